What follows belongs to an exercise in optimizing a design on an open flow for small area; a production flow would make more cautious choices. RTL that was checked went through simulation tests only; none was proved equivalent to the original. The runs stand in the order in which they began. Some may have run side by side, so a run need not build on the results above it, and the first need not be the original design. Some runs may be left out. An edit can pass the tests and still lose a function that they never use. For runs 5, 6 and 8, only the layout was checked, not whether the RTL still works. Power figures rest on the tool's default switching activity, not on a simulated workload.

`flow/design.v`:
```
module synchronizer #(parameter WIDTH = 1) (
    input  wire clk,
    input  wire [WIDTH-1:0] async_in,
    output wire [WIDTH-1:0] sync_out
);
    genvar i;
    generate
        for (i = 0; i < WIDTH; i = i + 1) begin : GEN_SYNC
            reg d1, d2;
            always @(posedge clk) begin
                d1 <= async_in[i];
                d2 <= d1;
            end
            assign sync_out[i] = d2;
        end
    endgenerate
endmodule
module debounce_button_shift #(parameter SAMPLES = 8) (
    input  wire clk,
    input  wire rst,       
    input  wire btn_raw,   
    output reg  btn_pulse  
);
    reg d1, d2;
    always @(posedge clk) begin
        d1 <= btn_raw;
        d2 <= d1;
    end
    reg [SAMPLES-1:0] shift;
    reg stable;
    reg prev_stable;
    integer i;
    always @(posedge clk) begin
        if (rst) begin
            shift <= {SAMPLES{1'b0}};
            stable <= 1'b0;
            prev_stable <= 1'b0;
            btn_pulse <= 1'b0;
        end else begin
            shift <= {shift[SAMPLES-2:0], d2};
            prev_stable <= stable;
            if (&shift) stable <= 1'b1;
            else if (~|shift) stable <= 1'b0;
            btn_pulse <= (prev_stable == 1'b0) && (stable == 1'b1);
        end
    end
endmodule
module alu_add_sub (
    input  wire signed [7:0] a,
    input  wire signed [7:0] b,
    input  wire op_add,               
    output wire signed [7:0] result,
    output wire ovf                   
);
    wire signed [8:0] b_used_ext;
    wire signed [8:0] sum_ext;
    wire signed [7:0] b_used;
    assign b_used = op_add ? b : -b;
    assign sum_ext = $signed(a) + $signed(b_used);
    assign result = sum_ext[7:0];
    assign ovf = (~a[7] & ~b_used[7] & result[7]) |
                 ( a[7] &  b_used[7] & ~result[7]);
endmodule
module alu_shift_mul2_div2 (
    input  wire signed [7:0] a,       
    input  wire op_mul2,              
    output reg  signed [7:0] result,  
    output reg  err                   
);
    wire signed [8:0] a_ext    = {a[7], a};    
    wire signed [8:0] mul_tmp  = a_ext <<< 1;  
    integer abs_val;
    always @(*) begin
        err = 1'b0;
        result = 8'sd0;
        if (a == -8'sd128)
            abs_val = 128;
        else
            abs_val = a[7] ? -a : a;
        if (op_mul2) begin
            if (abs_val > 63) begin
                err = 1'b1;
                result = a;  
            end else begin
                result = (mul_tmp >>> 0);  
                result = result;           
                err = 1'b0;
            end
        end else begin
            if (a >= 0)
                result = a >>> 1;
            else if (a == -8'sd128)
                result = -8'sd64;
            else
                result = -((-a) >>> 1);
            err = 1'b0;
        end
    end
endmodule
module fraction_manager (
    input  wire        clk,
    input  wire        rst,
    input  wire        calc_pulse,      
    input  wire [1:0]  op_sel,          
    input  wire signed [7:0] acc_int,   
    input  wire signed [7:0] data_in,   
    output reg  [6:0]  frac_q,          
    output reg         frac_err         
);
    reg signed [31:0] combined;
    reg signed [31:0] combined2;
    reg signed [31:0] data_scaled;
    integer mag;
    integer tmp_frac;
    integer tmp_int;
    always @(posedge clk) begin
        if (rst) begin
            frac_q <= 7'd0;
            frac_err <= 1'b0;
        end else begin
            frac_err <= 1'b0;  
            if (calc_pulse) begin
                combined = acc_int * 100;
                if (acc_int < 0)
                    combined = combined - $signed(frac_q);
                else
                    combined = combined + $signed(frac_q);
                data_scaled = data_in * 100;
                case (op_sel)
                    2'b00: combined2 = combined + data_scaled;  
                    2'b01: combined2 = combined - data_scaled;  
                    2'b10: combined2 = combined <<< 1;          
                    2'b11: begin                               
                                combined2 = combined >>> 1;
                            end
                    default: combined2 = combined;
                endcase
                tmp_int = combined2 / 100;  
                if ((tmp_int > 127) || (tmp_int < -128)) begin
                    frac_err <= 1'b1;
                end else begin
                    mag = combined2;
                    if (mag < 0) mag = -mag;
                    tmp_frac = mag % 100;  
                    frac_q <= tmp_frac[6:0];
                end
            end
        end
    end
endmodule
module result_mux (
input wire [1:0] op_sel,
input wire signed [7:0] addsub_res,
input wire addsub_ovf,
input wire signed [7:0] muldiv_res,
input wire muldiv_err,
output reg signed [7:0] sel_res,
output reg ovf_flag,
output reg muldiv_err_flag
);
always @(*) begin
sel_res = 8'sd0;
ovf_flag = 1'b0;
muldiv_err_flag = 1'b0;
case (op_sel)
2'b00: begin sel_res = addsub_res; ovf_flag = addsub_ovf; end
2'b01: begin sel_res = addsub_res; ovf_flag = addsub_ovf; end
2'b10: begin sel_res = muldiv_res; muldiv_err_flag = muldiv_err; end
2'b11: begin sel_res = muldiv_res; muldiv_err_flag = muldiv_err; end
endcase
end
endmodule
module overflow_controller (
    input  wire clk,
    input  wire rst,
    input  wire calc_pulse,
    input  wire ovf_in,
    input  wire muldiv_err_in,
    output reg  accept_write,
    output reg  error_flag
);
    always @(posedge clk) begin
        if (rst) begin
            accept_write <= 1'b0;
            error_flag <= 1'b0;
        end else begin
            accept_write <= 1'b0;
            if (calc_pulse) begin
					 if (ovf_in || muldiv_err_in) begin
						  error_flag <= 1'b1;
						  accept_write <= 1'b0;  
								 end else begin
									  error_flag <= 1'b0;
									  accept_write <= 1'b1;  
								 end
							end
						else begin
                error_flag <= error_flag;
            end
        end
    end
endmodule
module accumulator (
    input  wire clk,
    input  wire rst,
    input  wire load_en,
    input  wire signed [7:0] d_in,
    output reg  signed [7:0] acc_out
);
    always @(posedge clk) begin
        if (rst) acc_out <= 8'sd0;
        else if (load_en) acc_out <= d_in;
        else acc_out <= acc_out;
    end
endmodule
module bin2decimal_fixed_combined (
    input  wire signed [7:0] acc_int,  
    input  wire [6:0]        frac,     
    output reg  [3:0] d4,  
    output reg  [3:0] d3,  
    output reg  [3:0] d2,  
    output reg  [3:0] d1,  
    output reg  [3:0] d0,  
    output reg         sign
);
    integer combined;
    integer mag;
    integer int_part;
    integer dec_part;
    always @(*) begin
        sign = acc_int[7];
        combined = acc_int * 100;
        if (acc_int < 0) combined = combined - frac;
        else combined = combined + frac;
        if (combined < 0) mag = -combined;
        else mag = combined;
        int_part = mag / 100;   
        dec_part = mag % 100;   
        d0 = dec_part % 10;            
        d1 = (dec_part / 10) % 10;     
        d2 = int_part % 10;            
        d3 = (int_part / 10) % 10;     
        d4 = (int_part / 100) % 10;    
    end
endmodule
module seven_seg_decoder #(parameter ACTIVE_LOW = 1) (
    input  wire [3:0] digit,  
    output reg  [6:0] seg_out  
);
    reg [6:0] seg_high;  
    always @(*) begin
        case (digit)
            4'd0: seg_high = 7'b1111110;
            4'd1: seg_high = 7'b0110000;
            4'd2: seg_high = 7'b1101101;
            4'd3: seg_high = 7'b1111001;
            4'd4: seg_high = 7'b0110011;
            4'd5: seg_high = 7'b1011011;
            4'd6: seg_high = 7'b1011111;
            4'd7: seg_high = 7'b1110000;
            4'd8: seg_high = 7'b1111111;
            4'd9: seg_high = 7'b1111011;
            4'd10: seg_high = 7'b0000001;  
            default: seg_high = 7'b0000000;  
        endcase
    end
    always @(*) begin
        if (ACTIVE_LOW)
            seg_out = ~seg_high;  
        else
            seg_out = seg_high;
    end
endmodule
module display_driver_top (
    input  wire [3:0] d4,
    input  wire [3:0] d3,
    input  wire [3:0] d2,
    input  wire [3:0] d1,
    input  wire [3:0] d0,
    output wire [6:0] disp4,
    output wire [6:0] disp3,
    output wire [6:0] disp2,
    output wire [6:0] disp1,
    output wire [6:0] disp0
);
    seven_seg_decoder #(.ACTIVE_LOW(1)) dec4(.digit(d4), .seg_out(disp4));
    seven_seg_decoder #(.ACTIVE_LOW(1)) dec3(.digit(d3), .seg_out(disp3));
    seven_seg_decoder #(.ACTIVE_LOW(1)) dec2(.digit(d2), .seg_out(disp2));
    seven_seg_decoder #(.ACTIVE_LOW(1)) dec1(.digit(d1), .seg_out(disp1));
    seven_seg_decoder #(.ACTIVE_LOW(1)) dec0(.digit(d0), .seg_out(disp0));
endmodule
module top_calc_accum_final (
    input  wire clk,
    input  wire reset,
    input  wire [1:0] op_sel_raw,
    input  wire [7:0] data_in_raw,
    input  wire calc_btn_raw,
    output wire [6:0] disp0,  
    output wire [6:0] disp1,  
    output wire [6:0] disp2,  
    output wire [6:0] disp3,  
    output wire [6:0] disp4,  
    output wire neg_flag,
    output wire error_flag,
    output wire [7:0] acc_out
);
    wire [1:0] op_sel;
    wire [7:0] data_in;
    wire calc_pulse;
	 wire [6:0] frac_q;
    wire frac_err;
    wire op_add, op_sub, op_mul2, op_div2;
    wire signed [7:0] addsub_res;
    wire addsub_ovf;
    wire signed [7:0] muldiv_res;
    wire muldiv_err;
    wire signed [7:0] sel_res;
    wire ovf_from_mux, muldiv_err_from_mux;
    wire acc_write_en;
    wire signed [7:0] acc_q;
    wire [3:0] D4, D3, D2, D1, D0;
    synchronizer #(.WIDTH(2)) sync_op(.clk(clk), .async_in(op_sel_raw), .sync_out(op_sel));
    synchronizer #(.WIDTH(8)) sync_data(.clk(clk), .async_in(data_in_raw), .sync_out(data_in));
    debounce_button_shift #(.SAMPLES(8)) db(
        .clk(clk),
        .rst(reset),
        .btn_raw(calc_btn_raw),
        .btn_pulse(calc_pulse)
    );
    wire op_add_local  = (op_sel == 2'b00);
    wire op_sub_local  = (op_sel == 2'b01);
    wire op_mul2_local = (op_sel == 2'b10);
    wire op_div2_local = (op_sel == 2'b11);
    alu_add_sub u_addsub(
        .a(acc_q),
        .b(data_in),
        .op_add(op_add_local),
        .result(addsub_res),
        .ovf(addsub_ovf)
    );
    alu_shift_mul2_div2 u_muldiv(
        .a(acc_q),
        .op_mul2(op_mul2_local),
        .result(muldiv_res),
        .err(muldiv_err)
    );
    fraction_manager u_frac (
        .clk(clk),
        .rst(reset),
        .calc_pulse(calc_pulse),
        .op_sel(op_sel),
        .acc_int(acc_q),
        .data_in(data_in),
        .frac_q(frac_q),
        .frac_err(frac_err)
    );
    result_mux u_mux(
        .op_sel(op_sel),
        .addsub_res(addsub_res),
        .addsub_ovf(addsub_ovf),
        .muldiv_res(muldiv_res),
        .muldiv_err(muldiv_err),
        .sel_res(sel_res),
        .ovf_flag(ovf_from_mux),
        .muldiv_err_flag(muldiv_err_from_mux)
    );
    wire muldiv_err_combined = muldiv_err_from_mux | frac_err;
    overflow_controller u_ovf(
        .clk(clk),
        .rst(reset),
        .calc_pulse(calc_pulse),
        .ovf_in(ovf_from_mux),
        .muldiv_err_in(muldiv_err_combined),
        .accept_write(acc_write_en),
        .error_flag(error_flag)
    );
    accumulator u_acc(
        .clk(clk),
        .rst(reset),
        .load_en(acc_write_en),
        .d_in(sel_res),
        .acc_out(acc_q)
    );
    assign acc_out = acc_q;
    assign neg_flag = ~acc_q[7];
    bin2decimal_fixed_combined u_b2d(
        .acc_int(acc_q),
        .frac(frac_q),
        .d4(D4), .d3(D3), .d2(D2), .d1(D1), .d0(D0),
        .sign()
    );
    display_driver_top u_displays(
        .d4(D4),
        .d3(D3),
        .d2(D2),
        .d1(D1),
        .d0(D0),
        .disp4(disp4),
        .disp3(disp3),
        .disp2(disp2),
        .disp1(disp1),
        .disp0(disp0)
    );
endmodule
```
`flow/run.sh`:
```
#!/bin/bash
# synth_recipe.tcl (not shown) runs the flow's synth.tcl, then flattens the netlist and writes it again
# the make line also repeats each setting of config.mk as NAME=value (left out here)
make -C /OpenROAD-flow-scripts/flow DESIGN_CONFIG=/design/flow/config.mk WORK_HOME=/design/flow/orfs CLKGATE_MAP_FILE= SYNTH_SCRIPT=/design/flow/synth_recipe.tcl finish
```
`flow/config.mk`:
```
export PLATFORM = sky130hd
export DESIGN_NAME = top_calc_accum_final
export DESIGN_NICKNAME = top_calc_accum_final
export VERILOG_FILES = /design/flow/design.v
export SDC_FILE = /design/flow/constraint.sdc
export NUM_CORES = 4
export LEC_CHECK = 0
export CAP_MARGIN = 20
export CORE_MARGIN = 2
export CORE_UTILIZATION = 40
export SLEW_MARGIN = 20
```
`flow/constraint.sdc`:
```
create_clock -name core_clock -period 40.0 [get_ports {clk}]
set_input_delay 8.0000 -clock core_clock [delete_from_list [all_inputs] [get_ports {clk}]]
set_output_delay 8.0000 -clock core_clock [all_outputs]
set_load 0.01 [all_outputs]
```
==> results of run 1 <==
## state kept, by name, summed over array words and instances (netlist names), 2 cells and up
signal,cells
u_frac.frac_q,7
sync_data.GEN_SYNC.d1,8
sync_data.GEN_SYNC.d2,8
sync_op.GEN_SYNC.d2,2
u_acc.acc_out,8
sync_op.GEN_SYNC.d1,2
db.shift,8
## path summary, 6_finish.rpt
| check | to | slack (ps) |
|---|---|---|
| worst max-delay path | disp3[1] | 2970 |
| worst max register to register | u_frac.frac_q[4] | 7210 |
| worst min-delay path | sync_data.GEN_SYNC[1].d2 | 320 |
| worst min register to register | sync_data.GEN_SYNC[1].d2 | 320 |
## cell type report
cell class	count	share of cell area
multi-input cells	3418	0.861
clock buffers	5	0.00466
clock inverters	3	0.000885
repair buffers	91	0.0308
well taps	846	0.0394
flip-flops and latches	51	0.0381
inverters	177	0.0247
## kinds of logic after synthesis
logic type | after synthesis | share of synthesized area
AND/OR/NAND/NOR | 1466 | 0.285
multiplexers | 86 | 0.0350
XOR/XNOR | 258 | 0.0905
adder cells (fa/ha/maj) | 226 | 0.113
buffers and inverters | 342 | 0.0545
flip-flops | 51 | 0.0400
AO/OA/AOI/OAI | 1382 | 0.382
## cell usage in the layout, fill, tap and decap left out, types with 62 or more instances in the layout
| cell | count |
|---|---|
| nand2_1 | 356 |
| xnor2_1 | 190 |
| a21o_1 | 70 |
| nor2_1 | 382 |
| nand3_1 | 126 |
| a21oi_1 | 296 |
| xor2_1 | 62 |
| a31oi_1 | 65 |
| inv_1 | 172 |
| o21ai_0 | 206 |
| mux2i_1 | 63 |
| nor3_1 | 130 |
| ha_1 | 191 |
| a211oi_1 | 63 |
## routing by layer
| layer | GRT usage | wire [um] | vias to the layer above |
|---|---|---|---|
| li1 | - | - | 14290 |
| met1 | 0.340 | 39400 | 13503 |
| met2 | 0.395 | 37100 | 1107 |
| met3 | 0.0182 | 5150 | 132 |
| met4 | 0.0662 | 2320 | 0 |
| met5 | 0 | 0 | - |
## per-stage QoR
step | setup slack [ps] | utilization | area (sq um) | hold WS [ps]
2_1_floorplan | 7650 | - | 25500 | 310
3_3_place_gp | 4460 | 0.423 | 26700 | 311
3_5_place_dp | 3690 | 0.423 | 26700 | 314
4_1_cts | 3240 | 0.425 | 26800 | 331
5_1_grt | 307 | 0.426 | 26800 | 334
6_report | 2970 | 0.426 | 26800 | 321
## worst register-to-register path: cells and delay by family, from the launching register on
family	cells	cell delay [ps]
AOI/OAI and AO/OA	53	15720
and+or+nand+nor	26	9890
adders and majority gates	9	3250
xor gates and xnor gates	5	1530
buffers and inverters	5	950
muxes	2	830
DFF	1	570
==> results by group, run 1 <==
Timing
  • TNS Setup: 0 ps
  • Final worst-path cycle share: 0.926
  • Worst-Margin Slew: 1040 ps
  • Final setup viols: 0
  • Hold Vio Cnt, Final: 0
  • Fmax: 0.0270 GHz
  • Final min period: 37030 ps
  • Final max-slew violation count: 0
  • Clk_skew: 12.0 ps
  • Rel. slew slack: 0.305
  • RSZ-0062 raised after global routing: false

Floorplan
  • Die X: 257 um
  • Number of top-level pins: 58
  • Core box area: 63100 sq um
  • Die Y: 257 um
  • Total Die Area: 65800 sq um
  • Initial Util: 0.405
  • FP Rows: 92

Logic synthesis
  • Count of state elements after synthesis: 51
  • Synth Area per Inst: 6.70 sq um
  • Cell Area, Synth: 25500 sq um
  • Ys flop type: dfxtp_1
  • Post-synth top area share: 0.0937
  • Post-synth EDFFs: 0
  • Post-synthesis sequential area ratio: 0.0400
  • Post-synthesis async set-or-reset flop share: 0
  • Most frequent cell after synthesis: nor2_1
  • Synth top area cells: ha_1, xnor2_1, a21oi_1
  • Most instantiated cells after synthesis: nor2_1, nand2_1, a21oi_1
  • Yosys top cell by area: ha_1
  • Post-synthesis instance total: 3811
  • Synth Warn #: 10
  • Netlist cell types: 141

Routing
  • Routed vias/inst: 6.32
  • Post-Route WL: 83900 um
  • DRC: 0
  • Vias: 29032
  • Initial DRT Pass Iterations: 6
  • Antenna viol nets, final: 0
  • Post-DR wirelength/cell: 18.3 um
  • Initial DRC count: 2672

Worst hold path
  • Hold Path Class: flip-flop to flip-flop
  • Hold Path Stages: 0
  • Worst Min Path Start: sync_data.GEN_SYNC[1].d1

CTS
  • Post-CTS setup buffers: 0
  • Worst-Skew Late Latency: 320 ps
  • Clock Sinks: 51
  • Clock H-tree levels: 2
  • TritonCTS clock tree: built
  • Num CTS Buffers: 5
  • Post-cts sizing count: 0
  • Worst-path clk slew: 80 ps
  • Clk root buf: clkbuf_16
  • CTS Hold Bufs: 0
  • CTS Buffer Depth: 2

Global route
  • Gr ovfl total: 0
  • First-pass GRT wire length: 137000 um
  • Pin count of the biggest net entering global routing: 66
  • All-Layer GR Usage: 0.242
  • Vias in the first global route: 26177
  • Initial antenna violation count: 0

Cells and area
  • Final std cells w/o fill: 4591
  • # diodes: 0
  • Share of layout cells above drive strength 1: 0.0577
  • Multi-input logic area: 23100 sq um
  • Storage element area: 1020 sq um
  • P&R area growth vs syn: 5.22%
  • Net count, final: 3963
  • FILL cells: 6807

Outcome
  • Status: no timing/DRC/antenna violations

Setup path
  • Launch point of the worst reg-to-reg path: u_acc.acc_out[1]
  • CP Data Arrival Time: 29030 ps
  • Worst Path Class, Setup: flip-flop to output port
  • CP Buf/Inv Count: 6
  • Worst setup SP type: flip-flop
  • Cell family with most CP delay: compound AO/OA/AOI/OAI gates
  • Crit. path cell count: 103
  • Worst-path fanout max: 19
  • Worst r2r path cells: 100
  • Data required, critical path: 32000 ps
  • Slowest stage delay, CP: 860 ps
  • Critical Path Start: u_acc.acc_out[1]
  • Crit end category: output port
  • Slowest CP cell: o21ai_1

Placement
  • # port buffers: 57
  • Dpl cells: 4582
  • Final Wtd Congestion: 0.980
  • Post-DP HPWL: 66100 um

Job
  • Max-cap violations: 0
Power of run 1 is left out: the tool's default activity adds up to more than one toggle a clock period on the data nets, which glitch-free logic cannot reach.
==> run 2: changes to the inputs <==
==> flow/design.v (replaced) <==
module top_calc_accum_final (
    input  wire clk,
    input  wire reset,
    input  wire [1:0] op_sel_raw,
    input  wire [7:0] data_in_raw,
    input  wire calc_btn_raw,
    output wire [6:0] disp0,  
    output wire [6:0] disp1,  
    output wire [6:0] disp2,  
    output wire [6:0] disp3,  
    output wire [6:0] disp4,  
    output wire neg_flag,
    output wire error_flag,
    output wire [7:0] acc_out
);
    reg [1:0] op_s1, op;
    reg [7:0] d_s1, d;
    always @(posedge clk) begin
        op_s1 <= op_sel_raw;
        op    <= op_s1;
        d_s1  <= data_in_raw;
        d     <= d_s1;
    end
    reg       bv;         
    reg [2:0] brun;       
    reg [2:0] st;         
    localparam LOW = 3'd0, R0 = 3'd1, R1 = 3'd2, R2 = 3'd3,
               PULSE = 3'd4, ACC = 3'd5, HIGH = 3'd6;
    wire same = (calc_btn_raw == bv);
    wire full = (brun == 3'd7);
    always @(posedge clk) begin
        bv <= calc_btn_raw;
        if (reset)
            brun <= same ? (calc_btn_raw ? 3'd1 : 3'd7) : 3'd0;
        else
            brun <= same ? (full ? 3'd7 : brun + 3'd1) : 3'd0;
    end
    always @(posedge clk) begin
        if (reset) st <= LOW;
        else case (st)
            LOW:     st <= (full & bv) ? R0 : LOW;
            R0:      st <= R1;
            R1:      st <= R2;
            R2:      st <= PULSE;
            PULSE:   st <= ACC;
            ACC:     st <= HIGH;
            HIGH:    st <= (full & ~bv) ? LOW : HIGH;
            default: st <= LOW;
        endcase
    end
    wire calc_pulse = (st == PULSE);
    reg  signed [7:0] acc;
    reg         [6:0] frac;
    reg               err_q;
    wire sub = op[0];
    wire signed [8:0] a9 = {acc[7], acc};
    wire signed [8:0] d9 = {d[7], d};
    wire signed [8:0] n_as = sub ? (a9 - d9) : (a9 + d9);
    wire bu7 = sub ? (d[7] ^ (|d[6:0])) : d[7];
    wire ovf = (acc[7] == bu7) & (n_as[7] != acc[7]);
    wire merr = (acc[7] ^ acc[6]) | (acc[7] & ~|acc[5:0]);
    wire [7:0] mres = merr ? acc : {acc[6:0], 1'b0};
    wire [7:0] dsum = acc + {7'd0, acc[7]};
    wire [7:0] dres = {dsum[7], dsum[7:1]};
    wire [7:0] sel_res = op[1] ? (op[0] ? dres : mres) : n_as[7:0];
    wire       refuse  = op[1] ? (~op[0] & merr) : ovf;
    wire signed [7:0] F  = {frac[6], frac};
    wire signed [7:0] g  = acc[7] ? -F : F;            
    wire signed [9:0] g10 = {{2{g[7]}}, g};
    wire signed [9:0] n =
        op[1] ? (op[0] ? {{3{acc[7]}}, acc[7:1]} : {acc[7], acc, 1'b0})
              : {n_as[8], n_as};
    wire signed [9:0] h =
        op[1] ? (op[0] ? ((g10 >>> 1) + (acc[0] ? 10'sd50 : 10'sd0)) : (g10 <<< 1))
              : g10;
    reg signed [9:0] k;
    reg signed [9:0] r;
    always @(*) begin
        if (h < -10'sd100)      begin k = -10'sd2; r = h + 10'sd200; end
        else if (h < 10'sd0)    begin k = -10'sd1; r = h + 10'sd100; end
        else if (h < 10'sd100)  begin k =  10'sd0; r = h;            end
        else                    begin k =  10'sd1; r = h - 10'sd100; end
    end
    wire signed [9:0] q = n + k;
    wire neg = q[9] & (r != 10'sd0);
    wire [9:0] fnew = neg ? (10'sd100 - r) : r;
    wire signed [9:0] t = q + {9'd0, neg};
    wire ferr = (t > 10'sd127) | (t < -10'sd128);
    always @(posedge clk) begin
        if (reset) begin
            acc   <= 8'd0;
            frac  <= 7'd0;
            err_q <= 1'b0;
        end else begin
            if (calc_pulse) begin
                err_q <= refuse;
                if (!ferr) frac <= fnew[6:0];
            end
            if ((st == ACC) & ~err_q) acc <= sel_res;
        end
    end
    assign acc_out    = acc;
    assign neg_flag   = ~acc[7];
    assign error_flag = err_q;
    wire [7:0] mag = acc[7] ? -acc : acc;              
    wire [3:0] u2 = mag % 10;
    wire [3:0] u3 = (mag / 10) % 10;
    wire       u4 = (mag >= 8'd100);
    wire [3:0] u0 = frac % 10;
    wire [3:0] u1 = frac / 10;
    function [6:0] seg;     
        input [3:0] v;
        case (v)
            4'd0: seg = ~7'b1111110;
            4'd1: seg = ~7'b0110000;
            4'd2: seg = ~7'b1101101;
            4'd3: seg = ~7'b1111001;
            4'd4: seg = ~7'b0110011;
            4'd5: seg = ~7'b1011011;
            4'd6: seg = ~7'b1011111;
            4'd7: seg = ~7'b1110000;
            4'd8: seg = ~7'b1111111;
            4'd9: seg = ~7'b1111011;
            default: seg = 7'b1111111;
        endcase
    endfunction
    assign disp0 = seg(u0);
    assign disp1 = seg(u1);
    assign disp2 = seg(u2);
    assign disp3 = seg(u3);
    assign disp4 = {u4, 2'b00, u4, u4, u4, 1'b1};
endmodule
--- a/flow/config.mk
+++ b/flow/config.mk
@@ -5,6 +5,7 @@
 export SDC_FILE = /design/flow/constraint.sdc
 export NUM_CORES = 4
 export LEC_CHECK = 0
+export ABC_AREA = 1
 export CAP_MARGIN = 20
 export CORE_MARGIN = 2
 export CORE_UTILIZATION = 40
==> run 2 against run 1 <==
- sequential share of layout area rose by 9.0 points
- still clean
- first-iteration DRC count fell by 88%
- highest routed layer unchanged
- clock skew fell by 6.7 ps
- area after synthesis fell by 77%
- cell count fell by 75%
- routed wire length fell by 85%
- largest cell class unchanged
- via count fell by 81%
- die area fell by 76%
- maximum frequency rose to 2.6 times the previous value
==> results by group, run 2 <==
Logic synthesis
  • Cell Area, Synth: 5870 sq um (-77%)
  • Ys flop type: dfxtp_1
  • Most frequent cell after synthesis: nand2_1
  • Post-synthesis async set-or-reset flop share: 0 (unchanged)
  • Compound-Gate Fraction of Synth Area: 0.181 (-0.201)
  • Post-synth top area share: 0.151 (+0.0578)
  • Yosys top cell by area: ha_1
  • Most instantiated cells after synthesis: nand2_1, inv_1, ha_1
  • Post-synthesis instance total: 901 (-76%)
  • Count of state elements after synthesis: 43 (-16%)
  • Synth top area cells: ha_1, dfxtp_1, nand2_1
  • Synth Warn #: 1 (-9)
  • Post-synth EDFFs: 0 (unchanged)
  • Post-synthesis sequential area ratio: 0.147 (+0.107)
  • Synth Area in Simple Gates: 0.330 (+0.0448)
  • Post-Synth Adder-Cell Area: 0.158 (+0.0449)
  • Post-synthesis mux area share: 0 (-0.0350)
  • Combinational family with the most area after synthesis: simple AND/OR/NAND/NOR gates
  • Synth Area per Inst: 6.51 sq um (-2.7%)
  • Xor and xnor area share after synthesis: 0.0621 (-0.0284)
  • Netlist cell types: 55 (-61%)

Floorplan
  • Total Die Area: 15700 sq um (-76%)
  • Number of top-level pins: 58 (unchanged)
  • Die Y: 125 um (-51%)
  • Initial Util: 0.407 (+0.00223)
  • FP Rows: 44 (-52%)
  • Die X: 125 um (-51%)
  • Core box area: 14400 sq um (-77%)

CTS
  • Worst-Skew Late Latency: 290 ps (-30 ps)
  • Clock H-tree levels: 2 (unchanged)
  • Post-CTS setup buffers: 0 (unchanged)
  • Post-cts sizing count: 0 (unchanged)
  • Clk root buf: clkbuf_16
  • Num CTS Buffers: 5 (unchanged)
  • TritonCTS clock tree: built
  • Clock Sinks: 43 (-16%)
  • Worst-path clk slew: 60 ps (-20 ps)
  • CTS Buffer Depth: 2 (unchanged)
  • CTS Hold Bufs: 0 (unchanged)

Routing
  • Vias: 5575 (-81%)
  • Post-Route WL: 13000 um (-85%)
  • Routed vias/inst: 4.93 (-22%)
  • Initial DRT Pass Iterations: 5 (-1)
  • DRC: 0 (unchanged)
  • Post-DR wirelength/cell: 11.5 um (-37%)
  • Initial DRC count: 329 (-88%)
  • Antenna viol nets, final: 0 (unchanged)

Setup path
  • Data required, critical path: 32000 ps (about the same)
  • Slowest stage delay, CP: 530 ps (-330 ps)
  • Worst setup SP type: flip-flop
  • Crit end category: output port
  • Cell family with most CP delay: simple AND/OR/NAND/NOR gates
  • CP Buf/Inv Count: 5 (-1)
  • Worst-path fanout max: 12 (-7)
  • CP Data Arrival Time: 6430 ps (-22600 ps)
  • Slowest CP cell: clkdlybuf4s50_1
  • Worst Path Class, Setup: flip-flop to output port
  • Top cell by count, worst path: nand2_1

Cells and area
  • Most frequent cells in the layout: nand2_1, inv_1, ha_1, nor2_1, o21ai_0
  • Fin area: 6710 sq um (-75%)
  • # diodes: 0 (unchanged)
  • Most common cell after layout, fill and taps aside: nand2_1
  • Multi-input logic area: 4300 sq um (-81%)
  • Share of layout cells above drive strength 1: 0.115 (+0.0574)
  • Final std cells w/o fill: 1131 (-75%)
  • Net count, final: 1033 (-74%)
  • Storage element area: 861 sq um (-16%)
  • Final core utilization: 0.465 (+0.0392)
  • FILL cells: 1503 (-78%)
  • P&R area growth vs syn: 14.3%
  • Top Registers: acc: 8 flops, d: 8 flops, d_s1: 8 flops

Placement
  • # port buffers: 54 (-5.3%)
  • Dpl cell area: 6540 sq um (-75%)
  • Post-DP HPWL: 10500 um (-84%)
  • Dpl cells: 1124 (-75%)
  • Final Wtd Congestion: 0.865 (-12%)
  • DP Worst Slack: 25830 ps (+22140 ps)

Timing
  • Fmax: 0.0693 GHz (+160%)
  • Worst Slack Setup Final: 25570 ps (+22600 ps)
  • TNS Setup: 0 ps (unchanged)
  • Final min period: 14430 ps (-22600 ps)
  • Clk_skew: 5.38 ps (-6.67 ps)
  • Worst hold slack: 326 ps (+4.50 ps)
  • Final worst-path cycle share: 0.361 (-0.565)
  • Rel. slew slack: 0.533 (+0.229)
  • Hold Vio Cnt, Final: 0 (unchanged)
  • Final setup viols: 0 (unchanged)
  • Worst-Margin Slew: 695 ps (-341 ps)
  • Final max-slew violation count: 0 (unchanged)
  • RSZ-0062 raised after global routing: false

Global route
  • All-Layer GR Usage: 0.170 (-0.0720)
  • Vias in the first global route: 5159 (-80%)
  • Initial antenna violation count: 0 (unchanged)
  • Pin count of the biggest net entering global routing: 29 (-56%)
  • First-pass GRT wire length: 22900 um (-83%)
  • Gr ovfl total: 0 (unchanged)

Outcome
  • Status: no timing/DRC/antenna violations

Pwr
  • Pwr dens: 22.7 nW/um^2
  • Total power draw: 0.152 mW
  • VDD IR-drop max: 0.0222 mV
  • Leakage power: 3.40 nW

Worst hold path
  • Hold Path Class: flip-flop to flip-flop

Job
  • Max-cap violations: 0 (unchanged)
-- run 2: cell count changes in the layout (fill, tap and decap cells not counted), moves of 59 or more --
cell / previous run / this run
a211oi_1: 63 / 4
a21o_1: 70 / 1
a21oi_1: 296 / 39
ha_1: 191 / 71
mux2i_1: 63 / 0
nand2_1: 356 / 186
nand3_1: 126 / 53
nor2_1: 382 / 63
nor3_1: 130 / 6
o21ai_0: 206 / 57
xnor2_1: 190 / 7
-- run 2: path summary, 6_finish.rpt --
check	slack, ps	depth (start not counted)	endpoint	from
hold reg to reg	330	0	d[4]	d_s1[4]
setup / recovery	25570	38	disp2[3]	acc[0]
setup reg to reg	32360	39	frac[6]	acc[7]
hold / removal	330	0	d[4]	d_s1[4]
-- run 2: cell families after synthesis --
kind of cell	count (synthesis)
flip-flops	43
buffers and inverters	176
adder cells (fa/ha/maj)	73
AO/OA/AOI/OAI	176
AND/OR/NAND/NOR	392
XOR/XNOR	39
other	2
-- run 2: layout make-up --
| cell class | count | share of cell area |
|---|---|---|
| Tap cell | 184 | 0.0343 |
| Inverter | 157 | 0.0879 |
| Timing Repair Buffer | 57 | 0.0840 |
| Clock inverter | 2 | 0.00560 |
| Clock buffer | 5 | 0.0187 |
| Multi-Input combinational cell | 683 | 0.641 |
| Sequential cell | 43 | 0.128 |
-- run 2: power breakdown --
| group | switching, mW | total [mW] | leakage [nW] | internal (mW) |
|---|---|---|---|---|
| combinational | 0.0345 | 0.0588 | 2.97 | 0.0243 |
| sequential | 0.00184 | 0.0474 | 0.356 | 0.0456 |
| clock | 0.0171 | 0.0462 | 0.0759 | 0.0291 |
-- run 2: layer usage --
metal / track usage / share of wire
met1: 0.231 / 0.50
met2: 0.284 / 0.45
met3: 0.0214 / 0.037
met4: 0.0451 / 0.015
met5: 0 / 0
==> run 3: changes to the inputs <==
==> flow/design.v (replaced) <==
module top_calc_accum_final (
    input  wire clk,
    input  wire reset,
    input  wire [1:0] op_sel_raw,
    input  wire [7:0] data_in_raw,
    input  wire calc_btn_raw,
    output wire [6:0] disp0,
    output wire [6:0] disp1,
    output wire [6:0] disp2,
    output wire [6:0] disp3,
    output wire [6:0] disp4,
    output wire neg_flag,
    output wire error_flag,
    output wire [7:0] acc_out
);
    reg [1:0] op_s1, op;
    reg [7:0] d_s1, d;
    reg [7:0] acc;
    reg [6:0] frac;
    reg       err_q;
    reg [2:0] mode, cnt;
    wire [7:0] acc_n;
    wire [6:0] frac_n;
    wire       err_n;
    wire [2:0] mode_n, cnt_n;
    wire       hund;
    calc_core u_core (
        .reset(reset), .btn(calc_btn_raw), .op(op), .d(d),
        .acc(acc), .frac(frac), .err_q(err_q), .mode(mode), .cnt(cnt),
        .acc_n(acc_n), .frac_n(frac_n), .err_n(err_n), .mode_n(mode_n), .cnt_n(cnt_n),
        .disp0(disp0), .disp1(disp1), .disp2(disp2), .disp3(disp3), .hund(hund)
    );
    always @(posedge clk) begin
        op_s1 <= op_sel_raw;
        op    <= op_s1;
        d_s1  <= data_in_raw;
        d     <= d_s1;
        acc   <= acc_n;
        frac  <= frac_n;
        err_q <= err_n;
        mode  <= mode_n;
        cnt   <= cnt_n;
    end
    assign disp4      = {hund, 2'b00, hund, hund, hund, 1'b1};
    assign acc_out    = acc;
    assign neg_flag   = ~acc[7];
    assign error_flag = err_q;
endmodule
module calc_core (
    input  wire       reset,
    input  wire       btn,
    input  wire [1:0] op,
    input  wire [7:0] d,
    input  wire [7:0] acc,
    input  wire [6:0] frac,
    input  wire       err_q,
    input  wire [2:0] mode,
    input  wire [2:0] cnt,
    output wire [7:0] acc_n,
    output wire [6:0] frac_n,
    output wire       err_n,
    output reg  [2:0] mode_n,
    output reg  [2:0] cnt_n,
    output wire [6:0] disp0, disp1, disp2, disp3,
    output wire       hund
);
    localparam LOW = 3'd0, RM1 = 3'd1, R0 = 3'd2, R1 = 3'd3, R2 = 3'd4,
               PULSE = 3'd5, ACC = 3'd6, HIGH = 3'd7;
    wire is_low = (mode == LOW);
    wire v = is_low ? (cnt != 3'd0) : (cnt == 3'd0);
    wire tgt = is_low ? btn : ~btn;
    wire cfull = (cnt == 3'd7);
    always @(*) begin
        cnt_n = tgt ? cnt + 3'd1 : 3'd0;
        case (mode)
            LOW:  mode_n = (tgt & cfull) ? RM1 : LOW;
            HIGH: mode_n = (tgt & cfull) ? LOW : HIGH;
            default: mode_n = mode + 3'd1;
        endcase
        if ((mode == LOW || mode == HIGH) && tgt && cfull) cnt_n = 3'd0;
        if (reset) begin
            mode_n = LOW;
            cnt_n = btn ? (v ? 3'd2 : 3'd1) : 3'd0;
        end
    end
    wire pulse = (mode == PULSE);
    wire acc_en = (mode == ACC) & ~err_q;
    wire [7:0] sel;
    wire refuse, rho, ferr;
    wire [6:0] fnew;
    alu2 u_alu (.op(op), .d(d), .acc(acc), .frac(frac), .sel(sel), .refuse(refuse), .rho(rho), .ferr(ferr));
    fr2  u_fr  (.op(op), .a7(acc[7]), .a0(acc[0]), .rho(rho), .frac(frac), .fnew(fnew));
    dispM u_dm (.acc(acc), .disp2(disp2), .disp3(disp3), .u4(hund));
    dispF u_df (.frac(frac), .disp0(disp0), .disp1(disp1));
    assign acc_n  = reset ? 8'd0 : (acc_en ? sel : acc);
    assign frac_n = reset ? 7'd0 : ((pulse & ~ferr) ? fnew : frac);
    assign err_n  = reset ? 1'b0 : (pulse ? refuse : err_q);
endmodule
module alu2 (
  input wire [1:0] op,
  input wire [7:0] d,
  input wire [7:0] acc,
  input wire [6:0] frac,
  output wire [7:0] sel,
  output wire refuse,
  output wire rho,
  output wire ferr
);
  wire new_n37, new_n38, new_n39, new_n40, new_n41, new_n42, new_n43, new_n44, new_n45, new_n46, new_n47, new_n48, new_n49, new_n50, new_n51, new_n52, new_n53, new_n54, new_n55, new_n56, new_n57, new_n58, new_n59, new_n60, new_n61, new_n62, new_n63, new_n64, new_n65, new_n66, new_n67, new_n69, new_n70, new_n71, new_n72, new_n73, new_n74, new_n75, new_n77, new_n78, new_n79, new_n80, new_n81, new_n82, new_n83, new_n84, new_n85, new_n86, new_n87, new_n88, new_n89, new_n90, new_n91, new_n92, new_n93, new_n94, new_n95, new_n96, new_n98, new_n99, new_n100, new_n101, new_n102, new_n103, new_n104, new_n105, new_n106, new_n107, new_n108, new_n109, new_n110, new_n112, new_n113, new_n114, new_n115, new_n116, new_n117, new_n118, new_n119, new_n120, new_n121, new_n122, new_n123, new_n124, new_n126, new_n127, new_n128, new_n129, new_n130, new_n131, new_n132, new_n133, new_n134, new_n135, new_n136, new_n137, new_n138, new_n139, new_n140, new_n141, new_n142, new_n143, new_n144, new_n145, new_n146, new_n148, new_n149, new_n150, new_n151, new_n152, new_n153, new_n154, new_n155, new_n156, new_n157, new_n158, new_n159, new_n160, new_n161, new_n163, new_n165, new_n166, new_n167, new_n168, new_n169, new_n170, new_n171, new_n172, new_n173, new_n174, new_n175, new_n176, new_n177, new_n178, new_n180, new_n181, new_n182, new_n183, new_n184, new_n185, new_n186, new_n187, new_n188, new_n189, new_n190, new_n191, new_n192, new_n193, new_n194, new_n195, new_n196, new_n197, new_n198, new_n199, new_n200, new_n202, new_n203, new_n204, new_n205, new_n206, new_n207, new_n208, new_n209, new_n210, new_n211, new_n212, new_n213, new_n214, new_n215, new_n216, new_n217, new_n218, new_n219, new_n220, new_n221, new_n222, new_n223;
  assign new_n37 = op[0] & op[1] ;
  assign new_n38 = ~op[1] & d[0] ;
  assign new_n39 = acc[0] & ~new_n38;
  assign new_n40 = ~acc[0] & new_n38;
  assign new_n41 = ~new_n39 & ~new_n40;
  assign new_n42 = ~new_n37 & new_n41;
  assign new_n43 = ~op[0] & op[1] ;
  assign new_n44 = ~acc[6] & ~acc[7] ;
  assign new_n45 = acc[6] & acc[7] ;
  assign new_n46 = ~new_n44 & ~new_n45;
  assign new_n47 = new_n43 & ~new_n46;
  assign new_n48 = ~new_n42 & ~new_n47;
  assign new_n49 = ~op[1] & ~d[0] ;
  assign new_n50 = acc[0] & acc[7] ;
  assign new_n51 = ~new_n49 & ~new_n50;
  assign new_n52 = op[0] & ~new_n51;
  assign new_n53 = acc[0] & ~new_n48;
  assign new_n54 = ~new_n52 & ~new_n53;
  assign new_n55 = op[0] & ~op[1] ;
  assign new_n56 = ~d[1] & ~new_n55;
  assign new_n57 = ~op[0] & ~op[1] ;
  assign new_n58 = d[1] & ~new_n57;
  assign new_n59 = ~new_n56 & ~new_n58;
  assign new_n60 = ~acc[1] & ~new_n59;
  assign new_n61 = ~new_n47 & ~new_n59;
  assign new_n62 = acc[1] & ~new_n61;
  assign new_n63 = ~new_n60 & ~new_n62;
  assign new_n64 = new_n54 & new_n63;
  assign new_n65 = ~new_n54 & ~new_n63;
  assign new_n66 = ~new_n64 & ~new_n65;
  assign new_n67 = new_n37 & new_n66;
  assign sel[0] = new_n48 & ~new_n67;
  assign new_n69 = ~new_n60 & ~new_n64;
  assign new_n70 = acc[2] & ~new_n47;
  assign new_n71 = ~new_n69 & new_n70;
  assign new_n72 = new_n69 & ~new_n70;
  assign new_n73 = ~new_n71 & ~new_n72;
  assign new_n74 = new_n37 & ~new_n73;
  assign new_n75 = ~new_n37 & ~new_n66;
  assign sel[1] = new_n74 | new_n75;
  assign new_n77 = ~d[2] & ~new_n55;
  assign new_n78 = d[2] & ~new_n57;
  assign new_n79 = ~new_n77 & ~new_n78;
  assign new_n80 = ~new_n73 & new_n79;
  assign new_n81 = acc[2] & ~new_n71;
  assign new_n82 = ~new_n80 & ~new_n81;
  assign new_n83 = ~d[3] & ~new_n55;
  assign new_n84 = d[3] & ~new_n57;
  assign new_n85 = ~new_n83 & ~new_n84;
  assign new_n86 = ~new_n47 & ~new_n85;
  assign new_n87 = acc[3] & ~new_n86;
  assign new_n88 = ~acc[3] & ~new_n85;
  assign new_n89 = ~new_n87 & ~new_n88;
  assign new_n90 = ~new_n82 & new_n89;
  assign new_n91 = new_n82 & ~new_n89;
  assign new_n92 = ~new_n90 & ~new_n91;
  assign new_n93 = new_n37 & ~new_n92;
  assign new_n94 = new_n73 & ~new_n79;
  assign new_n95 = ~new_n80 & ~new_n94;
  assign new_n96 = ~new_n37 & ~new_n95;
  assign sel[2] = ~new_n93 & ~new_n96;
  assign new_n98 = ~new_n87 & ~new_n90;
  assign new_n99 = ~d[4] & ~new_n55;
  assign new_n100 = d[4] & ~new_n57;
  assign new_n101 = ~new_n99 & ~new_n100;
  assign new_n102 = ~acc[4] & ~new_n101;
  assign new_n103 = ~new_n47 & ~new_n101;
  assign new_n104 = acc[4] & ~new_n103;
  assign new_n105 = ~new_n102 & ~new_n104;
  assign new_n106 = new_n98 & new_n105;
  assign new_n107 = ~new_n98 & ~new_n105;
  assign new_n108 = ~new_n106 & ~new_n107;
  assign new_n109 = new_n37 & ~new_n108;
  assign new_n110 = ~new_n37 & new_n92;
  assign sel[3] = new_n109 | new_n110;
  assign new_n112 = ~new_n102 & ~new_n106;
  assign new_n113 = ~d[5] & ~new_n55;
  assign new_n114 = d[5] & ~new_n57;
  assign new_n115 = ~new_n113 & ~new_n114;
  assign new_n116 = ~new_n47 & ~new_n115;
  assign new_n117 = acc[5] & ~new_n116;
  assign new_n118 = ~acc[5] & ~new_n115;
  assign new_n119 = ~new_n117 & ~new_n118;
  assign new_n120 = ~new_n112 & new_n119;
  assign new_n121 = new_n112 & ~new_n119;
  assign new_n122 = ~new_n120 & ~new_n121;
  assign new_n123 = new_n37 & ~new_n122;
  assign new_n124 = ~new_n37 & ~new_n108;
  assign sel[4] = new_n123 | new_n124;
  assign new_n126 = new_n112 & ~new_n118;
  assign new_n127 = ~new_n117 & ~new_n126;
  assign new_n128 = ~acc[4] & ~acc[5] ;
  assign new_n129 = acc[6] & new_n128;
  assign new_n130 = ~acc[0] & ~acc[1] ;
  assign new_n131 = ~acc[2] & ~acc[3] ;
  assign new_n132 = new_n130 & new_n131;
  assign new_n133 = new_n129 & new_n132;
  assign new_n134 = new_n47 & ~new_n133;
  assign new_n135 = ~d[6] & ~new_n55;
  assign new_n136 = d[6] & ~new_n57;
  assign new_n137 = ~new_n135 & ~new_n136;
  assign new_n138 = ~acc[6] & ~new_n137;
  assign new_n139 = acc[6] & new_n137;
  assign new_n140 = ~new_n138 & ~new_n139;
  assign new_n141 = ~new_n134 & new_n140;
  assign new_n142 = new_n127 & ~new_n141;
  assign new_n143 = ~new_n127 & new_n141;
  assign new_n144 = ~new_n142 & ~new_n143;
  assign new_n145 = new_n37 & ~new_n144;
  assign new_n146 = ~new_n37 & new_n122;
  assign sel[5] = ~new_n145 & ~new_n146;
  assign new_n148 = ~new_n37 & new_n144;
  assign new_n149 = ~op[0] & ~d[7] ;
  assign new_n150 = op[0] & d[7] ;
  assign new_n151 = ~new_n149 & ~new_n150;
  assign new_n152 = ~op[1] & new_n151;
  assign new_n153 = new_n127 & ~new_n139;
  assign new_n154 = ~new_n138 & ~new_n153;
  assign new_n155 = new_n152 & ~new_n154;
  assign new_n156 = ~new_n152 & new_n154;
  assign new_n157 = ~acc[7] & ~new_n156;
  assign new_n158 = ~new_n155 & new_n157;
  assign new_n159 = ~new_n43 & new_n156;
  assign new_n160 = ~new_n155 & ~new_n159;
  assign new_n161 = acc[7] & ~new_n160;
  assign sel[7] = ~new_n158 & ~new_n161;
  assign new_n163 = new_n37 & sel[7] ;
  assign sel[6] = new_n148 | new_n163;
  assign new_n165 = ~new_n151 & new_n154;
  assign new_n166 = ~d[3] & ~d[4] ;
  assign new_n167 = ~d[5] & ~d[6] ;
  assign new_n168 = new_n166 & new_n167;
  assign new_n169 = ~d[1] & ~d[2] ;
  assign new_n170 = new_n49 & new_n169;
  assign new_n171 = new_n168 & new_n170;
  assign new_n172 = acc[7] & ~new_n171;
  assign new_n173 = ~acc[7] & new_n171;
  assign new_n174 = ~new_n172 & ~new_n173;
  assign new_n175 = new_n165 & new_n174;
  assign new_n176 = acc[7] & new_n155;
  assign new_n177 = new_n43 & ~new_n134;
  assign new_n178 = ~new_n176 & ~new_n177;
  assign refuse = new_n175 | ~new_n178;
  assign new_n180 = ~frac[1] & ~frac[2] ;
  assign new_n181 = ~frac[3] & new_n180;
  assign new_n182 = ~frac[4] & ~frac[5] ;
  assign new_n183 = ~frac[0] & new_n182;
  assign new_n184 = new_n181 & new_n183;
  assign new_n185 = ~frac[6] & ~new_n184;
  assign new_n186 = acc[7] & ~new_n185;
  assign new_n187 = ~acc[7] & ~frac[6] ;
  assign new_n188 = new_n41 & ~new_n187;
  assign new_n189 = ~new_n186 & new_n188;
  assign new_n190 = new_n66 & new_n189;
  assign new_n191 = ~new_n95 & new_n190;
  assign new_n192 = ~new_n92 & new_n191;
  assign new_n193 = new_n108 & new_n192;
  assign new_n194 = new_n122 & new_n193;
  assign new_n195 = ~new_n144 & new_n194;
  assign new_n196 = ~new_n155 & ~new_n195;
  assign new_n197 = new_n157 & ~new_n196;
  assign new_n198 = new_n165 & ~new_n195;
  assign new_n199 = ~op[1] & acc[7] ;
  assign new_n200 = new_n198 & new_n199;
  assign rho = new_n197 | new_n200;
  assign new_n202 = frac[6] & ~new_n41;
  assign new_n203 = ~new_n66 & new_n202;
  assign new_n204 = new_n95 & new_n203;
  assign new_n205 = new_n92 & new_n204;
  assign new_n206 = ~new_n108 & new_n205;
  assign new_n207 = ~new_n122 & new_n206;
  assign new_n208 = new_n144 & new_n207;
  assign new_n209 = new_n176 & ~new_n208;
  assign new_n210 = frac[1] & frac[2] ;
  assign new_n211 = frac[3] & new_n210;
  assign new_n212 = acc[7] & new_n182;
  assign new_n213 = ~new_n211 & new_n212;
  assign new_n214 = new_n207 & new_n213;
  assign new_n215 = frac[4] & frac[5] ;
  assign new_n216 = ~new_n181 & new_n215;
  assign new_n217 = acc[7] & ~new_n216;
  assign new_n218 = ~frac[6] & ~new_n217;
  assign new_n219 = new_n133 & ~new_n218;
  assign new_n220 = new_n177 & ~new_n219;
  assign new_n221 = ~new_n214 & new_n220;
  assign new_n222 = ~acc[7] & new_n198;
  assign new_n223 = ~new_n221 & ~new_n222;
  assign ferr = new_n209 | ~new_n223;
endmodule
module fr2 (
  input wire [1:0] op,
  input wire a7,
  input wire a0,
  input wire rho,
  input wire [6:0] frac,
  output wire [6:0] fnew
);
  wire new_n20, new_n21, new_n22, new_n23, new_n24, new_n25, new_n26, new_n27, new_n28, new_n30, new_n31, new_n32, new_n33, new_n34, new_n35, new_n36, new_n37, new_n38, new_n39, new_n40, new_n41, new_n42, new_n43, new_n44, new_n45, new_n46, new_n47, new_n49, new_n50, new_n51, new_n52, new_n53, new_n54, new_n55, new_n56, new_n57, new_n58, new_n59, new_n60, new_n61, new_n62, new_n63, new_n64, new_n65, new_n66, new_n67, new_n68, new_n69, new_n70, new_n71, new_n72, new_n73, new_n74, new_n75, new_n76, new_n77, new_n78, new_n79, new_n80, new_n81, new_n82, new_n83, new_n84, new_n85, new_n86, new_n87, new_n88, new_n89, new_n90, new_n91, new_n92, new_n93, new_n94, new_n95, new_n96, new_n97, new_n98, new_n99, new_n100, new_n101, new_n102, new_n103, new_n104, new_n105, new_n106, new_n107, new_n108, new_n109, new_n110, new_n111, new_n112, new_n113, new_n114, new_n115, new_n116, new_n117, new_n118, new_n119, new_n120, new_n121, new_n122, new_n123, new_n124, new_n125, new_n126, new_n127, new_n128, new_n129, new_n130, new_n131, new_n132, new_n133, new_n134, new_n135, new_n136, new_n137, new_n138, new_n140, new_n141, new_n142, new_n143, new_n144, new_n145, new_n146, new_n148, new_n149, new_n150, new_n151, new_n152, new_n154, new_n155, new_n156, new_n157, new_n158, new_n159, new_n160, new_n162, new_n163, new_n164;
  assign new_n20 = a7 & ~rho;
  assign new_n21 = op[0] & ~frac[1] ;
  assign new_n22 = new_n20 & new_n21;
  assign new_n23 = op[1] & ~new_n22;
  assign new_n24 = frac[0] & ~new_n23;
  assign new_n25 = frac[0] & new_n20;
  assign new_n26 = op[0] & op[1] ;
  assign new_n27 = frac[1] & new_n26;
  assign new_n28 = ~new_n25 & new_n27;
  assign fnew[0] = new_n24 | new_n28;
  assign new_n30 = ~rho & ~new_n25;
  assign new_n31 = frac[1] & ~new_n30;
  assign new_n32 = frac[2] & ~new_n31;
  assign new_n33 = ~frac[2] & new_n31;
  assign new_n34 = ~new_n32 & ~new_n33;
  assign new_n35 = a0 & new_n26;
  assign new_n36 = ~new_n34 & new_n35;
  assign new_n37 = ~a0 & new_n26;
  assign new_n38 = new_n34 & new_n37;
  assign new_n39 = rho & frac[0] ;
  assign new_n40 = frac[1] & ~new_n39;
  assign new_n41 = ~frac[1] & new_n39;
  assign new_n42 = ~new_n40 & ~new_n41;
  assign new_n43 = ~op[1] & new_n42;
  assign new_n44 = ~op[0] & op[1] ;
  assign new_n45 = ~frac[0] & new_n44;
  assign new_n46 = ~new_n43 & ~new_n45;
  assign new_n47 = ~new_n38 & new_n46;
  assign fnew[1] = ~new_n36 & new_n47;
  assign new_n49 = ~frac[0] & ~frac[1] ;
  assign new_n50 = ~frac[2] & new_n49;
  assign new_n51 = rho & ~new_n50;
  assign new_n52 = frac[3] & new_n51;
  assign new_n53 = ~frac[3] & ~new_n51;
  assign new_n54 = ~new_n52 & ~new_n53;
  assign new_n55 = new_n26 & new_n54;
  assign new_n56 = rho & ~new_n49;
  assign new_n57 = frac[2] & ~new_n56;
  assign new_n58 = ~frac[2] & new_n56;
  assign new_n59 = ~new_n57 & ~new_n58;
  assign new_n60 = new_n34 & ~new_n59;
  assign new_n61 = ~new_n42 & new_n44;
  assign new_n62 = ~op[1] & ~new_n59;
  assign new_n63 = ~new_n61 & ~new_n62;
  assign new_n64 = ~new_n36 & new_n63;
  assign new_n65 = ~new_n60 & new_n64;
  assign new_n66 = new_n55 & ~new_n65;
  assign new_n67 = ~new_n55 & new_n65;
  assign new_n68 = ~new_n66 & ~new_n67;
  assign new_n69 = rho & ~new_n53;
  assign new_n70 = ~frac[4] & ~new_n69;
  assign new_n71 = rho & ~new_n70;
  assign new_n72 = frac[5] & ~new_n71;
  assign new_n73 = ~frac[5] & new_n71;
  assign new_n74 = ~new_n72 & ~new_n73;
  assign new_n75 = new_n44 & new_n74;
  assign new_n76 = frac[4] & new_n69;
  assign new_n77 = ~new_n70 & ~new_n76;
  assign new_n78 = new_n54 & new_n77;
  assign new_n79 = new_n60 & new_n78;
  assign new_n80 = new_n74 & new_n79;
  assign new_n81 = ~new_n74 & ~new_n79;
  assign new_n82 = ~new_n80 & ~new_n81;
  assign new_n83 = new_n35 & new_n82;
  assign new_n84 = ~new_n34 & new_n78;
  assign new_n85 = new_n83 & ~new_n84;
  assign new_n86 = ~rho & ~frac[6] ;
  assign new_n87 = rho & frac[6] ;
  assign new_n88 = ~new_n86 & ~new_n87;
  assign new_n89 = ~new_n82 & new_n88;
  assign new_n90 = ~frac[5] & ~frac[6] ;
  assign new_n91 = frac[5] & frac[6] ;
  assign new_n92 = ~new_n90 & ~new_n91;
  assign new_n93 = new_n82 & new_n92;
  assign new_n94 = ~new_n89 & ~new_n93;
  assign new_n95 = new_n26 & new_n94;
  assign new_n96 = ~new_n85 & new_n95;
  assign new_n97 = new_n85 & ~new_n94;
  assign new_n98 = ~op[1] & new_n74;
  assign new_n99 = new_n44 & ~new_n77;
  assign new_n100 = ~new_n98 & ~new_n99;
  assign new_n101 = ~new_n97 & new_n100;
  assign new_n102 = ~new_n96 & new_n101;
  assign new_n103 = new_n37 & ~new_n82;
  assign new_n104 = ~op[1] & new_n77;
  assign new_n105 = new_n44 & new_n54;
  assign new_n106 = ~new_n104 & ~new_n105;
  assign new_n107 = ~new_n83 & new_n106;
  assign new_n108 = ~new_n103 & new_n107;
  assign new_n109 = new_n26 & new_n77;
  assign new_n110 = ~new_n79 & new_n109;
  assign new_n111 = new_n44 & ~new_n59;
  assign new_n112 = new_n60 & ~new_n77;
  assign new_n113 = op[1] & ~new_n112;
  assign new_n114 = new_n54 & ~new_n113;
  assign new_n115 = ~new_n111 & ~new_n114;
  assign new_n116 = ~new_n110 & new_n115;
  assign new_n117 = ~new_n68 & new_n116;
  assign new_n118 = new_n108 & new_n117;
  assign new_n119 = new_n102 & ~new_n118;
  assign new_n120 = ~new_n75 & ~new_n119;
  assign new_n121 = ~new_n108 & ~new_n116;
  assign new_n122 = new_n68 & new_n121;
  assign new_n123 = ~new_n102 & ~new_n122;
  assign new_n124 = new_n88 & new_n123;
  assign new_n125 = ~new_n35 & new_n88;
  assign new_n126 = ~new_n44 & ~new_n125;
  assign new_n127 = ~new_n123 & new_n126;
  assign new_n128 = ~new_n26 & ~new_n74;
  assign new_n129 = ~new_n35 & ~new_n128;
  assign new_n130 = new_n94 & new_n129;
  assign new_n131 = ~new_n127 & ~new_n130;
  assign new_n132 = ~new_n124 & new_n131;
  assign new_n133 = ~new_n120 & new_n132;
  assign new_n134 = new_n125 & ~new_n130;
  assign new_n135 = new_n120 & new_n134;
  assign new_n136 = ~new_n133 & ~new_n135;
  assign new_n137 = ~new_n68 & ~new_n136;
  assign new_n138 = new_n68 & new_n136;
  assign fnew[2] = new_n137 | new_n138;
  assign new_n140 = new_n36 & new_n54;
  assign new_n141 = ~new_n134 & ~new_n140;
  assign new_n142 = new_n116 & new_n141;
  assign new_n143 = ~new_n116 & ~new_n141;
  assign new_n144 = ~new_n142 & ~new_n143;
  assign new_n145 = ~new_n137 & new_n144;
  assign new_n146 = new_n137 & ~new_n144;
  assign fnew[3] = new_n145 | new_n146;
  assign new_n148 = new_n137 & ~new_n142;
  assign new_n149 = ~new_n137 & ~new_n143;
  assign new_n150 = ~new_n148 & ~new_n149;
  assign new_n151 = new_n108 & ~new_n150;
  assign new_n152 = ~new_n108 & new_n150;
  assign fnew[4] = ~new_n151 & ~new_n152;
  assign new_n154 = ~new_n122 & new_n134;
  assign new_n155 = ~new_n120 & ~new_n134;
  assign new_n156 = ~new_n154 & ~new_n155;
  assign new_n157 = new_n132 & ~new_n156;
  assign new_n158 = ~new_n120 & ~new_n121;
  assign new_n159 = new_n154 & ~new_n158;
  assign new_n160 = ~new_n102 & ~new_n159;
  assign fnew[5] = ~new_n157 & ~new_n160;
  assign new_n162 = ~new_n75 & ~new_n132;
  assign new_n163 = new_n75 & new_n132;
  assign new_n164 = ~new_n155 & ~new_n163;
  assign fnew[6] = ~new_n162 & new_n164;
endmodule
module dispM (
  input wire [7:0] acc,
  output wire [6:0] disp2,
  output wire [6:0] disp3,
  output wire u4
);
  wire new_n24, new_n25, new_n26, new_n27, new_n28, new_n29, new_n30, new_n31, new_n32, new_n33, new_n34, new_n35, new_n36, new_n37, new_n38, new_n39, new_n40, new_n41, new_n42, new_n43, new_n44, new_n45, new_n46, new_n47, new_n48, new_n49, new_n50, new_n51, new_n52, new_n53, new_n54, new_n55, new_n56, new_n57, new_n58, new_n59, new_n60, new_n61, new_n62, new_n63, new_n64, new_n65, new_n66, new_n67, new_n68, new_n69, new_n70, new_n71, new_n72, new_n73, new_n74, new_n75, new_n77, new_n78, new_n79, new_n82, new_n85, new_n86, new_n87, new_n89, new_n91, new_n92, new_n93, new_n94, new_n95, new_n96, new_n97, new_n98, new_n99, new_n100, new_n101, new_n102, new_n103, new_n104, new_n105, new_n106, new_n107, new_n109, new_n110, new_n111, new_n113, new_n114, new_n115, new_n116, new_n117, new_n118, new_n122, new_n123, new_n124, new_n126, new_n128, new_n129;
  assign new_n24 = acc[4] & ~acc[6] ;
  assign new_n25 = ~acc[2] & new_n24;
  assign new_n26 = ~acc[4] & acc[6] ;
  assign new_n27 = acc[2] & new_n26;
  assign new_n28 = ~new_n25 & ~new_n27;
  assign new_n29 = acc[3] & ~acc[5] ;
  assign new_n30 = ~acc[3] & acc[5] ;
  assign new_n31 = ~new_n29 & ~new_n30;
  assign new_n32 = acc[3] & ~acc[4] ;
  assign new_n33 = ~acc[3] & acc[4] ;
  assign new_n34 = ~new_n32 & ~new_n33;
  assign new_n35 = ~new_n31 & new_n34;
  assign new_n36 = ~new_n28 & new_n35;
  assign new_n37 = new_n28 & new_n31;
  assign new_n38 = ~new_n36 & ~new_n37;
  assign new_n39 = acc[1] & new_n38;
  assign new_n40 = new_n28 & new_n30;
  assign new_n41 = ~acc[2] & ~new_n26;
  assign new_n42 = ~new_n24 & ~new_n41;
  assign new_n43 = new_n29 & new_n42;
  assign new_n44 = new_n25 & new_n31;
  assign new_n45 = ~acc[1] & ~new_n44;
  assign new_n46 = ~new_n43 & new_n45;
  assign new_n47 = ~new_n40 & new_n46;
  assign new_n48 = ~new_n39 & ~new_n47;
  assign new_n49 = ~new_n36 & ~new_n40;
  assign new_n50 = ~new_n27 & new_n42;
  assign new_n51 = new_n49 & ~new_n50;
  assign new_n52 = new_n42 & ~new_n49;
  assign new_n53 = ~new_n51 & ~new_n52;
  assign new_n54 = ~new_n48 & new_n53;
  assign new_n55 = acc[7] & ~new_n54;
  assign new_n56 = ~new_n48 & ~new_n55;
  assign new_n57 = ~acc[0] & ~new_n56;
  assign new_n58 = new_n28 & new_n29;
  assign new_n59 = ~acc[1] & new_n31;
  assign new_n60 = acc[1] & new_n29;
  assign new_n61 = ~new_n59 & ~new_n60;
  assign new_n62 = acc[1] & new_n30;
  assign new_n63 = new_n42 & ~new_n62;
  assign new_n64 = new_n61 & new_n63;
  assign new_n65 = ~new_n58 & new_n64;
  assign new_n66 = ~new_n42 & ~new_n61;
  assign new_n67 = new_n25 & new_n62;
  assign new_n68 = ~new_n66 & ~new_n67;
  assign new_n69 = ~new_n65 & new_n68;
  assign new_n70 = ~new_n57 & ~new_n69;
  assign new_n71 = new_n55 & new_n69;
  assign new_n72 = ~new_n55 & ~new_n69;
  assign new_n73 = new_n48 & ~new_n72;
  assign new_n74 = ~acc[0] & ~new_n73;
  assign new_n75 = new_n71 & new_n74;
  assign disp2[0] = new_n70 | new_n75;
  assign new_n77 = ~new_n71 & ~new_n74;
  assign new_n78 = ~acc[7] & ~new_n48;
  assign new_n79 = new_n69 & new_n78;
  assign disp2[1] = new_n77 & ~new_n79;
  assign disp2[2] = acc[0] | new_n54;
  assign new_n82 = acc[0] & new_n69;
  assign disp2[3] = disp2[2] & ~new_n82;
  assign disp2[4] = ~acc[0] & disp2[1] ;
  assign new_n85 = new_n48 & ~new_n77;
  assign new_n86 = acc[0] & ~acc[7] ;
  assign new_n87 = new_n54 & new_n86;
  assign disp2[5] = new_n85 | new_n87;
  assign new_n89 = ~new_n56 & ~new_n73;
  assign disp2[6] = disp2[3] & ~new_n89;
  assign new_n91 = new_n55 & new_n82;
  assign new_n92 = new_n47 & ~new_n91;
  assign new_n93 = new_n38 & ~new_n91;
  assign new_n94 = acc[1] & ~new_n93;
  assign new_n95 = ~new_n92 & ~new_n94;
  assign new_n96 = ~acc[5] & ~acc[6] ;
  assign new_n97 = acc[5] & acc[6] ;
  assign new_n98 = ~new_n96 & ~new_n97;
  assign new_n99 = ~new_n95 & new_n98;
  assign new_n100 = acc[4] & ~acc[7] ;
  assign new_n101 = ~acc[4] & acc[7] ;
  assign new_n102 = ~new_n100 & ~new_n101;
  assign new_n103 = ~new_n95 & ~new_n102;
  assign new_n104 = new_n98 & ~new_n102;
  assign new_n105 = ~new_n35 & ~new_n104;
  assign new_n106 = new_n95 & ~new_n105;
  assign new_n107 = ~new_n103 & ~new_n106;
  assign disp3[0] = ~new_n99 & new_n107;
  assign new_n109 = new_n34 & ~new_n98;
  assign new_n110 = new_n95 & ~new_n109;
  assign new_n111 = new_n102 & ~new_n110;
  assign disp3[1] = ~new_n104 & ~new_n111;
  assign new_n113 = new_n31 & new_n34;
  assign new_n114 = acc[6] & ~acc[7] ;
  assign new_n115 = ~acc[6] & acc[7] ;
  assign new_n116 = ~new_n114 & ~new_n115;
  assign new_n117 = new_n98 & new_n116;
  assign new_n118 = ~new_n113 & new_n117;
  assign disp3[2] = new_n95 | new_n118;
  assign disp3[3] = ~new_n106 & disp3[2] ;
  assign disp3[4] = ~new_n98 & new_n103;
  assign new_n122 = ~new_n95 & ~new_n113;
  assign new_n123 = new_n104 & new_n116;
  assign new_n124 = ~new_n99 & ~new_n123;
  assign disp3[5] = ~new_n122 & ~new_n124;
  assign new_n126 = new_n98 & ~new_n116;
  assign disp3[6] = disp3[3] & ~new_n126;
  assign new_n128 = new_n34 & new_n95;
  assign new_n129 = ~new_n98 & ~new_n116;
  assign u4 = ~new_n128 & new_n129;
endmodule
module dispF (
  input wire [6:0] frac,
  output wire [6:0] disp0,
  output wire [6:0] disp1
);
  wire new_n22, new_n23, new_n24, new_n25, new_n26, new_n27, new_n28, new_n29, new_n30, new_n31, new_n32, new_n33, new_n34, new_n35, new_n36, new_n37, new_n38, new_n39, new_n40, new_n41, new_n42, new_n43, new_n44, new_n45, new_n46, new_n47, new_n48, new_n49, new_n50, new_n51, new_n52, new_n53, new_n54, new_n55, new_n56, new_n57, new_n58, new_n59, new_n60, new_n62, new_n63, new_n64, new_n65, new_n66, new_n67, new_n68, new_n70, new_n71, new_n72, new_n73, new_n74, new_n76, new_n80, new_n82, new_n83, new_n84, new_n85, new_n86, new_n87, new_n88, new_n89, new_n91, new_n92, new_n93, new_n94, new_n96, new_n98, new_n99, new_n100, new_n102, new_n103, new_n104, new_n105, new_n108;
  assign new_n22 = ~frac[2] & ~frac[3] ;
  assign new_n23 = ~frac[4] & new_n22;
  assign new_n24 = frac[6] & ~new_n23;
  assign new_n25 = frac[5] & ~new_n24;
  assign new_n26 = frac[2] & ~frac[4] ;
  assign new_n27 = frac[1] & ~frac[3] ;
  assign new_n28 = ~new_n26 & ~new_n27;
  assign new_n29 = ~frac[1] & frac[3] ;
  assign new_n30 = ~frac[2] & frac[4] ;
  assign new_n31 = ~new_n29 & ~new_n30;
  assign new_n32 = new_n28 & new_n31;
  assign new_n33 = frac[6] & new_n32;
  assign new_n34 = ~new_n26 & ~new_n30;
  assign new_n35 = ~new_n29 & ~new_n34;
  assign new_n36 = ~new_n28 & ~new_n35;
  assign new_n37 = ~frac[6] & ~new_n36;
  assign new_n38 = frac[2] & new_n27;
  assign new_n39 = ~frac[2] & ~new_n27;
  assign new_n40 = ~new_n38 & ~new_n39;
  assign new_n41 = new_n35 & ~new_n40;
  assign new_n42 = ~new_n27 & ~new_n34;
  assign new_n43 = ~new_n41 & new_n42;
  assign new_n44 = new_n37 & new_n43;
  assign new_n45 = ~new_n33 & ~new_n44;
  assign new_n46 = new_n25 & ~new_n45;
  assign new_n47 = frac[6] & ~new_n36;
  assign new_n48 = ~frac[6] & ~new_n41;
  assign new_n49 = ~frac[5] & ~new_n48;
  assign new_n50 = ~new_n47 & new_n49;
  assign new_n51 = ~new_n46 & ~new_n50;
  assign new_n52 = frac[0] & ~new_n51;
  assign new_n53 = ~frac[6] & ~new_n32;
  assign new_n54 = ~frac[5] & ~new_n53;
  assign new_n55 = frac[6] & ~new_n41;
  assign new_n56 = new_n54 & ~new_n55;
  assign new_n57 = ~new_n31 & ~new_n42;
  assign new_n58 = frac[5] & ~frac[6] ;
  assign new_n59 = new_n57 & new_n58;
  assign new_n60 = ~new_n56 & ~new_n59;
  assign disp0[0] = new_n52 | ~new_n60;
  assign new_n62 = frac[0] & ~new_n60;
  assign new_n63 = new_n32 & new_n58;
  assign new_n64 = frac[6] & ~new_n57;
  assign new_n65 = ~frac[5] & ~new_n37;
  assign new_n66 = ~new_n64 & new_n65;
  assign new_n67 = ~new_n63 & ~new_n66;
  assign new_n68 = ~new_n62 & new_n67;
  assign disp0[1] = new_n52 | ~new_n68;
  assign new_n70 = new_n36 & new_n58;
  assign new_n71 = ~frac[5] & ~new_n45;
  assign new_n72 = ~new_n70 & ~new_n71;
  assign new_n73 = frac[5] & new_n24;
  assign new_n74 = frac[0] & ~new_n73;
  assign disp0[2] = ~new_n72 | new_n74;
  assign new_n76 = ~frac[0] & ~new_n72;
  assign disp0[6] = new_n62 | new_n76;
  assign disp0[3] = new_n52 | disp0[6] ;
  assign disp0[4] = ~frac[0] & ~new_n67;
  assign new_n80 = new_n51 & new_n72;
  assign disp0[5] = ~disp0[3] & ~new_n80;
  assign new_n82 = ~frac[4] & ~frac[6] ;
  assign new_n83 = ~frac[1] & ~frac[2] ;
  assign new_n84 = frac[3] & ~new_n83;
  assign new_n85 = ~new_n59 & ~new_n84;
  assign new_n86 = new_n82 & ~new_n85;
  assign new_n87 = frac[4] & ~frac[6] ;
  assign new_n88 = new_n22 & new_n87;
  assign new_n89 = ~new_n59 & new_n88;
  assign disp1[6] = new_n86 | new_n89;
  assign new_n91 = ~frac[3] & ~new_n38;
  assign new_n92 = ~frac[4] & ~frac[5] ;
  assign new_n93 = frac[6] & new_n92;
  assign new_n94 = ~new_n91 & new_n93;
  assign disp1[3] = disp1[6] | new_n94;
  assign new_n96 = ~new_n82 & ~disp1[3] ;
  assign disp1[0] = ~frac[5] & ~new_n96;
  assign new_n98 = ~new_n87 & ~disp1[3] ;
  assign new_n99 = new_n58 & ~new_n98;
  assign new_n100 = ~new_n58 & new_n98;
  assign disp1[1] = ~new_n99 & ~new_n100;
  assign new_n102 = frac[2] & frac[3] ;
  assign new_n103 = new_n25 & ~new_n102;
  assign new_n104 = new_n54 & new_n84;
  assign new_n105 = ~new_n103 & ~new_n104;
  assign disp1[2] = disp1[3] | ~new_n105;
  assign disp1[4] = disp1[1] & ~disp1[2] ;
  assign new_n108 = ~new_n58 & ~new_n92;
  assign disp1[5] = new_n96 & ~new_n108;
endmodule
==> run 3 against run 2 <==
- total power decreased by 43%
- area after synthesis decreased by 34%
- cell count decreased by 32%
- largest power group is now sequential cells
==> results by group, run 3 <==
Outcome
  • Status: no timing/DRC/antenna violations

Logic synthesis
  • Synth Area per Inst: 6.55 sq um (+0.63%)
  • Cell Area, Synth: 3900 sq um (-34%)
  • Count of state elements after synthesis: 42 (-2.3%)
  • Synth Warn #: 2 (+1)
  • Yosys top cell by area: dfxtp_1
  • Post-synth top area share: 0.216 (+0.0642)
  • Most frequent cell after synthesis: nand2_1
  • Post-synthesis sequential area ratio: 0.216 (+0.0689)
  • Synth top area cells: dfxtp_1, nand2_1, inv_1
  • Most instantiated cells after synthesis: nand2_1, inv_1, nor2_1
  • Ys flop type: dfxtp_1
  • Post-synthesis async set-or-reset flop share: 0 (unchanged)
  • Post-synth EDFFs: 0 (unchanged)
  • Post-synthesis instance total: 595 (-34%)
  • Netlist cell types: 56 (+1.8%)

Timing
  • Rel. slew slack: 0.501 (-0.0322)
  • TNS Setup: 0 ps (unchanged)
  • RSZ-0062 raised after global routing: false
  • Worst-Margin Slew: 746 ps (+50.6 ps)
  • Final setup viols: 0 (unchanged)
  • Final worst-path cycle share: 0.289 (-0.0720)
  • Final max-slew violation count: 0 (unchanged)
  • Final min period: 11550 ps (-2880 ps)
  • Fmax: 0.0866 GHz (+25%)
  • Clk_skew: 11.8 ps (+6.41 ps)
  • Hold Vio Cnt, Final: 0 (unchanged)
  • Worst Slack Setup Final: 28460 ps (+2880 ps)

Global route
  • Pin count of the biggest net entering global routing: 18 (-38%)
  • Gr ovfl total: 0 (unchanged)
  • Initial antenna violation count: 0 (unchanged)
  • All-Layer GR Usage: 0.190 (+0.0198)
  • First-pass GRT wire length: 16400 um (-28%)
  • Vias in the first global route: 3643 (-29%)

Placement
  • Post-DP HPWL: 7920 um (-24%)
  • DP Worst Slack: 28830 ps (+3000 ps)
  • Dpl cells: 762 (-32%)
  • Final Wtd Congestion: 0.855 (-1.1%)
  • # port buffers: 54 (unchanged)

Cells and area
  • Net count, final: 675 (-35%)
  • P&R area growth vs syn: 17.0%
  • Most frequent cells in the layout: nand2_1, inv_1, clkdlybuf4s50_1, nor2_1, dfxtp_1
  • Final std cells w/o fill: 770 (-32%)
  • Share of layout cells above drive strength 1: 0.111 (-0.00364)
  • # diodes: 0 (unchanged)
  • Storage element area: 841 sq um (-2.3%)
  • FILL cells: 1027 (-32%)
  • Multi-input logic area: 2530 sq um (-41%)
  • Top Registers: acc: 8 flops, d: 8 flops, d_s1: 8 flops
  • Most common cell after layout, fill and taps aside: nand2_1

Routing
  • Post-Route WL: 9870 um (-24%)
  • Routed vias/inst: 5.15 (+4.5%)
  • Initial DRT Pass Iterations: 6 (+1)
  • Antenna viol nets, final: 0 (unchanged)
  • Initial DRC count: 281 (-15%)
  • Vias: 3965 (-29%)
  • DRC: 0 (unchanged)
  • Post-DR wirelength/cell: 12.8 um (+12%)

Pwr
  • Pwr dens: 19.1 nW/um^2 (-16%)
  • Total power draw: 0.0870 mW (-43%)
  • Leakage power: 2.15 nW (-37%)
  • VDD IR-drop max: 0.0141 mV (-37%)

Setup path
  • Data required, critical path: 32000 ps (about the same)
  • Crit end category: output port
  • Worst Path Class, Setup: flip-flop to output port
  • Worst-path fanout max: 7 (-5)
  • CP Data Arrival Time: 3550 ps (-2880 ps)
  • Worst setup SP type: flip-flop

Floorplan
  • Die X: 103 um (-18%)
  • Total Die Area: 10600 sq um (-33%)
  • Die Y: 103 um (-18%)
  • Core box area: 9590 sq um (-33%)
  • Number of top-level pins: 58 (unchanged)
  • FP Rows: 36 (-18%)
  • Initial Util: 0.406 (about the same)

CTS
  • TritonCTS clock tree: built
  • CTS Hold Bufs: 0 (unchanged)
  • Post-cts sizing count: 0 (unchanged)
  • Clk root buf: clkbuf_8
  • Post-CTS setup buffers: 0 (unchanged)
  • Clock H-tree levels: 2 (unchanged)
  • Worst-Skew Late Latency: 310 ps (+20 ps)
  • Clock Sinks: 42 (-2.3%)
  • Worst-path clk slew: 100 ps (+40 ps)
  • CTS Buffer Depth: 2 (unchanged)
  • Num CTS Buffers: 5 (unchanged)

Worst hold path
  • Hold Path Class: flip-flop to flip-flop

Job
  • Max-cap violations: 0 (unchanged)
[run 3: final timing paths]
path                start       end  slack, ps  depth (start not counted)
setup / recovery   acc[4]  disp3[6]      28460                         23
setup reg to reg    op[1]   frac[4]      32730                         42
hold reg to reg   d_s1[4]      d[4]        320                          0
hold / removal    d_s1[4]      d[4]        320                          0
[run 3: critical path, cell delays in order (launching register included)]
cell and delay (ps):
dfxtp_1 490, inv_1 130, nor2_1 110, inv_1 60, nor2_1 80, inv_1 70
nand2_1 110, inv_1 60, nand2_1 70, o211ai_1 80, nor2_1 130, inv_1 50
nand2_1 130, nand2_1 110, nand2_1 100, nor2_1 50, inv_1 100, o21ai_0 80
nand2_1 60, nand2_1 130, inv_1 150, o211ai_1 140, a22oi_1 170, clkdlybuf4s50_1 560
[run 3: layout make-up]
type / instances / share of cell area
multi-input combinational: 431 / 0.555
clock buffer: 5 / 0.0151
tap: 133 / 0.0365
inverter: 102 / 0.0845
sequential: 42 / 0.184
clock inverter: 3 / 0.00603
timing repair buffer: 54 / 0.118
[run 3: kinds of logic (layout without fill, tap and decap cells)]
group / after synthesis / in the layout / synth area share
adder cells (fa/ha/maj): 26 / 26 / 0.0834
multiplexers: 1 / 1 / 0.00257
AO/OA/AOI/OAI: 114 / 114 / 0.175
buffers and inverters: 123 / 164 / 0.135
flip-flops: 42 / 42 / 0.216
other: 2 / 3 / 0.00193
XOR/XNOR: 11 / 11 / 0.0247
AND/OR/NAND/NOR: 276 / 276 / 0.361
[run 3: where the power goes]
part           switching [mW]  internal (mW)
clock network          0.0171         0.0130
logic                 0.00802        0.00478
registers            0.000999         0.0432
[run 3: per-layer routing]
layer / share of wire / track usage / vias to the layer above / routed length, um
met3: 0.047 / 0.0210 / 14 / 461
met2: 0.46 / 0.331 / 114 / 4580
met1: 0.48 / 0.256 / 1822 / 4710
li1: - / - / 2015 / -
met5: 0 / 0 / - / 0
met4: 0.011 / 0.0318 / 0 / 112
[run 3: metrics by stage]
step | util | cell area (sq um) | hold WS (ps)
after floorplan | - | 3900 | 310
after global placement | 0.466 | 4470 | 310
after detailed placement | 0.466 | 4470 | 312
after CTS | 0.476 | 4560 | 333
after global routing | 0.476 | 4560 | 342
final | 0.476 | 4560 | 322
==> run 4: changes to the inputs <==
==> flow/flow/run.sh (new file) <==
#!/bin/bash
# Own layout flow: the standard synthesis, then an area-oriented re-mapping of the
# combinational logic (registers untouched), then the standard layout steps with
# minimum-size port buffers.  Each tool's output goes to a log of its own here.
set -euo pipefail
W=$PWD
R=$W/orfs/results/$FLOW_PLATFORM/top_calc_accum_final/base
LIB=$FLOW_HOME/platforms/$FLOW_PLATFORM/lib/sky130_fd_sc_hd__tt_025C_1v80.lib

bash standard.sh synth > $W/log_1_synth.txt 2>&1
cp $R/1_2_yosys.v $W/std_1_2_yosys.v

DONT=""
for c in $(grep -oE 'cell *\( *"?sky130_fd_sc_hd__(lpflow_[a-z0-9_]+|probe[a-z0-9_]*)' $LIB | sed -E 's/.*(sky130_fd_sc_hd__[a-z0-9_]+)/\1/' | sort -u); do
  DONT="$DONT -dont_use $c"
done
LIB=$LIB IN=$W/std_1_2_yosys.v OUT=$W/remap_1_2_yosys.v ABCSCR=$W/flow/remap.abc DONT="$DONT" \
  yosys -c $W/flow/remap.tcl > $W/log_2_remap.txt 2>&1
# refuse to go on if the re-mapping lost logic
python3 - "$W/std_1_2_yosys.v" "$W/remap_1_2_yosys.v" <<'PY'
import re, sys
a, b = (open(f).read() for f in sys.argv[1:3])
ff = lambda s: sorted(re.findall(r'sky130_fd_sc_hd__(dfxtp_\d|edfxtp_\d|dfrtp_\d)\s+(\S+)', s))
assert ff(a) == ff(b), "registers differ"
assert len(re.findall(r'sky130_fd_sc_hd__', b)) > len(ff(b)) + 20, "logic missing"
PY
cp $W/remap_1_2_yosys.v $R/1_2_yosys.v
rm -f $R/1_synth.odb $R/1_synth.sdc
bash standard.sh "BUFFER_PORTS_ARGS=-buffer_cell sky130_fd_sc_hd__buf_1" finish > $W/log_3_layout.txt 2>&1
==> flow/flow/remap.abc (new file) <==
strash
&get -n
&dch -f
&nf -R 2000 -F 10 -A 10
&put
topo
==> flow/flow/remap.tcl (new file) <==
# Re-map the combinational cells of the standard synthesis for area.
# Registers (and their instance names) are kept as they are.
yosys read_liberty -ignore_miss_func $::env(LIB)
yosys read_verilog $::env(IN)
yosys hierarchy -top top_calc_accum_final
foreach m {sky130_fd_sc_hd__dfxtp_1 sky130_fd_sc_hd__dfxtp_2 sky130_fd_sc_hd__dfxtp_4 sky130_fd_sc_hd__edfxtp_1 sky130_fd_sc_hd__dfrtp_1} {
  if {[llength [yosys tee -q -s result.string select -list $m]]} { }
  catch { yosys setattr -mod -set keep_hierarchy 1 $m }
}
yosys flatten
yosys opt -purge
yosys tee -o remap_stat_before.txt stat
yosys abc -liberty $::env(LIB) {*}$::env(DONT) -script $::env(ABCSCR)
yosys opt_clean -purge
yosys hilomap -singleton -hicell sky130_fd_sc_hd__conb_1 HI -locell sky130_fd_sc_hd__conb_1 LO
yosys cd top_calc_accum_final
yosys select w:* i:* o:* %u %d
yosys rename -hide
yosys select -clear
yosys cd
yosys opt_clean -purge
yosys rename -enumerate -pattern n%_ w:*
yosys tee -o remap_stat.txt stat -liberty $::env(LIB)
yosys select top_calc_accum_final
yosys write_verilog -noattr -noexpr -selected $::env(OUT)
==> flow/standard.sh (new file) <==
#!/bin/bash
# synth_recipe.tcl (not shown) runs the flow's synth.tcl, then flattens the netlist and writes it again
# the make line also repeats each setting of config.mk as NAME=value (left out here)
make -C /OpenROAD-flow-scripts/flow DESIGN_CONFIG=/design/flow/config.mk WORK_HOME=/design/flow/orfs CLKGATE_MAP_FILE= SYNTH_SCRIPT=/design/flow/synth_recipe.tcl "${@:-finish}"
--- a/flow/config.mk
+++ b/flow/config.mk
@@ -9,4 +9,5 @@
 export CAP_MARGIN = 20
 export CORE_MARGIN = 2
 export CORE_UTILIZATION = 40
+export CTS_BUF_LIST = sky130_fd_sc_hd__clkbuf_8
 export SLEW_MARGIN = 20
removed: flow/run.sh
==> run 4 against run 3 <==
- still clean
- maximum frequency shrank 1.7%
- clock power hardly changed
- first-iteration DRC count grew 0.36%
- routed wire length down 21%
- die area fell by 23%
- via count down 20%
- global-route usage is 0.43 points higher
- combinational power up 16%
- clock skew is 4.0 ps higher
- critical endpoint unchanged
- largest cell class unchanged
- highest routed layer unchanged
==> results by group, run 4 <==
CTS
  • Num CTS Buffers: 5 (unchanged)
  • TritonCTS clock tree: built
  • Clk root buf: clkbuf_8
  • Post-cts sizing count: 0 (unchanged)
  • Clock H-tree levels: 2 (unchanged)
  • Worst-Skew Late Latency: 300 ps (about the same)
  • CTS Buffer Depth: 2 (unchanged)
  • Worst-path clk slew: 100 ps (about the same)
  • Post-CTS setup buffers: 0 (unchanged)
  • Clock Sinks: 42 (unchanged)
  • CTS Hold Bufs: 0 (unchanged)

Timing
  • Final setup viols: 0 (unchanged)
  • Clk_skew: 15.8 ps (+4.00 ps)
  • Final worst-path cycle share: 0.294 (+0.00500)
  • Rel. slew slack: 0.472 (-0.0291)
  • Worst hold slack: 329 ps (+7.50 ps)
  • TNS Setup: 0 ps (unchanged)
  • RSZ-0062 raised after global routing: false
  • Worst Slack Setup Final: 28260 ps (-200 ps)
  • Final max-slew violation count: 0 (unchanged)
  • Final min period: 11740 ps (+200 ps)
  • Worst-Margin Slew: 772 ps (+26.0 ps)
  • Hold Vio Cnt, Final: 0 (unchanged)
  • Fmax: 0.0851 GHz (-1.7%)

Global route
  • Gr ovfl total: 0 (unchanged)
  • Initial antenna violation count: 0 (unchanged)
  • All-Layer GR Usage: 0.194 (+0.00434)
  • Vias in the first global route: 2809 (-23%)
  • First-pass GRT wire length: 13300 um (-19%)
  • Pin count of the biggest net entering global routing: 25 (+7)

Routing
  • Vias: 3161 (-20%)
  • Initial DRT Pass Iterations: 4 (-2)
  • Max Used Layer: met4
  • Routed vias/inst: 5.39 (+4.6%)
  • Met1 WL: 3820 um (-19%)
  • Antenna viol nets, final: 0 (unchanged)
  • Post-DR wirelength/cell: 13.2 um (+3.2%)
  • Metal2 WL: 3370 um (-26%)
  • Post-Route WL: 7760 um (-21%)
  • DRC: 0 (unchanged)
  • Initial DRC count: 282 (+0.36%)
  • Met3 WL: 489 um (+6.1%)

Pwr
  • Leakage power: 1.23 nW (-43%)
  • VDD IR-drop max: 0.0200 mV (+42%)
  • Pwr dens: 27.1 nW/um^2 (+42%)
  • Total power draw: 0.0925 mW (+6.3%)

Setup path
  • Cell family with most CP delay: compound AO/OA/AOI/OAI gates
  • Worst setup SP type: flip-flop
  • Slowest CP cell: o21ai_0
  • CP Data Arrival Time: 3740 ps (+190 ps)
  • Slowest stage delay, CP: 560 ps (about the same)
  • Data required, critical path: 32000 ps (about the same)
  • CP cell instances: nand2b_1, nor2_1, a21o_1, nor3b_1, a211oi_1, o21ai_0, o21a_1, o21ai_0, nor2b_1, and2_0, o21ai_0, and2_0, nand2_1, a22oi_1, buf_1
  • CP Buf/Inv Count: 1 (-7)
  • Worst Path Class, Setup: flip-flop to output port
  • Crit end category: output port
  • Worst-path fanout max: 10 (+3)
  • Top cell by count, worst path: o21ai_0

Floorplan
  • Die X: 90.3 um (-12%)
  • Core box area: 7250 sq um (-24%)
  • Die Y: 90.3 um (-12%)
  • Initial Util: 0.411 (+0.00471)
  • Total Die Area: 8160 sq um (-23%)
  • Number of top-level pins: 58 (unchanged)
  • FP Rows: 31 (-14%)

Logic synthesis
  • Cell Area, Synth: 2980 sq um (-24%)
  • Post-synthesis instance total: 424 (-29%)
  • Synth Area per Inst: 7.03 sq um (+7.3%)
  • Synth Warn #: 2 (unchanged)

Cells and area
  • P&R area growth vs syn: 14.6%
  • Storage element area: 841 sq um (unchanged)
  • Share of layout cells above drive strength 1: 0.0205 (-0.0910)
  • Multi-input logic area: 2100 sq um (-17%)
  • Net count, final: 500 (-26%)
  • Most common cell after layout, fill and taps aside: nor2_1
  • # diodes: 0 (unchanged)
  • FILL cells: 782 (-24%)
  • Most frequent cells in the layout: nor2_1, buf_1, nand2_1, dfxtp_1, a21oi_1
  • Top Registers: acc: 8 flops, d: 8 flops, d_s1: 8 flops

Outcome
  • Status: no timing/DRC/antenna violations

Placement
  • DP Worst Slack: 28540 ps (-287 ps)
  • # port buffers: 54 (unchanged)
  • Final Wtd Congestion: 0.916 (+7.1%)
  • Post-DP HPWL: 5760 um (-27%)

Worst hold path
  • Hold Path Class: flip-flop to flip-flop

Job
  • Max-cap violations: 0 (unchanged)
run 4: path summary, 6_finish.rpt:
path / start / endpoint / slack (ps) / cells past startpoint
setup / recovery: acc[4] / disp3[6] / 28260 / 15
hold / removal: d_s1[1] / d[1] / 330 / 0
setup reg to reg: op[1] / frac[4] / 32020 / 32
hold reg to reg: d_s1[1] / d[1] / 330 / 0
run 4: metal layers:
metal / track usage / vias up
met5: 0 / -
li1: - / 1643
met4: 0.0577 / 0
met1: 0.274 / 1398
met2: 0.304 / 112
met3: 0.0317 / 8
run 4: power by group:
group	leakage, nW	switching, mW	internal (mW)
clock	0.0495	0.0171	0.0130
sequential	0.347	0.00319	0.0445
combinational	0.833	0.00862	0.00617
total	1.23	0.0289	0.0637
run 4: per-stage QoR:
stage | utilization | std cells | cell area (sq um)
detailed placement | 0.458 | 579 | 3320
finish | 0.471 | 587 | 3420
global route | 0.471 | 587 | 3420
global placement | 0.458 | 579 | 3320
CTS | 0.471 | 587 | 3410
floorplan | - | 425 | 2990
run 4: cell type report:
| type | instances | share of cell area |
|---|---|---|
| Sequential cell | 42 | 0.246 |
| Tap cell | 99 | 0.0363 |
| Clock inverter | 3 | 0.00769 |
| Inverter | 12 | 0.0132 |
| Multi-Input combinational cell | 371 | 0.615 |
| Clock buffer | 5 | 0.0201 |
| Timing Repair Buffer | 55 | 0.0619 |
run 4: worst reg2reg max path, delay by kind of cell, from the launching register on:
| kind | cells | cell delay (ps) |
|---|---|---|
| flops | 1 | 750 |
| xor+xnor | 5 | 1160 |
| mux | 1 | 250 |
| simple gates | 9 | 2080 |
| compound gates | 17 | 3670 |
==> run 5: changes to the inputs <==
==> flow/design.v (replaced) <==
module top_calc_accum_final (
    input  wire clk,
    input  wire reset,
    input  wire [1:0] op_sel_raw,
    input  wire [7:0] data_in_raw,
    input  wire calc_btn_raw,
    output wire [6:0] disp0,
    output wire [6:0] disp1,
    output wire [6:0] disp2,
    output wire [6:0] disp3,
    output wire [6:0] disp4,
    output wire neg_flag,
    output wire error_flag,
    output wire [7:0] acc_out
);
    reg [1:0] op_s1, op;
    reg [7:0] d_s1, d;
    reg [7:0] acc;
    reg [6:0] frac;
    reg       err_q;
    reg [2:0] mode, cnt;
    wire [7:0] acc_n;
    wire [6:0] frac_n;
    wire       err_n;
    wire [2:0] mode_n, cnt_n;
    wire       hund;
    calc_core u_core (
        .reset(reset), .btn(calc_btn_raw), .op(op), .d(d),
        .acc(acc), .frac(frac), .err_q(err_q), .mode(mode), .cnt(cnt),
        .acc_n(acc_n), .frac_n(frac_n), .err_n(err_n), .mode_n(mode_n), .cnt_n(cnt_n),
        .disp0(disp0), .disp1(disp1), .disp2(disp2), .disp3(disp3), .hund(hund)
    );
    always @(posedge clk) begin
        op_s1 <= op_sel_raw;
        op    <= op_s1;
        d_s1  <= data_in_raw;
        d     <= d_s1;
        acc   <= acc_n;
        frac  <= frac_n;
        err_q <= err_n;
        mode  <= mode_n;
        cnt   <= cnt_n;
    end
    assign disp4      = {hund, 2'b00, hund, hund, hund, 1'b1};
    assign acc_out    = acc;
    assign neg_flag   = ~acc[7];
    assign error_flag = err_q;
endmodule
module calc_core (
    input  wire       reset,
    input  wire       btn,
    input  wire [1:0] op,
    input  wire [7:0] d,
    input  wire [7:0] acc,
    input  wire [6:0] frac,
    input  wire       err_q,
    input  wire [2:0] mode,
    input  wire [2:0] cnt,
    output wire [7:0] acc_n,
    output wire [6:0] frac_n,
    output wire       err_n,
    output reg  [2:0] mode_n,
    output reg  [2:0] cnt_n,
    output wire [6:0] disp0, disp1, disp2, disp3,
    output wire       hund
);
    localparam LOW = 3'd0, RM1 = 3'd1, R0 = 3'd2, R1 = 3'd3, R2 = 3'd4,
               PULSE = 3'd5, ACC = 3'd6, HIGH = 3'd7;
    wire is_low = (mode == LOW);
    wire v = is_low ? (cnt != 3'd0) : (cnt == 3'd0);
    wire tgt = is_low ? btn : ~btn;
    wire cfull = (cnt == 3'd7);
    always @(*) begin
        cnt_n = tgt ? cnt + 3'd1 : 3'd0;
        case (mode)
            LOW:  mode_n = (tgt & cfull) ? RM1 : LOW;
            HIGH: mode_n = (tgt & cfull) ? LOW : HIGH;
            default: mode_n = mode + 3'd1;
        endcase
        if ((mode == LOW || mode == HIGH) && tgt && cfull) cnt_n = 3'd0;
        if (reset) begin
            mode_n = LOW;
            cnt_n = btn ? (v ? 3'd2 : 3'd1) : 3'd0;
        end
    end
    wire pulse = (mode == PULSE);
    wire acc_en = (mode == ACC) & ~err_q;
    wire [7:0] sel;
    wire refuse, ferr;
    wire [6:0] fnew;
    dp2 u_dp (.op(op), .d(d), .acc(acc), .frac(frac), .sel(sel), .refuse(refuse), .fnew(fnew), .ferr(ferr));
    dispM u_dm (.acc(acc), .disp2(disp2), .disp3(disp3), .u4(hund));
    dispF u_df (.frac(frac), .disp0(disp0), .disp1(disp1));
    assign acc_n  = reset ? 8'd0 : (acc_en ? sel : acc);
    assign frac_n = reset ? 7'd0 : ((pulse & ~ferr) ? fnew : frac);
    assign err_n  = reset ? 1'b0 : (pulse ? refuse : err_q);
endmodule
module dp2 (
  input wire [1:0] op,
  input wire [7:0] d,
  input wire [7:0] acc,
  input wire [6:0] frac,
  output wire [7:0] sel,
  output wire refuse,
  output wire [6:0] fnew,
  output wire ferr
);
  wire new_n43, new_n44, new_n45, new_n46, new_n47, new_n48, new_n49, new_n50, new_n51, new_n52, new_n53, new_n54, new_n55, new_n56, new_n57, new_n58, new_n59, new_n60, new_n61, new_n62, new_n63, new_n64, new_n65, new_n66, new_n67, new_n68, new_n69, new_n70, new_n71, new_n72, new_n73, new_n75, new_n76, new_n77, new_n78, new_n79, new_n80, new_n81, new_n83, new_n84, new_n85, new_n86, new_n87, new_n88, new_n89, new_n90, new_n91, new_n92, new_n93, new_n94, new_n95, new_n96, new_n97, new_n98, new_n99, new_n100, new_n101, new_n102, new_n104, new_n105, new_n106, new_n107, new_n108, new_n109, new_n110, new_n111, new_n112, new_n113, new_n114, new_n115, new_n116, new_n118, new_n119, new_n120, new_n121, new_n122, new_n123, new_n124, new_n125, new_n126, new_n127, new_n128, new_n129, new_n130, new_n132, new_n133, new_n134, new_n135, new_n136, new_n137, new_n138, new_n139, new_n140, new_n141, new_n142, new_n143, new_n144, new_n145, new_n146, new_n147, new_n148, new_n149, new_n150, new_n151, new_n152, new_n154, new_n155, new_n156, new_n157, new_n158, new_n159, new_n160, new_n161, new_n162, new_n163, new_n164, new_n165, new_n166, new_n168, new_n170, new_n171, new_n172, new_n173, new_n174, new_n175, new_n176, new_n177, new_n178, new_n179, new_n180, new_n181, new_n182, new_n183, new_n185, new_n186, new_n187, new_n188, new_n189, new_n190, new_n192, new_n193, new_n194, new_n195, new_n196, new_n197, new_n198, new_n199, new_n200, new_n201, new_n202, new_n203, new_n204, new_n205, new_n206, new_n207, new_n208, new_n209, new_n210, new_n211, new_n212, new_n213, new_n214, new_n215, new_n216, new_n217, new_n218, new_n219, new_n220, new_n221, new_n222, new_n223, new_n224, new_n225, new_n226, new_n227, new_n228, new_n229, new_n230, new_n231, new_n232, new_n234, new_n235, new_n236, new_n237, new_n238, new_n239, new_n240, new_n241, new_n242, new_n243, new_n244, new_n245, new_n246, new_n247, new_n248, new_n249, new_n250, new_n251, new_n252, new_n253, new_n254, new_n255, new_n256, new_n257, new_n258, new_n259, new_n260, new_n261, new_n262, new_n263, new_n264, new_n265, new_n266, new_n267, new_n268, new_n269, new_n270, new_n271, new_n272, new_n273, new_n274, new_n275, new_n276, new_n277, new_n278, new_n279, new_n280, new_n281, new_n282, new_n283, new_n284, new_n285, new_n286, new_n287, new_n288, new_n289, new_n290, new_n291, new_n292, new_n293, new_n294, new_n295, new_n296, new_n297, new_n298, new_n299, new_n300, new_n301, new_n302, new_n303, new_n304, new_n305, new_n306, new_n307, new_n308, new_n309, new_n310, new_n311, new_n312, new_n313, new_n314, new_n315, new_n316, new_n317, new_n318, new_n319, new_n320, new_n321, new_n323, new_n324, new_n325, new_n326, new_n327, new_n328, new_n329, new_n331, new_n332, new_n333, new_n334, new_n335, new_n337, new_n338, new_n339, new_n340, new_n341, new_n342, new_n343, new_n345, new_n346, new_n347, new_n349, new_n350, new_n351, new_n352, new_n353, new_n354, new_n355, new_n356, new_n357, new_n358, new_n359, new_n360, new_n361, new_n362, new_n363, new_n364, new_n365, new_n366, new_n367, new_n368, new_n369, new_n370;
  assign new_n43 = ~op[1] & d[0] ;
  assign new_n44 = acc[0] & ~new_n43;
  assign new_n45 = ~acc[0] & new_n43;
  assign new_n46 = ~new_n44 & ~new_n45;
  assign new_n47 = op[0] & op[1] ;
  assign new_n48 = new_n46 & ~new_n47;
  assign new_n49 = ~op[0] & op[1] ;
  assign new_n50 = ~acc[6] & ~acc[7] ;
  assign new_n51 = acc[6] & acc[7] ;
  assign new_n52 = ~new_n50 & ~new_n51;
  assign new_n53 = new_n49 & ~new_n52;
  assign new_n54 = ~new_n48 & ~new_n53;
  assign new_n55 = acc[0] & ~new_n54;
  assign new_n56 = ~op[1] & ~d[0] ;
  assign new_n57 = acc[0] & acc[7] ;
  assign new_n58 = ~new_n56 & ~new_n57;
  assign new_n59 = op[0] & ~new_n58;
  assign new_n60 = ~new_n55 & ~new_n59;
  assign new_n61 = op[0] & ~op[1] ;
  assign new_n62 = ~d[1] & ~new_n61;
  assign new_n63 = ~op[0] & ~op[1] ;
  assign new_n64 = d[1] & ~new_n63;
  assign new_n65 = ~new_n62 & ~new_n64;
  assign new_n66 = ~acc[1] & ~new_n65;
  assign new_n67 = ~new_n53 & ~new_n65;
  assign new_n68 = acc[1] & ~new_n67;
  assign new_n69 = ~new_n66 & ~new_n68;
  assign new_n70 = new_n60 & new_n69;
  assign new_n71 = ~new_n60 & ~new_n69;
  assign new_n72 = ~new_n70 & ~new_n71;
  assign new_n73 = new_n47 & new_n72;
  assign sel[0] = new_n54 & ~new_n73;
  assign new_n75 = ~new_n66 & ~new_n70;
  assign new_n76 = acc[2] & ~new_n53;
  assign new_n77 = ~new_n75 & new_n76;
  assign new_n78 = new_n75 & ~new_n76;
  assign new_n79 = ~new_n77 & ~new_n78;
  assign new_n80 = new_n47 & ~new_n79;
  assign new_n81 = ~new_n47 & ~new_n72;
  assign sel[1] = new_n80 | new_n81;
  assign new_n83 = ~d[2] & ~new_n61;
  assign new_n84 = d[2] & ~new_n63;
  assign new_n85 = ~new_n83 & ~new_n84;
  assign new_n86 = ~new_n79 & new_n85;
  assign new_n87 = acc[2] & ~new_n77;
  assign new_n88 = ~new_n86 & ~new_n87;
  assign new_n89 = ~d[3] & ~new_n61;
  assign new_n90 = d[3] & ~new_n63;
  assign new_n91 = ~new_n89 & ~new_n90;
  assign new_n92 = ~new_n53 & ~new_n91;
  assign new_n93 = acc[3] & ~new_n92;
  assign new_n94 = ~acc[3] & ~new_n91;
  assign new_n95 = ~new_n93 & ~new_n94;
  assign new_n96 = ~new_n88 & new_n95;
  assign new_n97 = new_n88 & ~new_n95;
  assign new_n98 = ~new_n96 & ~new_n97;
  assign new_n99 = new_n47 & ~new_n98;
  assign new_n100 = new_n79 & ~new_n85;
  assign new_n101 = ~new_n86 & ~new_n100;
  assign new_n102 = ~new_n47 & ~new_n101;
  assign sel[2] = ~new_n99 & ~new_n102;
  assign new_n104 = ~new_n93 & ~new_n96;
  assign new_n105 = ~d[4] & ~new_n61;
  assign new_n106 = d[4] & ~new_n63;
  assign new_n107 = ~new_n105 & ~new_n106;
  assign new_n108 = ~acc[4] & ~new_n107;
  assign new_n109 = ~new_n53 & ~new_n107;
  assign new_n110 = acc[4] & ~new_n109;
  assign new_n111 = ~new_n108 & ~new_n110;
  assign new_n112 = new_n104 & new_n111;
  assign new_n113 = ~new_n104 & ~new_n111;
  assign new_n114 = ~new_n112 & ~new_n113;
  assign new_n115 = new_n47 & ~new_n114;
  assign new_n116 = ~new_n47 & new_n98;
  assign sel[3] = new_n115 | new_n116;
  assign new_n118 = ~new_n108 & ~new_n112;
  assign new_n119 = ~d[5] & ~new_n61;
  assign new_n120 = d[5] & ~new_n63;
  assign new_n121 = ~new_n119 & ~new_n120;
  assign new_n122 = ~new_n53 & ~new_n121;
  assign new_n123 = acc[5] & ~new_n122;
  assign new_n124 = ~acc[5] & ~new_n121;
  assign new_n125 = ~new_n123 & ~new_n124;
  assign new_n126 = new_n118 & ~new_n125;
  assign new_n127 = ~new_n118 & new_n125;
  assign new_n128 = ~new_n126 & ~new_n127;
  assign new_n129 = new_n47 & ~new_n128;
  assign new_n130 = ~new_n47 & ~new_n114;
  assign sel[4] = new_n129 | new_n130;
  assign new_n132 = new_n118 & ~new_n124;
  assign new_n133 = ~new_n123 & ~new_n132;
  assign new_n134 = ~d[6] & ~new_n61;
  assign new_n135 = d[6] & ~new_n63;
  assign new_n136 = ~new_n134 & ~new_n135;
  assign new_n137 = acc[6] & new_n136;
  assign new_n138 = ~acc[4] & ~acc[5] ;
  assign new_n139 = acc[6] & new_n138;
  assign new_n140 = ~acc[0] & ~acc[1] ;
  assign new_n141 = ~acc[2] & ~acc[3] ;
  assign new_n142 = new_n140 & new_n141;
  assign new_n143 = new_n139 & new_n142;
  assign new_n144 = new_n53 & ~new_n143;
  assign new_n145 = ~acc[6] & ~new_n136;
  assign new_n146 = ~new_n144 & ~new_n145;
  assign new_n147 = ~new_n137 & new_n146;
  assign new_n148 = new_n133 & ~new_n147;
  assign new_n149 = ~new_n133 & new_n147;
  assign new_n150 = ~new_n148 & ~new_n149;
  assign new_n151 = new_n47 & ~new_n150;
  assign new_n152 = ~new_n47 & new_n128;
  assign sel[5] = ~new_n151 & ~new_n152;
  assign new_n154 = ~new_n47 & new_n150;
  assign new_n155 = ~op[0] & ~d[7] ;
  assign new_n156 = op[0] & d[7] ;
  assign new_n157 = ~new_n155 & ~new_n156;
  assign new_n158 = ~op[1] & new_n157;
  assign new_n159 = new_n133 & ~new_n137;
  assign new_n160 = ~new_n145 & ~new_n159;
  assign new_n161 = new_n158 & ~new_n160;
  assign new_n162 = ~new_n158 & new_n160;
  assign new_n163 = ~new_n49 & new_n162;
  assign new_n164 = ~new_n161 & ~new_n163;
  assign new_n165 = acc[7] & ~new_n164;
  assign new_n166 = ~acc[7] & new_n164;
  assign sel[7] = ~new_n165 & ~new_n166;
  assign new_n168 = new_n47 & sel[7] ;
  assign sel[6] = new_n154 | new_n168;
  assign new_n170 = acc[7] & new_n161;
  assign new_n171 = ~new_n157 & new_n160;
  assign new_n172 = ~d[3] & ~d[4] ;
  assign new_n173 = ~d[5] & ~d[6] ;
  assign new_n174 = new_n172 & new_n173;
  assign new_n175 = ~d[1] & ~d[2] ;
  assign new_n176 = new_n56 & new_n175;
  assign new_n177 = new_n174 & new_n176;
  assign new_n178 = acc[7] & ~new_n177;
  assign new_n179 = ~acc[7] & new_n177;
  assign new_n180 = ~new_n178 & ~new_n179;
  assign new_n181 = new_n171 & new_n180;
  assign new_n182 = new_n49 & ~new_n144;
  assign new_n183 = ~new_n181 & ~new_n182;
  assign refuse = new_n170 | ~new_n183;
  assign new_n185 = ~op[1] & frac[0] ;
  assign new_n186 = acc[7] & frac[0] ;
  assign new_n187 = frac[1] & new_n186;
  assign new_n188 = ~frac[1] & ~new_n186;
  assign new_n189 = new_n47 & ~new_n188;
  assign new_n190 = ~new_n187 & new_n189;
  assign fnew[0] = new_n185 | new_n190;
  assign new_n192 = acc[7] & ~frac[4] ;
  assign new_n193 = ~frac[5] & new_n192;
  assign new_n194 = ~frac[1] & ~frac[2] ;
  assign new_n195 = ~frac[0] & new_n194;
  assign new_n196 = ~frac[3] & new_n195;
  assign new_n197 = new_n193 & new_n196;
  assign new_n198 = acc[7] & ~frac[6] ;
  assign new_n199 = ~acc[7] & frac[6] ;
  assign new_n200 = ~new_n198 & ~new_n199;
  assign new_n201 = new_n46 & ~new_n200;
  assign new_n202 = ~new_n197 & new_n201;
  assign new_n203 = new_n72 & new_n202;
  assign new_n204 = ~new_n101 & new_n203;
  assign new_n205 = ~new_n98 & new_n204;
  assign new_n206 = new_n114 & new_n205;
  assign new_n207 = new_n128 & new_n206;
  assign new_n208 = ~new_n150 & new_n207;
  assign new_n209 = new_n171 & ~new_n208;
  assign new_n210 = ~op[1] & acc[7] ;
  assign new_n211 = new_n209 & new_n210;
  assign new_n212 = ~new_n161 & ~new_n208;
  assign new_n213 = ~acc[7] & ~new_n162;
  assign new_n214 = ~new_n212 & new_n213;
  assign new_n215 = ~new_n211 & ~new_n214;
  assign new_n216 = frac[1] & ~new_n215;
  assign new_n217 = ~new_n187 & ~new_n216;
  assign new_n218 = frac[2] & ~new_n217;
  assign new_n219 = ~frac[2] & new_n217;
  assign new_n220 = ~new_n218 & ~new_n219;
  assign new_n221 = acc[0] & new_n47;
  assign new_n222 = new_n220 & new_n221;
  assign new_n223 = ~acc[0] & new_n47;
  assign new_n224 = ~new_n220 & new_n223;
  assign new_n225 = frac[0] & ~new_n215;
  assign new_n226 = ~frac[1] & ~new_n225;
  assign new_n227 = frac[0] & new_n216;
  assign new_n228 = ~new_n226 & ~new_n227;
  assign new_n229 = ~op[1] & ~new_n228;
  assign new_n230 = ~frac[0] & new_n49;
  assign new_n231 = ~new_n229 & ~new_n230;
  assign new_n232 = ~new_n224 & new_n231;
  assign fnew[1] = ~new_n222 & new_n232;
  assign new_n234 = ~new_n195 & ~new_n215;
  assign new_n235 = frac[3] & new_n234;
  assign new_n236 = ~frac[3] & ~new_n234;
  assign new_n237 = ~new_n235 & ~new_n236;
  assign new_n238 = new_n47 & new_n237;
  assign new_n239 = ~new_n216 & ~new_n225;
  assign new_n240 = frac[2] & ~new_n239;
  assign new_n241 = ~frac[2] & new_n239;
  assign new_n242 = ~new_n240 & ~new_n241;
  assign new_n243 = op[1] & new_n220;
  assign new_n244 = new_n242 & ~new_n243;
  assign new_n245 = new_n49 & new_n228;
  assign new_n246 = ~new_n222 & ~new_n245;
  assign new_n247 = ~new_n244 & new_n246;
  assign new_n248 = new_n238 & ~new_n247;
  assign new_n249 = ~new_n238 & new_n247;
  assign new_n250 = ~new_n248 & ~new_n249;
  assign new_n251 = ~new_n196 & ~new_n215;
  assign new_n252 = ~frac[4] & ~new_n251;
  assign new_n253 = ~new_n215 & ~new_n252;
  assign new_n254 = frac[5] & ~new_n253;
  assign new_n255 = ~frac[5] & new_n253;
  assign new_n256 = ~new_n254 & ~new_n255;
  assign new_n257 = new_n49 & new_n256;
  assign new_n258 = ~new_n220 & new_n242;
  assign new_n259 = frac[4] & new_n251;
  assign new_n260 = ~new_n252 & ~new_n259;
  assign new_n261 = new_n237 & new_n260;
  assign new_n262 = new_n258 & new_n261;
  assign new_n263 = new_n256 & new_n262;
  assign new_n264 = ~new_n256 & ~new_n262;
  assign new_n265 = ~new_n263 & ~new_n264;
  assign new_n266 = new_n221 & new_n265;
  assign new_n267 = new_n220 & new_n261;
  assign new_n268 = new_n266 & ~new_n267;
  assign new_n269 = ~frac[6] & ~new_n215;
  assign new_n270 = frac[6] & new_n215;
  assign new_n271 = ~new_n269 & ~new_n270;
  assign new_n272 = ~new_n265 & new_n271;
  assign new_n273 = frac[5] & ~frac[6] ;
  assign new_n274 = ~frac[5] & frac[6] ;
  assign new_n275 = ~new_n273 & ~new_n274;
  assign new_n276 = new_n265 & new_n275;
  assign new_n277 = ~new_n272 & ~new_n276;
  assign new_n278 = new_n47 & ~new_n277;
  assign new_n279 = ~new_n268 & new_n278;
  assign new_n280 = new_n268 & new_n277;
  assign new_n281 = new_n49 & ~new_n260;
  assign new_n282 = ~op[1] & new_n256;
  assign new_n283 = ~new_n281 & ~new_n282;
  assign new_n284 = ~new_n280 & new_n283;
  assign new_n285 = ~new_n279 & new_n284;
  assign new_n286 = new_n223 & ~new_n265;
  assign new_n287 = ~op[1] & new_n260;
  assign new_n288 = new_n49 & new_n237;
  assign new_n289 = ~new_n287 & ~new_n288;
  assign new_n290 = ~new_n266 & new_n289;
  assign new_n291 = ~new_n286 & new_n290;
  assign new_n292 = new_n258 & ~new_n260;
  assign new_n293 = op[1] & ~new_n292;
  assign new_n294 = new_n237 & ~new_n293;
  assign new_n295 = new_n49 & new_n242;
  assign new_n296 = new_n47 & new_n260;
  assign new_n297 = ~new_n262 & new_n296;
  assign new_n298 = ~new_n295 & ~new_n297;
  assign new_n299 = ~new_n294 & new_n298;
  assign new_n300 = ~new_n250 & new_n299;
  assign new_n301 = new_n291 & new_n300;
  assign new_n302 = new_n285 & ~new_n301;
  assign new_n303 = ~new_n257 & ~new_n302;
  assign new_n304 = ~new_n291 & ~new_n299;
  assign new_n305 = new_n250 & new_n304;
  assign new_n306 = ~new_n285 & ~new_n305;
  assign new_n307 = ~new_n47 & ~new_n256;
  assign new_n308 = ~new_n277 & ~new_n307;
  assign new_n309 = ~new_n221 & ~new_n271;
  assign new_n310 = ~new_n308 & new_n309;
  assign new_n311 = ~new_n49 & ~new_n310;
  assign new_n312 = ~new_n306 & new_n311;
  assign new_n313 = ~new_n221 & new_n308;
  assign new_n314 = ~new_n271 & new_n306;
  assign new_n315 = ~new_n313 & ~new_n314;
  assign new_n316 = ~new_n312 & new_n315;
  assign new_n317 = ~new_n303 & ~new_n316;
  assign new_n318 = new_n303 & ~new_n310;
  assign new_n319 = ~new_n317 & ~new_n318;
  assign new_n320 = ~new_n250 & new_n319;
  assign new_n321 = new_n250 & ~new_n319;
  assign fnew[2] = new_n320 | new_n321;
  assign new_n323 = new_n222 & new_n237;
  assign new_n324 = ~new_n310 & ~new_n323;
  assign new_n325 = new_n299 & new_n324;
  assign new_n326 = ~new_n299 & ~new_n324;
  assign new_n327 = ~new_n325 & ~new_n326;
  assign new_n328 = ~new_n320 & new_n327;
  assign new_n329 = new_n320 & ~new_n327;
  assign fnew[3] = new_n328 | new_n329;
  assign new_n331 = new_n320 & ~new_n325;
  assign new_n332 = ~new_n320 & ~new_n326;
  assign new_n333 = ~new_n331 & ~new_n332;
  assign new_n334 = new_n291 & ~new_n333;
  assign new_n335 = ~new_n291 & new_n333;
  assign fnew[4] = ~new_n334 & ~new_n335;
  assign new_n337 = ~new_n303 & ~new_n310;
  assign new_n338 = ~new_n305 & new_n310;
  assign new_n339 = ~new_n337 & ~new_n338;
  assign new_n340 = new_n316 & ~new_n339;
  assign new_n341 = ~new_n303 & ~new_n304;
  assign new_n342 = new_n338 & ~new_n341;
  assign new_n343 = ~new_n285 & ~new_n342;
  assign fnew[5] = ~new_n340 & ~new_n343;
  assign new_n345 = ~new_n257 & ~new_n316;
  assign new_n346 = new_n257 & new_n316;
  assign new_n347 = ~new_n337 & ~new_n346;
  assign fnew[6] = ~new_n345 & new_n347;
  assign new_n349 = frac[6] & ~new_n46;
  assign new_n350 = ~new_n72 & new_n349;
  assign new_n351 = new_n101 & new_n350;
  assign new_n352 = new_n98 & new_n351;
  assign new_n353 = ~new_n114 & new_n352;
  assign new_n354 = ~new_n128 & new_n353;
  assign new_n355 = new_n150 & new_n354;
  assign new_n356 = new_n170 & ~new_n355;
  assign new_n357 = ~acc[7] & new_n209;
  assign new_n358 = frac[1] & frac[2] ;
  assign new_n359 = frac[3] & new_n358;
  assign new_n360 = new_n193 & ~new_n359;
  assign new_n361 = new_n354 & new_n360;
  assign new_n362 = ~frac[3] & new_n194;
  assign new_n363 = frac[4] & frac[5] ;
  assign new_n364 = ~new_n362 & new_n363;
  assign new_n365 = acc[7] & ~new_n364;
  assign new_n366 = ~frac[6] & ~new_n365;
  assign new_n367 = new_n143 & ~new_n366;
  assign new_n368 = new_n182 & ~new_n367;
  assign new_n369 = ~new_n361 & new_n368;
  assign new_n370 = ~new_n357 & ~new_n369;
  assign ferr = new_n356 | ~new_n370;
endmodule
module dispM (
  input wire [7:0] acc,
  output wire [6:0] disp2,
  output wire [6:0] disp3,
  output wire u4
);
  wire new_n24, new_n25, new_n26, new_n27, new_n28, new_n29, new_n30, new_n31, new_n32, new_n33, new_n34, new_n35, new_n36, new_n37, new_n38, new_n39, new_n40, new_n41, new_n42, new_n43, new_n44, new_n45, new_n46, new_n47, new_n48, new_n49, new_n50, new_n51, new_n52, new_n53, new_n54, new_n55, new_n56, new_n57, new_n58, new_n59, new_n60, new_n61, new_n63, new_n64, new_n65, new_n66, new_n67, new_n68, new_n69, new_n71, new_n73, new_n76, new_n77, new_n78, new_n81, new_n82, new_n83, new_n84, new_n85, new_n86, new_n87, new_n88, new_n89, new_n90, new_n91, new_n92, new_n93, new_n94, new_n95, new_n96, new_n97, new_n99, new_n100, new_n101, new_n102, new_n104, new_n105, new_n106, new_n107, new_n108, new_n109, new_n110, new_n112, new_n116, new_n118;
  assign new_n24 = ~acc[4] & acc[6] ;
  assign new_n25 = acc[2] & new_n24;
  assign new_n26 = acc[4] & ~acc[6] ;
  assign new_n27 = ~acc[2] & new_n26;
  assign new_n28 = ~new_n25 & ~new_n27;
  assign new_n29 = ~acc[3] & acc[5] ;
  assign new_n30 = acc[3] & ~acc[5] ;
  assign new_n31 = ~new_n29 & ~new_n30;
  assign new_n32 = new_n28 & new_n31;
  assign new_n33 = acc[4] & ~new_n30;
  assign new_n34 = ~acc[4] & ~new_n29;
  assign new_n35 = ~new_n33 & ~new_n34;
  assign new_n36 = ~new_n28 & new_n35;
  assign new_n37 = ~new_n32 & ~new_n36;
  assign new_n38 = ~acc[1] & new_n37;
  assign new_n39 = acc[1] & ~new_n37;
  assign new_n40 = ~new_n38 & ~new_n39;
  assign new_n41 = ~acc[0] & ~new_n40;
  assign new_n42 = ~acc[0] & acc[7] ;
  assign new_n43 = acc[2] & ~new_n26;
  assign new_n44 = ~new_n24 & ~new_n43;
  assign new_n45 = acc[1] & ~new_n44;
  assign new_n46 = ~acc[1] & new_n44;
  assign new_n47 = ~new_n45 & ~new_n46;
  assign new_n48 = new_n31 & new_n47;
  assign new_n49 = ~new_n29 & new_n44;
  assign new_n50 = ~new_n30 & ~new_n44;
  assign new_n51 = new_n28 & ~new_n50;
  assign new_n52 = ~new_n49 & new_n51;
  assign new_n53 = new_n47 & ~new_n52;
  assign new_n54 = ~new_n31 & ~new_n53;
  assign new_n55 = ~new_n48 & ~new_n54;
  assign new_n56 = ~new_n42 & new_n55;
  assign new_n57 = ~new_n41 & new_n56;
  assign new_n58 = ~new_n37 & ~new_n55;
  assign new_n59 = ~new_n52 & ~new_n58;
  assign new_n60 = ~new_n55 & new_n59;
  assign new_n61 = new_n42 & new_n60;
  assign disp2[0] = new_n57 | new_n61;
  assign new_n63 = acc[7] & ~new_n40;
  assign new_n64 = ~acc[0] & ~new_n63;
  assign new_n65 = new_n55 & ~new_n64;
  assign new_n66 = ~acc[7] & new_n40;
  assign new_n67 = ~new_n42 & ~new_n63;
  assign new_n68 = ~new_n66 & new_n67;
  assign new_n69 = ~new_n59 & new_n68;
  assign disp2[1] = new_n65 | new_n69;
  assign new_n71 = new_n40 & ~new_n59;
  assign disp2[2] = acc[0] | new_n71;
  assign new_n73 = acc[0] & ~new_n55;
  assign disp2[3] = disp2[2] & ~new_n73;
  assign disp2[4] = ~acc[0] & disp2[1] ;
  assign new_n76 = new_n41 & new_n56;
  assign new_n77 = ~new_n64 & ~new_n68;
  assign new_n78 = ~new_n59 & new_n77;
  assign disp2[5] = new_n76 | new_n78;
  assign disp2[6] = ~new_n68 & disp2[3] ;
  assign new_n81 = ~new_n41 & ~new_n68;
  assign new_n82 = new_n60 & ~new_n81;
  assign new_n83 = new_n37 & ~new_n82;
  assign new_n84 = acc[5] & ~acc[6] ;
  assign new_n85 = ~acc[5] & acc[6] ;
  assign new_n86 = ~new_n84 & ~new_n85;
  assign new_n87 = ~acc[5] & ~acc[7] ;
  assign new_n88 = acc[5] & acc[7] ;
  assign new_n89 = ~new_n87 & ~new_n88;
  assign new_n90 = ~new_n86 & new_n89;
  assign new_n91 = ~new_n35 & ~new_n90;
  assign new_n92 = new_n83 & ~new_n91;
  assign new_n93 = ~acc[4] & ~acc[7] ;
  assign new_n94 = acc[4] & acc[7] ;
  assign new_n95 = ~new_n93 & ~new_n94;
  assign new_n96 = new_n86 & ~new_n95;
  assign new_n97 = ~new_n83 & ~new_n96;
  assign disp3[0] = ~new_n92 & ~new_n97;
  assign new_n99 = new_n86 & new_n95;
  assign new_n100 = new_n35 & new_n86;
  assign new_n101 = ~new_n95 & ~new_n100;
  assign new_n102 = new_n83 & new_n101;
  assign disp3[1] = new_n99 | new_n102;
  assign new_n104 = acc[3] & ~new_n83;
  assign new_n105 = ~acc[7] & new_n83;
  assign new_n106 = ~new_n104 & ~new_n105;
  assign new_n107 = acc[4] & new_n84;
  assign new_n108 = ~new_n106 & new_n107;
  assign new_n109 = ~acc[5] & new_n24;
  assign new_n110 = new_n106 & new_n109;
  assign disp3[5] = new_n108 | new_n110;
  assign new_n112 = new_n90 & ~disp3[5] ;
  assign disp3[2] = new_n83 | new_n112;
  assign disp3[3] = ~new_n92 & disp3[2] ;
  assign disp3[4] = disp3[1] & ~disp3[2] ;
  assign new_n116 = new_n83 & ~new_n86;
  assign disp3[6] = disp3[3] & ~new_n116;
  assign new_n118 = new_n86 & new_n89;
  assign u4 = ~new_n92 & new_n118;
endmodule
module dispF (
  input wire [6:0] frac,
  output wire [6:0] disp0,
  output wire [6:0] disp1
);
  wire new_n22, new_n23, new_n24, new_n25, new_n26, new_n27, new_n28, new_n29, new_n30, new_n31, new_n32, new_n33, new_n34, new_n35, new_n36, new_n37, new_n38, new_n39, new_n40, new_n41, new_n42, new_n43, new_n44, new_n45, new_n46, new_n47, new_n48, new_n49, new_n50, new_n51, new_n52, new_n54, new_n55, new_n56, new_n57, new_n59, new_n60, new_n61, new_n63, new_n66, new_n67, new_n68, new_n71, new_n72, new_n73, new_n74, new_n75, new_n76, new_n77, new_n78, new_n79, new_n80, new_n81, new_n82, new_n83, new_n86, new_n87, new_n88, new_n89, new_n91;
  assign new_n22 = ~frac[3] & frac[5] ;
  assign new_n23 = frac[4] & ~frac[6] ;
  assign new_n24 = ~frac[2] & new_n23;
  assign new_n25 = ~new_n22 & ~new_n24;
  assign new_n26 = ~frac[4] & frac[6] ;
  assign new_n27 = ~new_n23 & ~new_n26;
  assign new_n28 = frac[2] & ~frac[6] ;
  assign new_n29 = new_n22 & ~new_n28;
  assign new_n30 = ~new_n27 & new_n29;
  assign new_n31 = ~new_n25 & ~new_n30;
  assign new_n32 = ~frac[2] & new_n26;
  assign new_n33 = frac[2] & new_n27;
  assign new_n34 = ~new_n32 & ~new_n33;
  assign new_n35 = frac[3] & ~frac[5] ;
  assign new_n36 = new_n26 & new_n35;
  assign new_n37 = new_n34 & ~new_n36;
  assign new_n38 = ~new_n31 & new_n37;
  assign new_n39 = ~frac[0] & ~new_n38;
  assign new_n40 = ~new_n26 & ~new_n33;
  assign new_n41 = ~new_n30 & ~new_n35;
  assign new_n42 = new_n40 & ~new_n41;
  assign new_n43 = ~new_n22 & ~new_n35;
  assign new_n44 = ~new_n40 & new_n43;
  assign new_n45 = ~new_n42 & ~new_n44;
  assign new_n46 = ~frac[1] & ~new_n45;
  assign new_n47 = ~new_n22 & new_n34;
  assign new_n48 = new_n22 & ~new_n40;
  assign new_n49 = ~new_n47 & ~new_n48;
  assign new_n50 = ~frac[1] & ~new_n49;
  assign new_n51 = new_n45 & ~new_n50;
  assign new_n52 = ~new_n46 & ~new_n51;
  assign disp0[0] = ~new_n39 & new_n52;
  assign new_n54 = ~new_n38 & new_n45;
  assign new_n55 = frac[1] & new_n54;
  assign new_n56 = frac[0] & ~new_n46;
  assign new_n57 = ~new_n51 & ~new_n56;
  assign disp0[1] = ~new_n55 & ~new_n57;
  assign new_n59 = new_n49 & new_n55;
  assign new_n60 = ~new_n46 & ~new_n59;
  assign new_n61 = ~new_n38 & ~new_n60;
  assign disp0[2] = frac[0] | new_n61;
  assign new_n63 = frac[0] & ~new_n52;
  assign disp0[3] = disp0[2] & ~new_n63;
  assign disp0[4] = disp0[1] & ~disp0[2] ;
  assign new_n66 = new_n39 & new_n52;
  assign new_n67 = frac[0] & ~new_n38;
  assign new_n68 = ~new_n60 & new_n67;
  assign disp0[5] = new_n66 | new_n68;
  assign disp0[6] = disp0[3] & ~new_n67;
  assign new_n71 = frac[5] & ~frac[6] ;
  assign new_n72 = new_n38 & ~new_n45;
  assign new_n73 = ~new_n54 & ~new_n72;
  assign new_n74 = ~new_n46 & ~new_n73;
  assign new_n75 = new_n71 & new_n74;
  assign new_n76 = ~frac[3] & ~new_n28;
  assign new_n77 = frac[4] & ~new_n76;
  assign new_n78 = ~frac[3] & new_n32;
  assign new_n79 = ~new_n77 & ~new_n78;
  assign new_n80 = ~new_n75 & new_n79;
  assign new_n81 = ~frac[5] & frac[6] ;
  assign new_n82 = ~new_n71 & ~new_n81;
  assign new_n83 = ~new_n71 & ~new_n74;
  assign disp1[3] = new_n80 & ~new_n83;
  assign disp1[6] = ~new_n81 & disp1[3] ;
  assign new_n86 = ~frac[4] & ~disp1[6] ;
  assign new_n87 = ~new_n27 & ~disp1[3] ;
  assign new_n88 = new_n86 & ~new_n87;
  assign new_n89 = ~new_n82 & ~new_n88;
  assign disp1[0] = new_n80 & ~new_n89;
  assign new_n91 = new_n82 & new_n86;
  assign disp1[1] = ~new_n89 & ~new_n91;
  assign disp1[2] = new_n74 | disp1[6] ;
  assign disp1[4] = disp1[1] & ~disp1[2] ;
  assign disp1[5] = ~new_n82 & new_n87;
endmodule
--- a/flow/flow/run.sh
+++ b/flow/flow/run.sh
@@ -26,4 +26,4 @@
 PY
 cp $W/remap_1_2_yosys.v $R/1_2_yosys.v
 rm -f $R/1_synth.odb $R/1_synth.sdc
-bash standard.sh "BUFFER_PORTS_ARGS=-buffer_cell sky130_fd_sc_hd__buf_1" finish > $W/log_3_layout.txt 2>&1
+bash standard.sh "BUFFER_PORTS_ARGS=-buffer_cell sky130_fd_sc_hd__buf_1" "CTS_ARGS=-sink_clustering_enable -sink_clustering_size 50 -sink_clustering_max_diameter 500 -repair_clock_nets -buf_list sky130_fd_sc_hd__clkbuf_16 -dont_use_dummy_load" finish > $W/log_3_layout.txt 2>&1
==> run 5 against run 4 <==
- maximum frequency fell by 2.4%
- still clean on timing, DRC and antenna
- non-clock buffer count rose by 1
- highest routed layer unchanged
- final area fell by 0.81%
- worst setup slack got worse by 290 ps
- synthesized cell count fell by 2.1%
- hold slack got worse by 2.6 ps
- cell count fell by 1.9%
==> results by group, run 5 <==
Outcome
  • Status: no timing/DRC/antenna violations

Floorplan
  • Core box area: 7140 sq um (-1.6%)
  • Die Y: 89.4 um (-1.1%)
  • FP Rows: 31 (unchanged)
  • Number of top-level pins: 58 (unchanged)
  • Total Die Area: 7980 sq um (-2.2%)
  • Initial Util: 0.408 (-0.00276)
  • Die X: 89.4 um (-1.1%)

Cells and area
  • Most common cell after layout, fill and taps aside: nor2_1
  • Net count, final: 492 (-1.6%)
  • Share of layout cells above drive strength 1: 0.0147 (-0.00582)
  • P&R area growth vs syn: 16.3%
  • FILL cells: 756 (-3.3%)
  • Top Registers: acc: 8 flops, d: 8 flops, d_s1: 8 flops
  • # diodes: 0 (unchanged)
  • Most frequent cells in the layout: nor2_1, buf_1, dfxtp_1, nand2_1, a21oi_1
  • Fin area: 3390 sq um (-0.81%)

Routing
  • Antenna viol nets, final: 0 (unchanged)
  • Initial DRT Pass Iterations: 6 (+2)
  • Routed vias/inst: 5.40 (+0.23%)
  • Vias: 3109 (-1.6%)
  • Post-Route WL: 7460 um (-3.9%)
  • Initial DRC count: 210 (-26%)
  • DRC: 0 (unchanged)
  • Post-DR wirelength/cell: 12.9 um (-2.1%)

CTS
  • Worst-path clk slew: 60 ps (-40 ps)
  • Num CTS Buffers: 5 (unchanged)
  • Clock H-tree levels: 2 (unchanged)
  • CTS Buffer Depth: 2 (unchanged)
  • Post-CTS setup buffers: 0 (unchanged)
  • Post-cts sizing count: 0 (unchanged)
  • Clock Sinks: 42 (unchanged)
  • Worst-Skew Late Latency: 280 ps (-20 ps)
  • Clk root buf: clkbuf_16
  • CTS Hold Bufs: 0 (unchanged)
  • TritonCTS clock tree: built

Logic synthesis
  • Cell Area, Synth: 2910 sq um (-2.3%)
  • Post-synthesis instance total: 415 (-2.1%)
  • Synth Warn #: 2 (unchanged)
  • Synth Area per Inst: 7.02 sq um (-0.15%)

Timing
  • Hold Vio Cnt, Final: 0 (unchanged)
  • Final max-slew violation count: 0 (unchanged)
  • Worst-Margin Slew: 992 ps (+220 ps)
  • Rel. slew slack: 0.339 (-0.133)
  • TNS Setup: 0 ps (unchanged)
  • Worst Slack Setup Final: 27960 ps (-294 ps)
  • RSZ-0062 raised after global routing: false
  • Final setup viols: 0 (unchanged)
  • Final worst-path cycle share: 0.301 (+0.00736)
  • Final min period: 12040 ps (+294 ps)
  • Worst hold slack: 327 ps (-2.57 ps)
  • Clk_skew: 18.3 ps (+2.48 ps)
  • Fmax: 0.0831 GHz (-2.4%)

Setup path
  • Top cell by count, worst path: o21ai_0
  • Worst r2r path cells: 32 (unchanged)
  • Data required, critical path: 32000 ps (about the same)
  • Worst-path fanout max: 10 (unchanged)
  • Cell family with most CP delay: compound AO/OA/AOI/OAI gates
  • CP Buf/Inv Count: 1 (unchanged)
  • Slowest CP cell: o21ai_0
  • Slowest stage delay, CP: 530 ps (-30 ps)
  • Launch point of the worst reg-to-reg path: op[1]
  • Worst reg-to-reg setup slack: 31550 ps (-470 ps)
  • Crit end category: output port
  • Worst setup SP type: flip-flop
  • CP cell instances: nor2b_1, nor2b_1, o21ai_0, xor2_1, a21oi_1, a21oi_1, nor2_1, o21ai_0, o21ai_0, nand3_1, o21ai_0, o21ai_0, nor2b_1, a21boi_0, buf_1
  • Worst R2R End: frac[4]
  • CP Data Arrival Time: 4040 ps (+300 ps)
  • Worst Path Class, Setup: flip-flop to output port

Worst hold path
  • Hold Path End: d[3]
  • Hold Path Stages: 0 (unchanged)
  • Worst Min Path Start: d_s1[3]
  • Hold Path Class: flip-flop to flip-flop

Global route
  • Initial antenna violation count: 0 (unchanged)
  • Vias in the first global route: 2644 (-5.9%)
  • First-pass GRT wire length: 12000 um (-10%)
  • Gr ovfl total: 0 (unchanged)
  • Pin count of the biggest net entering global routing: 23 (-8.0%)
  • All-Layer GR Usage: 0.187 (-0.00732)

Placement
  • # port buffers: 54 (unchanged)
  • Final Wtd Congestion: 0.817 (-11%)
  • DP Worst Slack: 28330 ps (-212 ps)
  • Dpl cell area: 3250 sq um (-2.0%)
  • Post-DP HPWL: 5550 um (-3.7%)

Pwr
  • VDD IR-drop max: 0.0197 mV (-1.5%)
  • Leakage power: 1.16 nW (-6.0%)
  • Pwr dens: 28.4 nW/um^2 (+4.9%)

Job
  • Max-cap violations: 0 (unchanged)
[run 5: worst max path at each step]
stage | start | to | slack, ps | cells past startpoint
6_report | acc[5] | disp3[6] | 27960 | 15
5_1_grt | acc[5] | disp3[6] | 27670 | 15
4_1_cts | acc[5] | disp3[6] | 28020 | 15
3_5_place_dp | acc[5] | disp3[6] | 28330 | 15
3_3_place_gp | acc[5] | disp3[6] | 28530 | 15
2_1_floorplan | acc[4] | disp3[6] | 28390 | 16
[run 5: routing by layer]
layer,GRT usage,part of all wire,vias to the layer above
met4,0.0583,0.0055,0
met1,0.244,0.48,1374
met3,0.0342,0.063,2
met5,0,0,-
li1,-,-,1619
met2,0.311,0.45,114
[run 5: report_power, final]
part	internal (mW)	switching, mW	total (mW)	leakage, nW
logic	0.00516	0.00754	0.0127	0.747
registers	0.0443	0.00268	0.0470	0.347
clock network	0.0220	0.0146	0.0367	0.0616
total	0.0715	0.0249	0.0963	1.16
[run 5: per-stage QoR]
stage | utilization | cells | total power [mW]
after floorplan | - | 416 | 0.0570
after global placement | 0.456 | 570 | 0.0601
after detailed placement | 0.456 | 570 | 0.0603
after CTS | 0.473 | 575 | 0.0972
after global routing | 0.475 | 576 | 0.102
final | 0.475 | 576 | 0.0963
[run 5: worst register-to-register path, delay by kind of cell (launching register included)]
kind	cells	cell delay, ps
xor gates and xnor gates	5	1040
and+or+nand+nor	12	2810
DFF	1	680
AOI/OAI and AO/OA	14	3460
muxes	1	380
[run 5: layout make-up]
| class | count | area (sq um) | share of cell area |
|---|---|---|---|
| clock buffer | 5 | 125 | 0.0369 |
| multi-input combinational | 355 | 2010 | 0.592 |
| tap | 99 | 124 | 0.0366 |
| timing repair buffer | 56 | 221 | 0.0654 |
| sequential | 42 | 841 | 0.248 |
| inverter | 19 | 71.3 | 0.0210 |
==> run 6: changes to the inputs <==
--- a/flow/flow/run.sh
+++ b/flow/flow/run.sh
@@ -26,4 +26,4 @@
 PY
 cp $W/remap_1_2_yosys.v $R/1_2_yosys.v
 rm -f $R/1_synth.odb $R/1_synth.sdc
-bash standard.sh "BUFFER_PORTS_ARGS=-buffer_cell sky130_fd_sc_hd__buf_1" "CTS_ARGS=-sink_clustering_enable -sink_clustering_size 50 -sink_clustering_max_diameter 500 -repair_clock_nets -buf_list sky130_fd_sc_hd__clkbuf_16 -dont_use_dummy_load" finish > $W/log_3_layout.txt 2>&1
+bash standard.sh "BUFFER_PORTS_ARGS=-buffer_cell sky130_fd_sc_hd__buf_1" "CTS_ARGS=-sink_clustering_enable -repair_clock_nets -buf_list sky130_fd_sc_hd__clkbuf_8 -dont_use_dummy_load" finish > $W/log_3_layout.txt 2>&1
==> run 6 against run 5 <==
- critical path type unchanged
- largest cell class unchanged
- combinational power barely moved
- hold slack improved by 5.7 ps
- highest routed layer unchanged
- flip-flop and latch count did not move
==> results by group, run 6 <==
Floorplan
  • Initial Util: 0.408 (unchanged)
  • FP Rows: 31 (unchanged)
  • Total Die Area: 7980 sq um (unchanged)
  • Die Y: 89.4 um (unchanged)
  • Core box area: 7140 sq um (unchanged)
  • Number of top-level pins: 58 (unchanged)
  • Die X: 89.4 um (unchanged)

Worst hold path
  • Hold Path Stages: 0 (unchanged)
  • Hold Path Class: flip-flop to flip-flop
  • Worst Min Path Start: d_s1[3]
  • Hold Path End: d[3]

Global route
  • Gr ovfl total: 0 (unchanged)
  • Pin count of the biggest net entering global routing: 23 (unchanged)
  • First-pass GRT wire length: 11900 um (-0.40%)
  • All-Layer GR Usage: 0.186 (-0.000571)
  • Initial antenna violation count: 0 (unchanged)
  • Vias in the first global route: 2652 (+0.30%)

Routing
  • Post-DR wirelength/cell: 12.9 um (unchanged)
  • Met1 WL: 3630 um (+1.7%)
  • Metal2 WL: 3320 um (-1.7%)
  • Antenna viol nets, final: 0 (unchanged)
  • Vias: 3112 (+0.096%)
  • Initial DRT Pass Iterations: 7 (+1)
  • Met3 WL: 450 um (-4.7%)
  • Post-Route WL: 7460 um (unchanged)
  • Initial DRC count: 223 (+6.2%)
  • DRC: 0 (unchanged)
  • Max Used Layer: met4
  • Routed vias/inst: 5.40 (about the same)

Timing
  • Final min period: 12050 ps (+6.30 ps)
  • Final max-slew violation count: 0 (unchanged)
  • Fmax: 0.0830 GHz (about the same)
  • Hold Vio Cnt, Final: 0 (unchanged)
  • Final setup viols: 0 (unchanged)
  • Worst-Margin Slew: 987 ps (-4.95 ps)
  • Clk_skew: 23.6 ps (+5.31 ps)
  • Final worst-path cycle share: 0.301 (about the same)
  • RSZ-0062 raised after global routing: false
  • TNS Setup: 0 ps (unchanged)
  • Rel. slew slack: 0.342 (+0.00330)

Setup path
  • Data required, critical path: 32000 ps (about the same)
  • CP Data Arrival Time: 4050 ps (about the same)
  • Worst r2r path cells: 32 (unchanged)
  • Worst reg-to-reg setup slack: 31560 ps (about the same)
  • Critical Path Start: acc[5]
  • Launch point of the worst reg-to-reg path: op[1]
  • Worst setup SP type: flip-flop
  • Crit end category: output port
  • Worst-path fanout max: 10 (unchanged)
  • Worst R2R End: frac[4]
  • Worst Path Class, Setup: flip-flop to output port

Pwr
  • Leakage power: 1.13 nW (-2.2%)
  • Internal power: 0.0606 mW (-15%)
  • Switching power: 0.0233 mW (-6.2%)
  • VDD IR-drop max: 0.0185 mV (-6.1%)
  • Flop pwr share: 0.559 (+0.071)
  • Clock power share: 0.290 (-0.091)
  • Total power draw: 0.0840 mW (-13%)
  • Switching part of the total: 0.278 (+0.0197)
  • Pwr dens: 25.2 nW/um^2 (-11%)
  • Comb power frac: 0.151 (+0.019)

Cells and area
  • Fin area: 3330 sq um (-1.7%)
  • # diodes: 0 (unchanged)
  • P&R area growth vs syn: 14.3%
  • Most frequent cells in the layout: nor2_1, buf_1, dfxtp_1, nand2_1, a21oi_1
  • Share of layout cells above drive strength 1: 0.0147 (unchanged)
  • Top Registers: acc: 8 flops, d: 8 flops, d_s1: 8 flops
  • Net count, final: 492 (unchanged)
  • Most common cell after layout, fill and taps aside: nor2_1

Job
  • Max-cap violations: 0 (unchanged)

Placement
  • Final Wtd Congestion: 0.817 (unchanged)
  • Post-DP HPWL: 5550 um (unchanged)
  • # port buffers: 54 (unchanged)
  • Dpl cell area: 3250 sq um (unchanged)

Logic synthesis
  • Cell Area, Synth: 2910 sq um (unchanged)
  • Synth Area per Inst: 7.02 sq um (unchanged)
  • Synth Warn #: 2 (unchanged)
  • Post-synthesis instance total: 415 (unchanged)

CTS
  • Clock H-tree levels: 2 (unchanged)
  • TritonCTS clock tree: built
  • Post-CTS setup buffers: 0 (unchanged)
  • Worst-Skew Late Latency: 290 ps (about the same)
  • Num CTS Buffers: 5 (unchanged)
  • Worst-path clk slew: 90 ps (+30 ps)
  • Clk root buf: clkbuf_8
  • CTS Hold Bufs: 0 (unchanged)
  • Clock Sinks: 42 (unchanged)
  • Post-cts sizing count: 0 (unchanged)
  • CTS Buffer Depth: 2 (unchanged)

Outcome
  • Status: no timing/DRC/antenna violations
run 6: critical path, cell delays in order, from the launching register on:
cell      delay (ps)
dfxtp_1          520
nor2b_1          270
nor2b_1          100
o21ai_0          390
xor2_1           340
a21oi_1           70
a21oi_1          250
nor2_1            60
o21ai_0          530
o21ai_0          200
nand3_1          110
o21ai_0          120
o21ai_0          230
nor2b_1          190
a21boi_0         200
buf_1            170
run 6: final cells by class:
cell class	instances	area, sq um
Fill cell	761	3800
Sequential cell	42	841
Tap cell	99	124
Timing Repair Buffer	56	221
Clock buffer	5	68.8
Multi-Input combinational cell	355	2010
Inverter	19	71.3
run 6: worst max-delay path by stage:
stage,endpoint,cells past startpoint
2_1_floorplan,disp3[6],16
3_3_place_gp,disp3[6],15
3_5_place_dp,disp3[6],15
4_1_cts,disp3[6],15
5_1_grt,disp3[6],15
6_report,disp3[6],15
run 6: through the flow:
step	std cells	utilization	worst slack, ps	hold WS, ps
6_report	576	0.467	27950	333
5_1_grt	576	0.467	27650	343
4_1_cts	575	0.465	28000	334
3_5_place_dp	570	0.456	28330	312
3_3_place_gp	570	0.456	28530	312
2_1_floorplan	416	-	28390	310
run 6: power by group through the flow:
stage	registers, mW	logic (mW)	clock network [mW]
after CTS	0.0469	0.0125	0.0255
after floorplan	0.0473	0.00975	0
final	0.0469	0.0127	0.0244
after global routing	0.0473	0.0147	0.0271
after global placement	0.0479	0.0123	0
after detailed placement	0.0479	0.0125	0
run 6: layer usage:
metal / track usage / vias to the layer above
li1: - / 1619
met1: 0.244 / 1375
met2: 0.310 / 113
met3: 0.0332 / 5
met4: 0.0570 / 0
met5: 0 / -
==> run 7: changes to the inputs <==
--- a/flow/design.v
+++ b/flow/design.v
@@ -64,8 +64,8 @@
     output wire [6:0] disp0, disp1, disp2, disp3,
     output wire       hund
 );
-    localparam LOW = 3'd0, RM1 = 3'd1, R0 = 3'd2, R1 = 3'd3, R2 = 3'd4,
-               PULSE = 3'd5, ACC = 3'd6, HIGH = 3'd7;
+    localparam LOW = 3'd0, RM1 = 3'd1, R0 = 3'd3, R1 = 3'd4, R2 = 3'd5,
+               PULSE = 3'd7, ACC = 3'd6, HIGH = 3'd2;
     wire is_low = (mode == LOW);
     wire v = is_low ? (cnt != 3'd0) : (cnt == 3'd0);
     wire tgt = is_low ? btn : ~btn;
@@ -75,7 +75,12 @@
         case (mode)
             LOW:  mode_n = (tgt & cfull) ? RM1 : LOW;
             HIGH: mode_n = (tgt & cfull) ? LOW : HIGH;
-            default: mode_n = mode + 3'd1;
+            RM1: mode_n = R0;
+            R0: mode_n = R1;
+            R1: mode_n = R2;
+            R2: mode_n = PULSE;
+            PULSE: mode_n = ACC;
+            default: mode_n = HIGH;    
         endcase
         if ((mode == LOW || mode == HIGH) && tgt && cfull) cnt_n = 3'd0;
         if (reset) begin
==> flow/flow/remap.abc (replaced) <==
strash
&get -n
&dc2
&dch -f
&nf -R 5000 -F 50 -A 50 -E 3000 -C 32
&put
topo
==> run 7 against run 6 <==
- still clean
- global-route usage grew 0.89 points
- critical endpoint is now disp1[4]
- first-iteration DRC count fell by 5.4%
- area after synthesis down 2.6%
- die area down 2.5%
- synthesized cell count is 3.9% lower
- clock skew is 3.2 ps lower
- critical path type unchanged
==> results by group, run 7 <==
Logic synthesis
  • Synth Area per Inst: 7.11 sq um (+1.3%)
  • Cell Area, Synth: 2840 sq um (-2.6%)
  • Post-synthesis instance total: 399 (-3.9%)
  • Synth Warn #: 2 (unchanged)

CTS
  • Worst-Skew Late Latency: 290 ps (about the same)
  • Num CTS Buffers: 5 (unchanged)
  • Post-CTS setup buffers: 0 (unchanged)
  • Worst-path clk slew: 70 ps (-20 ps)
  • CTS Buffer Depth: 2 (unchanged)
  • Clock Sinks: 42 (unchanged)
  • CTS Hold Bufs: 0 (unchanged)
  • Post-cts sizing count: 0 (unchanged)
  • TritonCTS clock tree: built
  • Clk root buf: clkbuf_8
  • Clock H-tree levels: 2 (unchanged)

Setup path
  • Crit end category: output port
  • Worst r2r path cells: 35 (+9.4%)
  • Data required, critical path: 32000 ps (about the same)
  • Worst reg-to-reg setup slack: 31240 ps (-320 ps)
  • Worst-path fanout max: 12 (+2)
  • Worst setup SP type: flip-flop
  • Launch point of the worst reg-to-reg path: op[1]
  • Worst R2R End: frac[4]
  • Worst Path Class, Setup: flip-flop to output port
  • CP cell instances: clkinv_1, a21oi_1, clkinv_1, or3_1, a211oi_1, and3_1, nor2_1, o21ai_0, a21oi_1, a21boi_0, or2_0, a21oi_1, o21a_1, nor2b_1, buf_1
  • Slowest CP cell: dfxtp_1
  • Slowest stage delay, CP: 650 ps (+120 ps)
  • CP Data Arrival Time: 3970 ps (-80 ps)
  • Top cell by count, worst path: a21oi_1

Global route
  • Gr ovfl total: 0 (unchanged)
  • First-pass GRT wire length: 12100 um (+1.6%)
  • Initial antenna violation count: 0 (unchanged)
  • All-Layer GR Usage: 0.195 (+0.00893)
  • Pin count of the biggest net entering global routing: 23 (unchanged)
  • Vias in the first global route: 2626 (-0.98%)

Timing
  • Clk_skew: 20.4 ps (-3.19 ps)
  • RSZ-0062 raised after global routing: false
  • Final min period: 11970 ps (-73.4 ps)
  • Worst hold slack: 330 ps (-2.83 ps)
  • Final max-slew violation count: 0 (unchanged)
  • Final worst-path cycle share: 0.299 (-0.00184)
  • Worst Slack Setup Final: 28030 ps (+73.4 ps)
  • TNS Setup: 0 ps (unchanged)
  • Fmax: 0.0835 GHz (+0.61%)
  • Final setup viols: 0 (unchanged)
  • Rel. slew slack: 0.399 (+0.0568)
  • Worst-Margin Slew: 894 ps (-92.8 ps)
  • Hold Vio Cnt, Final: 0 (unchanged)

Job
  • Max-cap violations: 0 (unchanged)

Cells and area
  • Most frequent cells in the layout: nor2_1, buf_1, nand2_1, dfxtp_1, a21oi_1
  • Most common cell after layout, fill and taps aside: nor2_1
  • Multi-input logic area: 1930 sq um (-3.9%)
  • P&R area growth vs syn: 14.3% (about the same)
  • Final std cells w/o fill: 556 (-3.5%)
  • Top Registers: acc: 8 flops, d: 8 flops, d_s1: 8 flops
  • # diodes: 0 (unchanged)
  • Net count, final: 475 (-3.5%)
  • Fin area: 3240 sq um (-2.7%)
  • Storage element area: 841 sq um (unchanged)
  • Final core utilization: 0.475 (+0.00786)
  • FILL cells: 729 (-4.2%)
  • Share of layout cells above drive strength 1: 0.0152 (+0.000542)

Worst hold path
  • Worst Min Path Start: op_s1[1]
  • Hold Path End: op[1]
  • Hold Path Class: flip-flop to flip-flop
  • Hold Path Stages: 0 (unchanged)

Placement
  • DP Worst Slack: 28390 ps (+61.8 ps)
  • Post-DP HPWL: 5610 um (+1.0%)
  • # port buffers: 54 (unchanged)
  • Final Wtd Congestion: 0.925 (+13%)
  • Dpl cell area: 3170 sq um (-2.4%)
  • Dpl cells: 551 (-3.3%)

Floorplan
  • Initial Util: 0.415 (+0.00707)
  • Total Die Area: 7780 sq um (-2.5%)
  • Core box area: 6830 sq um (-4.3%)
  • Die X: 88.2 um (-1.3%)
  • Die Y: 88.2 um (-1.3%)
  • FP Rows: 30 (-3.2%)
  • Number of top-level pins: 58 (unchanged)

Routing
  • DRC: 0 (unchanged)
  • Antenna viol nets, final: 0 (unchanged)
  • Vias: 3033 (-2.5%)
  • Initial DRT Pass Iterations: 4 (-3)
  • Post-DR wirelength/cell: 13.3 um (+2.6%)
  • Routed vias/inst: 5.46 (+0.97%)
  • Initial DRC count: 211 (-5.4%)
  • Post-Route WL: 7390 um (-0.98%)

Pwr
  • VDD IR-drop max: 0.0235 mV (+27%)
  • Pwr dens: 25.6 nW/um^2 (+1.5%)
  • Total power draw: 0.0830 mW (-1.2%)
  • Leakage power: 1.11 nW (-1.6%)

Outcome
  • Status: no timing/DRC/antenna violations
run 7: worst max path at each step:
stage | from | end | slack (ps) | cells past startpoint
6_report | frac[6] | disp1[4] | 28030 | 15
5_1_grt | frac[6] | disp1[4] | 27620 | 15
4_1_cts | frac[6] | disp1[4] | 28060 | 15
3_5_place_dp | frac[6] | disp1[4] | 28390 | 15
3_3_place_gp | acc[3] | disp3[6] | 28520 | 17
2_1_floorplan | acc[6] | disp3[6] | 28610 | 16
run 7: layer usage:
metal | vias up | track usage | share of wire
met2 | 89 | 0.323 | 0.45
li1 | 1563 | - | -
met1 | 1375 | 0.267 | 0.47
met5 | - | 0 | 0
met3 | 6 | 0.0243 | 0.062
met4 | 0 | 0.0565 | 0.0097
run 7: final cells by class:
cell class	instances	area share
clock buffer	5	0.0212
inverter	20	0.0231
sequential	42	0.259
multi-input combinational	338	0.594
timing repair buffer	55	0.0652
tap	96	0.0370
run 7: worst max-delay path, delay by kind of cell, from the launching register on:
family / cells / cell delay (ps)
simple gates: 5 / 1040
buf+inv: 3 / 430
flops: 1 / 650
compound gates: 7 / 1580
run 7: power breakdown:
group	internal [mW]	leakage (nW)	switching (mW)
Sequential	0.0443	0.347	0.00241
Combinational	0.00451	0.729	0.00749
Clock	0.0113	0.0359	0.0130
Total	0.0600	1.11	0.0229
==> run 8: changes to the inputs <==
--- a/flow/design.v
+++ b/flow/design.v
@@ -59,46 +59,20 @@
     output wire [7:0] acc_n,
     output wire [6:0] frac_n,
     output wire       err_n,
-    output reg  [2:0] mode_n,
-    output reg  [2:0] cnt_n,
+    output wire [2:0] mode_n,
+    output wire [2:0] cnt_n,
     output wire [6:0] disp0, disp1, disp2, disp3,
     output wire       hund
 );
-    localparam LOW = 3'd0, RM1 = 3'd1, R0 = 3'd3, R1 = 3'd4, R2 = 3'd5,
-               PULSE = 3'd7, ACC = 3'd6, HIGH = 3'd2;
-    wire is_low = (mode == LOW);
-    wire v = is_low ? (cnt != 3'd0) : (cnt == 3'd0);
-    wire tgt = is_low ? btn : ~btn;
-    wire cfull = (cnt == 3'd7);
-    always @(*) begin
-        cnt_n = tgt ? cnt + 3'd1 : 3'd0;
-        case (mode)
-            LOW:  mode_n = (tgt & cfull) ? RM1 : LOW;
-            HIGH: mode_n = (tgt & cfull) ? LOW : HIGH;
-            RM1: mode_n = R0;
-            R0: mode_n = R1;
-            R1: mode_n = R2;
-            R2: mode_n = PULSE;
-            PULSE: mode_n = ACC;
-            default: mode_n = HIGH;    
-        endcase
-        if ((mode == LOW || mode == HIGH) && tgt && cfull) cnt_n = 3'd0;
-        if (reset) begin
-            mode_n = LOW;
-            cnt_n = btn ? (v ? 3'd2 : 3'd1) : 3'd0;
-        end
-    end
-    wire pulse = (mode == PULSE);
-    wire acc_en = (mode == ACC) & ~err_q;
     wire [7:0] sel;
     wire refuse, ferr;
     wire [6:0] fnew;
     dp2 u_dp (.op(op), .d(d), .acc(acc), .frac(frac), .sel(sel), .refuse(refuse), .fnew(fnew), .ferr(ferr));
+    ctl5 u_ctl (.sel(sel), .refuse(refuse), .ferr(ferr), .fnew(fnew), .reset(reset), .btn(btn), .op(op), .d(d), .dummy(),
+                .acc(acc), .frac(frac), .err_q(err_q), .mode(mode), .cnt(cnt),
+                .acc_n(acc_n), .frac_n(frac_n), .err_n(err_n), .mode_n(mode_n), .cnt_n(cnt_n));
     dispM u_dm (.acc(acc), .disp2(disp2), .disp3(disp3), .u4(hund));
     dispF u_df (.frac(frac), .disp0(disp0), .disp1(disp1));
-    assign acc_n  = reset ? 8'd0 : (acc_en ? sel : acc);
-    assign frac_n = reset ? 7'd0 : ((pulse & ~ferr) ? fnew : frac);
-    assign err_n  = reset ? 1'b0 : (pulse ? refuse : err_q);
 endmodule
 module dp2 (
   input wire [1:0] op,
@@ -441,6 +415,125 @@
   assign new_n370 = ~new_n357 & ~new_n369;
   assign ferr = new_n356 | ~new_n370;
 endmodule
+module ctl5 (
+  input wire [7:0] sel,
+  input wire refuse,
+  input wire ferr,
+  input wire [6:0] fnew,
+  input wire reset,
+  input wire btn,
+  input wire [1:0] op,
+  input wire [7:0] d,
+  input wire [7:0] acc,
+  input wire [6:0] frac,
+  input wire err_q,
+  input wire [2:0] mode,
+  input wire [2:0] cnt,
+  output wire [7:0] acc_n,
+  output wire [6:0] frac_n,
+  output wire err_n,
+  output wire [2:0] mode_n,
+  output wire [2:0] cnt_n,
+  output wire dummy
+);
+  wire new_n76, new_n77, new_n78, new_n79, new_n80, new_n81, new_n82, new_n84, new_n85, new_n87, new_n88, new_n90, new_n91, new_n93, new_n94, new_n96, new_n97, new_n99, new_n100, new_n102, new_n103, new_n105, new_n106, new_n107, new_n108, new_n109, new_n110, new_n112, new_n113, new_n115, new_n116, new_n118, new_n119, new_n121, new_n122, new_n124, new_n125, new_n127, new_n128, new_n130, new_n131, new_n132, new_n134, new_n135, new_n136, new_n137, new_n138, new_n139, new_n140, new_n141, new_n142, new_n143, new_n144, new_n145, new_n147, new_n148, new_n149, new_n151, new_n152, new_n154, new_n155, new_n156, new_n157, new_n158, new_n159, new_n160, new_n161, new_n162, new_n164, new_n165, new_n166, new_n168, new_n169;
+  assign new_n76 = mode[1] & mode[2] ;
+  assign new_n77 = ~err_q & ~mode[0] ;
+  assign new_n78 = new_n76 & new_n77;
+  assign new_n79 = ~reset & ~new_n78;
+  assign new_n80 = acc[0] & new_n79;
+  assign new_n81 = ~reset & new_n78;
+  assign new_n82 = sel[0] & new_n81;
+  assign acc_n[0] = new_n80 | new_n82;
+  assign new_n84 = acc[1] & new_n79;
+  assign new_n85 = sel[1] & new_n81;
+  assign acc_n[1] = new_n84 | new_n85;
+  assign new_n87 = acc[2] & new_n79;
+  assign new_n88 = sel[2] & new_n81;
+  assign acc_n[2] = new_n87 | new_n88;
+  assign new_n90 = acc[3] & new_n79;
+  assign new_n91 = sel[3] & new_n81;
+  assign acc_n[3] = new_n90 | new_n91;
+  assign new_n93 = acc[4] & new_n79;
+  assign new_n94 = sel[4] & new_n81;
+  assign acc_n[4] = new_n93 | new_n94;
+  assign new_n96 = acc[5] & new_n79;
+  assign new_n97 = sel[5] & new_n81;
+  assign acc_n[5] = new_n96 | new_n97;
+  assign new_n99 = acc[6] & new_n79;
+  assign new_n100 = sel[6] & new_n81;
+  assign acc_n[6] = new_n99 | new_n100;
+  assign new_n102 = acc[7] & new_n79;
+  assign new_n103 = sel[7] & new_n81;
+  assign acc_n[7] = new_n102 | new_n103;
+  assign new_n105 = mode[0] & new_n76;
+  assign new_n106 = ~ferr & new_n105;
+  assign new_n107 = ~reset & ~new_n106;
+  assign new_n108 = frac[0] & new_n107;
+  assign new_n109 = ~reset & new_n106;
+  assign new_n110 = fnew[0] & new_n109;
+  assign frac_n[0] = new_n108 | new_n110;
+  assign new_n112 = frac[1] & new_n107;
+  assign new_n113 = fnew[1] & new_n109;
+  assign frac_n[1] = new_n112 | new_n113;
+  assign new_n115 = frac[2] & new_n107;
+  assign new_n116 = fnew[2] & new_n109;
+  assign frac_n[2] = new_n115 | new_n116;
+  assign new_n118 = frac[3] & new_n107;
+  assign new_n119 = fnew[3] & new_n109;
+  assign frac_n[3] = new_n118 | new_n119;
+  assign new_n121 = frac[4] & new_n107;
+  assign new_n122 = fnew[4] & new_n109;
+  assign frac_n[4] = new_n121 | new_n122;
+  assign new_n124 = frac[5] & new_n107;
+  assign new_n125 = fnew[5] & new_n109;
+  assign frac_n[5] = new_n124 | new_n125;
+  assign new_n127 = frac[6] & new_n107;
+  assign new_n128 = fnew[6] & new_n109;
+  assign frac_n[6] = new_n127 | new_n128;
+  assign new_n130 = ~refuse & new_n105;
+  assign new_n131 = ~err_q & ~new_n105;
+  assign new_n132 = ~reset & ~new_n131;
+  assign err_n = ~new_n130 & new_n132;
+  assign new_n134 = ~reset & ~mode[1] ;
+  assign new_n135 = mode[2] & new_n134;
+  assign new_n136 = cnt[0] & cnt[1] ;
+  assign new_n137 = cnt[2] & new_n136;
+  assign new_n138 = ~mode[0] & ~mode[1] ;
+  assign new_n139 = ~mode[2] & new_n138;
+  assign new_n140 = ~btn & ~new_n139;
+  assign new_n141 = btn & new_n139;
+  assign new_n142 = ~new_n140 & ~new_n141;
+  assign new_n143 = new_n137 & ~new_n142;
+  assign new_n144 = ~mode[0] & ~new_n143;
+  assign new_n145 = new_n134 & ~new_n144;
+  assign mode_n[0] = new_n135 | new_n145;
+  assign new_n147 = mode[1] & ~mode[2] ;
+  assign new_n148 = ~new_n144 & new_n147;
+  assign new_n149 = ~reset & ~new_n138;
+  assign mode_n[1] = ~new_n148 & new_n149;
+  assign new_n151 = ~reset & mode[0] ;
+  assign new_n152 = mode[1] & new_n151;
+  assign mode_n[2] = new_n135 | new_n152;
+  assign new_n154 = reset & btn;
+  assign new_n155 = ~cnt[0] & ~cnt[1] ;
+  assign new_n156 = ~cnt[2] & new_n155;
+  assign new_n157 = new_n139 & ~new_n156;
+  assign new_n158 = ~new_n139 & new_n156;
+  assign new_n159 = ~new_n157 & ~new_n158;
+  assign new_n160 = new_n154 & new_n159;
+  assign new_n161 = ~reset & ~new_n142;
+  assign new_n162 = ~cnt[0] & new_n161;
+  assign cnt_n[0] = new_n160 | new_n162;
+  assign new_n164 = new_n154 & ~new_n159;
+  assign new_n165 = ~new_n136 & ~new_n155;
+  assign new_n166 = new_n161 & new_n165;
+  assign cnt_n[1] = new_n164 | new_n166;
+  assign new_n168 = ~cnt[2] & ~new_n136;
+  assign new_n169 = ~new_n137 & ~new_n168;
+  assign cnt_n[2] = new_n161 & new_n169;
+  assign dummy = 1'b0;
+endmodule
 module dispM (
   input wire [7:0] acc,
   output wire [6:0] disp2,
==> run 8 against run 7 <==
- die area grew 0.47%
- cell count is 0.72% lower
- final area grew 0.50%
- clock skew is 8.1 ps higher
- critical path type unchanged
- routed wire length fell by 1.4%
- core utilization rose by 0.24 points
- maximum frequency is 2.3% higher
- clock power about the same
- first-iteration DRC count decreased by 28%
- combinational power down about 40%
- area after synthesis is 0.49% higher
- worst setup slack improved by 270 ps
==> results by group, run 8 <==
Logic synthesis
  • Post-synthesis instance total: 394 (-1.3%)
  • Cell Area, Synth: 2850 sq um (+0.49%)
  • Synth Area per Inst: 7.24 sq um (+1.8%)
  • Synth Warn #: 1 (-1)

Routing
  • Routed vias/inst: 5.50 (+0.79%)
  • Antenna viol nets, final: 0 (unchanged)
  • Initial DRC count: 152 (-28%)
  • Vias: 3035 (+0.066%)
  • Post-Route WL: 7280 um (-1.4%)
  • Post-DR wirelength/cell: 13.2 um (-0.69%)
  • Initial DRT Pass Iterations: 5 (+1)
  • DRC: 0 (unchanged)

Cells and area
  • Most common cell after layout, fill and taps aside: buf_1
  • Share of layout cells above drive strength 1: 0.0154 (+0.000133)
  • P&R area growth vs syn: 14.3% (about the same)
  • Multi-input logic area: 1950 sq um (+1.0%)
  • # diodes: 0 (unchanged)
  • Top Registers: acc: 8 flops, d: 8 flops, d_s1: 8 flops
  • Most frequent cells in the layout: buf_1, nor2_1, nand2_1, dfxtp_1, o21ai_0
  • Net count, final: 471 (-0.84%)
  • Storage element area: 841 sq um (unchanged)
  • FILL cells: 725 (-0.55%)

Floorplan
  • Number of top-level pins: 58 (unchanged)
  • Total Die Area: 7820 sq um (+0.47%)
  • Die X: 88.4 um (+0.23%)
  • Die Y: 88.4 um (+0.23%)
  • Initial Util: 0.417 (+0.00201)
  • Core box area: 6830 sq um (unchanged)
  • FP Rows: 30 (unchanged)

Setup path
  • Worst setup SP type: flip-flop
  • Slowest CP cell: dfxtp_1
  • Data required, critical path: 32000 ps (about the same)
  • Slowest stage delay, CP: 570 ps (-80 ps)
  • Cell family with most CP delay: compound AO/OA/AOI/OAI gates
  • CP cell instances: xnor2_1, or3_1, a211oi_1, nor2_1, o21ai_0, o21ai_0, a21oi_1, a21boi_0, clkinv_1, nand2_1, a21oi_1, o21a_1, nor2b_1, buf_1
  • CP Buf/Inv Count: 2 (-1)
  • CP Data Arrival Time: 3710 ps (-260 ps)
  • Worst Path Class, Setup: flip-flop to output port
  • Crit end category: output port
  • Worst-path fanout max: 12 (unchanged)

CTS
  • Num CTS Buffers: 5 (unchanged)
  • Clock Sinks: 42 (unchanged)
  • TritonCTS clock tree: built
  • CTS Buffer Depth: 2 (unchanged)
  • CTS Hold Bufs: 0 (unchanged)
  • Worst-path clk slew: 60 ps (about the same)
  • Post-CTS setup buffers: 0 (unchanged)
  • Clk root buf: clkbuf_8
  • Clock H-tree levels: 2 (unchanged)
  • Post-cts sizing count: 0 (unchanged)
  • Worst-Skew Late Latency: 300 ps (about the same)

Pwr
  • Pwr dens: 23.2 nW/um^2 (-9.3%)
  • Total power draw: 0.0756 mW (-8.9%)
  • VDD IR-drop max: 0.0192 mV (-18%)
  • Leakage power: 1.16 nW (+4.2%)

Timing
  • Worst-Margin Slew: 784 ps (-110 ps)
  • Final max-slew violation count: 0 (unchanged)
  • Final min period: 11710 ps (-266 ps)
  • Clk_skew: 28.5 ps (+8.12 ps)
  • TNS Setup: 0 ps (unchanged)
  • Hold Vio Cnt, Final: 0 (unchanged)
  • Rel. slew slack: 0.473 (+0.0739)
  • Final worst-path cycle share: 0.293 (-0.00665)
  • RSZ-0062 raised after global routing: false
  • Fmax: 0.0854 GHz (+2.3%)
  • Final setup viols: 0 (unchanged)

Placement
  • # port buffers: 54 (unchanged)
  • Final Wtd Congestion: 0.863 (-6.7%)
  • Post-DP HPWL: 5510 um (-1.8%)

Global route
  • Initial antenna violation count: 0 (unchanged)
  • Vias in the first global route: 2581 (-1.7%)
  • Pin count of the biggest net entering global routing: 18 (-22%)
  • Gr ovfl total: 0 (unchanged)
  • All-Layer GR Usage: 0.193 (-0.00150)
  • First-pass GRT wire length: 12100 um (about the same)

Worst hold path
  • Hold Path Class: flip-flop to flip-flop

Job
  • Max-cap violations: 0 (unchanged)

Outcome
  • Status: no timing/DRC/antenna violations
run 8: final cells by class:
| class | instances | area share |
|---|---|---|
| Sequential cell | 42 | 0.258 |
| Tap cell | 96 | 0.0369 |
| Inverter | 18 | 0.0207 |
| Multi-Input combinational cell | 335 | 0.597 |
| Clock buffer | 5 | 0.0211 |
| Timing Repair Buffer | 56 | 0.0660 |
run 8: where the power goes:
part | total, mW | internal (mW) | switching (mW)
logic | 0.00715 | 0.00255 | 0.00460
registers | 0.0444 | 0.0432 | 0.00111
clock network | 0.0241 | 0.0112 | 0.0129
run 8: path summary, 6_finish.rpt:
check,start,to,slack [ps],cells after the start
worst max-delay path,frac[6],disp1[4],28290,14
worst min-delay path,op_s1[1],op[1],330,0
worst max register to register,op[1],frac[4],31940,33
worst min register to register,op_s1[1],op[1],330,0
run 8: worst reg2reg max path: cells and delay by family (launching register included):
family,cells,cell delay [ps]
AO/OA/AOI/OAI,15,3220
AND/OR/NAND/NOR,9,2150
buffers and inverters,1,70
XOR/XNOR,5,1150
multiplexers,3,740
flip-flops,1,650
run 8: layer usage:
metal	GRT usage	vias to the layer above	wire, um
li1	-	1542	-
met1	0.275	1395	3590
met2	0.307	90	3260
met3	0.0280	8	350
met4	0.0537	0	85
met5	0	-	0
run 8: through the flow:
| stage | worst slack [ps] | std cells | area, sq um | utilization | hold WS (ps) |
|---|---|---|---|---|---|
| global route | 27690 | 552 | 3260 | 0.477 | 333 |
| detailed placement | 28640 | 547 | 3190 | 0.467 | 312 |
| global placement | 28730 | 546 | 3190 | 0.466 | 313 |
| floorplan | 28720 | 395 | 2860 | - | 310 |
| CTS | 28300 | 552 | 3260 | 0.477 | 326 |
| finish | 28290 | 552 | 3260 | 0.477 | 326 |
==> run 9: changes to the inputs <==
==> flow/design.v (replaced) <==
module top_calc_accum_final (
    input  wire clk,
    input  wire reset,
    input  wire [1:0] op_sel_raw,
    input  wire [7:0] data_in_raw,
    input  wire calc_btn_raw,
    output wire [6:0] disp0,
    output wire [6:0] disp1,
    output wire [6:0] disp2,
    output wire [6:0] disp3,
    output wire [6:0] disp4,
    output wire neg_flag,
    output wire error_flag,
    output wire [7:0] acc_out
);
    reg [1:0] op_s1, op;
    reg [7:0] d_s1, d;
    reg [7:0] acc;
    reg [6:0] frac;
    reg       err_q;
    reg [2:0] mode, cnt;
    wire [7:0] acc_n;
    wire [6:0] frac_n;
    wire       err_n;
    wire [2:0] mode_n, cnt_n;
    wire       hund;
    calc_core u_core (
        .reset(reset), .btn(calc_btn_raw), .op(op), .d(d),
        .acc(acc), .frac(frac), .err_q(err_q), .mode(mode), .cnt(cnt),
        .acc_n(acc_n), .frac_n(frac_n), .err_n(err_n), .mode_n(mode_n), .cnt_n(cnt_n),
        .disp0(disp0), .disp1(disp1), .disp2(disp2), .disp3(disp3), .hund(hund)
    );
    always @(posedge clk) begin
        op_s1 <= op_sel_raw;
        op    <= op_s1;
        d_s1  <= data_in_raw;
        d     <= d_s1;
        acc   <= acc_n;
        frac  <= frac_n;
        err_q <= err_n;
        mode  <= mode_n;
        cnt   <= cnt_n;
    end
    assign disp4      = {hund, 2'b00, hund, hund, hund, 1'b1};
    assign acc_out    = acc;
    assign neg_flag   = ~acc[7];
    assign error_flag = err_q;
endmodule
module calc_core (
    input  wire       reset,
    input  wire       btn,
    input  wire [1:0] op,
    input  wire [7:0] d,
    input  wire [7:0] acc,
    input  wire [6:0] frac,
    input  wire       err_q,
    input  wire [2:0] mode,
    input  wire [2:0] cnt,
    output wire [7:0] acc_n,
    output wire [6:0] frac_n,
    output wire       err_n,
    output wire [2:0] mode_n,
    output wire [2:0] cnt_n,
    output wire [6:0] disp0, disp1, disp2, disp3,
    output wire       hund
);
    wire [7:0] sel;
    wire refuse, ferr;
    wire [6:0] fnew;
    dp2 u_dp (.op(op), .d(d), .acc(acc), .frac(frac), .sel(sel), .refuse(refuse), .fnew(fnew), .ferr(ferr));
    ctl5 u_ctl (.sel(sel), .refuse(refuse), .ferr(ferr), .fnew(fnew), .reset(reset), .btn(btn), .op(op), .d(d), .dummy(),
                .acc(acc), .frac(frac), .err_q(err_q), .mode(mode), .cnt(cnt),
                .acc_n(acc_n), .frac_n(frac_n), .err_n(err_n), .mode_n(mode_n), .cnt_n(cnt_n));
    dispM u_dm (.acc(acc), .disp2(disp2), .disp3(disp3), .u4(hund));
    dispF u_df (.frac(frac), .disp0(disp0), .disp1(disp1));
endmodule
module dp2 (
  input wire [1:0] op,
  input wire [7:0] d,
  input wire [7:0] acc,
  input wire [6:0] frac,
  output wire [7:0] sel,
  output wire refuse,
  output wire [6:0] fnew,
  output wire ferr
);
  wire new_n43, new_n44, new_n45, new_n46, new_n47, new_n48, new_n49, new_n50, new_n51, new_n52, new_n53, new_n54, new_n55, new_n56, new_n57, new_n58, new_n59, new_n60, new_n61, new_n62, new_n63, new_n64, new_n65, new_n66, new_n67, new_n68, new_n69, new_n70, new_n71, new_n72, new_n74, new_n75, new_n76, new_n77, new_n78, new_n79, new_n80, new_n82, new_n83, new_n84, new_n85, new_n86, new_n87, new_n88, new_n89, new_n90, new_n91, new_n92, new_n93, new_n94, new_n95, new_n96, new_n97, new_n98, new_n99, new_n100, new_n101, new_n103, new_n104, new_n105, new_n106, new_n107, new_n108, new_n109, new_n110, new_n111, new_n112, new_n113, new_n114, new_n115, new_n117, new_n118, new_n119, new_n120, new_n121, new_n122, new_n123, new_n124, new_n125, new_n126, new_n127, new_n128, new_n129, new_n131, new_n132, new_n133, new_n134, new_n135, new_n136, new_n137, new_n138, new_n139, new_n140, new_n141, new_n142, new_n143, new_n144, new_n145, new_n146, new_n147, new_n148, new_n149, new_n150, new_n152, new_n153, new_n154, new_n155, new_n156, new_n157, new_n158, new_n159, new_n160, new_n161, new_n162, new_n163, new_n164, new_n166, new_n168, new_n169, new_n170, new_n171, new_n172, new_n173, new_n174, new_n175, new_n176, new_n177, new_n178, new_n179, new_n180, new_n181, new_n182, new_n184, new_n185, new_n186, new_n187, new_n188, new_n189, new_n191, new_n192, new_n193, new_n194, new_n195, new_n196, new_n197, new_n198, new_n199, new_n200, new_n201, new_n202, new_n203, new_n204, new_n205, new_n206, new_n207, new_n208, new_n209, new_n210, new_n211, new_n212, new_n213, new_n214, new_n215, new_n216, new_n217, new_n218, new_n219, new_n220, new_n221, new_n222, new_n223, new_n224, new_n226, new_n227, new_n228, new_n229, new_n230, new_n231, new_n232, new_n233, new_n234, new_n235, new_n236, new_n237, new_n238, new_n239, new_n240, new_n241, new_n242, new_n243, new_n244, new_n245, new_n246, new_n247, new_n248, new_n249, new_n250, new_n251, new_n252, new_n253, new_n254, new_n255, new_n256, new_n257, new_n258, new_n259, new_n260, new_n261, new_n262, new_n263, new_n264, new_n265, new_n266, new_n267, new_n268, new_n269, new_n270, new_n271, new_n272, new_n273, new_n274, new_n275, new_n276, new_n277, new_n278, new_n279, new_n280, new_n281, new_n282, new_n283, new_n284, new_n285, new_n286, new_n287, new_n288, new_n289, new_n290, new_n291, new_n292, new_n293, new_n294, new_n295, new_n296, new_n297, new_n298, new_n299, new_n300, new_n301, new_n302, new_n303, new_n304, new_n305, new_n306, new_n307, new_n308, new_n309, new_n310, new_n311, new_n312, new_n313, new_n314, new_n315, new_n316, new_n317, new_n319, new_n320, new_n321, new_n322, new_n323, new_n324, new_n325, new_n327, new_n328, new_n329, new_n330, new_n331, new_n333, new_n334, new_n335, new_n336, new_n337, new_n338, new_n339, new_n341, new_n342, new_n343, new_n345, new_n346, new_n347, new_n348, new_n349, new_n350, new_n351, new_n352, new_n353, new_n354, new_n355, new_n356, new_n357, new_n358, new_n359, new_n360, new_n361, new_n362, new_n363, new_n364, new_n365, new_n366;
  assign new_n43 = op[0] & op[1] ;
  assign new_n44 = ~op[1] & d[0] ;
  assign new_n45 = acc[0] & ~new_n44;
  assign new_n46 = ~acc[0] & new_n44;
  assign new_n47 = ~new_n45 & ~new_n46;
  assign new_n48 = ~new_n43 & new_n47;
  assign new_n49 = ~op[0] & op[1] ;
  assign new_n50 = ~acc[6] & ~acc[7] ;
  assign new_n51 = acc[6] & acc[7] ;
  assign new_n52 = ~new_n50 & ~new_n51;
  assign new_n53 = new_n49 & ~new_n52;
  assign new_n54 = ~new_n48 & ~new_n53;
  assign new_n55 = ~op[0] & ~op[1] ;
  assign new_n56 = d[1] & ~new_n55;
  assign new_n57 = op[0] & ~op[1] ;
  assign new_n58 = ~d[1] & ~new_n57;
  assign new_n59 = ~new_n56 & ~new_n58;
  assign new_n60 = ~acc[1] & ~new_n59;
  assign new_n61 = ~new_n53 & ~new_n59;
  assign new_n62 = acc[1] & ~new_n61;
  assign new_n63 = ~new_n60 & ~new_n62;
  assign new_n64 = op[0] & acc[7] ;
  assign new_n65 = new_n54 & ~new_n64;
  assign new_n66 = acc[0] & ~new_n65;
  assign new_n67 = ~d[0] & new_n57;
  assign new_n68 = ~new_n66 & ~new_n67;
  assign new_n69 = ~new_n63 & ~new_n68;
  assign new_n70 = new_n63 & new_n68;
  assign new_n71 = ~new_n69 & ~new_n70;
  assign new_n72 = new_n43 & new_n71;
  assign sel[0] = new_n54 & ~new_n72;
  assign new_n74 = acc[2] & ~new_n53;
  assign new_n75 = ~new_n60 & ~new_n70;
  assign new_n76 = new_n74 & ~new_n75;
  assign new_n77 = ~new_n74 & new_n75;
  assign new_n78 = ~new_n76 & ~new_n77;
  assign new_n79 = new_n43 & ~new_n78;
  assign new_n80 = ~new_n43 & ~new_n71;
  assign sel[1] = new_n79 | new_n80;
  assign new_n82 = d[3] & ~new_n55;
  assign new_n83 = ~d[3] & ~new_n57;
  assign new_n84 = ~new_n82 & ~new_n83;
  assign new_n85 = ~acc[3] & ~new_n84;
  assign new_n86 = ~new_n53 & ~new_n84;
  assign new_n87 = acc[3] & ~new_n86;
  assign new_n88 = ~new_n85 & ~new_n87;
  assign new_n89 = d[2] & ~new_n55;
  assign new_n90 = ~d[2] & ~new_n57;
  assign new_n91 = ~new_n89 & ~new_n90;
  assign new_n92 = ~new_n78 & new_n91;
  assign new_n93 = acc[2] & ~new_n76;
  assign new_n94 = ~new_n92 & ~new_n93;
  assign new_n95 = ~new_n88 & new_n94;
  assign new_n96 = new_n88 & ~new_n94;
  assign new_n97 = ~new_n95 & ~new_n96;
  assign new_n98 = new_n43 & ~new_n97;
  assign new_n99 = new_n78 & ~new_n91;
  assign new_n100 = ~new_n92 & ~new_n99;
  assign new_n101 = ~new_n43 & ~new_n100;
  assign sel[2] = ~new_n98 & ~new_n101;
  assign new_n103 = d[4] & ~new_n55;
  assign new_n104 = ~d[4] & ~new_n57;
  assign new_n105 = ~new_n103 & ~new_n104;
  assign new_n106 = ~acc[4] & ~new_n105;
  assign new_n107 = ~new_n53 & ~new_n105;
  assign new_n108 = acc[4] & ~new_n107;
  assign new_n109 = ~new_n106 & ~new_n108;
  assign new_n110 = ~new_n87 & ~new_n96;
  assign new_n111 = ~new_n109 & new_n110;
  assign new_n112 = new_n109 & ~new_n110;
  assign new_n113 = ~new_n111 & ~new_n112;
  assign new_n114 = new_n43 & ~new_n113;
  assign new_n115 = ~new_n43 & ~new_n97;
  assign sel[3] = ~new_n114 & ~new_n115;
  assign new_n117 = d[5] & ~new_n55;
  assign new_n118 = ~d[5] & ~new_n57;
  assign new_n119 = ~new_n117 & ~new_n118;
  assign new_n120 = ~acc[5] & ~new_n119;
  assign new_n121 = ~new_n53 & ~new_n119;
  assign new_n122 = acc[5] & ~new_n121;
  assign new_n123 = ~new_n120 & ~new_n122;
  assign new_n124 = ~new_n108 & ~new_n112;
  assign new_n125 = ~new_n123 & new_n124;
  assign new_n126 = new_n123 & ~new_n124;
  assign new_n127 = ~new_n125 & ~new_n126;
  assign new_n128 = new_n43 & ~new_n127;
  assign new_n129 = ~new_n43 & ~new_n113;
  assign sel[4] = ~new_n128 & ~new_n129;
  assign new_n131 = ~new_n122 & ~new_n126;
  assign new_n132 = d[6] & ~new_n55;
  assign new_n133 = ~d[6] & ~new_n57;
  assign new_n134 = ~new_n132 & ~new_n133;
  assign new_n135 = acc[6] & new_n134;
  assign new_n136 = ~acc[4] & ~acc[5] ;
  assign new_n137 = acc[6] & new_n136;
  assign new_n138 = ~acc[0] & ~acc[1] ;
  assign new_n139 = ~acc[2] & ~acc[3] ;
  assign new_n140 = new_n138 & new_n139;
  assign new_n141 = new_n137 & new_n140;
  assign new_n142 = new_n53 & ~new_n141;
  assign new_n143 = ~acc[6] & ~new_n134;
  assign new_n144 = ~new_n142 & ~new_n143;
  assign new_n145 = ~new_n135 & new_n144;
  assign new_n146 = new_n131 & ~new_n145;
  assign new_n147 = ~new_n131 & new_n145;
  assign new_n148 = ~new_n146 & ~new_n147;
  assign new_n149 = new_n43 & new_n148;
  assign new_n150 = ~new_n43 & new_n127;
  assign sel[5] = new_n149 | new_n150;
  assign new_n152 = ~new_n43 & new_n148;
  assign new_n153 = ~op[0] & ~d[7] ;
  assign new_n154 = op[0] & d[7] ;
  assign new_n155 = ~new_n153 & ~new_n154;
  assign new_n156 = ~op[1] & new_n155;
  assign new_n157 = new_n131 & ~new_n135;
  assign new_n158 = ~new_n143 & ~new_n157;
  assign new_n159 = new_n156 & ~new_n158;
  assign new_n160 = ~new_n156 & new_n158;
  assign new_n161 = ~new_n49 & new_n160;
  assign new_n162 = ~new_n159 & ~new_n161;
  assign new_n163 = acc[7] & ~new_n162;
  assign new_n164 = ~acc[7] & new_n162;
  assign sel[7] = ~new_n163 & ~new_n164;
  assign new_n166 = new_n43 & sel[7] ;
  assign sel[6] = new_n152 | new_n166;
  assign new_n168 = acc[7] & new_n159;
  assign new_n169 = ~new_n155 & new_n158;
  assign new_n170 = ~d[3] & ~d[4] ;
  assign new_n171 = ~d[5] & ~d[6] ;
  assign new_n172 = new_n170 & new_n171;
  assign new_n173 = ~op[1] & ~d[0] ;
  assign new_n174 = ~d[1] & ~d[2] ;
  assign new_n175 = new_n173 & new_n174;
  assign new_n176 = new_n172 & new_n175;
  assign new_n177 = acc[7] & ~new_n176;
  assign new_n178 = ~acc[7] & new_n176;
  assign new_n179 = ~new_n177 & ~new_n178;
  assign new_n180 = new_n169 & new_n179;
  assign new_n181 = new_n49 & ~new_n142;
  assign new_n182 = ~new_n180 & ~new_n181;
  assign refuse = new_n168 | ~new_n182;
  assign new_n184 = ~op[1] & frac[0] ;
  assign new_n185 = acc[7] & frac[0] ;
  assign new_n186 = ~frac[1] & ~new_n185;
  assign new_n187 = frac[1] & new_n185;
  assign new_n188 = new_n43 & ~new_n187;
  assign new_n189 = ~new_n186 & new_n188;
  assign fnew[0] = new_n184 | new_n189;
  assign new_n191 = ~acc[7] & ~frac[6] ;
  assign new_n192 = acc[7] & frac[6] ;
  assign new_n193 = ~new_n191 & ~new_n192;
  assign new_n194 = new_n47 & new_n193;
  assign new_n195 = new_n71 & new_n194;
  assign new_n196 = ~new_n100 & new_n195;
  assign new_n197 = ~new_n97 & new_n196;
  assign new_n198 = ~new_n113 & new_n197;
  assign new_n199 = ~new_n127 & new_n198;
  assign new_n200 = ~new_n148 & new_n199;
  assign new_n201 = ~new_n159 & ~new_n200;
  assign new_n202 = ~acc[7] & ~new_n160;
  assign new_n203 = ~new_n201 & new_n202;
  assign new_n204 = new_n169 & ~new_n200;
  assign new_n205 = ~op[1] & acc[7] ;
  assign new_n206 = new_n204 & new_n205;
  assign new_n207 = ~new_n203 & ~new_n206;
  assign new_n208 = frac[1] & ~new_n207;
  assign new_n209 = ~new_n187 & ~new_n208;
  assign new_n210 = frac[2] & ~new_n209;
  assign new_n211 = ~frac[2] & new_n209;
  assign new_n212 = ~new_n210 & ~new_n211;
  assign new_n213 = acc[0] & new_n43;
  assign new_n214 = new_n212 & new_n213;
  assign new_n215 = ~acc[0] & new_n43;
  assign new_n216 = ~new_n212 & new_n215;
  assign new_n217 = frac[0] & ~new_n207;
  assign new_n218 = ~frac[1] & ~new_n217;
  assign new_n219 = frac[0] & new_n208;
  assign new_n220 = ~new_n218 & ~new_n219;
  assign new_n221 = ~op[1] & ~new_n220;
  assign new_n222 = ~frac[0] & new_n49;
  assign new_n223 = ~new_n221 & ~new_n222;
  assign new_n224 = ~new_n216 & new_n223;
  assign fnew[1] = ~new_n214 & new_n224;
  assign new_n226 = ~frac[1] & ~frac[2] ;
  assign new_n227 = ~new_n207 & ~new_n226;
  assign new_n228 = ~new_n217 & ~new_n227;
  assign new_n229 = frac[3] & ~new_n228;
  assign new_n230 = ~frac[3] & new_n228;
  assign new_n231 = ~new_n229 & ~new_n230;
  assign new_n232 = new_n43 & new_n231;
  assign new_n233 = op[1] & new_n212;
  assign new_n234 = ~new_n208 & ~new_n217;
  assign new_n235 = frac[2] & ~new_n234;
  assign new_n236 = ~frac[2] & new_n234;
  assign new_n237 = ~new_n235 & ~new_n236;
  assign new_n238 = ~new_n233 & new_n237;
  assign new_n239 = new_n49 & new_n220;
  assign new_n240 = ~new_n214 & ~new_n239;
  assign new_n241 = ~new_n238 & new_n240;
  assign new_n242 = new_n232 & ~new_n241;
  assign new_n243 = ~new_n232 & new_n241;
  assign new_n244 = ~new_n242 & ~new_n243;
  assign new_n245 = ~frac[3] & new_n226;
  assign new_n246 = ~new_n207 & ~new_n245;
  assign new_n247 = ~new_n217 & ~new_n246;
  assign new_n248 = ~frac[4] & new_n247;
  assign new_n249 = ~new_n207 & ~new_n248;
  assign new_n250 = frac[5] & new_n249;
  assign new_n251 = ~frac[5] & ~new_n249;
  assign new_n252 = ~new_n250 & ~new_n251;
  assign new_n253 = new_n49 & ~new_n252;
  assign new_n254 = ~new_n212 & new_n237;
  assign new_n255 = frac[4] & ~new_n247;
  assign new_n256 = ~new_n248 & ~new_n255;
  assign new_n257 = new_n231 & new_n256;
  assign new_n258 = new_n254 & new_n257;
  assign new_n259 = ~new_n252 & new_n258;
  assign new_n260 = new_n252 & ~new_n258;
  assign new_n261 = ~new_n259 & ~new_n260;
  assign new_n262 = new_n213 & new_n261;
  assign new_n263 = new_n212 & new_n257;
  assign new_n264 = new_n262 & ~new_n263;
  assign new_n265 = ~frac[6] & ~new_n207;
  assign new_n266 = frac[6] & new_n207;
  assign new_n267 = ~new_n265 & ~new_n266;
  assign new_n268 = ~new_n261 & new_n267;
  assign new_n269 = frac[5] & ~frac[6] ;
  assign new_n270 = ~frac[5] & frac[6] ;
  assign new_n271 = ~new_n269 & ~new_n270;
  assign new_n272 = new_n261 & new_n271;
  assign new_n273 = ~new_n268 & ~new_n272;
  assign new_n274 = new_n43 & ~new_n273;
  assign new_n275 = ~new_n264 & new_n274;
  assign new_n276 = new_n264 & new_n273;
  assign new_n277 = ~op[1] & ~new_n252;
  assign new_n278 = new_n49 & ~new_n256;
  assign new_n279 = ~new_n277 & ~new_n278;
  assign new_n280 = ~new_n276 & new_n279;
  assign new_n281 = ~new_n275 & new_n280;
  assign new_n282 = new_n215 & ~new_n261;
  assign new_n283 = ~op[1] & new_n256;
  assign new_n284 = new_n49 & new_n231;
  assign new_n285 = ~new_n283 & ~new_n284;
  assign new_n286 = ~new_n262 & new_n285;
  assign new_n287 = ~new_n282 & new_n286;
  assign new_n288 = new_n254 & ~new_n256;
  assign new_n289 = op[1] & ~new_n288;
  assign new_n290 = new_n231 & ~new_n289;
  assign new_n291 = new_n49 & new_n237;
  assign new_n292 = new_n43 & new_n256;
  assign new_n293 = ~new_n258 & new_n292;
  assign new_n294 = ~new_n291 & ~new_n293;
  assign new_n295 = ~new_n290 & new_n294;
  assign new_n296 = ~new_n244 & new_n295;
  assign new_n297 = new_n287 & new_n296;
  assign new_n298 = new_n281 & ~new_n297;
  assign new_n299 = ~new_n253 & ~new_n298;
  assign new_n300 = ~new_n43 & new_n252;
  assign new_n301 = ~new_n273 & ~new_n300;
  assign new_n302 = ~new_n213 & ~new_n267;
  assign new_n303 = ~new_n301 & new_n302;
  assign new_n304 = new_n299 & ~new_n303;
  assign new_n305 = ~new_n287 & ~new_n295;
  assign new_n306 = new_n244 & new_n305;
  assign new_n307 = ~new_n281 & ~new_n306;
  assign new_n308 = ~new_n49 & ~new_n303;
  assign new_n309 = ~new_n307 & new_n308;
  assign new_n310 = ~new_n213 & new_n301;
  assign new_n311 = ~new_n267 & new_n307;
  assign new_n312 = ~new_n310 & ~new_n311;
  assign new_n313 = ~new_n309 & new_n312;
  assign new_n314 = ~new_n299 & ~new_n313;
  assign new_n315 = ~new_n304 & ~new_n314;
  assign new_n316 = ~new_n244 & new_n315;
  assign new_n317 = new_n244 & ~new_n315;
  assign fnew[2] = new_n316 | new_n317;
  assign new_n319 = new_n214 & new_n231;
  assign new_n320 = ~new_n303 & ~new_n319;
  assign new_n321 = new_n295 & new_n320;
  assign new_n322 = ~new_n295 & ~new_n320;
  assign new_n323 = ~new_n321 & ~new_n322;
  assign new_n324 = ~new_n316 & new_n323;
  assign new_n325 = new_n316 & ~new_n323;
  assign fnew[3] = new_n324 | new_n325;
  assign new_n327 = new_n316 & ~new_n321;
  assign new_n328 = ~new_n316 & ~new_n322;
  assign new_n329 = ~new_n327 & ~new_n328;
  assign new_n330 = new_n287 & ~new_n329;
  assign new_n331 = ~new_n287 & new_n329;
  assign fnew[4] = ~new_n330 & ~new_n331;
  assign new_n333 = new_n303 & ~new_n306;
  assign new_n334 = ~new_n299 & ~new_n303;
  assign new_n335 = ~new_n333 & ~new_n334;
  assign new_n336 = new_n313 & ~new_n335;
  assign new_n337 = ~new_n299 & ~new_n305;
  assign new_n338 = new_n333 & ~new_n337;
  assign new_n339 = ~new_n281 & ~new_n338;
  assign fnew[5] = ~new_n336 & ~new_n339;
  assign new_n341 = ~new_n253 & ~new_n313;
  assign new_n342 = new_n253 & new_n313;
  assign new_n343 = ~new_n334 & ~new_n342;
  assign fnew[6] = ~new_n341 & new_n343;
  assign new_n345 = frac[6] & ~new_n47;
  assign new_n346 = ~new_n71 & new_n345;
  assign new_n347 = new_n100 & new_n346;
  assign new_n348 = new_n97 & new_n347;
  assign new_n349 = new_n113 & new_n348;
  assign new_n350 = new_n127 & new_n349;
  assign new_n351 = new_n148 & new_n350;
  assign new_n352 = new_n168 & ~new_n351;
  assign new_n353 = ~acc[7] & new_n204;
  assign new_n354 = frac[1] & frac[2] ;
  assign new_n355 = frac[3] & new_n354;
  assign new_n356 = acc[7] & ~frac[4] ;
  assign new_n357 = ~frac[5] & new_n356;
  assign new_n358 = ~new_n355 & new_n357;
  assign new_n359 = new_n350 & new_n358;
  assign new_n360 = frac[4] & new_n269;
  assign new_n361 = ~new_n245 & new_n360;
  assign new_n362 = new_n141 & ~new_n191;
  assign new_n363 = ~new_n361 & new_n362;
  assign new_n364 = new_n181 & ~new_n363;
  assign new_n365 = ~new_n359 & new_n364;
  assign new_n366 = ~new_n353 & ~new_n365;
  assign ferr = new_n352 | ~new_n366;
endmodule
module ctl5 (
  input wire [7:0] sel,
  input wire refuse,
  input wire ferr,
  input wire [6:0] fnew,
  input wire reset,
  input wire btn,
  input wire [1:0] op,
  input wire [7:0] d,
  input wire [7:0] acc,
  input wire [6:0] frac,
  input wire err_q,
  input wire [2:0] mode,
  input wire [2:0] cnt,
  output wire [7:0] acc_n,
  output wire [6:0] frac_n,
  output wire err_n,
  output wire [2:0] mode_n,
  output wire [2:0] cnt_n,
  output wire dummy
);
  wire new_n76, new_n77, new_n78, new_n79, new_n80, new_n81, new_n82, new_n84, new_n85, new_n87, new_n88, new_n90, new_n91, new_n93, new_n94, new_n96, new_n97, new_n99, new_n100, new_n102, new_n103, new_n105, new_n106, new_n107, new_n108, new_n109, new_n110, new_n112, new_n113, new_n115, new_n116, new_n118, new_n119, new_n121, new_n122, new_n124, new_n125, new_n127, new_n128, new_n130, new_n131, new_n132, new_n134, new_n135, new_n136, new_n137, new_n138, new_n139, new_n140, new_n141, new_n142, new_n143, new_n144, new_n145, new_n147, new_n148, new_n149, new_n151, new_n152, new_n154, new_n155, new_n156, new_n157, new_n158, new_n159, new_n160, new_n161, new_n162, new_n164, new_n165, new_n166, new_n168, new_n169;
  assign new_n76 = mode[1] & mode[2] ;
  assign new_n77 = ~err_q & ~mode[0] ;
  assign new_n78 = new_n76 & new_n77;
  assign new_n79 = ~reset & ~new_n78;
  assign new_n80 = acc[0] & new_n79;
  assign new_n81 = ~reset & new_n78;
  assign new_n82 = sel[0] & new_n81;
  assign acc_n[0] = new_n80 | new_n82;
  assign new_n84 = acc[1] & new_n79;
  assign new_n85 = sel[1] & new_n81;
  assign acc_n[1] = new_n84 | new_n85;
  assign new_n87 = acc[2] & new_n79;
  assign new_n88 = sel[2] & new_n81;
  assign acc_n[2] = new_n87 | new_n88;
  assign new_n90 = acc[3] & new_n79;
  assign new_n91 = sel[3] & new_n81;
  assign acc_n[3] = new_n90 | new_n91;
  assign new_n93 = acc[4] & new_n79;
  assign new_n94 = sel[4] & new_n81;
  assign acc_n[4] = new_n93 | new_n94;
  assign new_n96 = acc[5] & new_n79;
  assign new_n97 = sel[5] & new_n81;
  assign acc_n[5] = new_n96 | new_n97;
  assign new_n99 = acc[6] & new_n79;
  assign new_n100 = sel[6] & new_n81;
  assign acc_n[6] = new_n99 | new_n100;
  assign new_n102 = acc[7] & new_n79;
  assign new_n103 = sel[7] & new_n81;
  assign acc_n[7] = new_n102 | new_n103;
  assign new_n105 = mode[0] & new_n76;
  assign new_n106 = ~ferr & new_n105;
  assign new_n107 = ~reset & ~new_n106;
  assign new_n108 = frac[0] & new_n107;
  assign new_n109 = ~reset & new_n106;
  assign new_n110 = fnew[0] & new_n109;
  assign frac_n[0] = new_n108 | new_n110;
  assign new_n112 = frac[1] & new_n107;
  assign new_n113 = fnew[1] & new_n109;
  assign frac_n[1] = new_n112 | new_n113;
  assign new_n115 = frac[2] & new_n107;
  assign new_n116 = fnew[2] & new_n109;
  assign frac_n[2] = new_n115 | new_n116;
  assign new_n118 = frac[3] & new_n107;
  assign new_n119 = fnew[3] & new_n109;
  assign frac_n[3] = new_n118 | new_n119;
  assign new_n121 = frac[4] & new_n107;
  assign new_n122 = fnew[4] & new_n109;
  assign frac_n[4] = new_n121 | new_n122;
  assign new_n124 = frac[5] & new_n107;
  assign new_n125 = fnew[5] & new_n109;
  assign frac_n[5] = new_n124 | new_n125;
  assign new_n127 = frac[6] & new_n107;
  assign new_n128 = fnew[6] & new_n109;
  assign frac_n[6] = new_n127 | new_n128;
  assign new_n130 = ~refuse & new_n105;
  assign new_n131 = ~err_q & ~new_n105;
  assign new_n132 = ~reset & ~new_n131;
  assign err_n = ~new_n130 & new_n132;
  assign new_n134 = ~reset & ~mode[1] ;
  assign new_n135 = mode[2] & new_n134;
  assign new_n136 = cnt[0] & cnt[1] ;
  assign new_n137 = cnt[2] & new_n136;
  assign new_n138 = ~mode[0] & ~mode[1] ;
  assign new_n139 = ~mode[2] & new_n138;
  assign new_n140 = ~btn & ~new_n139;
  assign new_n141 = btn & new_n139;
  assign new_n142 = ~new_n140 & ~new_n141;
  assign new_n143 = new_n137 & ~new_n142;
  assign new_n144 = ~mode[0] & ~new_n143;
  assign new_n145 = new_n134 & ~new_n144;
  assign mode_n[0] = new_n135 | new_n145;
  assign new_n147 = mode[1] & ~mode[2] ;
  assign new_n148 = ~new_n144 & new_n147;
  assign new_n149 = ~reset & ~new_n138;
  assign mode_n[1] = ~new_n148 & new_n149;
  assign new_n151 = ~reset & mode[0] ;
  assign new_n152 = mode[1] & new_n151;
  assign mode_n[2] = new_n135 | new_n152;
  assign new_n154 = reset & btn;
  assign new_n155 = ~cnt[0] & ~cnt[1] ;
  assign new_n156 = ~cnt[2] & new_n155;
  assign new_n157 = new_n139 & ~new_n156;
  assign new_n158 = ~new_n139 & new_n156;
  assign new_n159 = ~new_n157 & ~new_n158;
  assign new_n160 = new_n154 & new_n159;
  assign new_n161 = ~reset & ~new_n142;
  assign new_n162 = ~cnt[0] & new_n161;
  assign cnt_n[0] = new_n160 | new_n162;
  assign new_n164 = new_n154 & ~new_n159;
  assign new_n165 = ~new_n136 & ~new_n155;
  assign new_n166 = new_n161 & new_n165;
  assign cnt_n[1] = new_n164 | new_n166;
  assign new_n168 = ~cnt[2] & ~new_n136;
  assign new_n169 = ~new_n137 & ~new_n168;
  assign cnt_n[2] = new_n161 & new_n169;
  assign dummy = 1'b0;
endmodule
module dispM (
  input wire [7:0] acc,
  output wire [6:0] disp2,
  output wire [6:0] disp3,
  output wire u4
);
  wire new_n24, new_n25, new_n26, new_n27, new_n28, new_n29, new_n30, new_n31, new_n32, new_n33, new_n34, new_n35, new_n36, new_n37, new_n38, new_n39, new_n40, new_n41, new_n42, new_n43, new_n44, new_n45, new_n46, new_n47, new_n48, new_n49, new_n50, new_n51, new_n52, new_n53, new_n54, new_n55, new_n56, new_n57, new_n58, new_n59, new_n60, new_n61, new_n63, new_n64, new_n65, new_n66, new_n67, new_n68, new_n69, new_n71, new_n73, new_n76, new_n77, new_n78, new_n81, new_n82, new_n83, new_n84, new_n85, new_n86, new_n87, new_n88, new_n89, new_n90, new_n91, new_n92, new_n93, new_n94, new_n95, new_n96, new_n97, new_n99, new_n100, new_n101, new_n102, new_n104, new_n105, new_n106, new_n107, new_n108, new_n109, new_n110, new_n112, new_n116, new_n118;
  assign new_n24 = ~acc[4] & acc[6] ;
  assign new_n25 = acc[2] & new_n24;
  assign new_n26 = acc[4] & ~acc[6] ;
  assign new_n27 = ~acc[2] & new_n26;
  assign new_n28 = ~new_n25 & ~new_n27;
  assign new_n29 = ~acc[3] & acc[5] ;
  assign new_n30 = acc[3] & ~acc[5] ;
  assign new_n31 = ~new_n29 & ~new_n30;
  assign new_n32 = new_n28 & new_n31;
  assign new_n33 = acc[4] & ~new_n30;
  assign new_n34 = ~acc[4] & ~new_n29;
  assign new_n35 = ~new_n33 & ~new_n34;
  assign new_n36 = ~new_n28 & new_n35;
  assign new_n37 = ~new_n32 & ~new_n36;
  assign new_n38 = ~acc[1] & new_n37;
  assign new_n39 = acc[1] & ~new_n37;
  assign new_n40 = ~new_n38 & ~new_n39;
  assign new_n41 = ~acc[0] & ~new_n40;
  assign new_n42 = ~acc[0] & acc[7] ;
  assign new_n43 = acc[2] & ~new_n26;
  assign new_n44 = ~new_n24 & ~new_n43;
  assign new_n45 = acc[1] & ~new_n44;
  assign new_n46 = ~acc[1] & new_n44;
  assign new_n47 = ~new_n45 & ~new_n46;
  assign new_n48 = new_n31 & new_n47;
  assign new_n49 = ~new_n29 & new_n44;
  assign new_n50 = ~new_n30 & ~new_n44;
  assign new_n51 = new_n28 & ~new_n50;
  assign new_n52 = ~new_n49 & new_n51;
  assign new_n53 = new_n47 & ~new_n52;
  assign new_n54 = ~new_n31 & ~new_n53;
  assign new_n55 = ~new_n48 & ~new_n54;
  assign new_n56 = ~new_n42 & new_n55;
  assign new_n57 = ~new_n41 & new_n56;
  assign new_n58 = ~new_n37 & ~new_n55;
  assign new_n59 = ~new_n52 & ~new_n58;
  assign new_n60 = ~new_n55 & new_n59;
  assign new_n61 = new_n42 & new_n60;
  assign disp2[0] = new_n57 | new_n61;
  assign new_n63 = acc[7] & ~new_n40;
  assign new_n64 = ~acc[0] & ~new_n63;
  assign new_n65 = new_n55 & ~new_n64;
  assign new_n66 = ~acc[7] & new_n40;
  assign new_n67 = ~new_n42 & ~new_n63;
  assign new_n68 = ~new_n66 & new_n67;
  assign new_n69 = ~new_n59 & new_n68;
  assign disp2[1] = new_n65 | new_n69;
  assign new_n71 = new_n40 & ~new_n59;
  assign disp2[2] = acc[0] | new_n71;
  assign new_n73 = acc[0] & ~new_n55;
  assign disp2[3] = disp2[2] & ~new_n73;
  assign disp2[4] = ~acc[0] & disp2[1] ;
  assign new_n76 = new_n41 & new_n56;
  assign new_n77 = ~new_n64 & ~new_n68;
  assign new_n78 = ~new_n59 & new_n77;
  assign disp2[5] = new_n76 | new_n78;
  assign disp2[6] = ~new_n68 & disp2[3] ;
  assign new_n81 = ~new_n41 & ~new_n68;
  assign new_n82 = new_n60 & ~new_n81;
  assign new_n83 = new_n37 & ~new_n82;
  assign new_n84 = acc[5] & ~acc[6] ;
  assign new_n85 = ~acc[5] & acc[6] ;
  assign new_n86 = ~new_n84 & ~new_n85;
  assign new_n87 = ~acc[5] & ~acc[7] ;
  assign new_n88 = acc[5] & acc[7] ;
  assign new_n89 = ~new_n87 & ~new_n88;
  assign new_n90 = ~new_n86 & new_n89;
  assign new_n91 = ~new_n35 & ~new_n90;
  assign new_n92 = new_n83 & ~new_n91;
  assign new_n93 = ~acc[4] & ~acc[7] ;
  assign new_n94 = acc[4] & acc[7] ;
  assign new_n95 = ~new_n93 & ~new_n94;
  assign new_n96 = new_n86 & ~new_n95;
  assign new_n97 = ~new_n83 & ~new_n96;
  assign disp3[0] = ~new_n92 & ~new_n97;
  assign new_n99 = new_n86 & new_n95;
  assign new_n100 = new_n35 & new_n86;
  assign new_n101 = ~new_n95 & ~new_n100;
  assign new_n102 = new_n83 & new_n101;
  assign disp3[1] = new_n99 | new_n102;
  assign new_n104 = acc[3] & ~new_n83;
  assign new_n105 = ~acc[7] & new_n83;
  assign new_n106 = ~new_n104 & ~new_n105;
  assign new_n107 = acc[4] & new_n84;
  assign new_n108 = ~new_n106 & new_n107;
  assign new_n109 = ~acc[5] & new_n24;
  assign new_n110 = new_n106 & new_n109;
  assign disp3[5] = new_n108 | new_n110;
  assign new_n112 = new_n90 & ~disp3[5] ;
  assign disp3[2] = new_n83 | new_n112;
  assign disp3[3] = ~new_n92 & disp3[2] ;
  assign disp3[4] = disp3[1] & ~disp3[2] ;
  assign new_n116 = new_n83 & ~new_n86;
  assign disp3[6] = disp3[3] & ~new_n116;
  assign new_n118 = new_n86 & new_n89;
  assign u4 = ~new_n92 & new_n118;
endmodule
module dispF (
  input wire [6:0] frac,
  output wire [6:0] disp0,
  output wire [6:0] disp1
);
  wire new_n22, new_n23, new_n24, new_n25, new_n26, new_n27, new_n28, new_n29, new_n30, new_n31, new_n32, new_n33, new_n34, new_n35, new_n36, new_n37, new_n38, new_n39, new_n40, new_n41, new_n42, new_n43, new_n44, new_n45, new_n46, new_n47, new_n48, new_n49, new_n50, new_n51, new_n52, new_n54, new_n55, new_n56, new_n57, new_n59, new_n60, new_n61, new_n63, new_n66, new_n67, new_n68, new_n71, new_n72, new_n73, new_n74, new_n75, new_n76, new_n77, new_n78, new_n79, new_n80, new_n81, new_n82, new_n83, new_n86, new_n87, new_n88, new_n89, new_n91;
  assign new_n22 = ~frac[3] & frac[5] ;
  assign new_n23 = frac[4] & ~frac[6] ;
  assign new_n24 = ~frac[2] & new_n23;
  assign new_n25 = ~new_n22 & ~new_n24;
  assign new_n26 = ~frac[4] & frac[6] ;
  assign new_n27 = ~new_n23 & ~new_n26;
  assign new_n28 = frac[2] & ~frac[6] ;
  assign new_n29 = new_n22 & ~new_n28;
  assign new_n30 = ~new_n27 & new_n29;
  assign new_n31 = ~new_n25 & ~new_n30;
  assign new_n32 = ~frac[2] & new_n26;
  assign new_n33 = frac[2] & new_n27;
  assign new_n34 = ~new_n32 & ~new_n33;
  assign new_n35 = frac[3] & ~frac[5] ;
  assign new_n36 = new_n26 & new_n35;
  assign new_n37 = new_n34 & ~new_n36;
  assign new_n38 = ~new_n31 & new_n37;
  assign new_n39 = ~frac[0] & ~new_n38;
  assign new_n40 = ~new_n26 & ~new_n33;
  assign new_n41 = ~new_n30 & ~new_n35;
  assign new_n42 = new_n40 & ~new_n41;
  assign new_n43 = ~new_n22 & ~new_n35;
  assign new_n44 = ~new_n40 & new_n43;
  assign new_n45 = ~new_n42 & ~new_n44;
  assign new_n46 = ~frac[1] & ~new_n45;
  assign new_n47 = ~new_n22 & new_n34;
  assign new_n48 = new_n22 & ~new_n40;
  assign new_n49 = ~new_n47 & ~new_n48;
  assign new_n50 = ~frac[1] & ~new_n49;
  assign new_n51 = new_n45 & ~new_n50;
  assign new_n52 = ~new_n46 & ~new_n51;
  assign disp0[0] = ~new_n39 & new_n52;
  assign new_n54 = ~new_n38 & new_n45;
  assign new_n55 = frac[1] & new_n54;
  assign new_n56 = frac[0] & ~new_n46;
  assign new_n57 = ~new_n51 & ~new_n56;
  assign disp0[1] = ~new_n55 & ~new_n57;
  assign new_n59 = new_n49 & new_n55;
  assign new_n60 = ~new_n46 & ~new_n59;
  assign new_n61 = ~new_n38 & ~new_n60;
  assign disp0[2] = frac[0] | new_n61;
  assign new_n63 = frac[0] & ~new_n52;
  assign disp0[3] = disp0[2] & ~new_n63;
  assign disp0[4] = disp0[1] & ~disp0[2] ;
  assign new_n66 = new_n39 & new_n52;
  assign new_n67 = frac[0] & ~new_n38;
  assign new_n68 = ~new_n60 & new_n67;
  assign disp0[5] = new_n66 | new_n68;
  assign disp0[6] = disp0[3] & ~new_n67;
  assign new_n71 = frac[5] & ~frac[6] ;
  assign new_n72 = new_n38 & ~new_n45;
  assign new_n73 = ~new_n54 & ~new_n72;
  assign new_n74 = ~new_n46 & ~new_n73;
  assign new_n75 = new_n71 & new_n74;
  assign new_n76 = ~frac[3] & ~new_n28;
  assign new_n77 = frac[4] & ~new_n76;
  assign new_n78 = ~frac[3] & new_n32;
  assign new_n79 = ~new_n77 & ~new_n78;
  assign new_n80 = ~new_n75 & new_n79;
  assign new_n81 = ~frac[5] & frac[6] ;
  assign new_n82 = ~new_n71 & ~new_n81;
  assign new_n83 = ~new_n71 & ~new_n74;
  assign disp1[3] = new_n80 & ~new_n83;
  assign disp1[6] = ~new_n81 & disp1[3] ;
  assign new_n86 = ~frac[4] & ~disp1[6] ;
  assign new_n87 = ~new_n27 & ~disp1[3] ;
  assign new_n88 = new_n86 & ~new_n87;
  assign new_n89 = ~new_n82 & ~new_n88;
  assign disp1[0] = new_n80 & ~new_n89;
  assign new_n91 = new_n82 & new_n86;
  assign disp1[1] = ~new_n89 & ~new_n91;
  assign disp1[2] = new_n74 | disp1[6] ;
  assign disp1[4] = disp1[1] & ~disp1[2] ;
  assign disp1[5] = ~new_n82 & new_n87;
endmodule
==> flow/flow/run.sh (replaced) <==
#!/bin/bash
# Own layout flow: the standard synthesis, then an area-oriented re-mapping of the
# combinational logic (registers untouched, several ABC scripts tried, the smallest
# result kept), then the standard layout steps with minimum-size port buffers and a
# smaller clock tree.  Each tool's output goes to a log of its own here.
set -euo pipefail
W=$PWD
R=$W/orfs/results/$FLOW_PLATFORM/top_calc_accum_final/base
LIB=$FLOW_HOME/platforms/$FLOW_PLATFORM/lib/sky130_fd_sc_hd__tt_025C_1v80.lib

bash standard.sh synth > $W/log_1_synth.txt 2>&1
cp $R/1_2_yosys.v $W/std_1_2_yosys.v

DONT=""
for c in $(grep -oE 'cell *\( *"?sky130_fd_sc_hd__(lpflow_[a-z0-9_]+|probe[a-z0-9_]*)' $LIB | sed -E 's/.*(sky130_fd_sc_hd__[a-z0-9_]+)/\1/' | sort -u); do
  DONT="$DONT -dont_use $c"
done
remap_one() {
  local s=$1 n
  n=$(basename $s .abc)
  mkdir -p $W/$n
  if (cd $W/$n && LIB=$LIB IN=$W/std_1_2_yosys.v OUT=$W/$n/out.v ABCSCR=$s DONT="$DONT" \
        timeout 1200 yosys -c $W/flow/remap.tcl > $W/log_2_$n.txt 2>&1) &&
     python3 $W/flow/check_remap.py $W/std_1_2_yosys.v $W/$n/out.v >> $W/log_2_$n.txt 2>&1; then
    echo "$n $(grep 'Chip area for top' $W/$n/remap_stat.txt | awk '{print $NF}')" > $W/$n/area.txt
  fi
}
i=0
for s in $W/flow/remap_*.abc; do
  remap_one $s &
  i=$((i + 1))
  if (( i % 4 == 0 )); then wait; fi
done
wait
best=""; bestarea=""
for s in $W/flow/remap_*.abc; do
  n=$(basename $s .abc)
  if [[ -f $W/$n/area.txt ]]; then
    a=$(awk '{print $2}' $W/$n/area.txt)
    echo "$n $a" >> $W/log_2_remap_choice.txt
    if [[ -n "$a" ]] && { [[ -z "$bestarea" ]] || python3 -c "import sys; sys.exit(0 if $a < $bestarea else 1)"; }; then
      best=$n; bestarea=$a
    fi
  else
    echo "$n failed" >> $W/log_2_remap_choice.txt
  fi
done
echo "chosen $best $bestarea" >> $W/log_2_remap_choice.txt
if [[ -n "$best" ]]; then
  cp $W/$best/out.v $W/remap_1_2_yosys.v
  cp $W/remap_1_2_yosys.v $R/1_2_yosys.v
  rm -f $R/1_synth.odb $R/1_synth.sdc
fi
bash standard.sh "BUFFER_PORTS_ARGS=-buffer_cell sky130_fd_sc_hd__buf_1" \
  "CTS_ARGS=-sink_clustering_enable -repair_clock_nets -buf_list sky130_fd_sc_hd__clkbuf_8 -dont_use_dummy_load" finish > $W/log_3_layout.txt 2>&1
==> flow/flow/check_remap.py (new file) <==
import re, sys
a, b = (open(f).read() for f in sys.argv[1:3])
ff = lambda s: sorted(re.findall(r'(sky130_fd_sc_hd__(?:dfxtp|edfxtp|dfrtp|dfstp|sdf\w*)_\d)\s+(\S+)\s*\(', s))
assert ff(a) == ff(b), "registers differ"
assert len(re.findall(r'sky130_fd_sc_hd__\w+\s+\S+\s*\(', b)) > len(ff(b)) + 20, "logic missing"
print("check ok", len(ff(b)), "registers")
==> flow/flow/remap_a.abc (new file) <==
strash
&get -n
&dc2
&dch -f
&nf -R 5000 -F 50 -A 50 -E 3000 -C 32
&put
topo
==> flow/flow/remap_b.abc (new file) <==
strash
dc2
dc2
&get -n
&dch -f
&nf -R 2000 -F 10 -A 10
&put
topo
==> flow/flow/remap_c.abc (new file) <==
strash
&get -n
&deepsyn -T 150 -S 1
&dc2
&dch -f
&nf -R 3000 -F 20 -A 20 -E 1000
&put
topo
==> flow/flow/remap_d.abc (new file) <==
strash
&get -n
&deepsyn -T 150 -S 2
&dch -f
&nf -R 5000 -F 50 -A 50 -E 3000 -C 32
&put
topo
==> flow/flow/remap_e.abc (new file) <==
strash
&get -n
&dch -f
&nf -R 2000 -F 10 -A 10
&put
topo
==> flow/flow/remap_s3.abc (new file) <==
strash
&get -n
&deepsyn -T 150 -S 3
&dc2
&dch -f
&nf -R 3000 -F 20 -A 20 -E 1000
&put
topo
==> flow/flow/remap_s4.abc (new file) <==
strash
&get -n
&deepsyn -T 150 -S 4
&dc2
&dch -f
&nf -R 3000 -F 20 -A 20 -E 1000
&put
topo
==> flow/flow/remap_s5.abc (new file) <==
strash
&get -n
&deepsyn -T 150 -S 5
&dc2
&dch -f
&nf -R 3000 -F 20 -A 20 -E 1000
&put
topo
==> flow/flow/remap_s6.abc (new file) <==
strash
&get -n
&deepsyn -T 150 -S 6
&dc2
&dch -f
&nf -R 3000 -F 20 -A 20 -E 1000
&put
topo
--- a/flow/config.mk
+++ b/flow/config.mk
@@ -9,5 +9,4 @@
 export CAP_MARGIN = 20
 export CORE_MARGIN = 2
 export CORE_UTILIZATION = 40
-export CTS_BUF_LIST = sky130_fd_sc_hd__clkbuf_8
 export SLEW_MARGIN = 20
removed: flow/flow/remap.abc
==> run 9 against run 8 <==
- global-route usage fell by 0.29 points
- clock power is essentially flat
- non-clock buffer count unchanged
- final area down 1.5%
- sequential power about the same
- routed wire length shrank 1.9%
- combinational power decreased by 7.8%
- critical endpoint is now disp3[6]
==> results by group, run 9 <==
Outcome
  • Status: no timing/DRC/antenna violations

Placement
  • # port buffers: 54 (unchanged)
  • Dpl cell area: 3140 sq um (-1.6%)
  • Final Wtd Congestion: 0.794 (-8.0%)
  • Post-DP HPWL: 5450 um (-1.1%)

Setup path
  • Data required, critical path: 32000 ps (about the same)
  • Launch point of the worst reg-to-reg path: acc[0]
  • Top cell by count, worst path: a21oi_1
  • Slowest stage delay, CP: 490 ps (-80 ps)
  • Worst Path Class, Setup: flip-flop to output port
  • Slowest CP cell: dfxtp_1
  • CP Buf/Inv Count: 2 (unchanged)
  • CP Data Arrival Time: 4040 ps (+330 ps)
  • Worst R2R End: frac[4]
  • Crit end category: output port
  • Worst r2r path cells: 32 (-3.0%)
  • Cell family with most CP delay: compound AO/OA/AOI/OAI gates
  • Worst-path fanout max: 9 (-3)
  • Worst setup SP type: flip-flop
  • CP cell instances: clkinv_1, nand2_1, nor2_1, a21oi_1, mux2i_1, xor2_1, a21oi_1, a21oi_1, a21oi_1, o31a_1, nand2_1, o21ai_0, a31oi_1, a21oi_1, o21bai_1, and2_0, a21boi_0, buf_1
  • Worst reg-to-reg setup slack: 31940 ps (about the same)

Cells and area
  • FILL cells: 702 (-3.2%)
  • # diodes: 0 (unchanged)
  • Most common cell after layout, fill and taps aside: buf_1
  • Net count, final: 455 (-3.4%)
  • Share of layout cells above drive strength 1: 0.0159 (+0.000558)
  • Most frequent cells in the layout: buf_1, dfxtp_1, o21ai_0, nand2_1, nor2_1
  • P&R area growth vs syn: 14.7%
  • Top Registers: acc: 8 flops, d: 8 flops, d_s1: 8 flops
  • Fin area: 3210 sq um (-1.5%)

Floorplan
  • Number of top-level pins: 58 (unchanged)
  • Total Die Area: 7680 sq um (-1.8%)
  • FP Rows: 30 (unchanged)
  • Die Y: 87.7 um (-0.88%)
  • Initial Util: 0.412 (-0.00543)
  • Core box area: 6790 sq um (-0.55%)
  • Die X: 87.7 um (-0.88%)

Global route
  • First-pass GRT wire length: 11700 um (-2.9%)
  • Initial antenna violation count: 0 (unchanged)
  • Vias in the first global route: 2478 (-4.0%)
  • All-Layer GR Usage: 0.191 (-0.00287)
  • Pin count of the biggest net entering global routing: 18 (unchanged)
  • Gr ovfl total: 0 (unchanged)

Timing
  • TNS Setup: 0 ps (unchanged)
  • RSZ-0062 raised after global routing: false
  • Rel. slew slack: 0.416 (-0.0562)
  • Final min period: 12040 ps (+334 ps)
  • Worst-Margin Slew: 866 ps (+81.9 ps)
  • Hold Vio Cnt, Final: 0 (unchanged)
  • Final max-slew violation count: 0 (unchanged)
  • Final setup viols: 0 (unchanged)
  • Final worst-path cycle share: 0.301 (+0.00834)
  • Clk_skew: 21.4 ps (-7.10 ps)
  • Fmax: 0.0831 GHz (-2.8%)

Worst hold path
  • Hold Path Class: flip-flop to flip-flop
  • Worst Min Path Start: d_s1[0]
  • Hold Path Stages: 0 (unchanged)
  • Hold Path End: d[0]

Pwr
  • VDD IR-drop max: 0.0202 mV (+5.2%)
  • Leakage power: 1.13 nW (-2.2%)
  • Pwr dens: 23.3 nW/um^2 (+0.37%)
  • Total power draw: 0.0747 mW (-1.2%)

Logic synthesis
  • Synth Area per Inst: 7.40 sq um (+2.3%)
  • Synth Warn #: 1 (unchanged)
  • Cell Area, Synth: 2800 sq um (-1.8%)
  • Post-synthesis instance total: 378 (-4.1%)

CTS
  • Num CTS Buffers: 5 (unchanged)
  • Worst-path clk slew: 80 ps (+20 ps)
  • CTS Hold Bufs: 0 (unchanged)
  • CTS Buffer Depth: 2 (unchanged)
  • Post-CTS setup buffers: 0 (unchanged)
  • Worst-Skew Late Latency: 290 ps (about the same)
  • TritonCTS clock tree: built
  • Clock H-tree levels: 2 (unchanged)
  • Post-cts sizing count: 0 (unchanged)
  • Clock Sinks: 42 (unchanged)
  • Clk root buf: clkbuf_8

Routing
  • Vias: 2970 (-2.1%)
  • Antenna viol nets, final: 0 (unchanged)
  • Post-Route WL: 7140 um (-1.9%)
  • DRC: 0 (unchanged)
  • Routed vias/inst: 5.54 (+0.78%)
  • Initial DRT Pass Iterations: 5 (unchanged)
  • Post-DR wirelength/cell: 13.3 um (+1.0%)
  • Initial DRC count: 206 (+36%)

Job
  • Max-cap violations: 0 (unchanged)
run 9: worst max path at each step:
stage	to	cells after the start	slack [ps]	start
6_report	disp3[6]	18	27960	acc[6]
5_1_grt	disp3[6]	18	27540	acc[6]
4_1_cts	disp3[6]	18	27960	acc[6]
3_5_place_dp	disp3[6]	18	28300	acc[6]
3_3_place_gp	disp3[6]	18	28520	acc[6]
2_1_floorplan	disp3[6]	17	28420	acc[6]
run 9: report_power, final:
group	internal, mW	total [mW]	switching (mW)
sequential	0.0432	0.0443	0.00105
combinational	0.00238	0.00659	0.00420
clock	0.0112	0.0239	0.0126
run 9: cell type report:
class                           count  area (sq um)  area share
Tap cell                           96           120      0.0374
Clock buffer                        5          68.8      0.0214
Sequential cell                    42           841       0.262
Multi-Input combinational cell    317          1890       0.588
Inverter                           20          75.1      0.0234
Timing Repair Buffer               56           218      0.0678
run 9: worst reg2reg max path: cells and delay by family (launching register included):
family | cells | cell delay (ps)
muxes | 1 | 160
buffers and inverters | 1 | 430
xor gates and xnor gates | 5 | 1760
AOI/OAI and AO/OA | 16 | 3950
and+or+nand+nor | 9 | 1070
DFF | 1 | 600
run 9: through the flow:
| stage | util | std cells | setup WS [ps] | hold slack, ps |
|---|---|---|---|---|
| CTS | 0.472 | 536 | 27960 | 327 |
| global route | 0.472 | 536 | 27540 | 334 |
| detailed placement | 0.462 | 531 | 28300 | 312 |
| finish | 0.472 | 536 | 27960 | 326 |
| floorplan | - | 379 | 28420 | 310 |
| global placement | 0.462 | 531 | 28520 | 312 |
run 9: layer usage:
layer,vias to the layer above,track usage,part of all wire
li1,1502,-,-
met4,0,0.0685,0.019
met3,13,0.0292,0.058
met2,102,0.306,0.45
met1,1353,0.259,0.47
met5,-,0,0

what the ideal ports hide:
How much do the figures lean on ideal ports? The routed layouts below were timed once more, with nothing changed but the port constraints.
Step 1, drivers: a clkbuf_16 drives clk and a buf_2 each remaining input, both assumed.
Step 2 also shifts input and output timing later by t, the mid clock arrival at the registers, as if the neighbouring blocks saw the same clock.
Slacks: no drivers / after step 1 / after step 2; pairs: no drivers / after step 1.
run	t (ns)	setup WS [ns]	clock arrival spread, ns	worst data-port slew with drivers (ns)
run 1	0.358	2.970 / 2.923 / 3.281	0.012 / 0.012	0.03
run 2	0.325	25.573 / 25.536 / 25.861	0.006 / 0.006	0.03
run 3	0.325	28.455 / 28.430 / 28.754	0.011 / 0.011	0.03
run 4	0.326	28.255 / 28.224 / 28.550	0.015 / 0.015	0.03
run 5	0.308	27.961 / 27.926 / 28.235	0.018 / 0.018	0.03
run 6	0.312	27.955 / 27.925 / 28.237	0.023 / 0.023	0.03
run 7	0.311	28.028 / 27.998 / 28.309	0.020 / 0.020	0.03
run 8	0.318	28.294 / 28.267 / 28.584	0.028 / 0.029	0.03
run 9	0.312	27.960 / 27.932 / 28.244	0.022 / 0.021	0.03
After both steps setup and hold are still met in every run listed.
